This is an optimization exercise on Yosys and OpenROAD, whose aim is small area, not a production implementation.
RTL that was checked went through simulation tests only; none was proved equivalent to the original.
Runs are listed by start time; runs that overlapped did not see each other's results, and the first one shown may already differ from the original design.
Not every run is shown, and edits may drop behaviour that the tests do not exercise.
Only the layout flow was run in runs 1, 4 and 5; the RTL was not checked for function there.
No driver is modelled on the clock port, so clocking that relies on it looks cheaper here than on a real chip.

==> design/flow/design.v <==
module baud_rate_generator#(
  parameter CLK_FREQ = 50_000_000,
  parameter BAUD_RATE = 1200, 
  parameter SAMPLING_RATE = 16,
  parameter MAX_TICKS = (CLK_FREQ + BAUD_RATE*SAMPLING_RATE - 1) / (BAUD_RATE*SAMPLING_RATE),
  parameter COUNT_WIDTH = $clog2(MAX_TICKS)
)(
  input  wire       i_clk,
  input  wire       i_rst_n,
  input  wire [1:0] i_bd_rate,
  output wire       o_tick
);
  reg [13:0] baud_rate;
  wire [17:0] denomenator;
  wire [COUNT_WIDTH-1:0] max_ticks;
  reg [COUNT_WIDTH-1:0] counter;
  always @(*) begin
    case (i_bd_rate)
      2'b00:   baud_rate = 1200;
      2'b01:   baud_rate = 2400;
      2'b10:   baud_rate = 4800;
      2'b11:   baud_rate = 9600;
      default: baud_rate = 9600;
    endcase
  end
  assign denomenator = baud_rate*SAMPLING_RATE;
  assign max_ticks = (CLK_FREQ + denomenator - 1) / (denomenator);
  always @(posedge i_clk, negedge i_rst_n) begin
    if(!i_rst_n)
      counter <= 0;
    else if(counter == max_ticks)
      counter <= 0;
    else
      counter <= counter + 1;
  end
  assign o_tick = (counter == max_ticks);
endmodule
module fifo#(
  parameter WIDTH = 8,
  parameter DEPTH = 8
)(
  input wire              i_clk,
  input wire              i_rst_n,
  input wire  [WIDTH-1:0] i_wr_data,
  input wire              i_wr,
  input wire              i_rd,
  output wire [WIDTH-1:0] o_rd_data,
  output wire             o_full,
  output wire             o_empty
);
  reg [WIDTH-1:0] mem [0:DEPTH-1];
  reg [$clog2(DEPTH):0] wr_ptr, rd_ptr;
  assign o_full  = (wr_ptr[$clog2(DEPTH)] != rd_ptr[$clog2(DEPTH)]) && (wr_ptr[$clog2(DEPTH)-1:0] == rd_ptr[$clog2(DEPTH)-1:0]);
  assign o_empty = (rd_ptr == wr_ptr);
  always @(posedge i_clk, negedge i_rst_n) begin
    if(!i_rst_n) begin
      wr_ptr <= 'b0;
    end
    else if(i_wr && !o_full) begin
      mem[wr_ptr[$clog2(DEPTH)-1:0]] <= i_wr_data;
      wr_ptr <= wr_ptr + 1;
    end
    else if(i_wr && i_rd) begin
      mem[wr_ptr[$clog2(DEPTH)-1:0]] <= i_wr_data;
      wr_ptr <= wr_ptr + 1;
    end
  end
  assign o_rd_data = mem[rd_ptr[$clog2(DEPTH)-1:0]];
  always @(posedge i_clk, negedge i_rst_n) begin
    if(!i_rst_n) begin
      rd_ptr <= 'b0;
    end
    else if(i_rd && !o_empty) begin
      rd_ptr <= rd_ptr + 1;
    end
    else if(i_wr && i_rd) begin
      rd_ptr <= rd_ptr + 1;
    end
  end
endmodule
module rx#(
  parameter DBITS = 8,
  parameter SBITS = 2,
  parameter SAMPLING_RATE = 16
)(
  input  wire             i_clk,
  input  wire             i_rst_n,
  input  wire             i_rx,
  input  wire             i_s_tick,
  input  wire             i_d_num,
  input  wire             i_s_num, 
  input  wire [1:0]       i_par,
  output wire [2:0]       o_err,         
  output wire             o_rx_done,
  output wire [DBITS-1:0] o_rx_data
);
  localparam SB_TICKS = SBITS * SAMPLING_RATE;
  localparam [2:0]  IDLE  = 3'b000,
                    START = 3'b001,
                    DATA  = 3'b010,
                    PRTY  = 3'b011,
                    STOP  = 3'b100;
  wire [$clog2(SAMPLING_RATE*2):0] sb_ticks;
  wire [DBITS-1:0] dbits;
  reg stop_err, start_err, parity_err;
  reg stop_check, start_check, parity_check;
  reg [2:0] state_reg, state_next;
  reg [$clog2(SAMPLING_RATE*2)-1:0] s_reg, s_next;
  reg [$clog2(DBITS)-1:0] n_reg, n_next;
  reg [DBITS-1:0] b_reg, b_next;
  reg rx_done;
  assign sb_ticks = SAMPLING_RATE << i_s_num;
  assign dbits = i_d_num? 8'd8 : 8'd7;
  assign o_err = {stop_err, parity_err, start_err};
  always @(posedge i_clk, negedge i_rst_n) begin
    if(!i_rst_n)
      start_err <= 1'b0;
    else if(start_check)
      start_err <= (i_rx == 1'b0)? 1'b0 : 1'b1;
  end
  always @(posedge i_clk, negedge i_rst_n) begin
    if(!i_rst_n)
      stop_err <= 1'b0;
    else if(stop_check)
      stop_err <= (i_rx == 1'b1)? 1'b0 : 1'b1;
  end
  always @(posedge i_clk, negedge i_rst_n) begin
    if(!i_rst_n)
      parity_err <= 1'b0;
    else if(parity_check)
      case({i_par[0], i_d_num})
        2'b00:   parity_err <= ~^({o_rx_data[DBITS-2:0], i_rx});     
        2'b01:   parity_err <= ~^({o_rx_data, i_rx});                
        2'b10:   parity_err <= ^({o_rx_data[DBITS-2:0], i_rx});      
        2'b11:   parity_err <= ^({o_rx_data, i_rx});                 
        default: parity_err <= 1'b0;
      endcase
  end
  always @(posedge i_clk, negedge i_rst_n) begin
    if(!i_rst_n) begin
      state_reg <= IDLE;
      s_reg <= 'b0;
      n_reg <= 'b0;
      b_reg <= 'b0;
    end
    else begin
      state_reg <= state_next;
      s_reg <= s_next;
      n_reg <= n_next;
      b_reg <= b_next;
    end
  end
  always @(*) begin
    state_next = state_reg;
    s_next = s_reg;
    n_next = n_reg;
    b_next = b_reg;
    rx_done = 1'b0;
    start_check = 1'b0;
    parity_check = 1'b0;
    stop_check = 1'b0;
    case (state_reg)
      IDLE: begin
        if(!i_rx) begin
          state_next = START;
          s_next = 'b0;
        end
      end
      START: begin
        if(i_s_tick) begin
          if(s_reg == (SAMPLING_RATE/2-1)) begin
            state_next = DATA;
            start_check = 1'b1;
            s_next = 0;
            n_next = 0;
          end
          else begin
            s_next = s_reg + 1;
          end
        end
      end
      DATA: begin
        if(i_s_tick) begin
          if(s_reg == (SAMPLING_RATE-1)) begin
            s_next = 0;
            b_next = {i_rx, b_reg[DBITS-1:1]};
            if(n_reg == (dbits - 1)) begin
              state_next = ^(i_par)? PRTY : STOP;
            end
            else begin
              n_next = n_reg + 1;
            end
          end
          else begin
            s_next = s_reg + 1;
          end
        end
      end
      PRTY: begin
        if(i_s_tick) begin
          if(s_reg == (SAMPLING_RATE-1)) begin
            s_next = 0;
            parity_check = 1'b1;
            state_next = STOP;
          end
          else begin
            s_next = s_reg + 1;
          end
        end
      end
      STOP: begin
        if(i_s_tick) begin
          if(s_reg == (sb_ticks-1)) begin
            state_next = IDLE;
            stop_check = 1'b1;
            rx_done = 1'b1;
          end
          else begin
            s_next = s_reg + 1;
          end
        end
      end
      default: begin
        state_next = IDLE;
      end
    endcase
  end
  assign o_rx_data = i_d_num? b_reg : {b_reg >> 1};
  assign o_rx_done = rx_done;
endmodule
module tx#(
  parameter DBITS = 8,
  parameter SBITS = 2,
  parameter SAMPLING_RATE = 16
)(
  input  wire             i_clk,
  input  wire             i_rst_n,
  input  wire             i_tx_start,
  input  wire [DBITS-1:0] i_tx_data,
  input  wire             i_s_tick,
  input  wire             i_d_num,         
  input  wire             i_s_num,         
  input  wire [1:0]       i_par,           
  output wire             o_tx_done,
  output wire             o_tx
);
  localparam SB_TICKS = SBITS * SAMPLING_RATE;
  localparam [2:0]  IDLE  = 3'b000,
                    START = 3'b001,
                    DATA  = 3'b010,
                    PRTY  = 3'b011,
                    STOP  = 3'b100;
  wire [$clog2(SAMPLING_RATE*2):0] sb_ticks;
  wire [DBITS-1:0] dbits;
  reg pbit;
  reg [2:0] state_reg, state_next;
  reg [$clog2(SAMPLING_RATE*2)-1:0] s_reg, s_next;
  reg [$clog2(DBITS)-1:0] n_reg, n_next;
  reg [DBITS-1:0] b_reg, b_next;
  reg tx_reg, tx_next;
  reg tx_done;
  assign sb_ticks = SAMPLING_RATE << i_s_num;
  assign dbits = i_d_num? 8'd8 : 8'd7;
  always @(*) begin
    case({i_par[0], i_d_num})
      2'b00:   pbit = ~^(i_tx_data[DBITS-2:0]);     
      2'b01:   pbit = ~^(i_tx_data);                
      2'b10:   pbit = ^(i_tx_data[DBITS-2:0]);      
      2'b11:   pbit = ^(i_tx_data);                 
      default: pbit = ^(i_tx_data);
    endcase
  end
  always @(posedge i_clk, negedge i_rst_n) begin
    if(!i_rst_n) begin
      state_reg <= IDLE;
      s_reg <= 'b0;
      n_reg <= 'b0;
      b_reg <= 'b0;
      tx_reg <= 1'b1;
    end
    else begin
      state_reg <= state_next;
      s_reg <= s_next;
      n_reg <= n_next;
      b_reg <= b_next;
      tx_reg <= tx_next;
    end
  end
  always @(*) begin
    state_next = state_reg;
    s_next = s_reg;
    n_next = n_reg;
    b_next = b_reg;
    tx_next = tx_reg;
    tx_done = 1'b0;
    case(state_reg)
      IDLE: begin
        tx_next = 1'b1;
        if(i_tx_start) begin
          state_next = START;
          s_next = 0;
          b_next = i_tx_data;
        end
      end 
      START: begin
        tx_next = 1'b0;
        if(i_s_tick) begin
          if(s_reg == (SAMPLING_RATE-1)) begin
            state_next = DATA;
            s_next = 0;
            n_next = 0;
          end
          else begin
            s_next = s_reg + 1;
          end
        end
      end
      DATA: begin
        tx_next = b_reg[0];
        if(i_s_tick) begin
          if(s_reg == (SAMPLING_RATE-1)) begin
            s_next = 0;
            b_next = {1'b0, b_reg[DBITS-1:1]};
            if(n_reg == (dbits-1)) begin
              state_next = ^(i_par)? PRTY : STOP;
            end
            else begin
              n_next = n_reg + 1;
            end
          end
          else begin
            s_next = s_reg + 1;
          end
        end
      end
      PRTY: begin
        tx_next = pbit;
        if(i_s_tick) begin
          if(s_reg == (SAMPLING_RATE-1)) begin
            s_next = 0;
            state_next = STOP;
          end
          else begin
            s_next = s_reg + 1;
          end
        end
      end
      STOP: begin
        tx_next = 1'b1;
        if(i_s_tick) begin
          if(s_reg == (sb_ticks-1)) begin
            tx_done = 1'b1;
            state_next = IDLE;
          end
          else begin
            s_next = s_reg + 1;
          end
        end
      end 
      default: begin
        state_next = IDLE;
      end
    endcase
  end
  assign o_tx = tx_reg;
  assign o_tx_done = tx_done;
endmodule
module uart#(
  parameter CLK_FREQ = 50_000_000,
  parameter BAUD_RATE = 1200,
  parameter SAMPLING_RATE = 16,
  parameter DBITS = 8,
  parameter SBITS = 2,
  parameter FIFO_DEPTH = 8
)(
  input  wire             i_clk,
  input  wire             i_rst_n,
  input  wire             i_wr_uart,
  input  wire             i_rd_uart,
  input  wire [DBITS-1:0] i_wr_data,
  input  wire [1:0]       i_bd_rate,
  input  wire             i_d_num,
  input  wire             i_s_num,
  input  wire [1:0]       i_par,
  input  wire             i_rx,
  output wire             o_tx,
  output wire             o_rx_empty,
  output wire             o_tx_full,
  output wire             o_rx_full,
  output wire [2:0]       o_err,
  output wire [DBITS-1:0] o_rd_data
);
  wire s_tick;
  wire [DBITS-1:0] tx_fifo_rd_data;
  wire [DBITS-1:0] rx_fifo_wr_data;
  wire tx_fifo_empty, tx_fifo_not_empty;
  wire tx_fifo_rd;
  wire rx_fifo_wr;
  assign tx_fifo_not_empty = ~tx_fifo_empty;
  baud_rate_generator#(
    .CLK_FREQ(CLK_FREQ),
    .BAUD_RATE(BAUD_RATE),
    .SAMPLING_RATE(SAMPLING_RATE)
  ) baud_rate_generator_u(
    .i_clk(i_clk),
    .i_rst_n(i_rst_n),
    .i_bd_rate(i_bd_rate),
    .o_tick(s_tick)
  );
  fifo#(
    .WIDTH(DBITS),
    .DEPTH(FIFO_DEPTH)
  ) tx_fifo(
    .i_clk(i_clk),
    .i_rst_n(i_rst_n),
    .i_wr_data(i_wr_data),
    .i_wr(i_wr_uart),
    .i_rd(tx_fifo_rd),
    .o_rd_data(tx_fifo_rd_data),
    .o_full(o_tx_full),
    .o_empty(tx_fifo_empty)
  );
  tx#(
    .DBITS(DBITS),
    .SBITS(SBITS),
    .SAMPLING_RATE(SAMPLING_RATE)
  ) tx_u(
    .i_clk(i_clk),
    .i_rst_n(i_rst_n),
    .i_tx_start(tx_fifo_not_empty),
    .i_tx_data(tx_fifo_rd_data),
    .i_s_tick(s_tick),
    .i_d_num(i_d_num),
    .i_s_num(i_s_num),
    .i_par(i_par),
    .o_tx_done(tx_fifo_rd),
    .o_tx(o_tx)
  );
  fifo#(
    .WIDTH(DBITS),
    .DEPTH(FIFO_DEPTH)
  ) rx_fifo(
    .i_clk(i_clk),
    .i_rst_n(i_rst_n),
    .i_wr_data(rx_fifo_wr_data),
    .i_wr(rx_fifo_wr),
    .i_rd(i_rd_uart),
    .o_rd_data(o_rd_data),
    .o_full(o_rx_full),
    .o_empty(o_rx_empty)
  );
  rx#(
    .DBITS(DBITS),
    .SBITS(SBITS),
    .SAMPLING_RATE(SAMPLING_RATE)
  ) rx_u(
    .i_clk(i_clk),
    .i_rst_n(i_rst_n),
    .i_rx(i_rx),
    .i_s_tick(s_tick),
    .i_d_num(i_d_num),
    .i_s_num(i_s_num),
    .i_par(i_par),
    .o_err(o_err),
    .o_rx_done(rx_fifo_wr),
    .o_rx_data(rx_fifo_wr_data)
  );
endmodule
==> design/flow/run.sh <==
#!/bin/bash
# synth_recipe.tcl (not shown) runs the flow's synth.tcl, then flattens the netlist and writes it again
# the make line also repeats each setting of config.mk as NAME=value (left out here)
make -C /OpenROAD-flow-scripts/flow DESIGN_CONFIG=/design/flow/config.mk WORK_HOME=/design/flow/orfs CLKGATE_MAP_FILE= SYNTH_SCRIPT=/design/flow/synth_recipe.tcl finish
==> design/flow/config.mk <==
export PLATFORM = sky130hd
export DESIGN_NAME = uart
export DESIGN_NICKNAME = uart
export VERILOG_FILES = /design/flow/design.v
export SDC_FILE = /design/flow/constraint.sdc
export NUM_CORES = 4
export LEC_CHECK = 0
export CAP_MARGIN = 20
export CORE_MARGIN = 2
export CORE_UTILIZATION = 40
export SLEW_MARGIN = 20
==> design/flow/constraint.sdc <==
create_clock -name core_clock -period 20.0 [get_ports {i_clk}]
set_input_delay 4.0000 -clock core_clock [delete_from_list [all_inputs] [get_ports {i_clk}]]
set_output_delay 4.0000 -clock core_clock [all_outputs]
set_load 0.01 [all_outputs]
==> impl_metrics.toml, run 1 <==
[run_status]
outcome = "no timing/DRC/antenna violations"

[synthesis]
synth_ff_type = "edfxtp_1"
synth_xor_area_share_pct = 4.667
avgSynthCellArea_um2 = 9.725
synth_top_family_by_area = "compound AO/OA/AOI/OAI gates"
synth-simple-area-share_pct = 18.95
async_reset_ff_share_pct = 35.35
synth_mux_area_share_pct = 6.415
synth_adder_area_share_pct = 6.577
synth_enable_flop_cells = 128
synthCells = 1428
yosys_warnings = 5
yosysSeqAreaShare_pct = 40.30
synth_compound_area_share_pct = 19.52
synth-seq-cells = 198
synth_area_mm2 = 0.01389
ys_types = 110

[global_route]
grt-ovfl-total = 0
met1_usage_pct = 28.76
grt_max_degree = 57
grt_pass1_vias = 10858
grt_util_met2_pct = 33.17
grt_pass1_wl_mm = 59.15
global_route.peak_usage_layer = "met2"
grt_antenna_before_repair = 0
track_usage_pct = 20.40
grt_use_met3_pct = 3.036

[floorplanning]
die-area_mm2 = 0.03622
ios = 34
core_mm2 = 0.03437
die_h_um = 190.3
die_w_um = 190.3
initial_utilization_pct = 40.40
rows = 68

[place]
pre_cts_ws_ns = -0.06409
portBuffers = 33
globalplace.congestion = 0.9437
hpwl_mm = 26.12

[critical_path]
worst_path_largest_cell_delay_ns = 0.57
cp_max_fo = 10
critPathCaptureType = "register"
worstPathArrival_ns = 19.26
cpMaxStageDelayCell = "clkdlybuf4s50_1"
worst_ep_required_time_ns = 20.17
start_kind = "input port"
reg2regPathDepth = 12
r2r-start = "tx_fifo.rd_ptr[2]"
startpoint = "i_bd_rate[1]"
worstSetupPathType = "in2reg"

[flow_run]
maxCapViolCount = 0

[clocking]
clk_pin_slew_ns = 0.08
cts_max_path_buffers = 2
htreeDepth = 4
clk_latency_ns = 0.45
cts_buffers = 17
cts_tree = "done"
clock-sinks = 198
cts_root_buf = "clkbuf_16"
holdBufCountCts = 0

[drt]
ant_nets = 0
wl_per_cell_um = 19.09
drcViolationCount = 0
num_vias = 11497
drt-initial-drc-count = 975
viasPerCell = 5.914
first_pass_iters = 6
drt_wl_total_mm = 37.12

[worst_hold_path]
hp-start = "tx_u.tx_reg"
hp-class = "reg2reg"
hold_depth = 2

[timing]
slew_headroom_pct = 46.10
setup_ws_ns = 0.9119
worst_pin_slew_ns = 0.8086
hold_viol = 0
setup_viol = 0
finClkSkew_ns = 0.01447
period_minus_slack_ns = 19.09
fmax_mhz = 52.39
drv_slew = 0
fin_setup_tns_ns = 0
period_share_pct = 95.44

[finish]
fin_nets = 1568
drive_gt1_share_pct = 16.66
syn2layout_area_growth_pct = 14.57
fillerInstances = 3220
antenna_cells = 0
==> layout by cell type (no fill, tap or decap), types with 7 or more instances in the layout <==
master / netlist / layout
nor2_1: 139 / 132
nand2_1: 129 / 128
edfxtp_1: 128 / 128
ha_1: 73 / 73
dfrtp_1: 69 / 69
a21oi_1: 71 / 68
o21ai_0: 66 / 65
buf_4: 8 / 60
nand3_1: 52 / 51
xnor2_1: 48 / 48
mux2_2: 45 / 45
inv_1: 45 / 44
clkdlybuf4s50_1: 0 / 32
nor3_1: 32 / 31
a221oi_1: 24 / 23
and2_1: 24 / 22
mux2i_1: 20 / 20
nand4_1: 19 / 19
xor2_1: 19 / 18
clkbuf_16: 0 / 17
a222oi_1: 16 / 16
a31oi_1: 17 / 16
o211ai_1: 16 / 16
o31ai_1: 16 / 15
and3_1: 21 / 14
nor2b_1: 11 / 11
or3_1: 15 / 11
a211oi_1: 10 / 10
o21a_1: 9 / 9
or2_2: 9 / 9
a21o_1: 8 / 8
or4_1: 8 / 8
a41oi_1: 7 / 7
a211o_1: 8 / 7
nand2b_1: 7 / 7
mux2_4: 7 / 7
mux2_1: 7 / 7
nor3b_1: 10 / 7
==> worst paths after layout <==
check	to	slack [ns]
setup / recovery	tx_fifo.mem[1][6]	0.91
hold / removal	tx_u.tx_reg	0.47
setup reg to reg	tx_u.tx_reg	16.72
hold reg to reg	tx_u.tx_reg	0.47
max in group asynchronous	tx_fifo.wr_ptr[3]	15.57
min in group asynchronous	tx_u.b_reg[0]	3.41
==> critical path: cells and delay by family <==
kind / cells / cell delay (ns)
buffers and inverters: 8 / 1.83
and+or+nand+nor: 28 / 4.63
xor gates and xnor gates: 1 / 0.21
adders and majority gates: 9 / 2.47
AOI/OAI and AO/OA: 29 / 6.07
==> cells in the mapped netlist, drive strengths merged (8+ instances only) <==
| cell | number | area [µm²] |
|---|---|---|
| and3 | 21 | 131.4 |
| xnor2 | 49 | 436.7 |
| a221oi | 25 | 225.2 |
| a222oi | 16 | 160.2 |
| nor3 | 36 | 206.5 |
| nand3 | 54 | 280.3 |
| o211ai | 19 | 157.7 |
| or3 | 16 | 105.1 |
| o21a | 9 | 67.56 |
| nor4 | 8 | 56.30 |
| clkbuf | 46 | 172.7 |
| nor3b | 10 | 75.07 |
| or4 | 9 | 71.32 |
| ha | 73 | 913.4 |
| a211o | 8 | 70.07 |
| nor2b | 11 | 68.82 |
| or2 | 12 | 75.07 |
| edfxtp | 128 | 3844 |
| a31oi | 17 | 106.4 |
| mux2 | 59 | 690.7 |
| and2 | 25 | 156.4 |
| o31ai | 18 | 145.1 |
| mux2i | 20 | 200.2 |
| a211oi | 11 | 95.09 |
| nor2 | 141 | 539.3 |
| a21oi | 74 | 389.1 |
| o21ai | 76 | 402.9 |
| buf | 22 | 135.1 |
| a21o | 8 | 60.06 |
| dfrtp | 69 | 1727 |
| nand2 | 132 | 503.0 |
| inv | 46 | 172.7 |
| xor2 | 19 | 166.4 |
| nand4 | 20 | 140.1 |
==> per-layer routing <==
layer	routed length, µm	share of wire (%)
met2	17440	47
met5	0	0
met1	17240	46
met3	1953	5.3
met4	483	1.3
==> metrics by stage <==
stage / cells / utilization [%] / instance area, µm² / hold WS [ns]
after floorplan: 1428 / - / 13930 / 0.4471
after global placement: 1893 / 43.24 / 14860 / 0.4563
after detailed placement: 1893 / 43.24 / 14860 / 0.4606
after CTS: 1925 / 45.08 / 15500 / 0.4774
after global routing: 1944 / 46.29 / 15910 / 0.4961
final: 1944 / 46.29 / 15910 / 0.4729
==> area by class of cell <==
type | instances | area (µm²) | share of cell area, %
Clock buffer | 17 | 425.4 | 2.674
Clock inverter | 15 | 206.4 | 1.298
Inverter | 49 | 183.9 | 1.156
Multi-Input combinational cell | 1113 | 8082 | 50.79
Sequential cell | 198 | 5597 | 35.18
Tap cell | 455 | 569.3 | 3.578
Timing Repair Buffer | 97 | 847.1 | 5.324
==> timing repair <==
item	4_1_cts	5_1_grt
resized for setup	0	54
setup endpoints to repair	0	197
setup buffers	0	18
==> cell families (layout without fill, tap and decap cells) <==
group / Yosys count / count (layout)
AOI/OAI and AO/OA: 368 / 368
xor gates and xnor gates: 70 / 70
adders and majority gates: 73 / 73
buffers and inverters: 117 / 178
DFF: 198 / 198
muxes: 79 / 79
other: 1 / 1
and+or+nand+nor: 522 / 522
Power of run 1 is not shown: the default activity estimate is doubtful for this run.
==> run 2: changes to the inputs <==
--- a/design/flow/design.v
+++ b/design/flow/design.v
@@ -2,3 +2,3 @@
   parameter CLK_FREQ = 50_000_000,
-  parameter BAUD_RATE = 1200, 
+  parameter BAUD_RATE = 1200,
   parameter SAMPLING_RATE = 16,
@@ -12,5 +12,7 @@
 );
-  reg [13:0] baud_rate;
-  wire [17:0] denomenator;
-  wire [COUNT_WIDTH-1:0] max_ticks;
+  localparam [COUNT_WIDTH-1:0] M0 = (CLK_FREQ + 1200*SAMPLING_RATE - 1) / (1200*SAMPLING_RATE);
+  localparam [COUNT_WIDTH-1:0] M1 = (CLK_FREQ + 2400*SAMPLING_RATE - 1) / (2400*SAMPLING_RATE);
+  localparam [COUNT_WIDTH-1:0] M2 = (CLK_FREQ + 4800*SAMPLING_RATE - 1) / (4800*SAMPLING_RATE);
+  localparam [COUNT_WIDTH-1:0] M3 = (CLK_FREQ + 9600*SAMPLING_RATE - 1) / (9600*SAMPLING_RATE);
+  reg [COUNT_WIDTH-1:0] max_ticks;
   reg [COUNT_WIDTH-1:0] counter;
@@ -18,11 +20,9 @@
     case (i_bd_rate)
-      2'b00:   baud_rate = 1200;
-      2'b01:   baud_rate = 2400;
-      2'b10:   baud_rate = 4800;
-      2'b11:   baud_rate = 9600;
-      default: baud_rate = 9600;
+      2'b00:   max_ticks = M0;
+      2'b01:   max_ticks = M1;
+      2'b10:   max_ticks = M2;
+      default: max_ticks = M3;
     endcase
   end
-  assign denomenator = baud_rate*SAMPLING_RATE;
-  assign max_ticks = (CLK_FREQ + denomenator - 1) / (denomenator);
+  assign o_tick = (counter == max_ticks);
   always @(posedge i_clk, negedge i_rst_n) begin
@@ -30,8 +30,7 @@
       counter <= 0;
-    else if(counter == max_ticks)
+    else if(o_tick)
       counter <= 0;
     else
-      counter <= counter + 1;
+      counter <= counter + 1'b1;
   end
-  assign o_tick = (counter == max_ticks);
 endmodule
@@ -50,31 +49,26 @@
 );
+  localparam AW = $clog2(DEPTH);
   reg [WIDTH-1:0] mem [0:DEPTH-1];
-  reg [$clog2(DEPTH):0] wr_ptr, rd_ptr;
-  assign o_full  = (wr_ptr[$clog2(DEPTH)] != rd_ptr[$clog2(DEPTH)]) && (wr_ptr[$clog2(DEPTH)-1:0] == rd_ptr[$clog2(DEPTH)-1:0]);
+  reg [AW:0] wr_ptr, rd_ptr;
+  assign o_full  = (wr_ptr[AW] != rd_ptr[AW]) && (wr_ptr[AW-1:0] == rd_ptr[AW-1:0]);
   assign o_empty = (rd_ptr == wr_ptr);
+  wire do_wr = i_wr && (!o_full || i_rd);
+  wire do_rd = i_rd && (!o_empty || i_wr);
+  always @(posedge i_clk) begin
+    if(do_wr)
+      mem[wr_ptr[AW-1:0]] <= i_wr_data;
+  end
   always @(posedge i_clk, negedge i_rst_n) begin
-    if(!i_rst_n) begin
+    if(!i_rst_n)
       wr_ptr <= 'b0;
-    end
-    else if(i_wr && !o_full) begin
-      mem[wr_ptr[$clog2(DEPTH)-1:0]] <= i_wr_data;
-      wr_ptr <= wr_ptr + 1;
-    end
-    else if(i_wr && i_rd) begin
-      mem[wr_ptr[$clog2(DEPTH)-1:0]] <= i_wr_data;
-      wr_ptr <= wr_ptr + 1;
-    end
+    else if(do_wr)
+      wr_ptr <= wr_ptr + 1'b1;
   end
-  assign o_rd_data = mem[rd_ptr[$clog2(DEPTH)-1:0]];
   always @(posedge i_clk, negedge i_rst_n) begin
-    if(!i_rst_n) begin
+    if(!i_rst_n)
       rd_ptr <= 'b0;
-    end
-    else if(i_rd && !o_empty) begin
-      rd_ptr <= rd_ptr + 1;
-    end
-    else if(i_wr && i_rd) begin
-      rd_ptr <= rd_ptr + 1;
-    end
+    else if(do_rd)
+      rd_ptr <= rd_ptr + 1'b1;
   end
+  assign o_rd_data = mem[rd_ptr[AW-1:0]];
 endmodule
@@ -90,3 +84,3 @@
   input  wire             i_d_num,
-  input  wire             i_s_num, 
+  input  wire             i_s_num,
   input  wire [1:0]       i_par,
@@ -96,3 +90,2 @@
 );
-  localparam SB_TICKS = SBITS * SAMPLING_RATE;
   localparam [2:0]  IDLE  = 3'b000,
@@ -102,4 +95,2 @@
                     STOP  = 3'b100;
-  wire [$clog2(SAMPLING_RATE*2):0] sb_ticks;
-  wire [DBITS-1:0] dbits;
   reg stop_err, start_err, parity_err;
@@ -107,3 +98,3 @@
   reg [2:0] state_reg, state_next;
-  reg [$clog2(SAMPLING_RATE*2)-1:0] s_reg, s_next;
+  reg [4:0] s_reg, s_next;
   reg [$clog2(DBITS)-1:0] n_reg, n_next;
@@ -111,4 +102,6 @@
   reg rx_done;
-  assign sb_ticks = SAMPLING_RATE << i_s_num;
-  assign dbits = i_d_num? 8'd8 : 8'd7;
+  wire s_end  = (s_reg[3:0] == 4'd7);
+  wire sb_end = s_end & (s_reg[4] != i_s_num);
+  wire [4:0] s_inc = {(state_reg == STOP) & (s_reg[4] ^ (&s_reg[3:0])), s_reg[3:0] + 4'd1};
+  wire n_last = (n_reg == (i_d_num ? DBITS-1 : DBITS-2));
   assign o_err = {stop_err, parity_err, start_err};
@@ -118,3 +111,3 @@
     else if(start_check)
-      start_err <= (i_rx == 1'b0)? 1'b0 : 1'b1;
+      start_err <= i_rx;
   end
@@ -124,3 +117,3 @@
     else if(stop_check)
-      stop_err <= (i_rx == 1'b1)? 1'b0 : 1'b1;
+      stop_err <= ~i_rx;
   end
@@ -130,9 +123,3 @@
     else if(parity_check)
-      case({i_par[0], i_d_num})
-        2'b00:   parity_err <= ~^({o_rx_data[DBITS-2:0], i_rx});     
-        2'b01:   parity_err <= ~^({o_rx_data, i_rx});                
-        2'b10:   parity_err <= ^({o_rx_data[DBITS-2:0], i_rx});      
-        2'b11:   parity_err <= ^({o_rx_data, i_rx});                 
-        default: parity_err <= 1'b0;
-      endcase
+      parity_err <= ^(b_reg[DBITS-1:1]) ^ (i_d_num & b_reg[0]) ^ i_rx ^ ~i_par[0];
   end
@@ -141,5 +128,3 @@
       state_reg <= IDLE;
-      s_reg <= 'b0;
-      n_reg <= 'b0;
-      b_reg <= 'b0;
+      b_reg[DBITS-1] <= 1'b0;
     end
@@ -147,7 +132,10 @@
       state_reg <= state_next;
-      s_reg <= s_next;
-      n_reg <= n_next;
-      b_reg <= b_next;
+      b_reg[DBITS-1] <= b_next[DBITS-1];
     end
   end
+  always @(posedge i_clk) begin
+    s_reg <= s_next;
+    n_reg <= n_next;
+    b_reg[DBITS-2:0] <= b_next[DBITS-2:0];
+  end
   always @(*) begin
@@ -163,6 +151,5 @@
       IDLE: begin
-        if(!i_rx) begin
+        s_next = 0;
+        if(!i_rx)
           state_next = START;
-          s_next = 'b0;
-        end
       end
@@ -170,11 +157,8 @@
         if(i_s_tick) begin
-          if(s_reg == (SAMPLING_RATE/2-1)) begin
+          s_next = s_inc;
+          if(s_end) begin
             state_next = DATA;
             start_check = 1'b1;
-            s_next = 0;
             n_next = 0;
           end
-          else begin
-            s_next = s_reg + 1;
-          end
         end
@@ -183,6 +167,6 @@
         if(i_s_tick) begin
-          if(s_reg == (SAMPLING_RATE-1)) begin
-            s_next = 0;
+          s_next = s_inc;
+          if(s_end) begin
             b_next = {i_rx, b_reg[DBITS-1:1]};
-            if(n_reg == (dbits - 1)) begin
+            if(n_last) begin
               state_next = ^(i_par)? PRTY : STOP;
@@ -190,8 +174,5 @@
             else begin
-              n_next = n_reg + 1;
+              n_next = n_reg + 1'b1;
             end
           end
-          else begin
-            s_next = s_reg + 1;
-          end
         end
@@ -200,4 +181,4 @@
         if(i_s_tick) begin
-          if(s_reg == (SAMPLING_RATE-1)) begin
-            s_next = 0;
+          s_next = s_inc;
+          if(s_end) begin
             parity_check = 1'b1;
@@ -205,5 +186,2 @@
           end
-          else begin
-            s_next = s_reg + 1;
-          end
         end
@@ -212,3 +190,4 @@
         if(i_s_tick) begin
-          if(s_reg == (sb_ticks-1)) begin
+          s_next = s_inc;
+          if(sb_end) begin
             state_next = IDLE;
@@ -217,5 +196,2 @@
           end
-          else begin
-            s_next = s_reg + 1;
-          end
         end
@@ -227,3 +203,3 @@
   end
-  assign o_rx_data = i_d_num? b_reg : {b_reg >> 1};
+  assign o_rx_data = i_d_num? b_reg : {1'b0, b_reg[DBITS-1:1]};
   assign o_rx_done = rx_done;
@@ -246,3 +222,2 @@
 );
-  localparam SB_TICKS = SBITS * SAMPLING_RATE;
   localparam [2:0]  IDLE  = 3'b000,
@@ -252,4 +227,2 @@
                     STOP  = 3'b100;
-  wire [$clog2(SAMPLING_RATE*2):0] sb_ticks;
-  wire [DBITS-1:0] dbits;
   reg pbit;
@@ -258,15 +231,12 @@
   reg [$clog2(DBITS)-1:0] n_reg, n_next;
-  reg [DBITS-1:0] b_reg, b_next;
+  reg n_wrap, n_wrap_next;
   reg tx_reg, tx_next;
   reg tx_done;
-  assign sb_ticks = SAMPLING_RATE << i_s_num;
-  assign dbits = i_d_num? 8'd8 : 8'd7;
+  wire s_last  = &s_reg[3:0];
+  wire sb_last = s_last & (s_reg[4] == i_s_num);
+  wire [4:0] s_inc = {(state_reg == STOP) & (s_reg[4] ^ s_last), s_reg[3:0] + 4'd1};
+  wire n_last  = (n_reg == (i_d_num ? DBITS-1 : DBITS-2));
+  wire dbit    = ~n_wrap & i_tx_data[n_reg];
   always @(*) begin
-    case({i_par[0], i_d_num})
-      2'b00:   pbit = ~^(i_tx_data[DBITS-2:0]);     
-      2'b01:   pbit = ~^(i_tx_data);                
-      2'b10:   pbit = ^(i_tx_data[DBITS-2:0]);      
-      2'b11:   pbit = ^(i_tx_data);                 
-      default: pbit = ^(i_tx_data);
-    endcase
+    pbit = ^(i_tx_data[DBITS-2:0]) ^ (i_d_num & i_tx_data[DBITS-1]) ^ ~i_par[0];
   end
@@ -275,5 +245,2 @@
       state_reg <= IDLE;
-      s_reg <= 'b0;
-      n_reg <= 'b0;
-      b_reg <= 'b0;
       tx_reg <= 1'b1;
@@ -282,5 +249,2 @@
       state_reg <= state_next;
-      s_reg <= s_next;
-      n_reg <= n_next;
-      b_reg <= b_next;
       tx_reg <= tx_next;
@@ -288,2 +252,7 @@
   end
+  always @(posedge i_clk) begin
+    s_reg <= s_next;
+    n_reg <= n_next;
+    n_wrap <= n_wrap_next;
+  end
   always @(*) begin
@@ -292,4 +261,4 @@
     n_next = n_reg;
-    b_next = b_reg;
-    tx_next = tx_reg;
+    n_wrap_next = n_wrap;
+    tx_next = 1'b1;
     tx_done = 1'b0;
@@ -298,8 +267,6 @@
         tx_next = 1'b1;
-        if(i_tx_start) begin
+        s_next = 0;
+        if(i_tx_start)
           state_next = START;
-          s_next = 0;
-          b_next = i_tx_data;
-        end
-      end 
+      end
       START: begin
@@ -307,9 +274,7 @@
         if(i_s_tick) begin
-          if(s_reg == (SAMPLING_RATE-1)) begin
+          s_next = s_inc;
+          if(s_last) begin
             state_next = DATA;
-            s_next = 0;
             n_next = 0;
-          end
-          else begin
-            s_next = s_reg + 1;
+            n_wrap_next = 1'b0;
           end
@@ -318,8 +283,7 @@
       DATA: begin
-        tx_next = b_reg[0];
+        tx_next = dbit;
         if(i_s_tick) begin
-          if(s_reg == (SAMPLING_RATE-1)) begin
-            s_next = 0;
-            b_next = {1'b0, b_reg[DBITS-1:1]};
-            if(n_reg == (dbits-1)) begin
+          s_next = s_inc;
+          if(s_last) begin
+            if(n_last) begin
               state_next = ^(i_par)? PRTY : STOP;
@@ -327,8 +291,7 @@
             else begin
-              n_next = n_reg + 1;
+              n_next = n_reg + 1'b1;
+              if(&n_reg)
+                n_wrap_next = 1'b1;
             end
           end
-          else begin
-            s_next = s_reg + 1;
-          end
         end
@@ -338,9 +301,6 @@
         if(i_s_tick) begin
-          if(s_reg == (SAMPLING_RATE-1)) begin
-            s_next = 0;
+          s_next = s_inc;
+          if(s_last) begin
             state_next = STOP;
           end
-          else begin
-            s_next = s_reg + 1;
-          end
         end
@@ -350,3 +310,4 @@
         if(i_s_tick) begin
-          if(s_reg == (sb_ticks-1)) begin
+          s_next = s_inc;
+          if(sb_last) begin
             tx_done = 1'b1;
@@ -354,7 +315,4 @@
           end
-          else begin
-            s_next = s_reg + 1;
-          end
         end
-      end 
+      end
       default: begin
==> run 2 against run 1 <==
Effect of this change: still clean; cell count down 56%; clock-buffer cell count is the same; worst hold slack improved by 0.010 ns; synthesized cell count decreased by 62%; area after synthesis decreased by 38%; clock skew shrank 0.0023 ns; largest cell class is now registers.
==> impl_metrics.toml, run 2 <==
[synthesis]
yosys_warnings = 4
avgSynthCellArea_um2 = 15.88
async_reset_ff_share_pct = 20.42
synth_area_mm2 = 0.008637
yosysSeqAreaShare_pct = 64.16
synth_enable_flop_cells = 152
synth_ff_type = "edfxtp_1"
synth.most_common_cell = "edfxtp_1"
synth-seq-cells = 191
synthCells = 544
ys_top_cells_by_area = "edfxtp_1 (53%), dfrtp_1 (11%), mux4_2 (5.7%)"
synth_top_area_share_pct = 52.85
yosysTopAreaCell = "edfxtp_1"
synthTopCellsByCount = "edfxtp_1 (152), nor2_1 (47), xnor2_1 (44)"
ys_types = 64

[critical_path]
worstPathArrival_ns = 6.77
critPathCaptureType = "register"
crit_chain = "clkdlybuf4s50_1 -> inv_1 -> nor2_1 -> o41ai_2 -> nand3_1 -> nor4b_2 -> nand2b_1 -> nor2_1"
worstSetupPathType = "in2reg"
start_kind = "input port"
cp_max_fo = 8
critPathBufInv = 2
cp_common_cell = "nor2_1"
worst_ep_required_time_ns = 20.06
cpMaxStageDelayCell = "nor2_1"
worst_path_largest_cell_delay_ns = 0.58
cp.depth = 8
cp_top_family = "simple AND/OR/NAND/NOR gates"
reg2regPathDepth = 5

[clocking]
cts_setup_buffers = 0
cts_max_path_buffers = 2
cts_buffers = 17
clk_latency_ns = 0.43
htreeDepth = 4
clock-sinks = 191
cts_tree = "done"
holdBufCountCts = 0
post_cts_resized = 0
clk_pin_slew_ns = 0.07
cts_root_buf = "clkbuf_16"

[timing]
setup_viol = 0
worst_pin_slew_ns = 1.045
fmax_mhz = 149.0
period_share_pct = 33.55
hold_ws_ns = 0.4832
rsz0062_at_grt = "no"
fin_setup_tns_ns = 0
finClkSkew_ns = 0.01215
period_minus_slack_ns = 6.710
hold_viol = 0
drv_slew = 0
slew_headroom_pct = 30.13

[place]
portBuffers = 33
hpwl_mm = 10.72
globalplace.congestion = 0.7954

[run_status]
outcome = "no timing/DRC/antenna violations"

[drt]
first_pass_iters = 4
wl_per_cell_um = 17.75
viasPerCell = 5.105
drcViolationCount = 0
ant_nets = 0
num_vias = 4406
drt_wl_total_mm = 15.32
drt-initial-drc-count = 270

[global_route]
grt-ovfl-total = 0
grt_pass1_vias = 4548
grt_max_degree = 40
grt_antenna_before_repair = 0
track_usage_pct = 14.49
grt_pass1_wl_mm = 24.80

[finish]
syn2layout_area_growth_pct = 13.11
seq_area_mm2 = 0.005542
fin_util_pct = 46.33
layout_commonest_cell = "edfxtp_1"
fin_nets = 604
multiInputGateArea_mm2 = 0.002884
drive_gt1_share_pct = 17.86
fillerInstances = 1834
mostFrequentLayoutCells = "edfxtp_1 (152), nor2_1 (47), xnor2_1 (44)"
antenna_cells = 0

[worst_hold_path]
hold_depth = 2
hp-class = "reg2reg"

[floorplanning]
die-area_mm2 = 0.02278
die_h_um = 150.9
core_mm2 = 0.02109
initial_utilization_pct = 40.96
die_w_um = 150.9
ios = 34
rows = 53

[flow_run]
maxCapViolCount = 0
==> run 2: changes by cell type after synthesis, moves of 24 or more <==
cell / delta
nand2_1: -108
dfrtp_1: -31
a21oi_1: -66
a221oi_1: -24
inv_1: -28
nand3_1: -39
ha_1: -63
nor2_1: -92
clkbuf_1: -39
o21ai_0: -60
edfxtp_1: +24
nor3_1: -26
==> run 2: cell type report <==
class,count,area share (%)
tap,275,3.522
sequential,191,56.72
clock inverter,15,1.639
inverter,17,0.6532
clock buffer,17,4.355
multi-input combinational,311,29.52
timing repair buffer,37,3.586
==> run 2: path summary, 6_finish.rpt <==
path                       slack [ns]                                 to                             start
max reg2reg                     16.90                  rx_fifo.mem[2][5]  baud_rate_generator_u.counter[6]
min in group asynchronous        3.70  baud_rate_generator_u.counter[10]                           i_rst_n
min                              0.48                      rx_u.stop_err                     rx_u.stop_err
max in group asynchronous       15.72                  tx_u.state_reg[1]                           i_rst_n
min reg2reg                      0.48                      rx_u.stop_err                     rx_u.stop_err
max                             13.29                  rx_fifo.mem[2][5]                      i_bd_rate[0]
==> run 2: cells by family after synthesis <==
family | after synthesis | share of synthesized area, %
adders and majority gates | 12 | 1.680
muxes | 64 | 13.07
buffers and inverters | 42 | 2.984
xor gates and xnor gates | 61 | 6.432
AOI/OAI and AO/OA | 31 | 2.883
DFF | 191 | 64.16
and+or+nand+nor | 143 | 8.793
==> run 2: worst min-delay path: cells and delay by family, from the launching register on <==
| kind | cells | cell delay, ns |
|---|---|---|
| AO/OA/AOI/OAI | 1 | 0.06 |
| AND/OR/NAND/NOR | 1 | 0.05 |
| flip-flops | 1 | 0.34 |
==> run 2: metrics by stage <==
step / std cells / worst slack, ns / instance area, µm²
2_1_floorplan: 544 / 13.69 / 8637
3_3_place_gp: 829 / 12.72 / 9140
3_5_place_dp: 830 / 12.50 / 9154
4_1_cts: 862 / 12.96 / 9739
5_1_grt: 863 / 12.86 / 9769
6_report: 863 / 13.29 / 9769
==> run 2: per-layer routing <==
layer,wire length [µm],vias up,global-route usage (%)
met1,7037,2209,19.22
met5,0,-,0
met4,137,0,4.019
li1,-,2125,-
met2,7681,60,24.00
met3,464,12,3.464
Power of run 2 is not shown: the default activity estimate is doubtful for this run.
==> run 3: changes to the inputs <==
--- a/design/flow/config.mk
+++ b/design/flow/config.mk
@@ -7,5 +7,6 @@
 export LEC_CHECK = 0
+export ABC_AREA = 1
 export CAP_MARGIN = 20
 export CORE_MARGIN = 2
-export CORE_UTILIZATION = 40
+export CORE_UTILIZATION = 70
 export SLEW_MARGIN = 20
==> run 3 against run 2 <==
Effect of this change: worst hold slack gained 0.028 ns; first-iteration DRC count grew to 2.6 times the previous value; final area increased by 5.8%; via count increased by 56%; area after synthesis increased by 8.2%; critical path type is now reg2out; still clean; core utilization grew 32 points; clock skew down 0.0030 ns.
==> impl_metrics.toml, run 3 <==
[run_status]
outcome = "no timing/DRC/antenna violations"

[critical_path]
worstPathArrival_ns = 2.91
start_kind = "register"
r2r-start = "rx_fifo.rd_ptr[1]"
worstSetupPathType = "reg2out"
r2r_slack_ns = 17.20
cp_max_fo = 36
worst_ep_required_time_ns = 16.00
reg2regPathDepth = 7
critPathCaptureType = "output port"
r2r_end = "rx_fifo.mem[0][1]"
startpoint = "rx_fifo.rd_ptr[0]"

[place]
hpwl_mm = 13.82
globalplace.congestion = 0.8708
portBuffers = 33

[drt]
wl_met2_mm = 9.859
viasPerCell = 5.660
top_layer_used = "met4"
ant_nets = 0
routed-wl-met3_mm = 1.335
num_vias = 6888
drt-initial-drc-count = 698
drt_wl_total_mm = 20.24
drcViolationCount = 0
first_pass_iters = 7
wl_met1_mm = 8.525
wl_per_cell_um = 16.63

[clocking]
clk_pin_slew_ns = 0.06
holdBufCountCts = 0
post_cts_resized = 0
cts_max_path_buffers = 2
cts_tree = "done"
htreeDepth = 4
cts_setup_buffers = 0
cts_buffers = 17
clk_latency_ns = 0.43
clock-sinks = 191
cts_root_buf = "clkbuf_16"

[timing]
hold_viol = 0
fin_setup_tns_ns = 0
drv_slew = 0
setup_viol = 0
period_minus_slack_ns = 6.911
rsz0062_at_grt = "no"
slew_headroom_pct = 32.48
worst_pin_slew_ns = 1.002
period_share_pct = 34.55
fmax_mhz = 144.7
finClkSkew_ns = 0.009117

[global_route]
grt_max_degree = 40
grt_pass1_vias = 6670
grt_antenna_before_repair = 0
track_usage_pct = 29.83
grt-ovfl-total = 0
grt_pass1_wl_mm = 32.57

[worst_hold_path]
hold_end = "rx_u.parity_err"
hp-class = "reg2reg"
hold_depth = 2
hp-start = "rx_u.parity_err"

[finish]
syn2layout_area_growth_pct = 10.58
fillerInstances = 852
antenna_cells = 0
multiInputGateArea_mm2 = 0.003163
layout_commonest_cell = "nand2_1"
fin_nets = 1057
drive_gt1_share_pct = 5.764
mostFrequentLayoutCells = "nand2_1 (235), edfxtp_1 (152), nor2_1 (146)"
seq_area_mm2 = 0.005542

[synthesis]
synthCells = 1005
synth_top_area_share_pct = 48.85
synth.most_common_cell = "nand2_1"
synth_enable_flop_cells = 152
yosysTopAreaCell = "edfxtp_1"
synth_ff_type = "edfxtp_1"
async_reset_ff_share_pct = 20.42
ys_types = 45
yosys_warnings = 4
synth_area_mm2 = 0.009344
synthTopCellsByCount = "nand2_1 (235), edfxtp_1 (152), nor2_1 (146)"
synth-seq-cells = 191
ys_top_cells_by_area = "edfxtp_1 (49%), dfrtp_1 (10%), nand2_1 (9.4%)"
avgSynthCellArea_um2 = 9.297
yosysSeqAreaShare_pct = 59.31

[floorplanning]
rows = 42
die_h_um = 119.5
die-area_mm2 = 0.01429
core_mm2 = 0.01314
initial_utilization_pct = 71.12
die_w_um = 119.5
ios = 34

[flow_run]
maxCapViolCount = 0
## run 3: cell types whose count changed in the layout (fill, tap and decap cells not counted), moves of 11 or more
| cell | before | now |
|---|---|---|
| inv_1 | 17 | 121 |
| mux2_2 | 23 | 0 |
| mux4_1 | 11 | 0 |
| mux4_2 | 22 | 0 |
| nand2_1 | 21 | 235 |
| nand3_1 | 13 | 68 |
| nor2_1 | 47 | 146 |
| o21ai_0 | 6 | 64 |
| xnor2_1 | 44 | 19 |
## run 3: layout make-up
type / instances / area share [%]
well taps: 176 / 2.131
clock buffers: 19 / 4.190
multi-input cells: 654 / 30.61
repair buffers: 37 / 3.439
clock inverters: 13 / 1.332
inverters: 127 / 4.662
flip-flops and latches: 191 / 53.63
## run 3: per-stage QoR
step	util (%)	hold slack (ns)	std cells	instance area [µm²]	worst slack (ns)
floorplan	-	0.4542	1005	9344	14.11
global route	78.65	0.5275	1217	10330	12.87
detailed placement	74.30	0.4859	1185	9762	13.00
CTS	78.65	0.5071	1217	10330	13.09
finish	78.65	0.5117	1217	10330	13.09
global placement	74.30	0.4818	1185	9762	13.11
## run 3: cell families (layout without fill, tap and decap cells)
kind of cell | after synthesis | in the layout | share of synthesized area (%)
AOI/OAI and AO/OA | 117 | 117 | 6.896
buffers and inverters | 160 | 196 | 6.842
DFF | 191 | 191 | 59.31
and+or+nand+nor | 492 | 492 | 22.34
adders and majority gates | 10 | 10 | 1.339
xor gates and xnor gates | 35 | 35 | 3.281
## run 3: critical path: stages, from the launching register on
cell and delay (ns):
dfrtp_1 0.36, buf_4 0.23, inv_1 0.66, o21ai_0 0.18, o22ai_1 0.21, nor2_1 0.07
a31oi_1 0.18, clkdlybuf4s50_1 0.56
## run 3: how the worst max path moves through the flow
stage / to / depth (start not counted)
5_1_grt: o_rd_data[0] / 7
3_5_place_dp: rx_fifo.mem[2][0] / 12
4_1_cts: o_rd_data[0] / 7
6_report: o_rd_data[0] / 7
3_3_place_gp: rx_fifo.mem[2][4] / 12
2_1_floorplan: rx_fifo.mem[0][0] / 12
## run 3: metal layers
layer  vias to the layer above  GRT usage (%)
met3                        48          4.895
met2                       284          48.64
li1                       3350              -
met4                         0          12.35
met5                         -              0
met1                      3206          40.44
Power of run 3 is not shown: the default activity estimate is doubtful for this run.
==> run 4: changes to the inputs <==
--- a/design/flow/design.v
+++ b/design/flow/design.v
@@ -12,24 +12,25 @@
 );
-  localparam [COUNT_WIDTH-1:0] M0 = (CLK_FREQ + 1200*SAMPLING_RATE - 1) / (1200*SAMPLING_RATE);
-  localparam [COUNT_WIDTH-1:0] M1 = (CLK_FREQ + 2400*SAMPLING_RATE - 1) / (2400*SAMPLING_RATE);
-  localparam [COUNT_WIDTH-1:0] M2 = (CLK_FREQ + 4800*SAMPLING_RATE - 1) / (4800*SAMPLING_RATE);
-  localparam [COUNT_WIDTH-1:0] M3 = (CLK_FREQ + 9600*SAMPLING_RATE - 1) / (9600*SAMPLING_RATE);
-  reg [COUNT_WIDTH-1:0] max_ticks;
-  reg [COUNT_WIDTH-1:0] counter;
+  localparam [11:0] S0 = 12'h2d2,    
+                    S1 = 12'h532,    
+                    S2 = 12'h70b,    
+                    S3 = 12'ha31;    
+  reg [11:0] max_state;
+  reg [11:0] counter;
   always @(*) begin
     case (i_bd_rate)
-      2'b00:   max_ticks = M0;
-      2'b01:   max_ticks = M1;
-      2'b10:   max_ticks = M2;
-      default: max_ticks = M3;
+      2'b00:   max_state = S0;
+      2'b01:   max_state = S1;
+      2'b10:   max_state = S2;
+      default: max_state = S3;
     endcase
   end
-  assign o_tick = (counter == max_ticks);
+  assign o_tick = (counter == max_state);
+  wire fb = counter[11] ^ counter[5] ^ counter[3] ^ counter[0] ^ ~|counter[10:0];
   always @(posedge i_clk, negedge i_rst_n) begin
     if(!i_rst_n)
-      counter <= 0;
+      counter <= 12'd0;
     else if(o_tick)
-      counter <= 0;
+      counter <= 12'd0;
     else
-      counter <= counter + 1'b1;
+      counter <= {counter[10:0], fb};
   end
==> design/flow/flow/run.sh (new file) <==
#!/bin/bash
export BUFFER_PORTS_ARGS="-buffer_cell sky130_fd_sc_hd__buf_1"
export CTS_ARGS="-sink_clustering_enable -repair_clock_nets -dont_use_dummy_load -buf_list {sky130_fd_sc_hd__clkbuf_2 sky130_fd_sc_hd__clkbuf_4 sky130_fd_sc_hd__clkbuf_8}"
bash standard.sh > standard.log 2>&1
==> design/flow/standard.sh (new file) <==
#!/bin/bash
# synth_recipe.tcl (not shown) runs the flow's synth.tcl, then flattens the netlist and writes it again
# the make line also repeats each setting of config.mk as NAME=value (left out here)
make -C /OpenROAD-flow-scripts/flow DESIGN_CONFIG=/design/flow/config.mk WORK_HOME=/design/flow/orfs CLKGATE_MAP_FILE= SYNTH_SCRIPT=/design/flow/synth_recipe.tcl "${@:-finish}"
--- a/design/flow/config.mk
+++ b/design/flow/config.mk
@@ -7,3 +7,2 @@
 export LEC_CHECK = 0
-export ABC_AREA = 1
 export CAP_MARGIN = 20
removed: design/flow/run.sh
==> run 4 against run 3 <==
Effect of this change: core utilization is 3.0 points lower; worst hold slack worse by 0.027 ns; critical endpoint is now tx_fifo.mem[4][5]; global-route usage fell by 4.8 points; synthesized cell count fell by 45%; die area fell by 7.5%; register-to-register slack got worse by 0.82 ns; still clean on timing, DRC and antenna; highest routed layer unchanged; setup slack lost 0.48 ns; non-clock buffer count is 1 lower; wire length down 26%; largest cell class unchanged.
==> impl_metrics.toml, run 4 <==
[drt]
routed-wl-met3_um = 459
wl_per_cell_um = 20.70
first_pass_iters = 4
drcViolationCount = 0
wl_met1_mm = 6.365
ant_nets = 0
drt_wl_total_mm = 15.01
drt-initial-drc-count = 304
top_layer_used = "met4"
wl_met2_mm = 7.842
viasPerCell = 6.241
num_vias = 4525

[synthesis]
synth_mux_area_share_pct = 12.23
ys_top_cells_by_area = "edfxtp_1 (53%), dfrtp_1 (11%), mux4_2 (7.6%)"
yosysSeqAreaShare_pct = 64.32
synth-seq-cells = 191
ys_types = 60
avgSynthCellArea_um2 = 15.69
synth_adder_area_share_pct = 2.265
synth_top_family_by_area = "multiplexers"
synth_area_mm2 = 0.008616
synth_enable_flop_cells = 152
yosys_warnings = 4
synth_top_area_share_pct = 52.98
async_reset_ff_share_pct = 20.42
synth_compound_area_share_pct = 3.558
synthTopCellsByCount = "edfxtp_1 (152), xnor2_1 (42), nor2_1 (40)"
synth-simple-area-share_pct = 9.251
synth_ff_type = "edfxtp_1"
yosysTopAreaCell = "edfxtp_1"
synthCells = 549
synth.most_common_cell = "edfxtp_1"
synth_xor_area_share_pct = 6.404

[global_route]
grt_pass1_vias = 4655
grt-ovfl-total = 0
grt_max_degree = 40
grt_pass1_wl_mm = 24.59
grt_antenna_before_repair = 0
track_usage_pct = 25.06

[critical_path]
critPathCaptureType = "register"
crit_chain = "buf_1 -> inv_1 -> ha_1 -> or3_4 -> a2111oi_4 -> nand3_2 -> o31ai_4 -> nand2_4 -> nor4b_2"
startpoint = "i_bd_rate[0]"
cpMaxStageDelayCell = "nor4b_2"
r2r-start = "baud_rate_generator_u.counter[8]"
worst_path_largest_cell_delay_ns = 0.88
worstSetupPathType = "in2reg"
cp_max_fo = 19
worstPathArrival_ns = 7.46
cp_top_family = "simple AND/OR/NAND/NOR gates"
critPathBufInv = 2
start_kind = "input port"
worst_ep_required_time_ns = 20.07

[timing]
finClkSkew_ns = 0.02884
setup_viol = 0
fin_setup_tns_ns = 0
slew_headroom_pct = 31.61
hold_viol = 0
rsz0062_at_grt = "no"
worst_pin_slew_ns = 1.018
drv_slew = 0
period_minus_slack_ns = 7.388
period_share_pct = 36.94
fmax_mhz = 135.4

[finish]
syn2layout_area_growth_pct = 5.446
layout_commonest_cell = "edfxtp_1"
mostFrequentLayoutCells = "edfxtp_1 (152), xnor2_1 (42), nor2_1 (40)"
fin_util_pct = 75.64
antenna_cells = 0
fillerInstances = 738
drive_gt1_share_pct = 17.13
fin_nets = 613

[clocking]
post_cts_resized = 0
cts_max_path_buffers = 2
cts_tree = "done"
cts_setup_buffers = 0
holdBufCountCts = 0
htreeDepth = 4
clock-sinks = 191
clk_pin_slew_ns = 0.07
cts_buffers = 17
cts_root_buf = "clkbuf_8"
clk_latency_ns = 0.47

[flow_run]
maxCapViolCount = 0

[run_status]
outcome = "no timing/DRC/antenna violations"

[floorplanning]
ios = 34
die-area_mm2 = 0.01321
core_mm2 = 0.01201
initial_utilization_pct = 71.73
die_w_um = 114.9
rows = 40
die_h_um = 114.9

[worst_hold_path]
hp-class = "reg2reg"
hp-start = "baud_rate_generator_u.counter[2]"

[place]
hpwl_mm = 10.56
portBuffers = 33
globalplace.congestion = 0.8748
[run 4: cell count changes in the layout (fill, tap and decap cells not counted), sizes merged, moves of 11 or more]
cell / before / now
nand3: 70 / 18
xnor2: 19 / 42
clkdlybuf4s50: 32 / 0
mux4: 0 / 29
and2: 0 / 11
nand2: 241 / 19
a21oi: 16 / 3
o21ai: 74 / 8
nor2: 149 / 41
inv: 128 / 17
mux2: 0 / 32
buf: 5 / 36
[run 4: path summary, 6_finish.rpt]
check / to / slack (ns) / cells after the start
worst min register to register: baud_rate_generator_u.counter[3] / 0.48 / 0
worst max register to register: tx_fifo.mem[4][5] / 16.38 / 6
min in group asynchronous: tx_fifo.wr_ptr[3] / 3.67 / 1
max in group asynchronous: baud_rate_generator_u.counter[10] / 15.76 / 1
worst min-delay path: baud_rate_generator_u.counter[3] / 0.48 / 0
worst max-delay path: tx_fifo.mem[4][5] / 12.61 / 9
[run 4: kinds of logic after synthesis]
kind of cell	Yosys count
DFF	191
muxes	65
adders and majority gates	16
xor gates and xnor gates	59
AOI/OAI and AO/OA	35
buffers and inverters	41
and+or+nand+nor	142
[run 4: worst register-to-register path, delay by kind of cell, from the launching register on]
kind	cells	cell delay [ns]
and+or+nand+nor	4	1.85
AOI/OAI and AO/OA	2	0.95
DFF	1	0.42
[run 4: per-stage QoR]
stage	hold slack (ns)	setup WS (ns)	area, µm²	instances
after floorplan	0.4617	12.75	8616	549
after global placement	0.4594	12.40	8841	708
after detailed placement	0.4675	12.16	8841	708
after CTS	0.4847	12.65	9075	725
after global routing	0.5011	12.37	9085	725
final	0.4846	12.61	9085	725
[run 4: per-layer routing]
metal  track usage (%)  vias to the layer above
li1                  -                     2116
met1             33.74                     2292
met2             41.45                       93
met3             4.797                       24
met4             9.398                        0
met5                 0                        -
[run 4: layout make-up]
type / count / area, µm² / area share [%]
timing repair buffer: 36 / 147.6 / 1.625
inverter: 17 / 63.81 / 0.7024
multi-input combinational: 317 / 2914 / 32.08
tap: 147 / 183.9 / 2.025
clock buffer: 17 / 234.0 / 2.575
sequential: 191 / 5542 / 61.00
Power of run 4 is not shown: the default activity estimate is doubtful for this run.
==> run 5: changes to the inputs <==
--- a/design/flow/design.v
+++ b/design/flow/design.v
@@ -73,3 +73,10 @@
   end
-  assign o_rd_data = mem[rd_ptr[AW-1:0]];
+  reg [WIDTH-1:0] rd_data;
+  integer i;
+  always @(*) begin
+    rd_data = {WIDTH{1'b0}};
+    for (i = 0; i < DEPTH; i = i + 1)
+      rd_data = rd_data | (mem[i] & {WIDTH{rd_ptr[AW-1:0] == i}});
+  end
+  assign o_rd_data = rd_data;
 endmodule
@@ -239,3 +246,10 @@
   wire n_last  = (n_reg == (i_d_num ? DBITS-1 : DBITS-2));
-  wire dbit    = ~n_wrap & i_tx_data[n_reg];
+  reg dbit;
+  integer i;
+  always @(*) begin
+    dbit = 1'b0;
+    for (i = 0; i < DBITS; i = i + 1)
+      dbit = dbit | (i_tx_data[i] & (n_reg == i));
+    dbit = dbit & ~n_wrap;
+  end
   always @(*) begin
==> design/flow/flow/run.sh (replaced) <==
#!/bin/bash
# The standard layout, changed in three ways that leave the design and
# its registers as the standard synthesis makes them:
#  - synthesis maps the logic with an area-oriented ABC script
#    (flow/abc_area.script) instead of ORFS's speed script; everything else
#    in synthesis (synth_recipe.tcl and ORFS's synth.tcl) is unchanged;
#  - each port gets a buf_1 instead of ORFS's default port buffer;
#  - the clock tree uses clkbuf_8 buffers and no dummy balancing loads.
set -euo pipefail
HERE=$PWD
rm -rf "$HERE/orfs_scripts"
cp -r "$FLOW_HOME/scripts" "$HERE/orfs_scripts"
cp "$HERE/flow/abc_area.script" "$HERE/orfs_scripts/abc_speed.script"
bash standard.sh SCRIPTS_DIR="$HERE/orfs_scripts" synth > "$HERE/synth.log" 2>&1
export BUFFER_PORTS_ARGS="-buffer_cell sky130_fd_sc_hd__buf_1"
export CTS_ARGS="-sink_clustering_enable -repair_clock_nets -dont_use_dummy_load -buf_list {sky130_fd_sc_hd__clkbuf_8}"
bash standard.sh > "$HERE/standard.log" 2>&1
==> design/flow/flow/abc_area.script (new file) <==
strash
&get -n
&deepsyn -T 30 -S 1
&put
dch -f
&get -n
&nf -R 1000
&put
topo
==> run 5 against run 4 <==
Effect of this change: register-to-register slack worse by 0.48 ns; core utilization is 0.44 points higher; via count is 8.6% higher; flip-flop and latch count stayed put; critical endpoint is now tx_fifo.mem[4][4]; largest cell class unchanged.
==> impl_metrics.toml, run 5 <==
[run_status]
outcome = "no timing/DRC/antenna violations"

[timing]
drv_slew = 0
slew_headroom_pct = 35.42
period_share_pct = 38.64
finClkSkew_ns = 0.03028
worst_pin_slew_ns = 0.9613
fin_setup_tns_ns = 0
hold_viol = 0
rsz0062_at_grt = "no"
fmax_mhz = 129.4
period_minus_slack_ns = 7.729
setup_viol = 0

[global_route]
grt_max_degree = 40
grt_pass1_vias = 4931
track_usage_pct = 28.32
grt-ovfl-total = 0
grt_antenna_before_repair = 0
grt_pass1_wl_mm = 26.37

[synthesis]
yosysSeqAreaShare_pct = 68.77
async_reset_ff_share_pct = 20.42
synth_area_mm2 = 0.008058
synth_ff_type = "edfxtp_1"
avgSynthCellArea_um2 = 14.70
synthTopCellsByCount = "edfxtp_1 (152), dfrtp_1 (38), a222oi_1 (34), nor2_1 (34)"
synth_enable_flop_cells = 152
synthCells = 548
yosys_warnings = 4
ys_types = 43
synth-seq-cells = 191
synth.most_common_cell = "edfxtp_1"
ys_top_cells_by_area = "edfxtp_1 (57%), dfrtp_1 (12%), ha_1 (4.3%)"
synth_top_area_share_pct = 56.65
yosysTopAreaCell = "edfxtp_1"

[clocking]
cts_setup_buffers = 0
cts_max_path_buffers = 2
htreeDepth = 4
clk_pin_slew_ns = 0.08
clock-sinks = 191
post_cts_resized = 0
cts_buffers = 17
clk_latency_ns = 0.47
cts_root_buf = "clkbuf_8"
holdBufCountCts = 0
cts_tree = "done"

[finish]
syn2layout_area_growth_pct = 6.879
antenna_cells = 0
fin_nets = 645
mostFrequentLayoutCells = "edfxtp_1 (152), dfrtp_1 (38), a222oi_1 (34), nor2_1 (34), buf_1 (32)"
layout_commonest_cell = "edfxtp_1"
drive_gt1_share_pct = 4.530

[drt]
drt-initial-drc-count = 671
ant_nets = 0
wl_per_cell_um = 22.02
num_vias = 4912
drt_wl_total_mm = 16.27
first_pass_iters = 8
drcViolationCount = 0
viasPerCell = 6.647

[floorplanning]
rows = 39
initial_utilization_pct = 71.18
core_mm2 = 0.01132
die-area_mm2 = 0.01239
die_w_um = 111.3
ios = 34
die_h_um = 111.3

[place]
portBuffers = 33
globalplace.congestion = 0.9683
hpwl_mm = 11.47

[critical_path]
start_kind = "input port"
cp_max_fo = 15
worst_ep_required_time_ns = 20.09
worst_path_largest_cell_delay_ns = 0.78
cpMaxStageDelayCell = "nor3_1"
worstSetupPathType = "in2reg"
cp_common_cell = "nor3_1"
critPathCaptureType = "register"
crit_chain = "buf_1 -> clkinv_1 -> ha_1 -> a21oi_1 -> o21ai_0 -> nor3_1 -> o221ai_1 -> a2111oi_0 -> a21boi_0 -> buf_4 -> nand4_1 -> nor3_1 -> o21ai_0 -> clkinv_1 -> nand2_1 -> nor3_1"
worstPathArrival_ns = 7.82

[flow_run]
maxCapViolCount = 0

[worst_hold_path]
hp-class = "reg2reg"
run 5: cells by family after synthesis:
family | Yosys count | share of synthesized area, %
and+or+nand+nor | 154 | 9.891
DFF | 191 | 68.77
AOI/OAI and AO/OA | 94 | 9.100
adders and majority gates | 28 | 4.348
muxes | 13 | 1.786
buffers and inverters | 23 | 1.211
xor gates and xnor gates | 45 | 4.891
run 5: layout make-up:
type	instances	area [µm²]
Timing Repair Buffer	35	137.6
Fill cell	704	2709
Multi-Input combinational cell	334	2449
Clock buffer	17	234.0
Inverter	19	71.32
Tap cell	143	178.9
Sequential cell	191	5542
run 5: worst max-delay path: cells and delay by family:
family / cells / cell delay, ns
fa+ha+maj: 1 / 0.21
simple gates: 5 / 1.64
buf+inv: 4 / 0.64
compound gates: 6 / 1.33
run 5: per-stage QoR:
step / setup slack, ns / utilization, % / std cells / cell area (µm²) / hold WS [ns]
2_1_floorplan: 11.97 / - / 548 / 8058 / 0.4528
3_3_place_gp: 11.92 / 73.70 / 721 / 8343 / 0.4062
3_5_place_dp: 11.61 / 73.70 / 721 / 8343 / 0.4331
4_1_cts: 12.10 / 75.76 / 738 / 8577 / 0.4507
5_1_grt: 11.79 / 76.07 / 739 / 8612 / 0.4649
6_report: 12.27 / 76.07 / 739 / 8612 / 0.4374
run 5: path summary, 6_finish.rpt:
kind	startpoint	end	slack (ns)	cells after the start
max reg2reg	baud_rate_generator_u.counter[9]	tx_fifo.mem[4][4]	15.90	13
min reg2reg	baud_rate_generator_u.counter[2]	baud_rate_generator_u.counter[3]	0.44	0
min	baud_rate_generator_u.counter[2]	baud_rate_generator_u.counter[3]	0.44	0
max in group asynchronous	i_rst_n	rx_fifo.wr_ptr[3]	15.77	1
max	i_bd_rate[1]	tx_fifo.mem[4][4]	12.27	16
min in group asynchronous	i_rst_n	tx_fifo.wr_ptr[1]	3.65	1
run 5: routing by layer:
layer | GRT usage (%) | routed length (µm) | up-vias
li1 | - | - | 2209
met1 | 38.20 | 6495 | 2433
met2 | 45.65 | 8214 | 234
met3 | 5.303 | 1057 | 36
met4 | 12.67 | 507 | 0
met5 | 0 | 0 | -
Power of run 5 is not shown: the default activity estimate is doubtful for this run.
==> run 6: changes to the inputs <==
--- a/design/flow/design.v
+++ b/design/flow/design.v
@@ -12,6 +12,7 @@
 );
-  localparam [11:0] S0 = 12'h2d2,    
-                    S1 = 12'h532,    
-                    S2 = 12'h70b,    
-                    S3 = 12'ha31;    
+  localparam [11:0] Z  = 12'h440;    
+  localparam [11:0] S0 = 12'h700,    
+                    S1 = 12'h748,    
+                    S2 = 12'h402,    
+                    S3 = 12'h708;    
   reg [11:0] max_state;
@@ -27,8 +28,8 @@
   assign o_tick = (counter == max_state);
-  wire fb = counter[11] ^ counter[5] ^ counter[3] ^ counter[0] ^ ~|counter[10:0];
+  wire fb = counter[11] ^ counter[8] ^ counter[6] ^ counter[5] ^ ~|counter[10:0];
   always @(posedge i_clk, negedge i_rst_n) begin
     if(!i_rst_n)
-      counter <= 12'd0;
+      counter <= Z;
     else if(o_tick)
-      counter <= 12'd0;
+      counter <= Z;
     else
==> run 6 against run 5 <==
Effect of this change: still clean; non-clock buffer count unchanged; first-iteration DRC count is 2.7% higher; die area is 1.5% lower; fmax grew 11%; setup slack better by 0.77 ns; final area is 1.7% lower; clock skew decreased by 0.0090 ns; critical path type unchanged; critical endpoint is now rx_fifo.mem[0][7].
==> impl_metrics.toml, run 6 <==
[critical_path]
cp_max_fo = 11
worst_ep_required_time_ns = 20.07
worst_path_largest_cell_delay_ns = 0.81
reg2regPathDepth = 10
crit_chain = "buf_1 -> clkinv_1 -> o22ai_1 -> a32o_1 -> nand4_1 -> nor2_1 -> buf_4 -> nand4b_1 -> nand2b_1 -> a211oi_1 -> nand2b_1 -> nor3_1"
critPathCaptureType = "register"
worstSetupPathType = "in2reg"
r2r_slack_ns = 16.01
cpMaxStageDelayCell = "nor3_1"
worstPathArrival_ns = 7.02
r2r-start = "baud_rate_generator_u.counter[5]"
r2r_end = "rx_fifo.mem[0][7]"
cp_common_cell = "nand2b_1"
start_kind = "input port"

[timing]
rsz0062_at_grt = "no"
fmax_mhz = 143.8
finClkSkew_ns = 0.02128
hold_ws_ns = 0.3796
slew_headroom_pct = 32.45
worst_pin_slew_ns = 1.005
fin_setup_tns_ns = 0
setup_viol = 0
period_share_pct = 34.77
drv_slew = 0
period_minus_slack_ns = 6.954
hold_viol = 0

[place]
globalplace.congestion = 0.9013
hpwl_mm = 11.43
portBuffers = 33

[synthesis]
ys_types = 45
synth.most_common_cell = "edfxtp_1"
synthTopCellsByCount = "edfxtp_1 (152), dfrtp_1 (36), a222oi_1 (34)"
synthCells = 535
synth_top_area_share_pct = 57.55
avgSynthCellArea_um2 = 14.82
synth-seq-cells = 191
async_reset_ff_share_pct = 20.42
ys_top_cells_by_area = "edfxtp_1 (58%), dfrtp_1 (11%), a222oi_1 (4.3%)"
synth_enable_flop_cells = 152
synth_ff_type = "edfxtp_1"
yosysTopAreaCell = "edfxtp_1"
yosys_warnings = 4
yosysSeqAreaShare_pct = 69.90
synth_area_mm2 = 0.007931

[finish]
fin_nets = 624
drive_gt1_share_pct = 4.828
layout_commonest_cell = "edfxtp_1"
antenna_cells = 0
mostFrequentLayoutCells = "edfxtp_1 (152), dfrtp_1 (36), a222oi_1 (34)"
syn2layout_area_growth_pct = 6.768

[clocking]
cts_buffers = 17
clk_latency_ns = 0.45
cts_tree = "done"
htreeDepth = 4
cts_setup_buffers = 0
post_cts_resized = 0
cts_root_buf = "clkbuf_8"
clock-sinks = 191
clk_pin_slew_ns = 0.08
cts_max_path_buffers = 2
holdBufCountCts = 0

[floorplanning]
core_mm2 = 0.01094
ios = 34
initial_utilization_pct = 72.53
rows = 38
die-area_mm2 = 0.01220
die_w_um = 110.4
die_h_um = 110.4

[run_status]
outcome = "no timing/DRC/antenna violations"

[global_route]
met1_usage_pct = 36.18
grt_max_degree = 40
grt_antenna_before_repair = 0
global_route.peak_usage_layer = "met2"
grt_pass1_wl_mm = 25.70
track_usage_pct = 27.96
grt_util_met2_pct = 46.13
grt-ovfl-total = 0
grt_pass1_vias = 4793
grt_use_met3_pct = 7.300

[worst_hold_path]
hp-class = "reg2reg"
hold_end = "baud_rate_generator_u.counter[5]"
hp-start = "baud_rate_generator_u.counter[4]"
hold_depth = 0

[drt]
wl_per_cell_um = 22.33
first_pass_iters = 7
drt_wl_total_mm = 16.08
drcViolationCount = 0
drt-initial-drc-count = 689
ant_nets = 0
num_vias = 4784
viasPerCell = 6.644

[flow_run]
maxCapViolCount = 0
[run 6: final cells by class]
| cell class | instances | area, µm² |
|---|---|---|
| fill | 641 | 2467 |
| multi-input combinational | 317 | 2300 |
| inverter | 20 | 75.07 |
| clock buffer | 17 | 234.0 |
| timing repair buffer | 35 | 140.1 |
| sequential | 191 | 5544 |
| tap | 140 | 175.2 |
[run 6: routing by layer]
layer,routed length (µm),vias up
li1,-,2156
met1,6283,2336
met2,7993,254
met3,1341,38
met4,461,0
met5,0,-
[run 6: cells by family after synthesis]
group | count (synthesis) | synth area share (%)
flip-flops | 191 | 69.90
AND/OR/NAND/NOR | 149 | 9.718
AO/OA/AOI/OAI | 90 | 8.898
XOR/XNOR | 43 | 4.748
buffers and inverters | 27 | 1.420
adder cells (fa/ha/maj) | 23 | 3.628
multiplexers | 12 | 1.688
[run 6: worst max path at each step]
stage / start / slack [ns] / depth (start not counted) / end
floorplan: i_bd_rate[0] / 13.08 / 10 / rx_fifo.mem[1][0]
global placement: i_bd_rate[0] / 12.75 / 12 / rx_fifo.mem[0][0]
detailed placement: i_bd_rate[0] / 12.55 / 12 / rx_fifo.mem[0][5]
CTS: i_bd_rate[0] / 13.03 / 12 / rx_fifo.mem[1][2]
global route: i_bd_rate[0] / 12.64 / 12 / rx_fifo.mem[0][3]
finish: i_bd_rate[0] / 13.05 / 12 / rx_fifo.mem[0][7]
[run 6: through the flow]
step                setup slack, ns  instance area, µm²  instances  util, %
floorplan                     13.08                7931        535        -
global placement              12.75                8209        703    75.07
detailed placement            12.55                8209        703    75.07
CTS                           13.03                8443        720    77.21
global route                  12.64                8468        720    77.44
finish                        13.05                8468        720    77.44
[run 6: worst max-delay path, delay by kind of cell]
family	cells	cell delay, ns
compound gates	3	0.90
simple gates	6	1.76
buf+inv	3	0.36
Power of run 6 is not shown: the default activity estimate is doubtful for this run.
==> run 7: changes to the inputs <==
--- a/design/flow/design.v
+++ b/design/flow/design.v
@@ -111,6 +111,8 @@
   reg rx_done;
-  wire s_end  = (s_reg[3:0] == 4'd7);
+  wire [3:0] s_step = {s_reg[2:0], s_reg[3] ^ s_reg[2] ^ ~|s_reg[2:0]};
+  wire s_end  = (s_reg[3:0] == 4'd13);                           
   wire sb_end = s_end & (s_reg[4] != i_s_num);
-  wire [4:0] s_inc = {(state_reg == STOP) & (s_reg[4] ^ (&s_reg[3:0])), s_reg[3:0] + 4'd1};
-  wire n_last = (n_reg == (i_d_num ? DBITS-1 : DBITS-2));
+  wire [4:0] s_inc = {(state_reg == STOP) & (s_reg[4] ^ (s_reg[3:0] == 4'd8)), s_step};   
+  wire [2:0] n_step = {n_reg[1:0], n_reg[2] ^ n_reg[1] ^ ~|n_reg[1:0]};
+  wire n_last = (n_reg == (i_d_num ? 3'd4 : 3'd6));            
   assign o_err = {stop_err, parity_err, start_err};
@@ -183,3 +185,3 @@
             else begin
-              n_next = n_reg + 1'b1;
+              n_next = n_step;
             end
@@ -238,4 +240,4 @@
   reg [2:0] state_reg, state_next;
-  reg [$clog2(SAMPLING_RATE*2)-1:0] s_reg, s_next;
-  reg [$clog2(DBITS)-1:0] n_reg, n_next;
+  reg [4:0] s_reg, s_next;
+  reg [2:0] n_reg, n_next;
   reg n_wrap, n_wrap_next;
@@ -243,13 +245,21 @@
   reg tx_done;
-  wire s_last  = &s_reg[3:0];
-  wire sb_last = s_last & (s_reg[4] == i_s_num);
-  wire [4:0] s_inc = {(state_reg == STOP) & (s_reg[4] ^ s_last), s_reg[3:0] + 4'd1};
-  wire n_last  = (n_reg == (i_d_num ? DBITS-1 : DBITS-2));
   reg dbit;
-  integer i;
+  wire [3:0] s_step  = {s_reg[2:0], s_reg[3] ^ s_reg[2] ^ ~|s_reg[2:0]};
+  wire       s_last  = (s_reg[3:0] == 4'd8);                    
+  wire       sb_last = s_last & (s_reg[4] == i_s_num);
+  wire [4:0] s_inc   = {(state_reg == STOP) & (s_reg[4] ^ s_last), s_step};
+  wire [2:0] n_step  = {n_reg[1:0], n_reg[2] ^ n_reg[1] ^ ~|n_reg[1:0]};
+  wire       n_7     = (n_reg == 3'd4);                         
+  wire       n_last  = i_d_num ? n_7 : (n_reg == 3'd6);         
   always @(*) begin
-    dbit = 1'b0;
-    for (i = 0; i < DBITS; i = i + 1)
-      dbit = dbit | (i_tx_data[i] & (n_reg == i));
-    dbit = dbit & ~n_wrap;
+    case (n_reg)
+      3'd0:    dbit = i_tx_data[0];
+      3'd1:    dbit = i_tx_data[1];
+      3'd2:    dbit = i_tx_data[2];
+      3'd5:    dbit = i_tx_data[3];
+      3'd3:    dbit = i_tx_data[4];
+      3'd7:    dbit = i_tx_data[5];
+      3'd6:    dbit = i_tx_data[6];
+      default: dbit = i_tx_data[7];
+    endcase
   end
@@ -299,3 +309,3 @@
       DATA: begin
-        tx_next = dbit;
+        tx_next = dbit & ~n_wrap;
         if(i_s_tick) begin
@@ -307,4 +317,4 @@
             else begin
-              n_next = n_reg + 1'b1;
-              if(&n_reg)
+              n_next = n_step;
+              if(n_7)
                 n_wrap_next = 1'b1;
--- a/design/flow/flow/run.sh
+++ b/design/flow/flow/run.sh
@@ -15,3 +15,3 @@
 export BUFFER_PORTS_ARGS="-buffer_cell sky130_fd_sc_hd__buf_1"
-export CTS_ARGS="-sink_clustering_enable -repair_clock_nets -dont_use_dummy_load -buf_list {sky130_fd_sc_hd__clkbuf_8}"
+export CTS_ARGS="-sink_clustering_enable -repair_clock_nets -dont_use_dummy_load -buf_list {sky130_fd_sc_hd__clkbuf_8} -sink_clustering_size 24 -sink_clustering_max_diameter 80 -sink_clustering_levels 1"
 bash standard.sh > "$HERE/standard.log" 2>&1
==> run 7 against run 6 <==
Effect of this change: highest routed layer unchanged; clock skew increased by 0.0027 ns; first-iteration DRC count decreased by 26%; worst hold slack lost 0.011 ns; core utilization is 0.60 points lower; critical endpoint is now rx_fifo.mem[2][3]; setup slack worse by 0.73 ns; largest cell class unchanged.
==> impl_metrics.toml, run 7 <==
[floorplanning]
initial_utilization_pct = 72.04
rows = 38
ios = 34
die-area_mm2 = 0.01207
core_mm2 = 0.01089
die_w_um = 109.9
die_h_um = 109.9

[timing]
rsz0062_at_grt = "no"
setup_ws_ns = 12.31
fin_setup_tns_ns = 0
worst_pin_slew_ns = 0.8811
setup_viol = 0
period_share_pct = 38.44
fmax_mhz = 130.1
period_minus_slack_ns = 7.688
hold_viol = 0
finClkSkew_ns = 0.02402
slew_headroom_pct = 40.64
drv_slew = 0

[critical_path]
r2r-start = "baud_rate_generator_u.counter[5]"
worstPathArrival_ns = 7.76
reg2regPathDepth = 9
cp_top_family = "simple AND/OR/NAND/NOR gates"
worst_ep_required_time_ns = 20.07
r2r_slack_ns = 15.49
startpoint = "i_bd_rate[0]"
worst_path_largest_cell_delay_ns = 0.71
critical_path.endpoint = "rx_fifo.mem[2][3]"
crit_chain = "buf_1 -> clkinv_1 -> o21ai_0 -> nor4bb_1 -> o2111ai_1 -> a21oi_1 -> nand4b_1 -> nor3_1 -> o31ai_1 -> or2_0 -> nor2_1"
cp_max_fo = 10
cpMaxStageDelayCell = "a21oi_1"
r2r_end = "rx_fifo.mem[2][3]"
start_kind = "input port"
worstSetupPathType = "in2reg"
critPathBufInv = 2
cp.depth = 11
critPathCaptureType = "register"

[synthesis]
synthTopCellsByCount = "edfxtp_1 (152), dfrtp_1 (36), nor2_1 (34)"
ys_top_cells_by_area = "edfxtp_1 (58%), dfrtp_1 (11%), a222oi_1 (4.1%)"
synth_ff_type = "edfxtp_1"
synthCells = 529
synth-seq-cells = 191
avgSynthCellArea_um2 = 14.83
async_reset_ff_share_pct = 20.42
synth_area_mm2 = 0.007844
yosysSeqAreaShare_pct = 70.68
yosys_warnings = 4
yosysTopAreaCell = "edfxtp_1"
synth.most_common_cell = "edfxtp_1"
synth_enable_flop_cells = 152
ys_types = 42
synth_top_area_share_pct = 58.19

[clocking]
clock-sinks = 191
cts_root_buf = "clkbuf_8"
cts_tree = "done"
clk_latency_ns = 0.44
clk_pin_slew_ns = 0.08
cts_buffers = 17
cts_setup_buffers = 0
post_cts_resized = 0
htreeDepth = 4
cts_max_path_buffers = 2
holdBufCountCts = 0

[global_route]
grt_pass1_wl_mm = 24.29
grt_max_degree = 40
grt_antenna_before_repair = 0
grt-ovfl-total = 0
track_usage_pct = 28.47
grt_pass1_vias = 4571

[finish]
mostFrequentLayoutCells = "edfxtp_1 (152), dfrtp_1 (36), nor2_1 (34)"
syn2layout_area_growth_pct = 6.652
layout_commonest_cell = "edfxtp_1"
antenna_cells = 0
fillerInstances = 662
seq_area_mm2 = 0.005544
multiInputGateArea_mm2 = 0.002216
fin_util_pct = 76.83
fin_nets = 610
drive_gt1_share_pct = 4.545

[drt]
drt-initial-drc-count = 510
ant_nets = 0
first_pass_iters = 8
num_vias = 4673
drt_wl_total_mm = 15.86
viasPerCell = 6.563
drcViolationCount = 0
wl_per_cell_um = 22.28

[flow_run]
maxCapViolCount = 0

[place]
pre_cts_ws_ns = 11.65
hpwl_mm = 11.21
globalplace.congestion = 0.8814
portBuffers = 33

[run_status]
outcome = "no timing/DRC/antenna violations"

[worst_hold_path]
hp-class = "reg2reg"
-- run 7: worst register-to-register path, cell delays in order (launching register included) --
cell and delay (ns):
dfrtp_1 0.41, or3_1 0.37, nor3_1 0.22, o2111ai_1 0.21
a21oi_1 0.71, nand4b_1 0.42, nor3_1 0.52, o31ai_1 0.27
or2_0 0.38, nor2_1 0.63
-- run 7: cell families (layout without fill, tap and decap cells) --
kind of cell             after synthesis  count (layout)  share of synthesized area (%)
multiplexers                          15              15                          2.106
buffers and inverters                 26              69                          1.388
XOR/XNOR                              41              41                          4.578
AND/OR/NAND/NOR                      147             147                          9.523
flip-flops                           191             191                          70.68
adder cells (fa/ha/maj)               18              18                          2.839
AO/OA/AOI/OAI                         91              91                          8.885
-- run 7: metal layers --
metal	up-vias	global-route usage (%)	wire, µm
li1	2120	-	-
met1	2305	35.94	6075
met2	226	47.94	8264
met3	22	6.935	1240
met4	0	10.85	281
met5	-	0	0
-- run 7: worst min-delay path by stage --
stage / endpoint / start / cells past startpoint
floorplan: baud_rate_generator_u.counter[8] / baud_rate_generator_u.counter[7] / 1
global placement: baud_rate_generator_u.counter[8] / baud_rate_generator_u.counter[7] / 0
detailed placement: baud_rate_generator_u.counter[8] / baud_rate_generator_u.counter[7] / 0
CTS: baud_rate_generator_u.counter[8] / baud_rate_generator_u.counter[7] / 0
global route: baud_rate_generator_u.counter[8] / baud_rate_generator_u.counter[7] / 0
finish: baud_rate_generator_u.counter[5] / baud_rate_generator_u.counter[4] / 0
-- run 7: area by class of cell --
cell class	count	area share [%]
inverters	19	0.8525
well taps	140	2.094
multi-input cells	312	26.49
repair buffers	33	1.496
clock buffers	17	2.797
flip-flops and latches	191	66.27
-- run 7: metrics by stage --
stage               cell area [µm²]  hold slack [ns]  instances
global placement               8107           0.3486        695
floorplan                      7844           0.4212        529
CTS                            8341           0.3701        712
global route                   8366           0.3827        712
detailed placement             8107           0.3616        695
finish                         8366           0.3687        712
Power of run 7 is not shown: the default activity estimate is doubtful for this run.
==> run 8: changes to the inputs <==
--- a/design/flow/flow/run.sh
+++ b/design/flow/flow/run.sh
@@ -15,3 +15,3 @@
 export BUFFER_PORTS_ARGS="-buffer_cell sky130_fd_sc_hd__buf_1"
-export CTS_ARGS="-sink_clustering_enable -repair_clock_nets -dont_use_dummy_load -buf_list {sky130_fd_sc_hd__clkbuf_8} -sink_clustering_size 24 -sink_clustering_max_diameter 80 -sink_clustering_levels 1"
+export CTS_ARGS="-sink_clustering_enable -repair_clock_nets -dont_use_dummy_load -buf_list {sky130_fd_sc_hd__clkbuf_8}"
 bash standard.sh > "$HERE/standard.log" 2>&1
==> run 8 against run 7 <==
Effect of this change: largest cell class unchanged; sequential share of layout area unchanged; highest routed layer unchanged; die area did not move; clock-buffer cell count is the same; non-clock buffer count did not move; cell count is the same; clock skew is the same; final area stayed put; flip-flop and latch count unchanged.
==> impl_metrics.toml, run 8 <==
[clocking]
clk_pin_slew_ns = 0.08
cts_setup_buffers = 0
cts_buffers = 17
cts_max_path_buffers = 2
htreeDepth = 4
post_cts_resized = 0
holdBufCountCts = 0
cts_tree = "done"
cts_root_buf = "clkbuf_8"
clock-sinks = 191
clk_latency_ns = 0.44

[synthesis]
synthCells = 529
synth_area_mm2 = 0.007844
yosysSeqAreaShare_pct = 70.68
avgSynthCellArea_um2 = 14.83
ys_top_cells_by_area = "edfxtp_1 (58%), dfrtp_1 (11%), a222oi_1 (4.1%)"
async_reset_ff_share_pct = 20.42
ys_types = 42
synth_top_area_share_pct = 58.19
synth.most_common_cell = "edfxtp_1"
yosysTopAreaCell = "edfxtp_1"
synth-seq-cells = 191
synth_enable_flop_cells = 152
synth_ff_type = "edfxtp_1"
yosys_warnings = 4
synthTopCellsByCount = "edfxtp_1 (152), dfrtp_1 (36), nor2_1 (34)"

[critical_path]
r2r-start = "baud_rate_generator_u.counter[5]"
worst_ep_required_time_ns = 20.07
worstSetupPathType = "in2reg"
critPathCaptureType = "register"
cp_max_fo = 10
r2r_slack_ns = 15.49
cpMaxStageDelayCell = "a21oi_1"
crit_chain = "buf_1 -> clkinv_1 -> o21ai_0 -> nor4bb_1 -> o2111ai_1 -> a21oi_1 -> nand4b_1 -> nor3_1 -> o31ai_1 -> or2_0 -> nor2_1"
start_kind = "input port"
r2r_end = "rx_fifo.mem[2][3]"
worstPathArrival_ns = 7.76
worst_path_largest_cell_delay_ns = 0.71
reg2regPathDepth = 9

[timing]
rsz0062_at_grt = "no"
worst_pin_slew_ns = 0.8811
finClkSkew_ns = 0.02402
slew_headroom_pct = 40.64
period_minus_slack_ns = 7.688
setup_viol = 0
hold_viol = 0
drv_slew = 0
period_share_pct = 38.44
fin_setup_tns_ns = 0
fmax_mhz = 130.1

[floorplanning]
die_h_um = 109.9
die-area_mm2 = 0.01207
initial_utilization_pct = 72.04
rows = 38
ios = 34
core_mm2 = 0.01089
die_w_um = 109.9

[global_route]
grt-ovfl-total = 0
grt_pass1_wl_mm = 24.29
grt_pass1_vias = 4571
grt_antenna_before_repair = 0
grt_max_degree = 40
track_usage_pct = 28.47

[finish]
mostFrequentLayoutCells = "edfxtp_1 (152), dfrtp_1 (36), nor2_1 (34)"
seq_area_mm2 = 0.005544
multiInputGateArea_mm2 = 0.002216
fillerInstances = 662
design_area_mm2 = 0.008366
syn2layout_area_growth_pct = 6.652
fin_nets = 610
drive_gt1_share_pct = 4.545
antenna_cells = 0
layout_commonest_cell = "edfxtp_1"

[drt]
viasPerCell = 6.563
first_pass_iters = 8
wl_per_cell_um = 22.28
drt_wl_total_mm = 15.86
drcViolationCount = 0
drt-initial-drc-count = 510
num_vias = 4673
ant_nets = 0

[place]
globalplace.congestion = 0.8814
hpwl_mm = 11.21
portBuffers = 33
placed_area_mm2 = 0.008107

[worst_hold_path]
hold_depth = 0
hp-class = "reg2reg"
hp-start = "baud_rate_generator_u.counter[4]"
hold_end = "baud_rate_generator_u.counter[5]"

[run_status]
outcome = "no timing/DRC/antenna violations"

[flow_run]
maxCapViolCount = 0
run 8: cell counts after synthesis:
Identical to the previous run, type by type.
run 8: cell type report:
cell class                      count  share of cell area [%]
Multi-Input combinational cell    312                   26.49
Clock buffer                       17                   2.797
Tap cell                          140                   2.094
Sequential cell                   191                   66.27
Timing Repair Buffer               33                   1.496
Inverter                           19                  0.8525
run 8: cell families (layout without fill, tap and decap cells):
family	after synthesis	after routing	synth area share, %
AND/OR/NAND/NOR	147	147	9.523
XOR/XNOR	41	41	4.578
multiplexers	15	15	2.106
buffers and inverters	26	69	1.388
flip-flops	191	191	70.68
adder cells (fa/ha/maj)	18	18	2.839
AO/OA/AOI/OAI	91	91	8.885
run 8: routing by layer:
layer,track usage [%],routed length (µm),vias to the layer above,share of wire (%)
met4,10.85,281,0,1.8
met2,47.94,8264,226,52
met1,35.94,6075,2305,38
met3,6.935,1240,22,7.8
met5,0,0,-,0
li1,-,-,2120,-
run 8: how the worst max path moves through the flow:
stage,slack (ns),from,to
floorplan,12.86,i_bd_rate[0],rx_fifo.mem[0][0]
global placement,12.01,i_bd_rate[0],rx_fifo.mem[0][1]
detailed placement,11.65,i_bd_rate[0],rx_fifo.mem[0][5]
CTS,12.10,i_bd_rate[0],rx_fifo.mem[0][5]
global route,11.92,i_bd_rate[0],rx_fifo.mem[2][5]
finish,12.31,i_bd_rate[0],rx_fifo.mem[2][3]
run 8: through the flow:
stage	util (%)	worst slack, ns	hold WS (ns)	std cells
6_report	76.83	12.31	0.3687	712
5_1_grt	76.83	11.92	0.3827	712
4_1_cts	76.60	12.10	0.3701	712
3_5_place_dp	74.45	11.65	0.3616	695
3_3_place_gp	74.45	12.01	0.3486	695
2_1_floorplan	-	12.86	0.4212	529
run 8: critical path: cells and delay by family:
family,cells,cell delay (ns)
and+or+nand+nor,5,2.21
AOI/OAI and AO/OA,4,1.36
buffers and inverters,2,0.17
Power of run 8 is not shown: the default activity estimate is doubtful for this run.
==> run 9: changes to the inputs <==
--- a/design/flow/flow/run.sh
+++ b/design/flow/flow/run.sh
@@ -7,3 +7,5 @@
 #  - each port gets a buf_1 instead of ORFS's default port buffer;
-#  - the clock tree uses clkbuf_8 buffers and no dummy balancing loads.
+#  - the clock tree is built by flow/cts_tree.tcl (run as ORFS's
+#    PRE_CTS_TCL hook): one root buffer and 11 leaf buffers over k-means
+#    clusters of the flip-flops, instead of TritonCTS's 17-buffer H-tree.
 set -euo pipefail
@@ -15,3 +17,4 @@
 export BUFFER_PORTS_ARGS="-buffer_cell sky130_fd_sc_hd__buf_1"
-export CTS_ARGS="-sink_clustering_enable -repair_clock_nets -dont_use_dummy_load -buf_list {sky130_fd_sc_hd__clkbuf_8}"
+export PRE_CTS_TCL="$HERE/flow/cts_tree.tcl"
+export CTS_ARGS="-dont_use_dummy_load -buf_list {sky130_fd_sc_hd__clkbuf_8}"
 bash standard.sh > "$HERE/standard.log" 2>&1
==> design/flow/flow/cts_tree.tcl (new file) <==
# Builds the clock tree by hand: the clock port drives one root buffer, which
# drives NLEAF leaf buffers, each driving one cluster of flip-flops. The
# clusters come from k-means on the flip-flop positions, with sizes kept
# near-equal so every leaf sees a similar load.
proc mytree_build {nleaf rootm leafm} {
  set db [ord::get_db]
  set block [ord::get_db_block]
  set clk [$block findNet i_clk]
  set sinks {}
  foreach it [$clk getITerms] {
    set inst [$it getInst]
    set bb [$inst getBBox]
    lappend sinks [list $it [expr {([$bb xMin] + [$bb xMax]) / 2.0}] [expr {([$bb yMin] + [$bb yMax]) / 2.0}]]
  }
  set n [llength $sinks]
  set cap [expr {int(ceil(double($n) / $nleaf))}]
  # initial centres: sinks sorted by x then split, seeded along a grid
  set sorted [lsort -real -index 1 $sinks]
  set centres {}
  for {set k 0} {$k < $nleaf} {incr k} {
    set s [lindex $sorted [expr {int(($k + 0.5) * $n / $nleaf)}]]
    lappend centres [list [lindex $s 1] [lindex $s 2]]
  }
  for {set iter 0} {$iter < 30} {incr iter} {
    # capacitated assignment: greedily give each sink its nearest centre
    # with room, sinks taken in order of how much they prefer their best
    set prefs {}
    set i 0
    foreach s $sinks {
      set ds {}
      set k 0
      foreach c $centres {
        set dx [expr {[lindex $s 1] - [lindex $c 0]}]
        set dy [expr {[lindex $s 2] - [lindex $c 1]}]
        lappend ds [list $k [expr {abs($dx) + abs($dy)}]]
        incr k
      }
      set ds [lsort -real -index 1 $ds]
      set gap [expr {[lindex $ds 1 1] - [lindex $ds 0 1]}]
      lappend prefs [list $i $gap $ds]
      incr i
    }
    set prefs [lsort -real -decreasing -index 1 $prefs]
    for {set k 0} {$k < $nleaf} {incr k} { set cnt($k) 0 }
    array unset asg
    foreach p $prefs {
      foreach d [lindex $p 2] {
        set k [lindex $d 0]
        if {$cnt($k) < $cap} { set asg([lindex $p 0]) $k; incr cnt($k); break }
      }
    }
    set newc {}
    for {set k 0} {$k < $nleaf} {incr k} { set sx($k) 0.0; set sy($k) 0.0 }
    set i 0
    foreach s $sinks {
      set k $asg($i)
      set sx($k) [expr {$sx($k) + [lindex $s 1]}]
      set sy($k) [expr {$sy($k) + [lindex $s 2]}]
      incr i
    }
    for {set k 0} {$k < $nleaf} {incr k} {
      if {$cnt($k) > 0} {
        lappend newc [list [expr {$sx($k) / $cnt($k)}] [expr {$sy($k) / $cnt($k)}]]
      } else {
        lappend newc [lindex $centres $k]
      }
    }
    set centres $newc
  }
  set rm [$db findMaster $rootm]
  set lm [$db findMaster $leafm]
  # root at the centre of the leaf centres
  set rx 0.0; set ry 0.0
  foreach c $centres { set rx [expr {$rx + [lindex $c 0]}]; set ry [expr {$ry + [lindex $c 1]}] }
  set rx [expr {int($rx / $nleaf)}]; set ry [expr {int($ry / $nleaf)}]
  set root [odb::dbInst_create $block $rm "clkbuf_root"]
  $root setLocation $rx $ry
  $root setPlacementStatus PLACED
  set rnet [odb::dbNet_create $block "clknet_root"]
  $rnet setSigType CLOCK
  [$root findITerm A] connect $clk
  [$root findITerm X] connect $rnet
  for {set k 0} {$k < $nleaf} {incr k} {
    set c [lindex $centres $k]
    set leaf [odb::dbInst_create $block $lm "clkbuf_leaf_$k"]
    $leaf setLocation [expr {int([lindex $c 0])}] [expr {int([lindex $c 1])}]
    $leaf setPlacementStatus PLACED
    set net($k) [odb::dbNet_create $block "clknet_leaf_$k"]
    $net($k) setSigType CLOCK
    [$leaf findITerm A] connect $rnet
    [$leaf findITerm X] connect $net($k)
  }
  set i 0
  foreach s $sinks {
    set it [lindex $s 0]
    $it disconnect
    $it connect $net($asg($i))
    incr i
  }
  for {set k 0} {$k < $nleaf} {incr k} { puts "mytree: leaf $k drives $cnt($k) flip-flops" }
}

set mytree_nleaf 11
mytree_build $mytree_nleaf sky130_fd_sc_hd__clkbuf_8 sky130_fd_sc_hd__clkbuf_8
set_propagated_clock [all_clocks]
estimate_parasitics -placement
for {set k 0} {$k < $mytree_nleaf} {incr k} {
  set slew [get_property [get_pins clkbuf_leaf_$k/X] slew_max]
  puts "mytree: leaf $k output slew $slew ns"
  if {$slew > 0.110} {
    replace_cell [get_cells clkbuf_leaf_$k] sky130_fd_sc_hd__clkbuf_16
    puts "mytree: leaf $k upsized to clkbuf_16"
  }
}
set mytree_nets [list i_clk clknet_root]
for {set k 0} {$k < $mytree_nleaf} {incr k} { lappend mytree_nets clknet_leaf_$k }
set_cts_config -skip_nets $mytree_nets
==> run 9 against run 8 <==
Effect of this change: still clean; critical path depth unchanged; wire length about the same; global-route usage shrank 1.6 points; worst hold slack improved by 0.0094 ns; critical path type unchanged; critical endpoint unchanged; highest routed layer unchanged.
==> impl_metrics.toml, run 9 <==
[clocking]
post_cts_resized = 0
clk_latency_ns = 0.45
cts_setup_buffers = 0
clk_pin_slew_ns = 0.09
holdBufCountCts = 0

[place]
globalplace.congestion = 0.8814
dp_cells = 695
hpwl_mm = 11.21
portBuffers = 33
pre_cts_ws_ns = 11.65

[global_route]
grt_antenna_before_repair = 0
grt_pass1_vias = 4562
grt-ovfl-total = 0
grt_pass1_wl_mm = 24.14
track_usage_pct = 26.87
grt_max_degree = 40

[floorplanning]
die_h_um = 109.9
initial_utilization_pct = 72.04
rows = 38
core_mm2 = 0.01089
die-area_mm2 = 0.01207
die_w_um = 109.9
ios = 34

[synthesis]
synth_area_mm2 = 0.007844
synth_compound_area_share_pct = 8.885
synth_enable_flop_cells = 152
synth_ff_type = "edfxtp_1"
ys_types = 42
yosys_warnings = 4
synthCells = 529
synth_top_area_share_pct = 58.19
avgSynthCellArea_um2 = 14.83
synth_xor_area_share_pct = 4.578
yosysSeqAreaShare_pct = 70.68
async_reset_ff_share_pct = 20.42
ys_top_cells_by_area = "edfxtp_1 (58%), dfrtp_1 (11%), a222oi_1 (4.1%)"
synth_adder_area_share_pct = 2.839
yosysTopAreaCell = "edfxtp_1"
synth_top_family_by_area = "simple AND/OR/NAND/NOR gates"
synth_mux_area_share_pct = 2.106
synthTopCellsByCount = "edfxtp_1 (152), dfrtp_1 (36), nor2_1 (34)"
synth-simple-area-share_pct = 9.523
synth.most_common_cell = "edfxtp_1"
synth-seq-cells = 191

[critical_path]
cp_max_fo = 10
crit_chain = "buf_1 -> clkinv_1 -> o21ai_0 -> nor4bb_1 -> o2111ai_1 -> a21oi_1 -> nand4b_1 -> nor3_1 -> o31ai_1 -> or2_0 -> nor2_1"
start_kind = "input port"
worst_path_largest_cell_delay_ns = 0.71
critPathCaptureType = "register"
worst_ep_required_time_ns = 20.08
worstPathArrival_ns = 7.70
cpMaxStageDelayCell = "a21oi_1"
worstSetupPathType = "in2reg"

[finish]
mostFrequentLayoutCells = "edfxtp_1 (152), dfrtp_1 (36), nor2_1 (34)"
fin_nets = 605
antenna_cells = 0
fin_cells = 707
drive_gt1_share_pct = 3.704
layout_commonest_cell = "edfxtp_1"
syn2layout_area_growth_pct = 5.918

[drt]
drt_wl_total_mm = 15.85
drcViolationCount = 0
drt-initial-drc-count = 485
first_pass_iters = 8
ant_nets = 0
wl_per_cell_um = 22.42
num_vias = 4710
viasPerCell = 6.662

[timing]
setup_ws_ns = 12.38
drv_slew = 0
setup_viol = 0
rsz0062_at_grt = "no"
fmax_mhz = 131.2
period_minus_slack_ns = 7.624
worst_pin_slew_ns = 0.9016
finClkSkew_ns = 0.02636
slew_headroom_pct = 39.90
period_share_pct = 38.12
hold_viol = 0
fin_setup_tns_ns = 0

[worst_hold_path]
hp-class = "reg2reg"

[run_status]
outcome = "no timing/DRC/antenna violations"

[flow_run]
maxCapViolCount = 0
==> run 9: critical path, delay by kind of cell <==
| kind | cells | cell delay (ns) |
|---|---|---|
| compound gates | 4 | 1.37 |
| simple gates | 5 | 2.16 |
| buf+inv | 2 | 0.17 |
==> run 9: final cells by class <==
type | instances | area, µm²
Tap cell | 140 | 175.2
Inverter | 19 | 71.32
Fill cell | 672 | 2580
Buffer | 12 | 176.4
Multi-Input combinational cell | 312 | 2216
Sequential cell | 191 | 5544
Timing Repair Buffer | 33 | 125.1
==> run 9: kinds of logic (layout without fill, tap and decap cells) <==
family / Yosys count / count (layout)
adders and majority gates: 18 / 18
xor gates and xnor gates: 41 / 41
and+or+nand+nor: 147 / 147
muxes: 15 / 15
DFF: 191 / 191
buffers and inverters: 26 / 64
AOI/OAI and AO/OA: 91 / 91
==> run 9: through the flow <==
stage | hold WS, ns | cell area, µm² | util (%)
floorplan | 0.4212 | 7844 | -
global placement | 0.3486 | 8107 | 74.45
detailed placement | 0.3616 | 8107 | 74.45
CTS | 0.3791 | 8283 | 76.07
global route | 0.3954 | 8308 | 76.30
finish | 0.3781 | 8308 | 76.30
==> run 9: worst paths after layout <==
path	startpoint	cells after the start	end	slack (ns)
max in group asynchronous	i_rst_n	1	rx_fifo.rd_ptr[3]	15.74
worst min-delay path	baud_rate_generator_u.counter[4]	0	baud_rate_generator_u.counter[5]	0.38
worst max register to register	baud_rate_generator_u.counter[5]	9	rx_fifo.mem[2][3]	15.57
worst min register to register	baud_rate_generator_u.counter[4]	0	baud_rate_generator_u.counter[5]	0.38
worst max-delay path	i_bd_rate[0]	11	rx_fifo.mem[2][3]	12.38
min in group asynchronous	i_rst_n	1	tx_fifo.wr_ptr[1]	3.67
==> run 9: per-layer routing <==
layer	GRT usage, %	vias up	part of all wire (%)
li1	-	2113	-
met1	35.31	2366	40
met2	47.68	197	51
met3	2.727	34	5.9
met4	8.047	0	3.0
met5	0	-	0
Power of run 9 is not shown: the default activity estimate is doubtful for this run.
==> run 10: changes to the inputs <==
--- a/design/flow/flow/run.sh
+++ b/design/flow/flow/run.sh
@@ -4,4 +4,6 @@
 #  - synthesis maps the logic with an area-oriented ABC script
-#    (flow/abc_area.script) instead of ORFS's speed script; everything else
-#    in synthesis (synth_recipe.tcl and ORFS's synth.tcl) is unchanged;
+#    (flow/abc_area.script) instead of ORFS's speed script, and leaves
+#    adders to ABC instead of mapping them to half/full-adder cells first
+#    (ADDER_MAP_FILE empty); everything else in synthesis (synth_recipe.tcl
+#    and ORFS's synth.tcl) is unchanged;
 #  - each port gets a buf_1 instead of ORFS's default port buffer;
@@ -15,3 +17,3 @@
 cp "$HERE/flow/abc_area.script" "$HERE/orfs_scripts/abc_speed.script"
-bash standard.sh SCRIPTS_DIR="$HERE/orfs_scripts" synth > "$HERE/synth.log" 2>&1
+bash standard.sh SCRIPTS_DIR="$HERE/orfs_scripts" ADDER_MAP_FILE= synth > "$HERE/synth.log" 2>&1
 export BUFFER_PORTS_ARGS="-buffer_cell sky130_fd_sc_hd__buf_1"
==> run 10 against run 9 <==
Effect of this change: critical path depth did not move; area after synthesis fell by 0.81%; highest routed layer unchanged; final area fell by 0.45%; critical endpoint is now rx_fifo.mem[0][7]; cell count rose by 0.85%; die area fell by 0.78%; register-to-register slack improved by 0.65 ns.
==> impl_metrics.toml, run 10 <==
[run_status]
outcome = "no timing/DRC/antenna violations"

[place]
hpwl_mm = 11.27
placed_area_mm2 = 0.008064
portBuffers = 33
globalplace.congestion = 0.9190

[timing]
rsz0062_at_grt = "no"
slew_headroom_pct = 26.94
worst_pin_slew_ns = 1.088
fin_setup_tns_ns = 0
hold_viol = 0
fmax_mhz = 143.3
period_minus_slack_ns = 6.976
period_share_pct = 34.88
setup_viol = 0
drv_slew = 0
finClkSkew_ns = 0.01981

[synthesis]
synth_ff_type = "edfxtp_1"
yosysSeqAreaShare_pct = 71.26
synth-seq-cells = 191
yosys_warnings = 4
avgSynthCellArea_um2 = 14.60
ys_types = 44
synthCells = 533
synth_top_area_share_pct = 58.67
synthTopCellsByCount = "edfxtp_1 (152), a22oi_1 (48), dfrtp_1 (36)"
synth_area_mm2 = 0.007780
async_reset_ff_share_pct = 20.42
synth_enable_flop_cells = 152
yosysTopAreaCell = "edfxtp_1"
ys_top_cells_by_area = "edfxtp_1 (59%), dfrtp_1 (12%), a22oi_1 (4.6%)"
synth.most_common_cell = "edfxtp_1"

[critical_path]
reg2regPathDepth = 9
r2r_end = "rx_fifo.mem[0][7]"
cp_top_family = "simple AND/OR/NAND/NOR gates"
critical_path.endpoint = "rx_fifo.mem[0][7]"
start_kind = "input port"
cp_max_fo = 13
r2r_slack_ns = 16.22
worstPathArrival_ns = 7.04
worst_path_largest_cell_delay_ns = 0.84
startpoint = "i_bd_rate[0]"
r2r-start = "baud_rate_generator_u.counter[0]"
critPathCaptureType = "register"
cp.depth = 11
crit_chain = "buf_1 -> nand2b_1 -> nor4b_1 -> a31oi_1 -> a2111oi_2 -> buf_4 -> nand2_1 -> nor3_1 -> o31a_1 -> nand2b_1 -> nor3_1"
worstSetupPathType = "in2reg"
worst_ep_required_time_ns = 20.06
cpMaxStageDelayCell = "nor3_1"
critPathBufInv = 2

[finish]
fillerInstances = 664
drive_gt1_share_pct = 4.363
layout_commonest_cell = "edfxtp_1"
design_area_mm2 = 0.008270
antenna_cells = 0
fin_nets = 594
mostFrequentLayoutCells = "edfxtp_1 (152), a22oi_1 (48), dfrtp_1 (36)"
syn2layout_area_growth_pct = 6.304

[floorplanning]
rows = 38
die-area_mm2 = 0.01197
die_w_um = 109.4
die_h_um = 109.4
ios = 34
initial_utilization_pct = 71.77
core_mm2 = 0.01084

[drt]
num_vias = 4738
viasPerCell = 6.645
drcViolationCount = 0
drt_wl_total_mm = 16.06
ant_nets = 0
drt-initial-drc-count = 468
first_pass_iters = 5
wl_per_cell_um = 22.52

[clocking]
clk_latency_ns = 0.43
cts_setup_buffers = 0
holdBufCountCts = 0
clk_pin_slew_ns = 0.10
post_cts_resized = 0

[flow_run]
maxCapViolCount = 0

[global_route]
grt-ovfl-total = 0
grt_pass1_vias = 4545
grt_antenna_before_repair = 0
track_usage_pct = 27.88
grt_pass1_wl_mm = 25.39
grt_max_degree = 40

[worst_hold_path]
hp-start = "baud_rate_generator_u.counter[4]"
hp-class = "reg2reg"
==> run 10: cell count changes in the layout (fill, tap and decap cells not counted), sizes merged, moves of 8 or more <==
cell,change
a22o,+8
ha,-17
a22oi,+32
a222oi,-32
==> run 10: logic make-up after synthesis <==
logic type	synth area share [%]
flops	71.26
simple gates	10.73
compound gates	10.45
xor+xnor	4.953
buf+inv	1.061
mux	1.287
fa+ha+maj	0.2573
==> run 10: stage by stage <==
stage | utilization [%] | worst slack, ns | hold slack (ns) | instances
4_1_cts | 76.02 | 13.01 | 0.3853 | 713
6_report | 76.29 | 13.02 | 0.3908 | 713
5_1_grt | 76.29 | 12.73 | 0.3991 | 713
3_5_place_dp | 74.39 | 12.55 | 0.3624 | 701
2_1_floorplan | - | 11.84 | 0.4295 | 533
3_3_place_gp | 74.39 | 12.76 | 0.3596 | 701
==> run 10: metal layers <==
metal	track usage, %	wire length, µm	part of all wire [%]	vias to the layer above
met4	5.877	354	2.2	0
li1	-	-	-	2145
met3	2.549	1053	6.6	31
met2	48.10	8273	52	199
met1	39.53	6375	40	2363
met5	0	0	0	-
==> run 10: area by class of cell <==
| type | instances | area, µm² | share of cell area [%] |
|---|---|---|---|
| Sequential cell | 191 | 5544 | 67.03 |
| Tap cell | 140 | 175.2 | 2.118 |
| Multi-Input combinational cell | 323 | 2190 | 26.48 |
| Inverter | 12 | 45.04 | 0.5446 |
| Buffer | 12 | 176.4 | 2.133 |
| Timing Repair Buffer | 35 | 140.1 | 1.694 |
==> run 10: worst min-delay path by stage <==
stage                                            end  slack (ns)  cells past startpoint
floorplan           baud_rate_generator_u.counter[1]        0.43                      1
detailed placement  baud_rate_generator_u.counter[5]        0.36                      0
global route        baud_rate_generator_u.counter[5]        0.40                      0
CTS                 baud_rate_generator_u.counter[5]        0.39                      0
finish              baud_rate_generator_u.counter[5]        0.39                      0
global placement    baud_rate_generator_u.counter[5]        0.36                      0
Power of run 10 is not shown: the default activity estimate is doubtful for this run.
==> run 11: changes to the inputs <==
--- a/design/flow/design.v
+++ b/design/flow/design.v
@@ -107,3 +107,3 @@
   reg [2:0] state_reg, state_next;
-  reg [4:0] s_reg, s_next;
+  reg [3:0] s_reg, s_next;
   reg [$clog2(DBITS)-1:0] n_reg, n_next;
@@ -113,4 +113,4 @@
   wire s_end  = (s_reg[3:0] == 4'd13);                           
-  wire sb_end = s_end & (s_reg[4] != i_s_num);
-  wire [4:0] s_inc = {(state_reg == STOP) & (s_reg[4] ^ (s_reg[3:0] == 4'd8)), s_step};   
+  wire sb_end = s_end & (n_reg[0] != i_s_num);
+  wire s_15   = (s_reg == 4'd8);                                
   wire [2:0] n_step = {n_reg[1:0], n_reg[2] ^ n_reg[1] ^ ~|n_reg[1:0]};
@@ -168,3 +168,3 @@
         if(i_s_tick) begin
-          s_next = s_inc;
+          s_next = s_step;
           if(s_end) begin
@@ -178,3 +178,3 @@
         if(i_s_tick) begin
-          s_next = s_inc;
+          s_next = s_step;
           if(s_end) begin
@@ -183,2 +183,3 @@
               state_next = ^(i_par)? PRTY : STOP;
+              n_next = 0;
             end
@@ -192,3 +193,3 @@
         if(i_s_tick) begin
-          s_next = s_inc;
+          s_next = s_step;
           if(s_end) begin
@@ -201,3 +202,3 @@
         if(i_s_tick) begin
-          s_next = s_inc;
+          s_next = s_step;
           if(sb_end) begin
@@ -207,2 +208,4 @@
           end
+          else if(s_15)
+            n_next[0] = ~n_reg[0];
         end
@@ -240,3 +243,3 @@
   reg [2:0] state_reg, state_next;
-  reg [4:0] s_reg, s_next;
+  reg [3:0] s_reg, s_next;
   reg [2:0] n_reg, n_next;
@@ -248,4 +251,3 @@
   wire       s_last  = (s_reg[3:0] == 4'd8);                    
-  wire       sb_last = s_last & (s_reg[4] == i_s_num);
-  wire [4:0] s_inc   = {(state_reg == STOP) & (s_reg[4] ^ s_last), s_step};
+  wire       sb_last = s_last & (n_reg[0] == i_s_num);
   wire [2:0] n_step  = {n_reg[1:0], n_reg[2] ^ n_reg[1] ^ ~|n_reg[1:0]};
@@ -300,3 +302,3 @@
         if(i_s_tick) begin
-          s_next = s_inc;
+          s_next = s_step;
           if(s_last) begin
@@ -311,3 +313,3 @@
         if(i_s_tick) begin
-          s_next = s_inc;
+          s_next = s_step;
           if(s_last) begin
@@ -315,2 +317,3 @@
               state_next = ^(i_par)? PRTY : STOP;
+              n_next = 0;
             end
@@ -327,3 +330,3 @@
         if(i_s_tick) begin
-          s_next = s_inc;
+          s_next = s_step;
           if(s_last) begin
@@ -336,3 +339,3 @@
         if(i_s_tick) begin
-          s_next = s_inc;
+          s_next = s_step;
           if(sb_last) begin
@@ -341,2 +344,4 @@
           end
+          else if(s_last)
+            n_next[0] = ~n_reg[0];
         end
==> design/flow/flow/abc_area.script (replaced) <==
strash
&get -n
&deepsyn -T 30 -S 1
&put
dch -f
&get -n
&nf -R 1000
&put
strash
&get -n
&deepsyn -T 30 -S 1
&put
dch -f
&get -n
&nf -R 1000
&put
topo
==> run 11 against run 10 <==
Effect of this change: still clean; first-iteration DRC count is 3.8% higher; core utilization is 0.23 points lower; synthesized cell count is 2.1% higher; global-route usage is 0.75 points lower; clock skew is 0.011 ns lower; flip-flop and latch count is 2 lower; die area is 0.46% lower; critical path type unchanged; largest cell class unchanged.
==> impl_metrics.toml, run 11 <==
[timing]
period_minus_slack_ns = 7.285
period_share_pct = 36.42
fmax_mhz = 137.3
worst_pin_slew_ns = 1.060
drv_slew = 0
setup_viol = 0
hold_viol = 0
finClkSkew_ns = 0.008896
rsz0062_at_grt = "no"
fin_setup_tns_ns = 0
slew_headroom_pct = 29.21

[drt]
viasPerCell = 6.594
drt-initial-drc-count = 486
drt_wl_total_mm = 15.72
num_vias = 4774
first_pass_iters = 5
ant_nets = 0
drcViolationCount = 0
wl_per_cell_um = 21.71

[critical_path]
worstSetupPathType = "in2reg"
r2r_slack_ns = 15.72
worstPathArrival_ns = 7.36
critPathBufInv = 1
crit_chain = "buf_1 -> nor2b_1 -> a22o_1 -> o2111a_1 -> nand4_1 -> nor4_1 -> o31ai_1 -> or2_0 -> nor3_1"
cpMaxStageDelayCell = "nor3_1"
cp_max_fo = 14
cp_top_family = "simple AND/OR/NAND/NOR gates"
start_kind = "input port"
worst_path_largest_cell_delay_ns = 0.83
critPathCaptureType = "register"
worst_ep_required_time_ns = 20.07

[synthesis]
yosys_warnings = 4
ys_types = 44
avgSynthCellArea_um2 = 14.23
synth_top_area_share_pct = 58.17
synth_ff_type = "edfxtp_1"
async_reset_ff_share_pct = 20.63
synth_enable_flop_cells = 150
yosysTopAreaCell = "edfxtp_1"
synthCells = 544
yosysSeqAreaShare_pct = 70.82
synthTopCellsByCount = "edfxtp_1 (150), a22oi_1 (58), nor2_1 (37)"
synth_area_mm2 = 0.007744
ys_top_cells_by_area = "edfxtp_1 (58%), dfrtp_1 (12%), a22oi_1 (5.6%)"
synth.most_common_cell = "edfxtp_1"
synth-seq-cells = 189

[clocking]
cts_setup_buffers = 0
clk_pin_slew_ns = 0.10
holdBufCountCts = 0
post_cts_resized = 0
clk_latency_ns = 0.44

[global_route]
met1_usage_pct = 38.69
grt_util_met2_pct = 46.01
grt_pass1_vias = 4448
grt_pass1_wl_mm = 24.24
grt_max_degree = 40
grt-ovfl-total = 0
grt_use_met3_pct = 2.989
grt_antenna_before_repair = 0
global_route.peak_usage_layer = "met2"
track_usage_pct = 27.13

[place]
dp_cells = 711
portBuffers = 33
globalplace.congestion = 0.9079
hpwl_mm = 11.25

[flow_run]
maxCapViolCount = 0

[finish]
fin_util_pct = 76.06
syn2layout_area_growth_pct = 6.011
drive_gt1_share_pct = 3.938
mostFrequentLayoutCells = "edfxtp_1 (150), a22oi_1 (58), nor2_1 (37)"
layout_commonest_cell = "edfxtp_1"
antenna_cells = 0
fin_nets = 605
fin_cells = 724

[floorplanning]
ios = 34
die-area_mm2 = 0.01192
core_mm2 = 0.01079
die_h_um = 109.2
die_w_um = 109.2
rows = 38
initial_utilization_pct = 71.75

[worst_hold_path]
hp-class = "reg2reg"

[run_status]
outcome = "no timing/DRC/antenna violations"
run 11: area by class of cell:
| cell class | count | area, µm² |
|---|---|---|
| Timing Repair Buffer | 35 | 137.6 |
| Multi-Input combinational cell | 333 | 2191 |
| Tap cell | 140 | 175.2 |
| Inverter | 15 | 56.30 |
| Sequential cell | 189 | 5484 |
| Buffer | 12 | 165.2 |
| Fill cell | 669 | 2584 |
run 11: stage by stage:
step | instance area [µm²] | hold slack (ns) | worst slack (ns)
after floorplan | 7744 | 0.3744 | 13.15
after global placement | 8014 | 0.3556 | 12.54
after detailed placement | 8014 | 0.3656 | 12.22
after CTS | 8179 | 0.3893 | 12.68
after global routing | 8209 | 0.3980 | 12.37
final | 8209 | 0.3860 | 12.72
run 11: worst paths after layout:
check,endpoint,from,depth (start not counted)
max in group asynchronous,tx_fifo.wr_ptr[1],i_rst_n,1
worst min register to register,baud_rate_generator_u.counter[5],baud_rate_generator_u.counter[4],0
worst min-delay path,baud_rate_generator_u.counter[5],baud_rate_generator_u.counter[4],0
worst max register to register,rx_fifo.mem[6][5],baud_rate_generator_u.counter[0],7
min in group asynchronous,rx_fifo.wr_ptr[3],i_rst_n,1
worst max-delay path,rx_fifo.mem[6][5],i_bd_rate[0],9
run 11: routing by layer:
layer | vias up | wire (µm) | part of all wire [%]
li1 | 2157 | - | -
met1 | 2373 | 6512 | 41
met2 | 217 | 7792 | 50
met3 | 27 | 1027 | 6.5
met4 | 0 | 387 | 2.5
met5 | - | 0 | 0
run 11: worst reg2reg max path: stages (launching register included):
cell,delay [ns]
dfrtp_1,0.39
nor4_1,0.53
a21boi_0,0.24
nand4_1,0.50
nor4_1,0.79
o31ai_1,0.25
or2_0,0.38
nor3_1,0.83
run 11: cells by family (layout without fill, tap and decap cells):
family	after synthesis	count (layout)	share of synthesized area [%]
muxes	10	10	1.438
DFF	189	189	70.82
xor gates and xnor gates	46	46	5.203
AOI/OAI and AO/OA	106	106	9.711
buffers and inverters	22	62	1.212
and+or+nand+nor	171	171	11.62
Power of run 11 is not shown: the default activity estimate is doubtful for this run.
==> run 12: changes to the inputs <==
--- a/design/flow/flow/abc_area.script
+++ b/design/flow/flow/abc_area.script
@@ -9,2 +9,4 @@
 strash
+dc2
+strash
 &get -n
==> run 12 against run 11 <==
Effect of this change: critical endpoint is now tx_fifo.mem[1][0]; sequential share of layout area decreased by 0.34 points; highest routed layer unchanged; setup slack improved by 0.48 ns; still clean on timing, DRC and antenna; clock skew increased by 0.0054 ns; largest cell class unchanged; via count decreased by 0.19%; wire length increased by 1.7%; global-route usage increased by 0.57 points; area after synthesis decreased by 0.36%; cell count decreased by 0.28%.
==> impl_metrics.toml, run 12 <==
[clocking]
clk_latency_ns = 0.43
cts_setup_buffers = 0
holdBufCountCts = 0
clk_pin_slew_ns = 0.09
post_cts_resized = 0

[drt]
viasPerCell = 6.600
first_pass_iters = 4
num_vias = 4765
drt_wl_total_mm = 15.99
wl_per_cell_um = 22.15
ant_nets = 0
drcViolationCount = 0
drt-initial-drc-count = 452

[timing]
drv_slew = 0
period_minus_slack_ns = 6.800
finClkSkew_ns = 0.01427
fin_setup_tns_ns = 0
setup_viol = 0
worst_pin_slew_ns = 1.158
slew_headroom_pct = 22.23
rsz0062_at_grt = "no"
fmax_mhz = 147.1
period_share_pct = 34.00
hold_viol = 0

[worst_hold_path]
hold_depth = 0
hold_end = "baud_rate_generator_u.counter[1]"
hp-class = "reg2reg"
hp-start = "baud_rate_generator_u.counter[0]"

[critical_path]
critPathCaptureType = "register"
cp_top_family = "simple AND/OR/NAND/NOR gates"
worstSetupPathType = "in2reg"
r2r_slack_ns = 16.30
critPathBufInv = 4
reg2regPathDepth = 10
cpMaxStageDelayCell = "nor3_1"
cp_max_fo = 15
worst_ep_required_time_ns = 20.06
r2r_end = "tx_fifo.mem[1][0]"
crit_chain = "buf_1 -> clkinv_1 -> o21ai_0 -> and4_1 -> o211ai_1 -> buf_4 -> nand4bb_1 -> nor3_1 -> o21ai_0 -> clkinv_1 -> nand2_1 -> nor3_1"
r2r-start = "baud_rate_generator_u.counter[2]"
worst_path_largest_cell_delay_ns = 0.90
start_kind = "input port"
worstPathArrival_ns = 6.86

[floorplanning]
rows = 38
die-area_mm2 = 0.01188
core_mm2 = 0.01079
initial_utilization_pct = 71.49
die_h_um = 109.0
ios = 34
die_w_um = 109.0

[synthesis]
synth-seq-cells = 189
synthCells = 535
yosysTopAreaCell = "edfxtp_1"
synth_enable_flop_cells = 150
yosysSeqAreaShare_pct = 71.07
yosys_warnings = 4
synth_ff_type = "edfxtp_1"
synth.most_common_cell = "edfxtp_1"
synth_area_mm2 = 0.007716
synth_top_area_share_pct = 58.38
synthTopCellsByCount = "edfxtp_1 (150), a22oi_1 (46), nor2_1 (39)"
ys_types = 50
async_reset_ff_share_pct = 20.63
ys_top_cells_by_area = "edfxtp_1 (58%), dfrtp_1 (12%), a22oi_1 (4.5%)"
avgSynthCellArea_um2 = 14.42

[finish]
drive_gt1_share_pct = 5.670
mostFrequentLayoutCells = "edfxtp_1 (150), a22oi_1 (46), nor2_1 (39)"
layout_commonest_cell = "edfxtp_1"
syn2layout_area_growth_pct = 6.940
antenna_cells = 0
fin_nets = 603

[global_route]
grt_antenna_before_repair = 0
grt_pass1_wl_mm = 24.67
grt-ovfl-total = 0
grt_max_degree = 40
grt_pass1_vias = 4542
track_usage_pct = 27.70

[place]
hpwl_mm = 11.26
globalplace.congestion = 0.8932
portBuffers = 33

[flow_run]
maxCapViolCount = 0

[run_status]
outcome = "no timing/DRC/antenna violations"
-- run 12: changes by cell type in the layout (fill, tap and decap cells not counted), moves of 4 or more --
cell / delta
buf_4: +8
a221oi_1: +5
nor3b_2: +5
nand4_1: -11
a22oi_1: -12
a22o_1: +5
xor2_1: +4
or3_1: -4
xnor2_1: -8
nor3_1: -4
nor3b_1: -5
-- run 12: logic make-up (layout without fill, tap and decap cells) --
logic type,count (synthesis),after routing,synth area share (%)
flops,189,189,71.07
simple gates,162,162,10.93
compound gates,112,112,10.59
xor+xnor,42,42,4.767
buf+inv,19,66,1.070
mux,11,11,1.573
-- run 12: per-layer routing --
metal / routed length [µm] / GRT usage [%] / share of wire, %
met1: 6550 / 38.81 / 41
met2: 7920 / 48.76 / 50
met3: 1116 / 2.152 / 7.0
met4: 402 / 5.311 / 2.5
met5: 0 / 0 / 0
-- run 12: worst max-delay path by stage --
stage	start	endpoint	depth (start not counted)	slack (ns)
2_1_floorplan	i_bd_rate[0]	rx_fifo.mem[4][0]	7	13.08
3_3_place_gp	i_bd_rate[0]	rx_fifo.mem[3][0]	11	12.95
3_5_place_dp	i_bd_rate[0]	tx_fifo.mem[4][2]	11	12.70
4_1_cts	i_bd_rate[0]	tx_fifo.mem[4][4]	11	13.13
5_1_grt	i_bd_rate[0]	tx_fifo.mem[1][0]	12	12.94
6_report	i_bd_rate[0]	tx_fifo.mem[1][0]	12	13.20
-- run 12: per-stage QoR --
| step | std cells | setup WS (ns) | instance area (µm²) | util (%) | hold WS [ns] |
|---|---|---|---|---|---|
| floorplan | 535 | 13.08 | 7716 | - | 0.3736 |
| global placement | 710 | 12.95 | 8046 | 74.55 | 0.3595 |
| detailed placement | 710 | 12.70 | 8046 | 74.55 | 0.3630 |
| CTS | 722 | 13.13 | 8212 | 76.08 | 0.3879 |
| global route | 722 | 12.94 | 8252 | 76.45 | 0.4074 |
| finish | 722 | 13.20 | 8252 | 76.45 | 0.3852 |
-- run 12: cell type report --
cell class / instances / area, µm²
sequential: 189 / 5484
fill: 657 / 2541
multi-input combinational: 327 / 2190
timing repair buffer: 42 / 192.7
tap: 140 / 175.2
buffer: 12 / 165.2
inverter: 12 / 45.04
Power of run 12 is not shown: the default activity estimate is doubtful for this run.
==> run 13: changes to the inputs <==
--- a/design/flow/design.v
+++ b/design/flow/design.v
@@ -101,10 +101,9 @@
                     START = 3'b001,
-                    DATA  = 3'b010,
-                    PRTY  = 3'b011,
-                    STOP  = 3'b100;
+                    PRTY  = 3'b010,
+                    STOP  = 3'b100;    
   reg stop_err, start_err, parity_err;
   reg stop_check, start_check, parity_check;
-  reg [2:0] state_reg, state_next;
+  reg d_reg, d_next;
+  reg [2:0] q_reg, q_next;
   reg [3:0] s_reg, s_next;
-  reg [$clog2(DBITS)-1:0] n_reg, n_next;
   reg [DBITS-1:0] b_reg, b_next;
@@ -112,7 +111,7 @@
   wire [3:0] s_step = {s_reg[2:0], s_reg[3] ^ s_reg[2] ^ ~|s_reg[2:0]};
-  wire s_end  = (s_reg[3:0] == 4'd13);                           
-  wire sb_end = s_end & (n_reg[0] != i_s_num);
-  wire s_15   = (s_reg == 4'd8);                                
-  wire [2:0] n_step = {n_reg[1:0], n_reg[2] ^ n_reg[1] ^ ~|n_reg[1:0]};
-  wire n_last = (n_reg == (i_d_num ? 3'd4 : 3'd6));            
+  wire s_end  = (s_reg == 4'd13);                                
+  wire s_15   = (s_reg == 4'd8);                                 
+  wire sb_end = s_end & (q_reg[0] != i_s_num);
+  wire [2:0] n_step = {q_reg[1:0], q_reg[2] ^ q_reg[1] ^ ~|q_reg[1:0]};
+  wire n_last = (q_reg == (i_d_num ? 3'd4 : 3'd6));            
   assign o_err = {stop_err, parity_err, start_err};
@@ -138,3 +137,4 @@
     if(!i_rst_n) begin
-      state_reg <= IDLE;
+      d_reg <= 1'b0;
+      q_reg <= IDLE;
       b_reg[DBITS-1] <= 1'b0;
@@ -142,3 +142,4 @@
     else begin
-      state_reg <= state_next;
+      d_reg <= d_next;
+      q_reg <= q_next;
       b_reg[DBITS-1] <= b_next[DBITS-1];
@@ -148,3 +149,2 @@
     s_reg <= s_next;
-    n_reg <= n_next;
     b_reg[DBITS-2:0] <= b_next[DBITS-2:0];
@@ -152,5 +152,5 @@
   always @(*) begin
-    state_next = state_reg;
+    d_next = d_reg;
+    q_next = q_reg;
     s_next = s_reg;
-    n_next = n_reg;
     b_next = b_reg;
@@ -160,15 +160,13 @@
     stop_check = 1'b0;
-    case (state_reg)
-      IDLE: begin
-        s_next = 0;
-        if(!i_rx)
-          state_next = START;
-      end
-      START: begin
-        if(i_s_tick) begin
-          s_next = s_step;
-          if(s_end) begin
-            state_next = DATA;
-            start_check = 1'b1;
-            n_next = 0;
+    if(d_reg) begin
+      if(i_s_tick) begin
+        s_next = s_step;
+        if(s_end) begin
+          b_next = {i_rx, b_reg[DBITS-1:1]};
+          if(n_last) begin
+            d_next = 1'b0;
+            q_next = ^(i_par)? PRTY : STOP;
+          end
+          else begin
+            q_next = n_step;
           end
@@ -176,13 +174,17 @@
       end
-      DATA: begin
-        if(i_s_tick) begin
-          s_next = s_step;
-          if(s_end) begin
-            b_next = {i_rx, b_reg[DBITS-1:1]};
-            if(n_last) begin
-              state_next = ^(i_par)? PRTY : STOP;
-              n_next = 0;
-            end
-            else begin
-              n_next = n_step;
+    end
+    else begin
+      casez (q_reg)
+        IDLE: begin
+          s_next = 0;
+          if(!i_rx)
+            q_next = START;
+        end
+        START: begin
+          if(i_s_tick) begin
+            s_next = s_step;
+            if(s_end) begin
+              d_next = 1'b1;
+              q_next = 0;
+              start_check = 1'b1;
             end
@@ -190,28 +192,28 @@
         end
-      end
-      PRTY: begin
-        if(i_s_tick) begin
-          s_next = s_step;
-          if(s_end) begin
-            parity_check = 1'b1;
-            state_next = STOP;
+        PRTY: begin
+          if(i_s_tick) begin
+            s_next = s_step;
+            if(s_end) begin
+              parity_check = 1'b1;
+              q_next = STOP;
+            end
           end
         end
-      end
-      STOP: begin
-        if(i_s_tick) begin
-          s_next = s_step;
-          if(sb_end) begin
-            state_next = IDLE;
-            stop_check = 1'b1;
-            rx_done = 1'b1;
+        3'b10?: begin
+          if(i_s_tick) begin
+            s_next = s_step;
+            if(sb_end) begin
+              q_next = IDLE;
+              stop_check = 1'b1;
+              rx_done = 1'b1;
+            end
+            else if(s_15)
+              q_next[0] = ~q_reg[0];
           end
-          else if(s_15)
-            n_next[0] = ~n_reg[0];
         end
-      end
-      default: begin
-        state_next = IDLE;
-      end
-    endcase
+        default: begin
+          q_next = IDLE;
+        end
+      endcase
+    end
   end
@@ -238,9 +240,8 @@
                     START = 3'b001,
-                    DATA  = 3'b010,
-                    PRTY  = 3'b011,
-                    STOP  = 3'b100;
+                    PRTY  = 3'b010,
+                    STOP  = 3'b100;    
   reg pbit;
-  reg [2:0] state_reg, state_next;
+  reg d_reg, d_next;
+  reg [2:0] q_reg, q_next;
   reg [3:0] s_reg, s_next;
-  reg [2:0] n_reg, n_next;
   reg n_wrap, n_wrap_next;
@@ -250,9 +251,9 @@
   wire [3:0] s_step  = {s_reg[2:0], s_reg[3] ^ s_reg[2] ^ ~|s_reg[2:0]};
-  wire       s_last  = (s_reg[3:0] == 4'd8);                    
-  wire       sb_last = s_last & (n_reg[0] == i_s_num);
-  wire [2:0] n_step  = {n_reg[1:0], n_reg[2] ^ n_reg[1] ^ ~|n_reg[1:0]};
-  wire       n_7     = (n_reg == 3'd4);                         
-  wire       n_last  = i_d_num ? n_7 : (n_reg == 3'd6);         
+  wire       s_last  = (s_reg == 4'd8);                         
+  wire       sb_last = s_last & (q_reg[0] == i_s_num);
+  wire [2:0] n_step  = {q_reg[1:0], q_reg[2] ^ q_reg[1] ^ ~|q_reg[1:0]};
+  wire       n_7     = (q_reg == 3'd4);                         
+  wire       n_last  = i_d_num ? n_7 : (q_reg == 3'd6);         
   always @(*) begin
-    case (n_reg)
+    case (q_reg)
       3'd0:    dbit = i_tx_data[0];
@@ -272,3 +273,4 @@
     if(!i_rst_n) begin
-      state_reg <= IDLE;
+      d_reg <= 1'b0;
+      q_reg <= IDLE;
       tx_reg <= 1'b1;
@@ -276,3 +278,4 @@
     else begin
-      state_reg <= state_next;
+      d_reg <= d_next;
+      q_reg <= q_next;
       tx_reg <= tx_next;
@@ -282,3 +285,2 @@
     s_reg <= s_next;
-    n_reg <= n_next;
     n_wrap <= n_wrap_next;
@@ -286,5 +288,5 @@
   always @(*) begin
-    state_next = state_reg;
+    d_next = d_reg;
+    q_next = q_reg;
     s_next = s_reg;
-    n_next = n_reg;
     n_wrap_next = n_wrap;
@@ -292,17 +294,15 @@
     tx_done = 1'b0;
-    case(state_reg)
-      IDLE: begin
-        tx_next = 1'b1;
-        s_next = 0;
-        if(i_tx_start)
-          state_next = START;
-      end
-      START: begin
-        tx_next = 1'b0;
-        if(i_s_tick) begin
-          s_next = s_step;
-          if(s_last) begin
-            state_next = DATA;
-            n_next = 0;
-            n_wrap_next = 1'b0;
+    if(d_reg) begin
+      tx_next = dbit & ~n_wrap;
+      if(i_s_tick) begin
+        s_next = s_step;
+        if(s_last) begin
+          if(n_last) begin
+            d_next = 1'b0;
+            q_next = ^(i_par)? PRTY : STOP;
+          end
+          else begin
+            q_next = n_step;
+            if(n_7)
+              n_wrap_next = 1'b1;
           end
@@ -310,15 +310,19 @@
       end
-      DATA: begin
-        tx_next = dbit & ~n_wrap;
-        if(i_s_tick) begin
-          s_next = s_step;
-          if(s_last) begin
-            if(n_last) begin
-              state_next = ^(i_par)? PRTY : STOP;
-              n_next = 0;
-            end
-            else begin
-              n_next = n_step;
-              if(n_7)
-                n_wrap_next = 1'b1;
+    end
+    else begin
+      casez (q_reg)
+        IDLE: begin
+          tx_next = 1'b1;
+          s_next = 0;
+          if(i_tx_start)
+            q_next = START;
+        end
+        START: begin
+          tx_next = 1'b0;
+          if(i_s_tick) begin
+            s_next = s_step;
+            if(s_last) begin
+              d_next = 1'b1;
+              q_next = 0;
+              n_wrap_next = 1'b0;
             end
@@ -326,28 +330,27 @@
         end
-      end
-      PRTY: begin
-        tx_next = pbit;
-        if(i_s_tick) begin
-          s_next = s_step;
-          if(s_last) begin
-            state_next = STOP;
+        PRTY: begin
+          tx_next = pbit;
+          if(i_s_tick) begin
+            s_next = s_step;
+            if(s_last)
+              q_next = STOP;
           end
         end
-      end
-      STOP: begin
-        tx_next = 1'b1;
-        if(i_s_tick) begin
-          s_next = s_step;
-          if(sb_last) begin
-            tx_done = 1'b1;
-            state_next = IDLE;
+        3'b10?: begin
+          tx_next = 1'b1;
+          if(i_s_tick) begin
+            s_next = s_step;
+            if(sb_last) begin
+              tx_done = 1'b1;
+              q_next = IDLE;
+            end
+            else if(s_last)
+              q_next[0] = ~q_reg[0];
           end
-          else if(s_last)
-            n_next[0] = ~n_reg[0];
         end
-      end
-      default: begin
-        state_next = IDLE;
-      end
-    endcase
+        default: begin
+          q_next = IDLE;
+        end
+      endcase
+    end
   end
--- a/design/flow/config.mk
+++ b/design/flow/config.mk
@@ -10,2 +10,3 @@
 export CORE_UTILIZATION = 70
+export GPL_TIMING_DRIVEN = 0
 export SLEW_MARGIN = 20
==> run 13 against run 12 <==
Effect of this change: sequential share of layout area decreased by 1.1 points; setup slack got worse by 0.16 ns; register-to-register slack got worse by 0.13 ns; flip-flop and latch count decreased by 4; highest routed layer unchanged.
==> impl_metrics.toml, run 13 <==
[global_route]
grt_pass1_wl_mm = 23.24
grt_antenna_before_repair = 0
grt-ovfl-total = 0
grt_max_degree = 32
track_usage_pct = 25.66
grt_pass1_vias = 4466

[clocking]
holdBufCountCts = 0
post_cts_resized = 0
clk_pin_slew_ns = 0.10
cts_setup_buffers = 0
clk_latency_ns = 0.43

[synthesis]
ys_types = 43
synth_enable_flop_cells = 144
synth.most_common_cell = "edfxtp_1"
synth_area_mm2 = 0.007642
avgSynthCellArea_um2 = 14.18
synth_ff_type = "edfxtp_1"
yosysSeqAreaShare_pct = 70.06
async_reset_ff_share_pct = 22.16
synthCells = 539
synthTopCellsByCount = "edfxtp_1 (144), a22oi_1 (49), nor2_1 (45)"
synth_top_area_share_pct = 56.58
yosys_warnings = 4
synth-seq-cells = 185
yosysTopAreaCell = "edfxtp_1"
ys_top_cells_by_area = "edfxtp_1 (57%), dfrtp_1 (12%), a22oi_1 (4.8%)"

[finish]
fin_nets = 606
drive_gt1_share_pct = 5.641
antenna_cells = 0
layout_commonest_cell = "edfxtp_1"
mostFrequentLayoutCells = "edfxtp_1 (144), a22oi_1 (49), nor2_1 (45)"
syn2layout_area_growth_pct = 7.220
design_area_mm2 = 0.008194
fillerInstances = 645

[timing]
worst_pin_slew_ns = 1.018
rsz0062_at_grt = "no"
finClkSkew_ns = 0.01106
setup_viol = 0
period_minus_slack_ns = 6.964
hold_viol = 0
drv_slew = 0
period_share_pct = 34.82
fmax_mhz = 143.6
slew_headroom_pct = 31.86
fin_setup_tns_ns = 0
setup_ws_ns = 13.04

[worst_hold_path]
hp-class = "reg2reg"
hp-start = "baud_rate_generator_u.counter[0]"

[critical_path]
critical_path.endpoint = "tx_fifo.mem[3][7]"
r2r_end = "tx_fifo.mem[3][7]"
critPathCaptureType = "register"
start_kind = "input port"
worst_ep_required_time_ns = 20.06
cp_max_fo = 16
worstSetupPathType = "in2reg"
r2r_slack_ns = 16.17
startpoint = "i_bd_rate[0]"
reg2regPathDepth = 8
worstPathArrival_ns = 7.02
r2r-start = "baud_rate_generator_u.counter[0]"

[drt]
wl_per_cell_um = 20.70
drcViolationCount = 0
ant_nets = 0
drt-initial-drc-count = 365
viasPerCell = 6.335
first_pass_iters = 5
drt_wl_total_mm = 15.01
num_vias = 4593

[place]
placed_area_mm2 = 0.008013
hpwl_mm = 9.927
portBuffers = 33
globalplace.congestion = 0.8388
pre_cts_ws_ns = 12.40

[floorplanning]
initial_utilization_pct = 71.12
core_mm2 = 0.01075
ios = 34
rows = 38
die_h_um = 108.5
die-area_mm2 = 0.01177
die_w_um = 108.5

[run_status]
outcome = "no timing/DRC/antenna violations"

[flow_run]
maxCapViolCount = 0
run 13: cell count changes after synthesis, sizes merged, moves of 3 or more:
cell and delta:
a21oi +6, a22o +7, a22oi +3, and2 -8, edfxtp -6, mux2 +4, nand4 +4, nor2 +6
o21a -3, o31ai -3, xnor2 +6
run 13: cells by family (layout without fill, tap and decap cells):
family | after synthesis | after routing | share of synthesized area, %
DFF | 185 | 185 | 70.06
and+or+nand+nor | 160 | 160 | 10.76
AOI/OAI and AO/OA | 115 | 115 | 10.72
xor gates and xnor gates | 47 | 47 | 5.386
buffers and inverters | 18 | 64 | 1.031
muxes | 14 | 14 | 2.046
run 13: worst min-delay path by stage:
stage                                             endpoint  cells after the start  slack (ns)
final                     baud_rate_generator_u.counter[1]                      1        0.47
after global routing      baud_rate_generator_u.counter[3]                      1        0.49
after CTS                 baud_rate_generator_u.counter[3]                      1        0.47
after detailed placement  baud_rate_generator_u.counter[3]                      1        0.44
after global placement    baud_rate_generator_u.counter[1]                      1        0.44
after floorplan           baud_rate_generator_u.counter[1]                      1        0.43
run 13: metal layers:
metal  part of all wire [%]  GRT usage, %  vias to the layer above
met2                     52         45.49                      146
met4                    1.7         5.128                        0
met5                      0             0                        -
met1                     40         35.30                     2259
met3                    5.8         2.291                       20
li1                       -             -                     2168
run 13: critical path, stage by stage:
cell and delay, ns:
buf_1 0.10, xnor2_1 0.17, nand3_1 0.09, nor2_1 0.13
o2111ai_2 0.38, nand4bb_1 0.37, nor4_1 0.42, o21ai_0 0.27
nor2_1 0.24, nand2_1 0.12, nor2_1 0.73
run 13: final cells by class:
class	instances	area [µm²]	area share, %
Sequential cell	185	5354	65.34
Multi-Input combinational cell	336	2276	27.78
Buffer	19	202.7	2.474
Tap cell	140	175.2	2.138
Timing Repair Buffer	34	145.1	1.771
Inverter	11	41.29	0.5039
run 13: stage by stage:
stage	util [%]	std cells	hold WS, ns
finish	76.26	725	0.4726
global route	76.26	725	0.4870
CTS	76.11	725	0.4679
detailed placement	74.57	713	0.4428
global placement	73.91	712	0.4448
floorplan	-	539	0.4295
Power of run 13 is not shown: the default activity estimate is doubtful for this run.
==> run 14: changes to the inputs <==
--- a/design/flow/config.mk
+++ b/design/flow/config.mk
@@ -7,3 +7,3 @@
 export LEC_CHECK = 0
-export CAP_MARGIN = 20
+export CAP_MARGIN = 0
 export CORE_MARGIN = 2
@@ -11,2 +11,2 @@
 export GPL_TIMING_DRIVEN = 0
-export SLEW_MARGIN = 20
+export SLEW_MARGIN = 0
==> run 14 against run 13 <==
Effect of this change: cell count unchanged; setup slack got worse by 0.24 ns; worst hold slack got worse by 0.0028 ns; via count decreased by 0.39%; global-route usage increased by 0.18 points; wire length decreased by 1.9%; flip-flop and latch count unchanged; highest routed layer unchanged; still clean; die area unchanged; register-to-register slack got worse by 0.23 ns; clock skew increased by 0.0052 ns; final area decreased by 0.84%.
==> impl_metrics.toml, run 14 <==
[timing]
hold_viol = 0
rsz0062_at_grt = "no"
setup_ws_ns = 12.80
hold_ws_ns = 0.4699
worst_pin_slew_ns = 1.335
fmax_mhz = 138.8
finClkSkew_ns = 0.01623
fin_setup_tns_ns = 0
period_share_pct = 36.01
drv_slew = 0
setup_viol = 0
slew_headroom_pct = 10.33
period_minus_slack_ns = 7.202

[synthesis]
synth_top_area_share_pct = 56.58
synth.most_common_cell = "edfxtp_1"
yosys_warnings = 4
async_reset_ff_share_pct = 22.16
synthTopCellsByCount = "edfxtp_1 (144), a22oi_1 (49), nor2_1 (45)"
synth-simple-area-share_pct = 10.76
yosysSeqAreaShare_pct = 70.06
avgSynthCellArea_um2 = 14.18
synth_top_family_by_area = "simple AND/OR/NAND/NOR gates"
synthCells = 539
synth_mux_area_share_pct = 2.046
synth_enable_flop_cells = 144
ys_top_cells_by_area = "edfxtp_1 (57%), dfrtp_1 (12%), a22oi_1 (4.8%)"
synth_adder_area_share_pct = 0
synth_ff_type = "edfxtp_1"
yosysTopAreaCell = "edfxtp_1"
synth_compound_area_share_pct = 10.72
synth-seq-cells = 185
synth_xor_area_share_pct = 5.386
ys_types = 43
synth_area_mm2 = 0.007642

[critical_path]
cp_top_family = "simple AND/OR/NAND/NOR gates"
worstPathArrival_ns = 7.26
cpMaxStageDelayCell = "nor3_1"
reg2regPathDepth = 6
r2r-start = "baud_rate_generator_u.counter[0]"
critPathBufInv = 1
r2r_slack_ns = 15.94
r2r_end = "rx_fifo.mem[0][4]"
worst_ep_required_time_ns = 20.05
critPathCaptureType = "register"
cp_max_fo = 16
worstSetupPathType = "in2reg"
crit_chain = "buf_1 -> xnor2_1 -> nand3_1 -> nor2_1 -> o2111ai_1 -> or4_1 -> a21oi_1 -> nand2b_1 -> nor3_1"
start_kind = "input port"
worst_path_largest_cell_delay_ns = 0.94

[floorplanning]
initial_utilization_pct = 71.12
ios = 34
die_w_um = 108.5
core_mm2 = 0.01075
rows = 38
die_h_um = 108.5
die-area_mm2 = 0.01177

[clocking]
holdBufCountCts = 0
clk_pin_slew_ns = 0.10
post_cts_resized = 0
clk_latency_ns = 0.44
cts_setup_buffers = 0

[place]
hpwl_mm = 9.830
pre_cts_ws_ns = 12.09
globalplace.congestion = 0.8388
portBuffers = 33

[drt]
drt_wl_total_mm = 14.73
first_pass_iters = 5
ant_nets = 0
num_vias = 4575
drt-initial-drc-count = 420
wl_per_cell_um = 20.31
drcViolationCount = 0
viasPerCell = 6.310

[worst_hold_path]
hp-start = "baud_rate_generator_u.counter[2]"
hp-class = "reg2reg"
hold_end = "baud_rate_generator_u.counter[3]"
hold_depth = 1

[global_route]
grt_use_met3_pct = 2.893
grt_util_met2_pct = 45.67
global_route.peak_usage_layer = "met2"
grt_pass1_vias = 4436
grt-ovfl-total = 0
grt_pass1_wl_mm = 23.20
grt_antenna_before_repair = 0
grt_max_degree = 42
met1_usage_pct = 34.78
track_usage_pct = 25.84

[run_status]
outcome = "no timing/DRC/antenna violations"

[finish]
layout_commonest_cell = "edfxtp_1"
antenna_cells = 0
mostFrequentLayoutCells = "edfxtp_1 (144), a22oi_1 (49), nor2_1 (45)"
syn2layout_area_growth_pct = 6.320
drive_gt1_share_pct = 3.761
fin_nets = 606

[flow_run]
maxCapViolCount = 0
==> run 14: cell count changes in the layout (fill, tap and decap cells not counted) <==
| cell | before | now |
|---|---|---|
| o2111ai_1 | 0 | 1 |
| nor3b_1 | 0 | 6 |
| buf_12 | 1 | 0 |
| o2111ai_2 | 1 | 0 |
| nor3_1 | 4 | 8 |
| buf_4 | 3 | 4 |
| nor3_2 | 6 | 2 |
| nor3b_2 | 6 | 0 |
==> run 14: routing by layer <==
layer  wire [µm]  up-vias
met5           0        -
met4         342        0
met3         735       26
met2        7547      116
met1        6100     2269
li1            -     2164
==> run 14: final cells by class <==
cell class              instances  area (µm²)
fillers                       680        2620
inverters                      11       41.29
repair buffers                 34       132.6
flip-flops and latches        185        5354
well taps                     140       175.2
plain buffers                  19       202.7
multi-input cells             336        2220
==> run 14: worst register-to-register path: stages, from the launching register on <==
cell and delay (ns):
dfrtp_1 0.39, nor4_1 0.41, o2111ai_1 0.62, or4_1 0.77
a21oi_1 0.37, nand2b_1 0.17, nor3_1 0.94
==> run 14: worst max path at each step <==
| stage | from | to | depth (start not counted) |
|---|---|---|---|
| 2_1_floorplan | i_bd_rate[0] | rx_fifo.mem[4][0] | 8 |
| 3_3_place_gp | i_bd_rate[0] | tx_fifo.mem[0][7] | 11 |
| 3_5_place_dp | i_bd_rate[0] | rx_fifo.mem[4][4] | 9 |
| 4_1_cts | i_bd_rate[0] | rx_fifo.mem[4][4] | 9 |
| 5_1_grt | i_bd_rate[0] | rx_fifo.mem[0][4] | 8 |
| 6_report | i_bd_rate[0] | rx_fifo.mem[0][4] | 9 |
==> run 14: cell families after synthesis <==
group                  count (synthesis)
AO/OA/AOI/OAI                        115
XOR/XNOR                              47
buffers and inverters                 18
flip-flops                           185
multiplexers                          14
AND/OR/NAND/NOR                      160
==> run 14: through the flow <==
step	util, %	cell area [µm²]	std cells
2_1_floorplan	-	7642	539
3_3_place_gp	73.91	7941	712
3_5_place_dp	73.99	7950	713
4_1_cts	75.52	8115	725
5_1_grt	75.62	8125	725
6_report	75.62	8125	725
Power of run 14 is not shown: the default activity estimate is doubtful for this run.
==> run 15: changes to the inputs <==
--- a/design/flow/config.mk
+++ b/design/flow/config.mk
@@ -9,3 +9,3 @@
 export CORE_MARGIN = 2
-export CORE_UTILIZATION = 70
+export CORE_UTILIZATION = 78
 export GPL_TIMING_DRIVEN = 0
==> run 15 against run 14 <==
Effect of this change: core utilization increased by 8.8 points; area after synthesis unchanged; critical path depth unchanged; critical endpoint is now rx_fifo.mem[0][5]; largest cell class unchanged.
==> impl_metrics.toml, run 15 <==
[drt]
first_pass_iters = 5
drt_wl_total_mm = 14.75
viasPerCell = 6.589
ant_nets = 0
wl_per_cell_um = 20.54
drcViolationCount = 0
drt-initial-drc-count = 391
num_vias = 4731

[timing]
slew_headroom_pct = 9.198
worst_pin_slew_ns = 1.352
period_minus_slack_ns = 7.369
setup_ws_ns = 12.63
hold_viol = 0
rsz0062_at_grt = "no"
fin_setup_tns_ns = 0
drv_slew = 0
finClkSkew_ns = 0.01768
setup_viol = 0
fmax_mhz = 135.7
period_share_pct = 36.85

[critical_path]
reg2regPathDepth = 6
critPathBufInv = 1
cp_max_fo = 16
cpMaxStageDelayCell = "nor3_1"
worstPathArrival_ns = 7.43
critPathCaptureType = "register"
cp.depth = 9
cp_top_family = "simple AND/OR/NAND/NOR gates"
worstSetupPathType = "in2reg"
crit_chain = "buf_1 -> xnor2_1 -> nand3_1 -> nor2_1 -> o2111ai_1 -> or4_1 -> a21oi_1 -> nand2b_1 -> nor3_1"
worst_ep_required_time_ns = 20.06
worst_path_largest_cell_delay_ns = 1.04
start_kind = "input port"

[finish]
drive_gt1_share_pct = 3.761
antenna_cells = 0
design_area_mm2 = 0.008140
fin_nets = 606
layout_commonest_cell = "edfxtp_1"
mostFrequentLayoutCells = "edfxtp_1 (144), a22oi_1 (49), nor2_1 (45)"
syn2layout_area_growth_pct = 6.516
seq_area_mm2 = 0.005354
fillerInstances = 476
multiInputGateArea_mm2 = 0.002220

[global_route]
grt_max_degree = 42
grt_antenna_before_repair = 0
track_usage_pct = 28.44
grt_pass1_wl_mm = 22.75
grt_pass1_vias = 4508
grt-ovfl-total = 0

[clocking]
cts_setup_buffers = 0
holdBufCountCts = 0
clk_latency_ns = 0.45
clk_pin_slew_ns = 0.09
post_cts_resized = 0

[synthesis]
synth-seq-cells = 185
async_reset_ff_share_pct = 22.16
synth_area_mm2 = 0.007642
synthTopCellsByCount = "edfxtp_1 (144), a22oi_1 (49), nor2_1 (45)"
synthCells = 539
avgSynthCellArea_um2 = 14.18
synth_top_area_share_pct = 56.58
ys_top_cells_by_area = "edfxtp_1 (57%), dfrtp_1 (12%), a22oi_1 (4.8%)"
ys_types = 43
synth.most_common_cell = "edfxtp_1"
yosysTopAreaCell = "edfxtp_1"
yosysSeqAreaShare_pct = 70.06
synth_ff_type = "edfxtp_1"
yosys_warnings = 4
synth_enable_flop_cells = 144

[floorplanning]
die_w_um = 103.0
rows = 36
die-area_mm2 = 0.01061
initial_utilization_pct = 79.28
die_h_um = 103.0
core_mm2 = 0.009639
ios = 34

[worst_hold_path]
hp-class = "reg2reg"
hold_depth = 1

[run_status]
outcome = "no timing/DRC/antenna violations"

[place]
portBuffers = 33
pre_cts_ws_ns = 12.08
globalplace.congestion = 0.8499
placed_area_mm2 = 0.007954
hpwl_mm = 9.815

[flow_run]
maxCapViolCount = 0
## run 15: worst register-to-register path: cells and delay by family, from the launching register on
family | cells | cell delay, ns
and+or+nand+nor | 4 | 2.40
DFF | 1 | 0.39
AOI/OAI and AO/OA | 2 | 1.01
## run 15: area by class of cell
cell class / count / area share, %
inverters: 11 / 0.5072
plain buffers: 19 / 2.628
well taps: 133 / 2.044
flip-flops and latches: 185 / 65.77
repair buffers: 34 / 1.783
multi-input cells: 336 / 27.27
## run 15: stage by stage
stage | cells | hold slack [ns] | utilization, %
floorplan | 539 | 0.4295 | -
global placement | 705 | 0.4334 | 82.29
detailed placement | 706 | 0.4453 | 82.52
CTS | 718 | 0.4675 | 84.35
global route | 718 | 0.4854 | 84.45
finish | 718 | 0.4736 | 84.45
## run 15: final timing paths
kind                                                       start                          endpoint  slack [ns]
worst max-delay path                                i_bd_rate[0]                 rx_fifo.mem[0][5]       12.63
worst min-delay path            baud_rate_generator_u.counter[0]  baud_rate_generator_u.counter[1]        0.47
worst max register to register  baud_rate_generator_u.counter[0]                 rx_fifo.mem[0][5]       15.81
worst min register to register  baud_rate_generator_u.counter[0]  baud_rate_generator_u.counter[1]        0.47
max in group asynchronous                                i_rst_n                       tx_u.tx_reg       16.21
min in group asynchronous                                i_rst_n                 rx_fifo.wr_ptr[2]        3.51
## run 15: cell families after synthesis
| family | count (synthesis) | synth area share, % |
|---|---|---|
| flops | 185 | 70.06 |
| xor+xnor | 47 | 5.386 |
| simple gates | 160 | 10.76 |
| mux | 14 | 2.046 |
| compound gates | 115 | 10.72 |
| buf+inv | 18 | 1.031 |
## run 15: routing by layer
metal  global-route usage (%)  part of all wire, %
met5                        0                    0
met4                    9.109                  2.7
met3                    2.780                  7.7
met2                    51.55                   52
met1                    36.60                   37
Power of run 15 is not shown: the default activity estimate is doubtful for this run.
==> run 16: changes to the inputs <==
--- a/design/flow/flow/run.sh
+++ b/design/flow/flow/run.sh
@@ -1,3 +1,3 @@
 #!/bin/bash
-# The standard layout, changed in three ways that leave the design and
+# The standard layout, changed in four ways that leave the design and
 # its registers as the standard synthesis makes them:
@@ -8,2 +8,5 @@
 #    and ORFS's synth.tcl) is unchanged;
+#  - floorplanning removes the buffers synthesis left (REMOVE_ABC_BUFFERS),
+#    which the standard flow otherwise removes only in timing-driven global
+#    placement (turned off in config.mk);
 #  - each port gets a buf_1 instead of ORFS's default port buffer;
@@ -18,2 +21,3 @@
 bash standard.sh SCRIPTS_DIR="$HERE/orfs_scripts" ADDER_MAP_FILE= synth > "$HERE/synth.log" 2>&1
+export REMOVE_ABC_BUFFERS=1
 export BUFFER_PORTS_ARGS="-buffer_cell sky130_fd_sc_hd__buf_1"
--- a/design/flow/config.mk
+++ b/design/flow/config.mk
@@ -9,3 +9,3 @@
 export CORE_MARGIN = 2
-export CORE_UTILIZATION = 78
+export CORE_UTILIZATION = 70
 export GPL_TIMING_DRIVEN = 0
==> run 16 against run 15 <==
Effect of this change: still clean; die area grew 11%; register-to-register slack gained 0.04 ns; area after synthesis is the same; sequential share of layout area grew 0.36 points; critical endpoint is now tx_fifo.mem[0][4]; largest cell class unchanged.
==> impl_metrics.toml, run 16 <==
[synthesis]
avgSynthCellArea_um2 = 14.18
synthCells = 539
synth_top_area_share_pct = 56.58
yosysTopAreaCell = "edfxtp_1"
synth_ff_type = "edfxtp_1"
yosysSeqAreaShare_pct = 70.06
ys_top_cells_by_area = "edfxtp_1 (57%), dfrtp_1 (12%), a22oi_1 (4.8%)"
ys_types = 43
async_reset_ff_share_pct = 22.16
synth_enable_flop_cells = 144
yosys_warnings = 4
synth-seq-cells = 185
synth.most_common_cell = "edfxtp_1"
synthTopCellsByCount = "edfxtp_1 (144), a22oi_1 (49), nor2_1 (45)"
synth_area_mm2 = 0.007642

[timing]
hold_viol = 0
fmax_mhz = 136.9
worst_pin_slew_ns = 1.308
finClkSkew_ns = 0.01373
period_share_pct = 36.52
period_minus_slack_ns = 7.305
fin_setup_tns_ns = 0
drv_slew = 0
setup_viol = 0
slew_headroom_pct = 12.59
rsz0062_at_grt = "no"

[clocking]
post_cts_resized = 0
holdBufCountCts = 0
clk_latency_ns = 0.44
cts_setup_buffers = 0
clk_pin_slew_ns = 0.10

[floorplanning]
rows = 38
die_h_um = 108.5
core_mm2 = 0.01075
die_w_um = 108.5
die-area_mm2 = 0.01177
ios = 34
initial_utilization_pct = 71.12

[global_route]
grt_max_degree = 42
grt-ovfl-total = 0
track_usage_pct = 25.62
grt_pass1_vias = 4508
grt_antenna_before_repair = 0
grt_pass1_wl_mm = 22.99

[drt]
wl_per_cell_um = 20.92
drcViolationCount = 0
ant_nets = 0
drt_wl_total_mm = 15.02
first_pass_iters = 7
num_vias = 4629
drt-initial-drc-count = 396
viasPerCell = 6.447

[critical_path]
cp_max_fo = 16
critPathCaptureType = "register"
start_kind = "input port"
worst_ep_required_time_ns = 20.06
worstSetupPathType = "in2reg"
worstPathArrival_ns = 7.36

[finish]
antenna_cells = 0
layout_commonest_cell = "edfxtp_1"
fin_nets = 599
syn2layout_area_growth_pct = 5.943
drive_gt1_share_pct = 3.287
mostFrequentLayoutCells = "edfxtp_1 (144), a22oi_1 (49), nor2_1 (45)"

[flow_run]
maxCapViolCount = 0

[place]
globalplace.congestion = 0.8656
hpwl_mm = 9.860
portBuffers = 33

[worst_hold_path]
hp-class = "reg2reg"

[run_status]
outcome = "no timing/DRC/antenna violations"
-- run 16: metal layers --
layer / GRT usage (%) / vias up / share of wire (%)
met5: 0 / - / 0
met4: 4.304 / 0 / 2.0
met3: 2.833 / 22 / 6.7
met2: 45.89 / 170 / 52
met1: 34.82 / 2296 / 39
li1: - / 2141 / -
-- run 16: critical path: stages --
cell and delay [ns]:
buf_1 0.12, nor2b_1 0.19, xnor2_1 0.13, o2111ai_1 0.60, nand4bb_1 0.47, nor4_1 0.40, o21ai_0 0.27, clkinv_1 0.11
nand2_1 0.09, nor3_1 0.98
-- run 16: cells by family (layout without fill, tap and decap cells) --
family,count (synthesis),in the layout,share of synthesized area [%]
flops,185,185,70.06
simple gates,160,160,10.76
compound gates,115,115,10.72
xor+xnor,47,47,5.386
buf+inv,18,57,1.031
mux,14,14,2.046
-- run 16: metrics by stage --
| step | setup slack [ns] | cell area, µm² | instances | hold WS [ns] | utilization [%] |
|---|---|---|---|---|---|
| after floorplan | 13.27 | 7605 | 532 | 0.3540 | - |
| final | 12.70 | 8097 | 718 | 0.3886 | 75.35 |
| after global placement | 12.24 | 7904 | 705 | 0.3635 | 73.56 |
| after CTS | 12.46 | 8087 | 718 | 0.3896 | 75.26 |
| after detailed placement | 12.01 | 7910 | 706 | 0.3689 | 73.61 |
| after global routing | 12.29 | 8097 | 718 | 0.4006 | 75.35 |
-- run 16: worst paths after layout --
check,startpoint,endpoint,slack (ns),cells after the start
worst min-delay path,baud_rate_generator_u.counter[4],baud_rate_generator_u.counter[5],0.39,0
worst min register to register,baud_rate_generator_u.counter[4],baud_rate_generator_u.counter[5],0.39,0
max in group asynchronous,i_rst_n,rx_fifo.wr_ptr[0],15.72,1
min in group asynchronous,i_rst_n,rx_fifo.wr_ptr[3],3.69,1
worst max register to register,baud_rate_generator_u.counter[0],tx_fifo.mem[0][4],15.85,8
worst max-delay path,i_bd_rate[0],tx_fifo.mem[0][4],12.70,10
-- run 16: area by class of cell --
type	count	area, µm²
buffer	12	176.4
fill	661	2649
inverter	11	41.29
sequential	185	5354
timing repair buffer	34	130.1
multi-input combinational	336	2220
tap	140	175.2
Power of run 16 is not shown: the default activity estimate is doubtful for this run.
==> run 17: changes to the inputs <==
==> design/flow/flow/abc_area.script (replaced) <==
strash
&get -n
&deepsyn -T 30 -S 1
&put
dch -f
&get -n
&nf -R 1000 -p
&put
strash
dc2
strash
&get -n
&deepsyn -T 30 -S 1
&put
dch -f
&get -n
&nf -R 1000 -p
&put
topo
==> run 17 against run 16 <==
Effect of this change: still clean; cell count fell by 0.70%; core utilization rose by 0.23 points; setup slack got worse by 0.28 ns; global-route usage rose by 0.34 points; wire length barely moved; worst hold slack got worse by 0.018 ns; critical path depth rose by 1; die area fell by 0.29%; flip-flop and latch count did not move; first-iteration DRC count fell by 11%; clock skew rose by 0.0090 ns.
==> impl_metrics.toml, run 17 <==
[synthesis]
synthTopCellsByCount = "edfxtp_1 (144), a22oi_1 (54), nor2_1 (39)"
synth_xor_area_share_pct = 4.943
synth_mux_area_share_pct = 1.741
avgSynthCellArea_um2 = 14.29
synth_compound_area_share_pct = 11.40
synth_enable_flop_cells = 144
yosys_warnings = 4
synth_ff_type = "edfxtp_1"
ys_top_cells_by_area = "edfxtp_1 (57%), dfrtp_1 (12%), a22oi_1 (5.3%)"
ys_types = 46
async_reset_ff_share_pct = 22.16
synth-simple-area-share_pct = 10.71
synth_top_family_by_area = "compound AO/OA/AOI/OAI gates"
yosysSeqAreaShare_pct = 70.27
synth.most_common_cell = "edfxtp_1"
synth_adder_area_share_pct = 0
yosysTopAreaCell = "edfxtp_1"
synth-seq-cells = 185
synthCells = 533
synth_area_mm2 = 0.007619
synth_top_area_share_pct = 56.76

[critical_path]
cp_max_fo = 17
cpMaxStageDelayCell = "nor2b_1"
worst_path_largest_cell_delay_ns = 0.84
worstSetupPathType = "in2reg"
start_kind = "input port"
r2r_slack_ns = 15.66
worstPathArrival_ns = 7.64
critPathCaptureType = "register"
worst_ep_required_time_ns = 20.05
crit_chain = "buf_1 -> nor2b_1 -> nor4bb_1 -> a31oi_1 -> or3_1 -> nor3_1 -> and3b_1 -> o21ai_0 -> nand2b_1 -> nand2b_1 -> nor2b_1"

[finish]
antenna_cells = 0
layout_commonest_cell = "edfxtp_1"
design_area_mm2 = 0.008122
drive_gt1_share_pct = 3.839
fin_nets = 594
syn2layout_area_growth_pct = 6.602
mostFrequentLayoutCells = "edfxtp_1 (144), a22oi_1 (54), nor2_1 (39)"

[clocking]
clk_latency_ns = 0.44
post_cts_resized = 0
clk_pin_slew_ns = 0.10
holdBufCountCts = 0
cts_setup_buffers = 0

[timing]
drv_slew = 0
worst_pin_slew_ns = 1.414
setup_viol = 0
fin_setup_tns_ns = 0
rsz0062_at_grt = "no"
finClkSkew_ns = 0.02272
hold_viol = 0
period_share_pct = 37.95
fmax_mhz = 131.8
period_minus_slack_ns = 7.589
slew_headroom_pct = 5.501

[floorplanning]
core_mm2 = 0.01075
initial_utilization_pct = 70.90
ios = 34
die-area_mm2 = 0.01173
die_w_um = 108.3
rows = 38
die_h_um = 108.3

[drt]
drt-initial-drc-count = 351
wl_per_cell_um = 21.09
drcViolationCount = 0
num_vias = 4590
first_pass_iters = 4
drt_wl_total_mm = 15.04
ant_nets = 0
viasPerCell = 6.438

[place]
hpwl_mm = 9.868
placed_area_mm2 = 0.007914
portBuffers = 33
globalplace.congestion = 0.8230

[global_route]
track_usage_pct = 25.96
grt_max_degree = 22
grt-ovfl-total = 0
grt_pass1_wl_mm = 22.94
grt_antenna_before_repair = 0
grt_pass1_vias = 4398

[flow_run]
maxCapViolCount = 0

[run_status]
outcome = "no timing/DRC/antenna violations"

[worst_hold_path]
hp-class = "reg2reg"
==> run 17: cell count changes in the layout (fill, tap and decap cells not counted), moves of 3 or more <==
cell      change
or3_1         +3
nor3b_1       +3
a21oi_1       +3
nor2b_1       +3
and3_1        -4
xnor2_1       -4
mux2_1        -3
a221oi_1      -3
a22o_1        -5
nand2b_1      +3
nor2_1        -6
a22oi_1       +5
nand2_1       -6
==> run 17: kinds of logic (layout without fill, tap and decap cells) <==
logic type | Yosys count | count (layout)
AO/OA/AOI/OAI | 123 | 123
XOR/XNOR | 43 | 43
flip-flops | 185 | 185
multiplexers | 12 | 12
AND/OR/NAND/NOR | 154 | 154
buffers and inverters | 16 | 56
==> run 17: layout make-up <==
| cell class | instances | area (µm²) |
|---|---|---|
| plain buffers | 12 | 187.7 |
| fillers | 697 | 2624 |
| inverters | 9 | 33.78 |
| well taps | 140 | 175.2 |
| flip-flops and latches | 185 | 5354 |
| multi-input cells | 332 | 2213 |
| repair buffers | 35 | 157.7 |
==> run 17: worst max-delay path: cells and delay by family <==
kind            cells  cell delay [ns]
compound gates      2             0.26
buf+inv             1             0.14
simple gates        8             3.25
==> run 17: final timing paths <==
check / startpoint / endpoint / cells after the start
setup / recovery: i_bd_rate[0] / tx_fifo.mem[7][1] / 11
hold / removal: baud_rate_generator_u.counter[7] / baud_rate_generator_u.counter[8] / 0
setup reg to reg: baud_rate_generator_u.counter[0] / tx_fifo.mem[7][1] / 9
hold reg to reg: baud_rate_generator_u.counter[7] / baud_rate_generator_u.counter[8] / 0
max in group asynchronous: i_rst_n / rx_u.parity_err / 2
min in group asynchronous: i_rst_n / baud_rate_generator_u.counter[11] / 1
==> run 17: per-layer routing <==
metal | global-route usage, % | wire length [µm] | up-vias
li1 | - | - | 2137
met2 | 44.03 | 7358 | 184
met1 | 36.74 | 6247 | 2248
met4 | 6.044 | 254 | 0
met3 | 3.195 | 1176 | 21
met5 | 0 | 0 | -
==> run 17: per-stage QoR <==
step	instances	util (%)	setup slack, ns	hold WS, ns
after floorplan	526	-	13.04	0.3540
after global placement	699	73.33	11.93	0.3583
after detailed placement	700	73.65	11.85	0.3686
after CTS	712	75.40	12.32	0.3854
after global routing	713	75.58	12.15	0.3886
final	713	75.58	12.41	0.3711
Power of run 17 is not shown: the default activity estimate is doubtful for this run.
==> run 18: changes to the inputs <==
--- a/design/flow/design.v
+++ b/design/flow/design.v
@@ -53,5 +53,7 @@
   reg [WIDTH-1:0] mem [0:DEPTH-1];
-  reg [AW:0] wr_ptr, rd_ptr;
-  assign o_full  = (wr_ptr[AW] != rd_ptr[AW]) && (wr_ptr[AW-1:0] == rd_ptr[AW-1:0]);
-  assign o_empty = (rd_ptr == wr_ptr);
+  reg [AW-1:0] wr_ptr, rd_ptr;
+  reg          wrap_diff;
+  wire same = (wr_ptr == rd_ptr);
+  assign o_full  = same & wrap_diff;
+  assign o_empty = same & ~wrap_diff;
   wire do_wr = i_wr && (!o_full || i_rd);
@@ -60,3 +62,3 @@
     if(do_wr)
-      mem[wr_ptr[AW-1:0]] <= i_wr_data;
+      mem[wr_ptr] <= i_wr_data;
   end
@@ -74,2 +76,8 @@
   end
+  always @(posedge i_clk, negedge i_rst_n) begin
+    if(!i_rst_n)
+      wrap_diff <= 1'b0;
+    else
+      wrap_diff <= wrap_diff ^ (do_wr & (&wr_ptr)) ^ (do_rd & (&rd_ptr));
+  end
   reg [WIDTH-1:0] rd_data;
@@ -79,3 +87,3 @@
     for (i = 0; i < DEPTH; i = i + 1)
-      rd_data = rd_data | (mem[i] & {WIDTH{rd_ptr[AW-1:0] == i}});
+      rd_data = rd_data | (mem[i] & {WIDTH{rd_ptr == i}});
   end
==> run 18 against run 17 <==
Effect of this change: still clean; critical path depth stayed put; first-iteration DRC count grew 65%; synthesized cell count grew 1.5%; final area decreased by 1.1%; via count increased by 2.0%; register-to-register slack got worse by 0.31 ns; flip-flop and latch count shrank 2; worst hold slack improved by 0.016 ns; highest routed layer unchanged.
==> impl_metrics.toml, run 18 <==
[synthesis]
synth-seq-cells = 183
synth.most_common_cell = "edfxtp_1"
synthTopCellsByCount = "edfxtp_1 (144), a22oi_1 (48), nand2_1 (41)"
async_reset_ff_share_pct = 21.31
avgSynthCellArea_um2 = 13.99
synth_enable_flop_cells = 144
yosys_warnings = 4
synthCells = 541
synth_top_area_share_pct = 57.12
synth_area_mm2 = 0.007570
yosysSeqAreaShare_pct = 70.07
yosysTopAreaCell = "edfxtp_1"
ys_top_cells_by_area = "edfxtp_1 (57%), dfrtp_1 (12%), a22oi_1 (4.8%)"
synth_ff_type = "edfxtp_1"
ys_types = 44

[drt]
first_pass_iters = 5
ant_nets = 0
drcViolationCount = 0
wl_per_cell_um = 21.68
drt-initial-drc-count = 579
num_vias = 4682
drt_wl_total_mm = 15.54
viasPerCell = 6.530

[finish]
seq_area_mm2 = 0.005304
mostFrequentLayoutCells = "edfxtp_1 (144), a22oi_1 (48), nand2_1 (41)"
antenna_cells = 0
fin_nets = 602
design_area_mm2 = 0.008030
syn2layout_area_growth_pct = 6.083
multiInputGateArea_mm2 = 0.002175
fillerInstances = 630
layout_commonest_cell = "edfxtp_1"
drive_gt1_share_pct = 3.442

[critical_path]
worst_ep_required_time_ns = 20.06
r2r-start = "baud_rate_generator_u.counter[8]"
cpMaxStageDelayCell = "nor2b_1"
worstSetupPathType = "in2reg"
worstPathArrival_ns = 8.06
start_kind = "input port"
reg2regPathDepth = 9
r2r_end = "tx_fifo.mem[7][2]"
cp_max_fo = 13
cp_common_cell = "nand2b_1"
worst_path_largest_cell_delay_ns = 0.83
r2r_slack_ns = 15.35
critPathCaptureType = "register"
crit_chain = "buf_1 -> nand2b_1 -> nor4b_1 -> o21ai_1 -> buf_4 -> or4_1 -> nor4_1 -> o21ai_0 -> nand2b_1 -> nand2b_1 -> nor2b_1"

[global_route]
grt-ovfl-total = 0
grt_pass1_vias = 4570
track_usage_pct = 26.86
grt_antenna_before_repair = 0
grt_pass1_wl_mm = 23.85
grt_max_degree = 27

[clocking]
post_cts_resized = 0
clk_latency_ns = 0.44
holdBufCountCts = 0
clk_pin_slew_ns = 0.10
cts_setup_buffers = 0

[timing]
setup_viol = 0
worst_pin_slew_ns = 1.403
rsz0062_at_grt = "no"
drv_slew = 0
hold_ws_ns = 0.3867
slew_headroom_pct = 6.276
fin_setup_tns_ns = 0
period_minus_slack_ns = 8.006
hold_viol = 0
period_share_pct = 40.03
setup_ws_ns = 11.99
finClkSkew_ns = 0.01616
fmax_mhz = 124.9

[floorplanning]
core_mm2 = 0.01042
die_h_um = 108.0
die-area_mm2 = 0.01166
rows = 37
ios = 34
die_w_um = 108.0
initial_utilization_pct = 72.67

[worst_hold_path]
hp-start = "baud_rate_generator_u.counter[2]"
hp-class = "reg2reg"
hold_depth = 0
hold_end = "baud_rate_generator_u.counter[3]"

[place]
placed_area_mm2 = 0.007860
portBuffers = 33
hpwl_mm = 10.37
pre_cts_ws_ns = 11.71
globalplace.congestion = 0.8221

[flow_run]
maxCapViolCount = 0

[run_status]
outcome = "no timing/DRC/antenna violations"
## run 18: cell families (layout without fill, tap and decap cells)
family / after synthesis / count (layout) / synth area share, %
simple gates: 169 / 169 / 11.59
compound gates: 111 / 111 / 10.45
buf+inv: 24 / 64 / 1.339
flops: 183 / 183 / 70.07
xor+xnor: 43 / 43 / 4.975
mux: 11 / 11 / 1.587
## run 18: stage by stage
stage / instances / util (%)
after floorplan: 534 / -
after global placement: 703 / 75.14
after detailed placement: 705 / 75.46
after CTS: 717 / 77.05
after global routing: 717 / 77.09
final: 717 / 77.09
## run 18: worst max path at each step
stage | from | endpoint | slack, ns | cells past startpoint
5_1_grt | i_bd_rate[0] | tx_fifo.mem[7][7] | 11.75 | 11
4_1_cts | i_bd_rate[0] | tx_fifo.mem[7][7] | 12.07 | 11
2_1_floorplan | i_bd_rate[0] | tx_fifo.mem[7][0] | 12.94 | 9
3_5_place_dp | i_bd_rate[0] | tx_fifo.mem[7][0] | 11.71 | 11
6_report | i_bd_rate[0] | tx_fifo.mem[7][2] | 11.99 | 11
3_3_place_gp | i_bd_rate[0] | tx_fifo.mem[1][0] | 11.16 | 9
## run 18: metal layers
metal	up-vias	global-route usage, %	routed length, µm	part of all wire (%)
li1	2142	-	-	-
met1	2324	39.18	6305	41
met2	195	45.06	7800	50
met3	21	2.411	1145	7.4
met4	0	6.319	290	1.9
met5	-	0	0	0
## run 18: cell type report
| type | count | share of cell area, % |
|---|---|---|
| repair buffers | 35 | 1.901 |
| well taps | 136 | 2.119 |
| plain buffers | 12 | 2.057 |
| multi-input cells | 334 | 27.08 |
| inverters | 17 | 0.7946 |
| flip-flops and latches | 183 | 66.05 |
## run 18: worst max-delay path: cells and delay by family
| kind | cells | cell delay [ns] |
|---|---|---|
| buffers and inverters | 2 | 0.34 |
| and+or+nand+nor | 7 | 3.17 |
| AOI/OAI and AO/OA | 2 | 0.54 |
Power of run 18 is not shown: the default activity estimate is doubtful for this run.
==> run 19: changes to the inputs <==
--- a/design/flow/config.mk
+++ b/design/flow/config.mk
@@ -7,3 +7,3 @@
 export LEC_CHECK = 0
-export CAP_MARGIN = 0
+export CAP_MARGIN = 10
 export CORE_MARGIN = 2
@@ -11,2 +11,2 @@
 export GPL_TIMING_DRIVEN = 0
-export SLEW_MARGIN = 0
+export SLEW_MARGIN = 10
==> run 19 against run 18 <==
Effect of this change: cell count did not move; wire length decreased by 0.45%; global-route usage is 0.21 points higher; synthesized cell count did not move; area after synthesis unchanged; die area is the same; clock skew increased by 0.0073 ns; first-iteration DRC count shrank 5.9%; critical endpoint is now tx_fifo.mem[7][6].
==> impl_metrics.toml, run 19 <==
[critical_path]
worstPathArrival_ns = 7.82
r2r-start = "baud_rate_generator_u.counter[5]"
startpoint = "i_bd_rate[0]"
critPathBufInv = 2
r2r_slack_ns = 15.38
start_kind = "input port"
cp_max_fo = 9
reg2regPathDepth = 11
crit_chain = "buf_1 -> nand2b_1 -> nor4b_1 -> o21ai_1 -> buf_4 -> or4_1 -> nor4_1 -> o21ai_0 -> nand2b_1 -> nand2b_1 -> nor2b_1"
cp_common_cell = "nand2b_1"
worst_ep_required_time_ns = 20.05
cp_top_family = "simple AND/OR/NAND/NOR gates"
r2r_end = "tx_fifo.mem[7][6]"
worst_path_largest_cell_delay_ns = 0.84
critPathCaptureType = "register"
cpMaxStageDelayCell = "nor2b_1"
worstSetupPathType = "in2reg"

[finish]
drive_gt1_share_pct = 4.475
antenna_cells = 0
fin_nets = 602
syn2layout_area_growth_pct = 6.628
mostFrequentLayoutCells = "edfxtp_1 (144), a22oi_1 (48), nand2_1 (41)"
fillerInstances = 620
layout_commonest_cell = "edfxtp_1"

[timing]
hold_viol = 0
period_minus_slack_ns = 7.771
slew_headroom_pct = 15.57
fin_setup_tns_ns = 0
hold_ws_ns = 0.3894
drv_slew = 0
worst_pin_slew_ns = 1.264
period_share_pct = 38.86
setup_ws_ns = 12.23
setup_viol = 0
finClkSkew_ns = 0.02346
rsz0062_at_grt = "no"
fmax_mhz = 128.7

[synthesis]
avgSynthCellArea_um2 = 13.99
synthCells = 541
yosysTopAreaCell = "edfxtp_1"
ys_types = 44
synth-seq-cells = 183
yosys_warnings = 4
synthTopCellsByCount = "edfxtp_1 (144), a22oi_1 (48), nand2_1 (41)"
ys_top_cells_by_area = "edfxtp_1 (57%), dfrtp_1 (12%), a22oi_1 (4.8%)"
synth_area_mm2 = 0.007570
synth_enable_flop_cells = 144
synth.most_common_cell = "edfxtp_1"
yosysSeqAreaShare_pct = 70.07
synth_top_area_share_pct = 57.12
async_reset_ff_share_pct = 21.31
synth_ff_type = "edfxtp_1"

[drt]
drt-initial-drc-count = 545
ant_nets = 0
drcViolationCount = 0
drt_wl_total_mm = 15.47
first_pass_iters = 5
num_vias = 4684
wl_per_cell_um = 21.58
viasPerCell = 6.533

[global_route]
grt_pass1_wl_mm = 24.09
grt_antenna_before_repair = 0
track_usage_pct = 27.07
grt_max_degree = 27
grt-ovfl-total = 0
grt_pass1_vias = 4623

[clocking]
post_cts_resized = 0
cts_setup_buffers = 0
clk_pin_slew_ns = 0.10
holdBufCountCts = 0
clk_latency_ns = 0.44

[place]
pre_cts_ws_ns = 11.79
portBuffers = 33
hpwl_mm = 10.35
globalplace.congestion = 0.8221

[floorplanning]
rows = 37
die_w_um = 108.0
die_h_um = 108.0
core_mm2 = 0.01042
die-area_mm2 = 0.01166
initial_utilization_pct = 72.67
ios = 34

[worst_hold_path]
hold_end = "baud_rate_generator_u.counter[5]"
hp-start = "baud_rate_generator_u.counter[4]"
hp-class = "reg2reg"
hold_depth = 0

[run_status]
outcome = "no timing/DRC/antenna violations"

[flow_run]
maxCapViolCount = 0
run 19: logic make-up after synthesis:
| group | count (synthesis) | share of synthesized area, % |
|---|---|---|
| buf+inv | 24 | 1.339 |
| compound gates | 111 | 10.45 |
| flops | 183 | 70.07 |
| xor+xnor | 43 | 4.975 |
| mux | 11 | 1.587 |
| simple gates | 169 | 11.59 |
run 19: worst max-delay path by stage:
stage / to / slack [ns] / cells after the start
floorplan: tx_fifo.mem[7][0] / 12.94 / 9
global placement: tx_fifo.mem[1][0] / 11.16 / 9
detailed placement: tx_fifo.mem[7][0] / 11.79 / 11
CTS: tx_fifo.mem[7][0] / 12.22 / 11
global route: tx_fifo.mem[7][6] / 11.86 / 11
finish: tx_fifo.mem[7][6] / 12.23 / 11
run 19: per-layer routing:
layer | routed length [µm] | global-route usage (%) | up-vias
met4 | 309 | 7.326 | 0
met3 | 1117 | 3.074 | 23
met1 | 6384 | 39.55 | 2323
met2 | 7659 | 44.43 | 200
met5 | 0 | 0 | -
li1 | - | - | 2138
run 19: final cells by class:
cell class / instances / area (µm²) / area share (%)
flip-flops and latches: 183 / 5304 / 65.71
plain buffers: 12 / 176.4 / 2.186
inverters: 17 / 63.81 / 0.7906
repair buffers: 35 / 152.6 / 1.891
well taps: 136 / 170.2 / 2.108
multi-input cells: 334 / 2205 / 27.31
run 19: stage by stage:
stage	std cells	util (%)	instance area [µm²]
global route	717	77.49	8071
floorplan	534	-	7532
detailed placement	705	75.56	7870
CTS	717	77.25	8046
finish	717	77.49	8071
global placement	703	75.14	7826
Power of run 19 is not shown: the default activity estimate is doubtful for this run.
==> run 20: changes to the inputs <==
--- a/design/flow/config.mk
+++ b/design/flow/config.mk
@@ -7,3 +7,3 @@
 export LEC_CHECK = 0
-export CAP_MARGIN = 10
+export CAP_MARGIN = 20
 export CORE_MARGIN = 2
@@ -11,2 +11,2 @@
 export GPL_TIMING_DRIVEN = 0
-export SLEW_MARGIN = 10
+export SLEW_MARGIN = 20
==> run 20 against run 19 <==
Effect of this change: worst hold slack worse by 0.0053 ns; critical path depth decreased by 1; fmax grew 0.76%; via count down 1.2%; area after synthesis unchanged; core utilization rose by 0.12 points.
==> impl_metrics.toml, run 20 <==
[synthesis]
ys_types = 44
synth_compound_area_share_pct = 10.45
yosysSeqAreaShare_pct = 70.07
synth_enable_flop_cells = 144
synthTopCellsByCount = "edfxtp_1 (144), a22oi_1 (48), nand2_1 (41)"
synth_mux_area_share_pct = 1.587
synth_adder_area_share_pct = 0
synthCells = 541
async_reset_ff_share_pct = 21.31
synth_ff_type = "edfxtp_1"
synth.most_common_cell = "edfxtp_1"
ys_top_cells_by_area = "edfxtp_1 (57%), dfrtp_1 (12%), a22oi_1 (4.8%)"
yosysTopAreaCell = "edfxtp_1"
avgSynthCellArea_um2 = 13.99
synth-seq-cells = 183
synth_top_area_share_pct = 57.12
synth_xor_area_share_pct = 4.975
synth_top_family_by_area = "simple AND/OR/NAND/NOR gates"
yosys_warnings = 4
synth_area_mm2 = 0.007570
synth-simple-area-share_pct = 11.59

[timing]
slew_headroom_pct = 28.33
period_share_pct = 38.56
drv_slew = 0
period_minus_slack_ns = 7.713
hold_viol = 0
hold_ws_ns = 0.3841
finClkSkew_ns = 0.01519
setup_viol = 0
rsz0062_at_grt = "no"
fin_setup_tns_ns = 0
fmax_mhz = 129.7
worst_pin_slew_ns = 1.073

[place]
globalplace.congestion = 0.8221
portBuffers = 33
placed_area_mm2 = 0.007909
hpwl_mm = 10.27

[drt]
drt-initial-drc-count = 471
ant_nets = 0
wl_per_cell_um = 21.69
drcViolationCount = 0
first_pass_iters = 5
drt_wl_total_mm = 15.55
viasPerCell = 6.457
num_vias = 4630

[critical_path]
worst_path_largest_cell_delay_ns = 0.83
cpMaxStageDelayCell = "nor2b_1"
worst_ep_required_time_ns = 20.06
worstPathArrival_ns = 7.77
critPathCaptureType = "register"
cp_top_family = "simple AND/OR/NAND/NOR gates"
worstSetupPathType = "in2reg"
critPathBufInv = 1
cp_max_fo = 17
start_kind = "input port"
cp_common_cell = "nand2b_1"
crit_chain = "buf_1 -> nand2b_1 -> nor4b_1 -> o21ai_2 -> or4_1 -> nor4_1 -> o21ai_0 -> nand2b_1 -> nand2b_1 -> nor2b_1"

[clocking]
clk_pin_slew_ns = 0.10
clk_latency_ns = 0.44
post_cts_resized = 0
holdBufCountCts = 0
cts_setup_buffers = 0

[global_route]
grt-ovfl-total = 0
grt_antenna_before_repair = 0
grt_pass1_wl_mm = 24.05
grt_pass1_vias = 4539
grt_max_degree = 27
track_usage_pct = 27.10

[finish]
mostFrequentLayoutCells = "edfxtp_1 (144), a22oi_1 (48), nand2_1 (41)"
layout_commonest_cell = "edfxtp_1"
antenna_cells = 0
syn2layout_area_growth_pct = 6.793
drive_gt1_share_pct = 5.336
design_area_mm2 = 0.008084
fin_nets = 602

[worst_hold_path]
hp-class = "reg2reg"

[floorplanning]
core_mm2 = 0.01042
initial_utilization_pct = 72.67
die-area_mm2 = 0.01166
rows = 37
ios = 34
die_w_um = 108.0
die_h_um = 108.0

[flow_run]
maxCapViolCount = 0

[run_status]
outcome = "no timing/DRC/antenna violations"
==> run 20: cell count changes in the layout (fill, tap and decap cells not counted) <==
cell       before  now
nor3_1          8    6
clkbuf_16       1    0
o21ai_1         1    0
clkbuf_8       11   12
o21ai_2         0    1
nor3_2          4    6
nor3b_2         4    6
nor3b_1         3    1
==> run 20: worst reg2reg max path, delay by kind of cell, from the launching register on <==
| family | cells | cell delay, ns |
|---|---|---|
| AOI/OAI and AO/OA | 3 | 0.77 |
| DFF | 1 | 0.41 |
| and+or+nand+nor | 7 | 3.00 |
==> run 20: stage by stage <==
step | cells | setup slack (ns) | utilization (%)
finish | 717 | 12.29 | 77.61
floorplan | 534 | 12.94 | -
detailed placement | 705 | 11.83 | 75.93
CTS | 717 | 12.28 | 77.51
global placement | 703 | 11.16 | 75.14
global route | 717 | 11.95 | 77.61
==> run 20: path summary, 6_finish.rpt <==
| kind | slack [ns] | cells after the start | start | to |
|---|---|---|---|---|
| max | 12.29 | 10 | i_bd_rate[0] | tx_fifo.mem[7][5] |
| min | 0.38 | 0 | baud_rate_generator_u.counter[2] | baud_rate_generator_u.counter[3] |
| max reg2reg | 15.45 | 10 | baud_rate_generator_u.counter[5] | tx_fifo.mem[7][5] |
| min reg2reg | 0.38 | 0 | baud_rate_generator_u.counter[2] | baud_rate_generator_u.counter[3] |
| max in group asynchronous | 15.98 | 2 | i_rst_n | baud_rate_generator_u.counter[6] |
| min in group asynchronous | 3.47 | 1 | i_rst_n | rx_u.parity_err |
==> run 20: cell families after synthesis <==
group                     after synthesis
AOI/OAI and AO/OA                     111
xor gates and xnor gates               43
buffers and inverters                  24
DFF                                   183
muxes                                  11
and+or+nand+nor                       169
==> run 20: final cells by class <==
type	count	area (µm²)
inverters	17	63.81
multi-input cells	334	2228
repair buffers	35	152.6
well taps	136	170.2
plain buffers	12	165.2
flip-flops and latches	183	5304
fillers	602	2332
==> run 20: metal layers <==
metal	global-route usage [%]	part of all wire [%]	up-vias
li1	-	-	2134
met1	39.15	41	2295
met2	44.83	50	175
met3	4.159	7.2	26
met4	5.952	2.0	0
met5	0	0	-
Power of run 20 is not shown: the default activity estimate is doubtful for this run.

[static timing again, ports no longer ideal]
The flow's constraints put no driver on any port. The routed layouts listed below were extracted and timed again, unchanged, in two steps.
Step 1 assumes that a clkbuf_16 drives the clock port and a buf_2 every other input.
Step 2 times the ports against the registers' clock, not the clock port: input delays grow and output delays shrink by t, the midpoint of the rising clock arrivals with the driver on.
Three values: ideal ports, drivers, drivers and shift; two values: the first two.
run | shift t [ns] | slack for setup (ns) | worst setup path at the end | slew at the worst register clock pin (ns)
run 1 | 0.491 | 0.912 / 0.928 / 0.437 | input to register | 0.09 / 0.09
run 2 | 0.470 | 13.290 / 13.310 / 12.840 | input to register | 0.08 / 0.08
run 3 | 0.472 | 13.089 / 13.047 / 13.016 | input to register | 0.07 / 0.07
run 4 | 0.489 | 12.612 / 12.624 / 12.134 | input to register | 0.09 / 0.09
run 5 | 0.489 | 12.271 / 12.288 / 11.798 | input to register | 0.09 / 0.09
run 6 | 0.469 | 13.046 / 13.058 / 12.590 | input to register | 0.09 / 0.09
run 7 | 0.466 | 12.312 / 12.320 / 11.854 | input to register | 0.09 / 0.09
run 8 | 0.466 | 12.312 / 12.320 / 11.854 | input to register | 0.09 / 0.09
run 9 | 0.470 | 12.375 / 12.386 / 11.916 | input to register | 0.11 / 0.11
run 10 | 0.457 | 13.024 / 13.037 / 12.581 | input to register | 0.10 / 0.10
run 11 | 0.473 | 12.715 / 12.732 / 12.260 | input to register | 0.10 / 0.10
run 12 | 0.460 | 13.200 / 13.212 / 12.752 | input to register | 0.10 / 0.10
run 13 | 0.463 | 13.037 / 13.049 / 12.587 | input to register | 0.10 / 0.10
run 14 | 0.467 | 12.798 / 12.809 / 12.342 | input to register | 0.11 / 0.11
run 15 | 0.478 | 12.631 / 12.646 / 12.168 | input to register | 0.10 / 0.10
run 16 | 0.468 | 12.695 / 12.709 / 12.241 | input to register | 0.10 / 0.10
run 17 | 0.468 | 12.411 / 12.421 / 11.953 | input to register | 0.10 / 0.10
run 18 | 0.464 | 11.994 / 12.007 / 11.543 | input to register | 0.11 / 0.11
run 19 | 0.467 | 12.229 / 12.241 / 11.774 | input to register | 0.10 / 0.10
run 20 | 0.466 | 12.288 / 12.300 / 11.834 | input to register | 0.11 / 0.11
After both steps setup and hold are still met in every run listed. For run 4, which loses most, drivers alone change the setup slack by +0.012 ns; drivers and shift together by -0.478 ns.
